Context: an optimization exercise on an open-source flow, tuned for small area and a short achievable clock period. The choices shown serve that exercise and are no tape-out recipe.
RTL that was checked went through simulation tests only; none was proved equivalent to the original.
The runs stand in the order in which they began. Some may have run side by side, so a run need not build on the results above it, and the first need not be the original design.
Not every run is shown, and edits may drop behaviour that the tests do not exercise.
Only the layout flow was run in runs 9 and 10; the RTL was not checked for function there.

==> flow/design.v <==
module clock_divider #(parameter DIV = 2)(in_clk, sys_rst, rst, out_clk, rise);
	input in_clk;
    input sys_rst;
    input rst;
	output reg out_clk;
    output rise;
	reg [31:0] counter;
    assign rise = ~sys_rst & ~out_clk & (counter == (DIV/2) - 1);
	always @ (posedge in_clk) begin
        if (sys_rst) begin
            out_clk <= 0;
            counter <= 0;
        end
        else begin
        if(rst) begin
            out_clk <= 0;
            counter <= 0; 
        end
		if (counter == (DIV/2) - 1) begin
			out_clk <= ~out_clk;
			counter <= 0;
		end
		else begin
			counter <= counter + 1;
        end
        end
	end
endmodule
module note #(parameter H_MIDDLE = 320, WIDTH = 40, HEIGHT0 = 100, HEIGHT1 = 100)(clk, sys_rst, gameclk, in_reset, o_xlow, o_xhigh, o_ylow, o_yhigh);
   input clk, sys_rst;
   input gameclk, in_reset;
   output [9:0] o_xlow, o_xhigh, o_ylow;
   output reg [9:0] o_yhigh;
   wire [8:0] height;
   reg heightState;
   localparam SCREEN = 479;
   assign o_xlow = H_MIDDLE - WIDTH;
   assign o_xhigh = H_MIDDLE + WIDTH;
   assign o_ylow = o_yhigh - height;
   assign height = heightState ? HEIGHT0 : HEIGHT1;
   always @(posedge clk) begin
        if(sys_rst) begin
            o_yhigh <= 0;
            heightState <= 0;
        end
        else if(!gameclk) begin
        end
        else if(in_reset) begin
            o_yhigh <= 0;
            heightState <= 0;
        end
        else if(o_yhigh > SCREEN + height) begin
            o_yhigh <= 0;
            heightState <= ~heightState;
        end
        else begin
          o_yhigh <= o_yhigh + 1;
        end
    end
endmodule
module display (clk, sys_rst, switchClk, rst, score, segval, whichseg);
    input clk, sys_rst;
    input switchClk;
    input rst;
    input [13:0] score;
    output reg [6:0] segval;
    output reg [3:0] whichseg;
    reg [1:0] cntr;
    wire [6:0] digitval [3:0];
    assign digitval[0] = score % 10;
    assign digitval[1] = (score / 10) % 10;
    assign digitval[2] = (score / 100) % 10;
    assign digitval[3] = (score / 1000) % 10;
    always @ (*) begin
        case(cntr)
            0: begin whichseg = 4'b0111; end
            1: begin whichseg = 4'b1011; end
            2: begin whichseg = 4'b1101; end
            3: begin whichseg = 4'b1110; end
            default:  begin whichseg = 4'b0111; end
        endcase
    end
    always @ (*) begin
        case(digitval[cntr])
            0: segval = 7'b0000001;  
            1: segval = 7'b1001111;  
            2: segval = 7'b0010010;  
            3: segval = 7'b0000110;  
            4: segval = 7'b1001100;  
            5: segval = 7'b0100100;  
            6: segval = 7'b0100000;  
            7: segval = 7'b0001111;  
            8: segval = 7'b0000000;  
            9: segval = 7'b0000100;  
            default: segval = 7'b0000001;  
        endcase
    end
    always @(posedge clk) begin
        if (sys_rst) begin
            cntr <= 0;
        end
        else if (!switchClk) begin
        end
        else if (rst) begin
            cntr <= 0;
        end
        else begin
            cntr <= cntr + 1;
        end
    end
endmodule
module vga_controller(clk, sys_rst, VGAclk, reset, hsync, vsync, o_x, o_y);
    input clk, sys_rst;
    input VGAclk, reset;
    output hsync, vsync;
    output wire [9:0] o_x, o_y;
    reg [9:0] hcount, vcount;
    localparam HMAX = 799;
    localparam HACTIVE_START = 0;
    localparam HACTIVE_END = 639;
    localparam HSYNC_START = HACTIVE_END + 16;
    localparam HSYNC_END = HSYNC_START + 96;
    localparam VMAX = 524;
    localparam VACTIVE_START = 0;
    localparam VACTIVE_END = 479;
    localparam VSYNC_START = VACTIVE_END + 10;
    localparam VSYNC_END = VSYNC_START + 2;
    assign o_x = hcount <= HMAX ? hcount : HMAX;
    assign o_y = vcount <= VMAX ? vcount : VMAX;
    assign hsync = o_x < HSYNC_START || o_x > HSYNC_END;
    assign vsync = o_y < VSYNC_START || o_y > VSYNC_END;
    always @ (posedge clk) begin
        if (sys_rst) begin
            vcount <= 0;
            hcount <= 0;
        end
        else if (VGAclk) begin
        if(reset) begin
            vcount <= 0;
            hcount <= 0;
        end
        if (hcount == HMAX && vcount != VMAX) begin
            vcount <= vcount + 1;
            hcount <= 0;
        end
        else if (hcount == HMAX && vcount == VMAX) begin
            vcount <= 0;
            hcount <= 0;
        end
        else begin
            hcount <= hcount + 1;
        end
        end
    end
endmodule
module guitar_hero(clk, rst, btnRst, sw, hsync, vsync, buzzer, r, g, b, o_segval, o_whichseg);
    input clk, rst, btnRst;
    input [4:0] sw;
    output hsync, vsync;
    output reg [2:0] r, g;
    output reg [1:0] b;
    output [3:0] o_whichseg;
    output [6:0] o_segval;
    output reg buzzer;
    wire reset, VGAclk, gameclk, switchClk;
    wire a3, b3, c4, d4, e4;
    wire [9:0] x, y;
    wire [9:0] note1_xl, note1_xh, note1_yl, note1_yh;
    wire [9:0] note2_xl, note2_xh, note2_yl, note2_yh;
    wire [9:0] note3_xl, note3_xh, note3_yl, note3_yh;
    wire [9:0] note4_xl, note4_xh, note4_yl, note4_yh;
    wire [9:0] note5_xl, note5_xh, note5_yl, note5_yh;
    wire [13:0] total_score;
    reg [13:0] note1_score, note2_score, note3_score, note4_score, note5_score;
    reg [3:0] rstHist;
    assign reset = ~rstHist[3] & ~rstHist[2] & rstHist[1] & rstHist[0];
    assign total_score = note1_score + note2_score + note3_score + note4_score + note5_score;
    always @(posedge clk) begin
        if (rst)
            rstHist <= 4'b0000;
        else if (gameclk)
            rstHist <= {rstHist[2], rstHist[1], rstHist[0], btnRst};
    end
    localparam GAME_DIV = 200;
    clock_divider #(4) clock_vga(.in_clk(clk), .sys_rst(rst), .rst(reset), .out_clk(), .rise(VGAclk));
    clock_divider #(GAME_DIV) clock_game (.in_clk(clk), .sys_rst(rst), .rst(reset), .out_clk(), .rise(gameclk));
    clock_divider #(5000) clock_disp (.in_clk(clk), .sys_rst(rst), .rst(reset), .out_clk(), .rise(switchClk)); 
    vga_controller vga (.clk(clk), .sys_rst(rst), .VGAclk(VGAclk), .reset(reset), .hsync(hsync), .vsync(vsync), .o_x(x), .o_y(y));
    display disp(.clk(clk), .sys_rst(rst), .switchClk(switchClk), .rst(reset), .score(total_score), .segval(o_segval), .whichseg(o_whichseg));
    note #(114, 40, 73, 133) note1 (.clk(clk), .sys_rst(rst), .gameclk(gameclk), .in_reset(reset), .o_xlow(note1_xl), .o_xhigh(note1_xh), .o_ylow(note1_yl), .o_yhigh(note1_yh));
    note #(216, 40, 123, 67) note2 (.clk(clk), .sys_rst(rst), .gameclk(gameclk), .in_reset(reset), .o_xlow(note2_xl), .o_xhigh(note2_xh), .o_ylow(note2_yl), .o_yhigh(note2_yh));
    note #(318, 40, 53, 180) note3 (.clk(clk), .sys_rst(rst), .gameclk(gameclk), .in_reset(reset), .o_xlow(note3_xl), .o_xhigh(note3_xh), .o_ylow(note3_yl), .o_yhigh(note3_yh));
    note #(420, 40, 152, 43) note4 (.clk(clk), .sys_rst(rst), .gameclk(gameclk), .in_reset(reset), .o_xlow(note4_xl), .o_xhigh(note4_xh), .o_ylow(note4_yl), .o_yhigh(note4_yh));
    note #(522, 40, 85, 115) note5 (.clk(clk), .sys_rst(rst), .gameclk(gameclk), .in_reset(reset), .o_xlow(note5_xl), .o_xhigh(note5_xh), .o_ylow(note5_yl), .o_yhigh(note5_yh));
    clock_divider #(100000000 / 220) play_a3 (.in_clk(clk), .sys_rst(rst), .rst(reset), .out_clk(a3), .rise());
    clock_divider #(100000000 / 247) play_b3 (.in_clk(clk), .sys_rst(rst), .rst(reset), .out_clk(b3), .rise());
    clock_divider #(100000000 / 262) play_c4 (.in_clk(clk), .sys_rst(rst), .rst(reset), .out_clk(c4), .rise());
    clock_divider #(100000000 / 294) play_d4 (.in_clk(clk), .sys_rst(rst), .rst(reset), .out_clk(d4), .rise());
    clock_divider #(100000000 / 330) play_e4 (.in_clk(clk), .sys_rst(rst), .rst(reset), .out_clk(e4), .rise());
    localparam THICKNESS = 1;
    localparam VERTICAL_END = 431;
    localparam LINEV_1 = 63;
    localparam LINEV_2 = 165;
    localparam LINEV_3 = 267;
    localparam LINEV_4 = 369;
    localparam LINEV_5 = 471;
    localparam LINEV_6 = 573;
    localparam BOTTOM_LINE = 361;
    always @ (*) begin 
        if(x >= LINEV_1 - THICKNESS && x <= LINEV_1 + THICKNESS && y <= VERTICAL_END) begin
            r = 3'b011;
            g = 3'b011;
            b = 2'b01;
        end
        else if(x >= LINEV_2 - THICKNESS && x <= LINEV_2 + THICKNESS && y <= VERTICAL_END) begin
            r = 3'b011;
            g = 3'b011;
            b = 2'b01;
        end
        else if(x >= LINEV_3 - THICKNESS && x <= LINEV_3 + THICKNESS && y <= VERTICAL_END) begin
            r = 3'b011;
            g = 3'b011;
            b = 2'b01;
        end
        else if(x >= LINEV_4 - THICKNESS && x <= LINEV_4 + THICKNESS && y <= VERTICAL_END) begin
            r = 3'b011;
            g = 3'b011;
            b = 2'b01;
        end
        else if(x >= LINEV_5 - THICKNESS && x <= LINEV_5 + THICKNESS && y <= VERTICAL_END) begin
            r = 3'b011;
            g = 3'b011;
            b = 2'b01;
        end
        else if(x >= LINEV_6 - THICKNESS && x <= LINEV_6 + THICKNESS && y <= VERTICAL_END) begin
            r = 3'b011;
            g = 3'b011;
            b = 2'b01;
        end
        else if(x >= LINEV_1 && x <= LINEV_6 && y >= VERTICAL_END - THICKNESS && y <= VERTICAL_END + THICKNESS) begin
            r = 3'b011;
            g = 3'b011;
            b = 2'b01;
        end
        else if(y >= BOTTOM_LINE - THICKNESS && y <= BOTTOM_LINE + THICKNESS) begin
            r = 3'b111;
            g = 3'b111;
            b = 2'b11;
        end
        else if (y > VERTICAL_END + THICKNESS) begin
            r = 3'b000;
            g = 3'b000;
            b = 2'b00;
        end
        else if(x >= note1_xl && x <= note1_xh && y >= note1_yl && y <= note1_yh) begin
            r = 3'b111;
            g = 3'b000;
            b = 2'b00;
        end
        else if(x >= note2_xl && x <= note2_xh && y >= note2_yl && y <= note2_yh) begin
            r = 3'b000;
            g = 3'b000;
            b = 2'b11;
        end
        else if(x >= note3_xl && x <= note3_xh && y >= note3_yl && y <= note3_yh) begin
            r = 3'b000;
            g = 3'b111;
            b = 2'b00;
        end
        else if(x >= note4_xl && x <= note4_xh && y >= note4_yl && y <= note4_yh) begin
            r = 3'b111;
            g = 3'b111;
            b = 2'b00;
        end
        else if(x >= note5_xl && x <= note5_xh && y >= note5_yl && y <= note5_yh) begin
            r = 3'b111;
            g = 3'b000;
            b = 2'b11;
        end
        else begin
            r = 3'b000;
            g = 3'b000;
            b = 2'b00;
        end    
    end
   always @ (posedge clk) begin
    if(rst) begin
        note1_score <= 0;
        note2_score <= 0;
        note3_score <= 0;
        note4_score <= 0;
        note5_score <= 0;
    end
    else if(!gameclk) begin
    end
    else if(reset) begin
        note1_score <= 0;
        note2_score <= 0;
        note3_score <= 0;
        note4_score <= 0;
        note5_score <= 0;
    end
    else begin
        if (sw[4] && note1_yl <= BOTTOM_LINE - THICKNESS && note1_yh >= BOTTOM_LINE + THICKNESS) begin
            note1_score <= note1_score + 1;
        end
        else if (sw[4] && !(note1_yl <= BOTTOM_LINE - THICKNESS && note1_yh >= BOTTOM_LINE + THICKNESS) && note1_score > 0) begin
            note1_score <= note1_score - 1;
        end
        if (sw[3] && note2_yl <= BOTTOM_LINE - THICKNESS && note2_yh >= BOTTOM_LINE + THICKNESS) begin
            note2_score <= note2_score + 1;
        end
        else if (sw[3] && !(note2_yl <= BOTTOM_LINE - THICKNESS && note2_yh >= BOTTOM_LINE + THICKNESS) && note2_score > 0) begin
            note2_score <= note2_score - 1;
        end
        if (sw[2] && note3_yl <= BOTTOM_LINE - THICKNESS && note3_yh >= BOTTOM_LINE + THICKNESS) begin
            note3_score <= note3_score + 1;
        end
        else if (sw[2] && !(note3_yl <= BOTTOM_LINE - THICKNESS && note3_yh >= BOTTOM_LINE + THICKNESS) && note3_score > 0) begin
            note3_score <= note3_score - 1;
        end
        if (sw[1] && note4_yl <= BOTTOM_LINE - THICKNESS && note4_yh >= BOTTOM_LINE + THICKNESS) begin
            note4_score <= note4_score + 1;
        end
        else if (sw[1] && !(note4_yl <= BOTTOM_LINE - THICKNESS && note4_yh >= BOTTOM_LINE + THICKNESS) && note4_score > 0) begin
            note4_score <= note4_score - 1;
        end
        if (sw[0] && note5_yl <= BOTTOM_LINE - THICKNESS && note5_yh >= BOTTOM_LINE + THICKNESS) begin
            note5_score <= note5_score + 1;
        end
        else if (sw[0] && !(note5_yl <= BOTTOM_LINE - THICKNESS && note5_yh >= BOTTOM_LINE + THICKNESS) && note5_score > 0) begin
            note5_score <= note5_score - 1;
        end
    end
   end
   always @ (*) begin
        casex(sw) 
            5'b00000: buzzer = 1'b01;
            5'b1xxxx: buzzer = a3;
            5'b01xxx: buzzer = b3;
            5'b001xx: buzzer = c4;
            5'b0001x: buzzer = d4;
            5'b00001: buzzer = e4;
            default : buzzer = 1'b0;
        endcase
   end
endmodule
==> flow/run.sh <==
#!/bin/bash
# synth_recipe.tcl (not shown) runs the flow's synth.tcl, then flattens the netlist and writes it again
# the make line also repeats each setting of config.mk as NAME=value (left out here)
make -C /OpenROAD-flow-scripts/flow DESIGN_CONFIG=/design/flow/config.mk WORK_HOME=/design/flow/orfs CLKGATE_MAP_FILE= SYNTH_SCRIPT=/design/flow/synth_recipe.tcl finish
==> flow/config.mk <==
export PLATFORM = sky130hd
export DESIGN_NAME = guitar_hero
export DESIGN_NICKNAME = guitar_hero
export VERILOG_FILES = /design/flow/design.v
export SDC_FILE = /design/flow/constraint.sdc
export NUM_CORES = 4
export LEC_CHECK = 0
export ABC_CLOCK_PERIOD_IN_PS = 50000
export CAP_MARGIN = 20
export CORE_MARGIN = 2
export CORE_UTILIZATION = 40
export SLEW_MARGIN = 20
==> flow/constraint.sdc <==
create_clock -name core_clock -period 90.0 [get_ports {clk}]
set_input_delay 18.0000 -clock core_clock [delete_from_list [all_inputs] [get_ports {clk}]]
set_output_delay 18.0000 -clock core_clock [all_outputs]
set_load 0.01 [all_outputs]
==> flow_metrics.tcl, run 1 <==
set metrics [dict create \
    syn_area_per_cell_um2 7.34 \
    fin_nets 7230 \
    wl_met3_um 6530 \
    top_layer_used "met4" \
    rows 128 \
    die_h_um 355 \
    synthArstFlopShare 0 \
    grtUsageTotal 0.213 \
    dieWidth_um 355 \
    worst_ep_required_time_ns 72.00 \
    grt_max_degree 74 \
    n_fill_cell 12400 \
    synth_edf_count 0 \
    drt-met1-wl_um 66400 \
    r2r-end "note4_score[13]" \
    synth_flop_cell "dfxtp_1" \
    insertion_delay_ns 0.61 \
    slew_headroom 0.306 \
    path_buf_inv 16 \
    cp.arrival_ns 67.19 \
    design.portCount 30 \
    cts_buffers 51 \
    grt_pass1_wl_um 230000 \
    hold_slack_ns 0.446 \
    final_common_cell "nor2_1" \
    cpMaxStageDelayCell "clkdlybuf4s50_1" \
    ys_seq_elements 415 \
    final-hold-violation-count 0 \
    cp_slowest_stage_delay_ns 0.55 \
    detail-route-antenna-nets 0 \
    clk_path_buf_depth 3 \
    htreeDepth 2 \
    grt_overflow 0 \
    drcViolationCount 0 \
    r2r_start "note4.heightState" \
    crit_path_end "o_segval[1]" \
    cts_tree "built" \
    port_buffers 29 \
    clock_sinks 415 \
    dp_hpwl_um 108000 \
    area_delta_synth_final_pct 9.13 \
    wire_per_inst_um 16.9 \
    drive_gt1_frac 0.0649 \
    end_kind "output port" \
    fin_crit_sh 0.947 \
    routed_wl_um 141000 \
    setup_viol 0 \
    fin_crit_ns 85.19 \
    yosys_warnings 16 \
    first_pass_iters 6 \
    cts_hold_buf 0 \
    startpoint_type "flop" \
    synth_area_mm2 0.0494 \
    core-area_mm2 0.122 \
    mostFrequentLayoutCells "nor2_1, nand2_1, a21oi_1" \
    path_class "reg2out" \
    cp.depth 295 \
    worstHoldPathType "reg2reg" \
    cts-root-buf "clkbuf_16" \
    vias 48700 \
    status "no timing/DRC/antenna violations" \
    worst_pin_slew_ns 1.01 \
    fin_util 0.441 \
    min_from "play_a3.counter[0]" \
    cp_max_fo 21 \
    drv_cap 0 \
    final_cells 8378 \
    clock.fmax_mhz 11.7 \
    r2r_slack_ns 83.44 \
    initialDrtViolationCount 3845 \
    startpoint "disp.cntr[0]" \
    path_delay_family "simple AND/OR/NAND/NOR gates" \
    dr_wl_met2_um 64900 \
    skew_ns 0.0379 \
    reg2regPathDepth 28 \
    dieArea_mm2 0.126 \
    vias_per_cell 5.81 \
    cpMostUsedCell "ha_1" \
    synth-seq-area-share 0.168 \
    path_clk_slew_ns 0.06 \
    maxSlewViolCount 0 \
    antenna_found_initial 0 \
    gp_congestion 0.945 \
    diodes 0 \
    netlist-cell-type-count 136 \
    dp_cells 8250 \
    netlist_instances 6730 \
    start_util 0.404 \
    grt_pass1_vias 45200 \
]
-- sequential cells by signal (all words and copies together) (netlist names), 14 cells and up --
signal / flops
clock_disp.counter: 32
clock_game.counter: 32
clock_vga.counter: 32
note1_score: 14
note2_score: 14
note3_score: 14
note4_score: 14
note5_score: 14
play_a3.counter: 32
play_b3.counter: 32
play_c4.counter: 32
play_d4.counter: 32
play_e4.counter: 32
-- cell type report --
type | count | area [um^2] | area share
inverter | 329 | 1240 | 0.0230
clock buffer | 65 | 1380 | 0.0256
multi-input combinational | 5813 | 39600 | 0.735
clock inverter | 30 | 499 | 0.00926
tap | 1625 | 2030 | 0.0377
timing repair buffer | 101 | 845 | 0.0157
sequential | 415 | 8310 | 0.154
-- cells in the mapped netlist, drive strengths merged, types with 26 or more instances --
cell type / count / share of area
clkbuf: 153 / 0.012
mux2: 36 / 0.0082
and3: 122 / 0.015
nand3: 262 / 0.027
mux2i: 83 / 0.017
buf: 41 / 0.0054
nor3: 179 / 0.019
a21o: 131 / 0.020
o211ai: 40 / 0.0066
or3: 95 / 0.012
and2: 76 / 0.0096
or4: 31 / 0.0050
o21ai: 371 / 0.038
xnor2: 322 / 0.057
dfxtp: 415 / 0.17
or2: 49 / 0.0062
a31oi: 92 / 0.012
nor2b: 112 / 0.014
nand2b: 115 / 0.015
nor2: 898 / 0.068
fa: 45 / 0.018
nand4: 135 / 0.017
a211o: 29 / 0.0051
nor4: 93 / 0.013
o21bai: 59 / 0.0090
and4: 38 / 0.0068
a21oi: 484 / 0.050
a2111oi: 26 / 0.0071
nand2: 546 / 0.042
o21a: 77 / 0.012
o31ai: 42 / 0.0072
inv: 329 / 0.025
a211oi: 82 / 0.013
xor2: 264 / 0.047
ha: 466 / 0.12
-- routing by layer --
metal	vias up	GRT usage
met5	-	0
met4	0	0.0561
met1	22800	0.289
met2	1284	0.360
met3	225	0.0209
li1	24400	-
-- what timing repair did --
action | 4_1_cts | 5_1_grt
endpoints found under the hold margin | 0 | 0
gates resized for setup | 20 | 84
cloned | 0 | 3
pin swaps | 4 | 8
setup endpoints to repair | 7 | 7
buffers inserted | 8 | 22
-- kinds of logic after synthesis --
kind of cell    after synthesis  synth area share
simple gates               2850             0.289
fa+ha+maj                   513             0.137
buf+inv                     523            0.0421
compound gates             1723             0.234
xor+xnor                    586             0.105
other cells                   1         0.0000759
flops                       415             0.168
mux                         119            0.0254
-- stage by stage --
step | instance area [um^2] | setup WS [ns] | setup TNS (ns)
final | 53900 | 4.81 | 0
after detailed placement | 51300 | -2.97 | -19.37
after global placement | 51300 | -0.570 | -2.48
after floorplan | 49500 | 7.83 | 0
after CTS | 53300 | 0.137 | 0
after global routing | 53900 | -0.199 | -0.362
-- how the worst min path moves through the flow --
stage,end,slack [ns],depth (start not counted)
after floorplan,play_b3.counter[0],0.42,1
after global placement,play_a3.counter[0],0.43,1
after detailed placement,play_b3.counter[0],0.44,1
after CTS,play_a3.counter[0],0.45,1
after global routing,play_a3.counter[0],0.47,1
final,play_a3.counter[0],0.45,1
Power of run 1 is not shown: the default activity estimate is doubtful for this run.
==> run 2, diff against run 1 <==
==> flow/design.v (replaced) <==
module clock_divider #(parameter [17:0] TERM = 18'd0)(in_clk, sys_rst, rst, out_clk);
    input in_clk;
    input sys_rst;
    input rst;
    output reg out_clk;
    reg [17:0] lfsr;
    wire term = (lfsr == TERM);
    always @(posedge in_clk) begin
        if (sys_rst | term)
            lfsr <= 18'd0;
        else
            lfsr <= {lfsr[16:0], ~(lfsr[17] ^ lfsr[10])};
        if (sys_rst)
            out_clk <= 1'b0;
        else if (term)
            out_clk <= ~out_clk;
        else if (rst)
            out_clk <= 1'b0;
    end
endmodule
module note #(parameter HEIGHT0 = 100, HEIGHT1 = 100)(clk, sys_rst, gameclk, in_reset, o_yhigh, o_hs);
    input clk, sys_rst;
    input gameclk, in_reset;
    output reg [9:0] o_yhigh;
    output reg o_hs;
    localparam [9:0] END0 = 480 + HEIGHT1;
    localparam [9:0] END1 = 480 + HEIGHT0;
    wire last = o_hs ? ((o_yhigh & END1) == END1) : ((o_yhigh & END0) == END0);
    always @(posedge clk) begin
        if (sys_rst) begin
            o_yhigh <= 0;
            o_hs <= 0;
        end
        else if (gameclk) begin
            if (in_reset) begin
                o_yhigh <= 0;
                o_hs <= 0;
            end
            else if (last) begin
                o_yhigh <= 0;
                o_hs <= ~o_hs;
            end
            else
                o_yhigh <= o_yhigh + 1'b1;
        end
    end
endmodule
module lane_score(clk, clr, up, dn, zero);
    input clk, clr, up, dn;
    output zero;
    reg [13:0] s;
    assign zero = (s == 14'd0);
    wire fwd_fb = s[13] ^ s[4] ^ s[2] ^ s[0] ^ (s[12:0] == 13'd0);
    wire bwd_fb = s[0] ^ s[5] ^ s[3] ^ s[1] ^ (s[13:1] == 13'd0);
    always @(posedge clk) begin
        if (clr)
            s <= 14'd0;
        else if (up)
            s <= {s[12:0], fwd_fb};
        else if (dn)
            s <= {bwd_fb, s[13:1]};
    end
endmodule
module display (clk, sys_rst, switchClk, rst, clr, up, dn, segval, whichseg);
    input clk, sys_rst;
    input switchClk;
    input rst, clr;
    input [4:0] up, dn;
    output reg [6:0] segval;
    output reg [3:0] whichseg;
    reg [1:0] cntr;
    reg [3:0] d0, d1, d2, d3;
    reg top;
    wire [2:0] nup = up[0] + up[1] + up[2] + up[3] + up[4];
    wire [2:0] ndn = dn[0] + dn[1] + dn[2] + dn[3] + dn[4];
    wire [4:0] sum5 = d0 + nup + 5'd5 - ndn;
    reg [3:0] n0, n1, n2, n3;
    reg ntop;
    reg c0p, c0m, c1p, c1m, c2p, c2m, c3p, c3m;
    always @(*) begin
        c0p = (sum5 >= 15);
        c0m = (sum5 < 5);
        n0 = c0p ? sum5 - 5'd15 : c0m ? sum5 + 5'd5 : sum5 - 5'd5;
        c1p = c0p & (d1 == 9); c1m = c0m & (d1 == 0);
        n1 = c0p ? (c1p ? 4'd0 : d1 + 1'b1) : c0m ? (c1m ? 4'd9 : d1 - 1'b1) : d1;
        c2p = c1p & (d2 == 9); c2m = c1m & (d2 == 0);
        n2 = c1p ? (c2p ? 4'd0 : d2 + 1'b1) : c1m ? (c2m ? 4'd9 : d2 - 1'b1) : d2;
        c3p = c2p & (d3 == 9); c3m = c2m & (d3 == 0);
        n3 = c2p ? (c3p ? 4'd0 : d3 + 1'b1) : c2m ? (c3m ? 4'd9 : d3 - 1'b1) : d3;
        ntop = top ^ c3p ^ c3m;
        if (ntop && n3 == 6 && n2 == 3 && n1 == 8 && n0 >= 4) begin
            ntop = 0; n3 = 0; n2 = 0; n1 = 0; n0 = n0 - 4'd4;
        end
        else if (c3m && !top) begin
            ntop = 1; n3 = 6; n2 = 3;
            n1 = (n0 >= 6) ? 4'd8 : 4'd7;
            n0 = (n0 >= 6) ? n0 - 4'd6 : n0 + 4'd4;
        end
    end
    always @(posedge clk) begin
        if (clr) begin
            d0 <= 0; d1 <= 0; d2 <= 0; d3 <= 0; top <= 0;
        end
        else begin
            d0 <= n0; d1 <= n1; d2 <= n2; d3 <= n3; top <= ntop;
        end
    end
    always @(*) begin
        case (cntr)
            2'd0: whichseg = 4'b0111;
            2'd1: whichseg = 4'b1011;
            2'd2: whichseg = 4'b1101;
            default: whichseg = 4'b1110;
        endcase
    end
    reg [3:0] dig;
    always @(*) begin
        case (cntr)
            2'd0: dig = d0;
            2'd1: dig = d1;
            2'd2: dig = d2;
            default: dig = d3;
        endcase
    end
    always @(*) begin
        case (dig)
            4'd0: segval = 7'b0000001;
            4'd1: segval = 7'b1001111;
            4'd2: segval = 7'b0010010;
            4'd3: segval = 7'b0000110;
            4'd4: segval = 7'b1001100;
            4'd5: segval = 7'b0100100;
            4'd6: segval = 7'b0100000;
            4'd7: segval = 7'b0001111;
            4'd8: segval = 7'b0000000;
            4'd9: segval = 7'b0000100;
            default: segval = 7'bxxxxxxx;
        endcase
    end
    always @(posedge clk) begin
        if (sys_rst)
            cntr <= 0;
        else if (switchClk)
            cntr <= rst ? 2'd0 : cntr + 1'b1;
    end
endmodule
module vga_controller(clk, sys_rst, VGAclk, reset, hsync, vsync, o_x, o_y);
    input clk, sys_rst;
    input VGAclk, reset;
    output hsync, vsync;
    output reg [9:0] o_x, o_y;
    wire hlast = o_x[9] & o_x[8] & o_x[4] & o_x[3] & o_x[2] & o_x[1] & o_x[0];  
    wire vlast = o_y[9] & o_y[3] & o_y[2];                                     
    assign hsync = ~(o_x >= 10'd655 && o_x <= 10'd751);
    assign vsync = ~(o_y >= 10'd489 && o_y <= 10'd491);
    always @(posedge clk) begin
        if (sys_rst) begin
            o_x <= 0;
            o_y <= 0;
        end
        else if (VGAclk) begin
            o_x <= hlast ? 10'd0 : o_x + 1'b1;
            if (hlast)
                o_y <= vlast ? 10'd0 : o_y + 1'b1;
            else if (reset)
                o_y <= 0;
        end
    end
endmodule
module guitar_hero(clk, rst, btnRst, sw, hsync, vsync, buzzer, r, g, b, o_segval, o_whichseg);
    input clk, rst, btnRst;
    input [4:0] sw;
    output hsync, vsync;
    output reg [2:0] r, g;
    output reg [1:0] b;
    output [3:0] o_whichseg;
    output [6:0] o_segval;
    output reg buzzer;
    wire reset;
    wire a3, b3, c4, d4, e4;
    wire [9:0] x, y;
    reg [3:0] rstHist;
    assign reset = ~rstHist[3] & ~rstHist[2] & rstHist[1] & rstHist[0];
    reg [6:0] c100;
    reg [4:0] c25;
    reg vga_out, game_out, disp_out;
    wire vga_tc  = c100[0];
    wire game_tc = c100[6] & c100[5] & c100[1] & c100[0];    
    wire disp_tc = game_tc & c25[4] & c25[3];               
    wire VGAclk    = ~vga_out & vga_tc;
    wire gameclk   = ~game_out & game_tc;
    wire switchClk = ~disp_out & disp_tc;
    always @(posedge clk) begin
        if (rst) begin
            c100 <= 0;
            c25 <= 0;
        end
        else begin
            c100 <= game_tc ? 7'd0 : c100 + 1'b1;
            if (game_tc)
                c25 <= (c25[4] & c25[3]) ? 5'd0 : c25 + 1'b1;
        end
    end
    always @(posedge clk) begin
        if (rst) begin
            vga_out <= 0;
            game_out <= 0;
            disp_out <= 0;
        end
        else begin
            vga_out  <= vga_tc  ? ~vga_out  : vga_out  & ~reset;
            game_out <= game_tc ? ~game_out : game_out & ~reset;
            disp_out <= disp_tc ? ~disp_out : disp_out & ~reset;
        end
    end
    always @(posedge clk) begin
        if (rst)
            rstHist <= 4'b0000;
        else if (gameclk)
            rstHist <= {rstHist[2], rstHist[1], rstHist[0], btnRst};
    end
    vga_controller vga (.clk(clk), .sys_rst(rst), .VGAclk(VGAclk), .reset(reset), .hsync(hsync), .vsync(vsync), .o_x(x), .o_y(y));
    wire [9:0] yh1, yh2, yh3, yh4, yh5;
    wire hs1, hs2, hs3, hs4, hs5;
    note #(73, 133)  note1 (.clk(clk), .sys_rst(rst), .gameclk(gameclk), .in_reset(reset), .o_yhigh(yh1), .o_hs(hs1));
    note #(123, 67)  note2 (.clk(clk), .sys_rst(rst), .gameclk(gameclk), .in_reset(reset), .o_yhigh(yh2), .o_hs(hs2));
    note #(53, 180)  note3 (.clk(clk), .sys_rst(rst), .gameclk(gameclk), .in_reset(reset), .o_yhigh(yh3), .o_hs(hs3));
    note #(152, 43)  note4 (.clk(clk), .sys_rst(rst), .gameclk(gameclk), .in_reset(reset), .o_yhigh(yh4), .o_hs(hs4));
    note #(85, 115)  note5 (.clk(clk), .sys_rst(rst), .gameclk(gameclk), .in_reset(reset), .o_yhigh(yh5), .o_hs(hs5));
    clock_divider #(18'h1c37e) play_a3 (.in_clk(clk), .sys_rst(rst), .rst(reset), .out_clk(a3));
    clock_divider #(18'h36a3b) play_b3 (.in_clk(clk), .sys_rst(rst), .rst(reset), .out_clk(b3));
    clock_divider #(18'h07c8d) play_c4 (.in_clk(clk), .sys_rst(rst), .rst(reset), .out_clk(c4));
    clock_divider #(18'h1e197) play_d4 (.in_clk(clk), .sys_rst(rst), .rst(reset), .out_clk(d4));
    clock_divider #(18'h06577) play_e4 (.in_clk(clk), .sys_rst(rst), .rst(reset), .out_clk(e4));
    wire in1 = x >= 74  && x <= 154;
    wire in2 = x >= 176 && x <= 256;
    wire in3 = x >= 278 && x <= 358;
    wire in4 = x >= 380 && x <= 460;
    wire in5 = x >= 482 && x <= 562;
    reg [9:0] syh;
    reg [7:0] sh;
    always @(*) begin
        syh = 10'bx; sh = 8'bx;
        if (in1) begin syh = yh1; sh = hs1 ? 8'd73  : 8'd133; end
        if (in2) begin syh = yh2; sh = hs2 ? 8'd123 : 8'd67;  end
        if (in3) begin syh = yh3; sh = hs3 ? 8'd53  : 8'd180; end
        if (in4) begin syh = yh4; sh = hs4 ? 8'd152 : 8'd43;  end
        if (in5) begin syh = yh5; sh = hs5 ? 8'd85  : 8'd115; end
    end
    wire innote = (in1 | in2 | in3 | in4 | in5) && syh >= {2'b00, sh} && y <= syh && y + {2'b00, sh} >= syh;
    wire vline = (y <= 431) && (
        (x >= 62  && x <= 64)  || (x >= 164 && x <= 166) || (x >= 266 && x <= 268) ||
        (x >= 368 && x <= 370) || (x >= 470 && x <= 472) || (x >= 572 && x <= 574));
    wire hline = x >= 63 && x <= 573 && y >= 430 && y <= 432;
    wire bline = y >= 360 && y <= 362;
    always @ (*) begin
        if (vline || hline) begin
            r = 3'b011; g = 3'b011; b = 2'b01;
        end
        else if (bline) begin
            r = 3'b111; g = 3'b111; b = 2'b11;
        end
        else if (y > 432 || !innote) begin
            r = 3'b000; g = 3'b000; b = 2'b00;
        end
        else if (in1) begin
            r = 3'b111; g = 3'b000; b = 2'b00;
        end
        else if (in2) begin
            r = 3'b000; g = 3'b000; b = 2'b11;
        end
        else if (in3) begin
            r = 3'b000; g = 3'b111; b = 2'b00;
        end
        else if (in4) begin
            r = 3'b111; g = 3'b111; b = 2'b00;
        end
        else begin
            r = 3'b111; g = 3'b000; b = 2'b11;
        end
    end
    wire win1 = yh1 >= 362 && yh1 <= (hs1 ? 360 + 73  : 360 + 133);
    wire win2 = yh2 >= 362 && yh2 <= (hs2 ? 360 + 123 : 360 + 67);
    wire win3 = yh3 >= 362 && yh3 <= (hs3 ? 360 + 53  : 360 + 180);
    wire win4 = yh4 >= 362 && yh4 <= (hs4 ? 360 + 152 : 360 + 43);
    wire win5 = yh5 >= 362 && yh5 <= (hs5 ? 360 + 85  : 360 + 115);
    wire [4:0] win = {win1, win2, win3, win4, win5};
    wire tick = gameclk & ~reset;
    wire sclr = rst | (gameclk & reset);
    wire [4:0] nz;
    wire nz_n1, nz_n2, nz_n3, nz_n4, nz_n5;
    wire [4:0] up = {5{tick}} & sw & win;
    wire [4:0] dn = {5{tick}} & sw & ~win & nz;
    lane_score s1 (.clk(clk), .clr(sclr), .up(up[4]), .dn(dn[4]), .zero(nz_n1));
    lane_score s2 (.clk(clk), .clr(sclr), .up(up[3]), .dn(dn[3]), .zero(nz_n2));
    lane_score s3 (.clk(clk), .clr(sclr), .up(up[2]), .dn(dn[2]), .zero(nz_n3));
    lane_score s4 (.clk(clk), .clr(sclr), .up(up[1]), .dn(dn[1]), .zero(nz_n4));
    lane_score s5 (.clk(clk), .clr(sclr), .up(up[0]), .dn(dn[0]), .zero(nz_n5));
    assign nz = ~{nz_n1, nz_n2, nz_n3, nz_n4, nz_n5};
    display disp(.clk(clk), .sys_rst(rst), .switchClk(switchClk), .rst(reset), .clr(sclr), .up(up), .dn(dn), .segval(o_segval), .whichseg(o_whichseg));
    always @ (*) begin
        casez (sw)
            5'b1????: buzzer = a3;
            5'b01???: buzzer = b3;
            5'b001??: buzzer = c4;
            5'b0001?: buzzer = d4;
            5'b00001: buzzer = e4;
            default : buzzer = 1'b1;
        endcase
    end
endmodule
==> run 2 against run 1 <==
- still clean
- count of clock-buffer cells in the layout down 23
- clock skew down 0.010 ns
- hold slack worse by 0.0077 ns
- flip-flop and latch count fell by 137
- area after synthesis down 69%
- setup slack improved by 47 ns
- register-to-register slack got worse by 2.9 ns
- wire length decreased by 74%
- fmax rose by 130%
- die area is 68% lower
- global-route usage down 3.2 points
==> flow_metrics.tcl, run 2 <==
set metrics [dict create \
    fin_crit_sh 0.419 \
    end_kind "output port" \
    synth_edf_count 0 \
    maxSlewViolCount 0 \
    synth_area_mm2 0.0155 \
    path_clk_slew_ns 0.06 \
    final-hold-violation-count 0 \
    synth_top_cell_by_area "dfxtp_1" \
    gp_congestion 0.884 \
    diodes 0 \
    die_h_um 201 \
    dieWidth_um 201 \
    whs_endpoint "play_c4.lfsr[9]" \
    skew_ns 0.0274 \
    fin_crit_ns 37.75 \
    synth_commonest_cells "dfxtp_1, nor2_1, nand2_1, ha_1, a21oi_1" \
    synthArstFlopShare 0 \
    yosys_warnings 14 \
    hold_depth 1 \
    placed_area_mm2 0.0162 \
    grtUsageTotal 0.181 \
    startpoint_type "input port" \
    grt_max_degree 66 \
    grt_pass1_wl_um 62400 \
    tns_ns 0 \
    netlist-cell-type-count 77 \
    slew_headroom 0.350 \
    r2r_start "note1.o_hs" \
    rows 72 \
    synth_top_area_frac 0.360 \
    netlist_instances 1886 \
    path_class "in2out" \
    syn_area_per_cell_um2 8.20 \
    routed_wl_um 36700 \
    cp_max_fo 3 \
    area_delta_synth_final_pct 11.6 \
    ctsResizeCount 0 \
    grt_pass1_vias 12400 \
    rsz0062_at_grt "no" \
    drv_cap 0 \
    clock_sinks 278 \
    worstHoldPathType "reg2reg" \
    dp_hpwl_um 26000 \
    clock.fmax_mhz 26.5 \
    synth_flop_cell "dfxtp_1" \
    ys_seq_elements 278 \
    r2r-end "disp.d3[0]" \
    netlist_top_cells_area "dfxtp_1, ha_1, nor2_1" \
    initialDrtViolationCount 848 \
    synth-seq-area-share 0.360 \
    wire_per_inst_um 15.2 \
    cp.arrival_ns 19.75 \
    core-area_mm2 0.0384 \
    post-route-cell-area_mm2 0.0172 \
    antenna_found_initial 0 \
    cts_buffers 31 \
    worst_ep_required_time_ns 72.00 \
    vias_per_cell 5.47 \
    post_cts_buffers 0 \
    yosysMostFrequentCell "dfxtp_1" \
    first_pass_iters 5 \
    cts_tree "built" \
    dieArea_mm2 0.0402 \
    drcViolationCount 0 \
    drive_gt1_frac 0.0458 \
    grt_overflow 0 \
    detail-route-antenna-nets 0 \
    cts-root-buf "clkbuf_16" \
    final_common_cell "dfxtp_1" \
    design.portCount 30 \
    setup_viol 0 \
    start_util 0.403 \
    port_buffers 29 \
    fin_nets 2006 \
    reg2regPathDepth 32 \
    cts_hold_buf 0 \
    htreeDepth 1 \
    min_from "play_c4.lfsr[8]" \
    r2r_slack_ns 80.50 \
    worst_pin_slew_ns 0.962 \
    mostFrequentLayoutCells "dfxtp_1, nor2_1, nand2_1" \
    insertion_delay_ns 0.60 \
    status "no timing/DRC/antenna violations" \
    vias 13200 \
    clk_path_buf_depth 3 \
]
run 2: cell count changes after synthesis, sizes merged, moves of 95 or more:
cell    before  now
a21oi      484  103
nand3      262   52
inv        329   95
a21o       131   21
and3       122   20
nand4      135   35
ha         466  112
xnor2      322   43
dfxtp      415  278
o21ai      371   73
nand2      546  128
nand2b     115   20
nor2       898  247
xor2       264   52
run 2: layer usage:
metal / routed length (um) / track usage / vias up
met5: 0 / 0 / -
met4: 955 / 0.0585 / 0
met3: 1630 / 0.0219 / 71
met2: 16600 / 0.296 / 303
met1: 17500 / 0.249 / 6202
li1: - / - / 6660
run 2: layout make-up:
class	instances	area (um^2)
Clock inverter	15	228
Fill cell	3808	21100
Tap cell	518	648
Sequential cell	278	5570
Inverter	96	360
Multi-Input combinational cell	1428	9200
Clock buffer	42	867
Timing Repair Buffer	41	375
run 2: kinds of logic after synthesis:
logic type | share of synthesized area
muxes | 0.00785
AOI/OAI and AO/OA | 0.165
adders and majority gates | 0.104
and+or+nand+nor | 0.264
buffers and inverters | 0.0454
xor gates and xnor gates | 0.0538
DFF | 0.360
run 2: worst max path at each step:
stage	from	end	depth (start not counted)
floorplan	sw[1]	buzzer	4
global placement	sw[1]	buzzer	6
detailed placement	sw[1]	buzzer	6
CTS	sw[1]	buzzer	6
global route	sw[1]	buzzer	6
finish	sw[1]	buzzer	6
run 2: metrics by stage:
| step | std cells | hold slack (ns) | setup WS (ns) | utilization |
|---|---|---|---|---|
| 2_1_floorplan | 1886 | 0.420 | 53.32 | - |
| 3_3_place_gp | 2361 | 0.427 | 52.20 | 0.421 |
| 3_5_place_dp | 2361 | 0.432 | 52.25 | 0.421 |
| 4_1_cts | 2418 | 0.443 | 52.23 | 0.449 |
| 5_1_grt | 2418 | 0.463 | 52.11 | 0.449 |
| 6_report | 2418 | 0.438 | 52.25 | 0.449 |
run 2: critical path: stages:
cell             delay (ns)
clkdlybuf4s50_1        0.50
nor2_1                 0.05
a221oi_1               0.26
a211oi_1               0.07
o31ai_1                0.26
clkdlybuf4s50_1        0.60
Power of run 2 is not shown: the default activity estimate is doubtful for this run.
==> run 3, diff against run 2 <==
--- a/flow/design.v
+++ b/flow/design.v
@@ -5,9 +5,12 @@
     output reg out_clk;
-    reg [17:0] lfsr;
+    localparam [17:0] MASK = 18'h2aaaa;
+    reg [17:0] q;
+    wire [17:0] lfsr = q ^ MASK;
     wire term = (lfsr == TERM);
+    wire [17:0] nxt = {lfsr[16:0], ~(lfsr[17] ^ lfsr[10])};
     always @(posedge in_clk) begin
         if (sys_rst | term)
-            lfsr <= 18'd0;
+            q <= MASK;
         else
-            lfsr <= {lfsr[16:0], ~(lfsr[17] ^ lfsr[10])};
+            q <= nxt ^ MASK;
         if (sys_rst)
@@ -25,2 +28,38 @@
     output reg o_hs;
+    function [9:0] inc10;    
+        input [9:0] a;
+        input c;
+        integer i;
+        reg k;
+        begin
+            k = c;
+            for (i = 0; i < 10; i = i + 1) begin
+                inc10[i] = a[i] ^ k;
+                k = k & a[i];
+            end
+        end
+    endfunction
+    function le10;           
+        input [9:0] a, b;
+        integer i;
+        reg k;
+        begin
+            k = 1'b1;
+            for (i = 0; i < 10; i = i + 1)
+                k = (~a[i] & b[i]) | ((~a[i] | b[i]) & k);
+            le10 = k;
+        end
+    endfunction
+    function [9:0] add10;    
+        input [9:0] a, b;
+        integer i;
+        reg k;
+        begin
+            k = 1'b0;
+            for (i = 0; i < 10; i = i + 1) begin
+                add10[i] = a[i] ^ b[i] ^ k;
+                k = (a[i] & b[i]) | (k & (a[i] | b[i]));
+            end
+        end
+    endfunction
     localparam [9:0] END0 = 480 + HEIGHT1;
@@ -28,19 +67,6 @@
     wire last = o_hs ? ((o_yhigh & END1) == END1) : ((o_yhigh & END0) == END0);
+    wire clr = sys_rst | (gameclk & (in_reset | last));
     always @(posedge clk) begin
-        if (sys_rst) begin
-            o_yhigh <= 0;
-            o_hs <= 0;
-        end
-        else if (gameclk) begin
-            if (in_reset) begin
-                o_yhigh <= 0;
-                o_hs <= 0;
-            end
-            else if (last) begin
-                o_yhigh <= 0;
-                o_hs <= ~o_hs;
-            end
-            else
-                o_yhigh <= o_yhigh + 1'b1;
-        end
+        o_yhigh <= clr ? 10'd0 : inc10(o_yhigh, gameclk);
+        o_hs <= (sys_rst | (gameclk & in_reset)) ? 1'b0 : o_hs ^ (gameclk & last);
     end
@@ -51,13 +77,14 @@
     reg [13:0] s;
-    assign zero = (s == 14'd0);
-    wire fwd_fb = s[13] ^ s[4] ^ s[2] ^ s[0] ^ (s[12:0] == 13'd0);
-    wire bwd_fb = s[0] ^ s[5] ^ s[3] ^ s[1] ^ (s[13:1] == 13'd0);
-    always @(posedge clk) begin
-        if (clr)
-            s <= 14'd0;
-        else if (up)
-            s <= {s[12:0], fwd_fb};
-        else if (dn)
-            s <= {bwd_fb, s[13:1]};
+    wire z1 = (s[12:1] == 12'd0);
+    assign zero = z1 & ~s[13] & ~s[0];
+    wire fwd_fb = s[13] ^ s[4] ^ s[2] ^ s[0] ^ (z1 & ~s[0]);
+    wire bwd_fb = s[0] ^ s[5] ^ s[3] ^ s[1] ^ (z1 & ~s[13]);
+    wire hold = ~up & ~dn;
+    integer i;
+    reg [13:0] n;
+    always @(*) begin
+        for (i = 0; i < 14; i = i + 1)
+            n[i] = (up & (i == 0 ? fwd_fb : s[i-1])) | (dn & (i == 13 ? bwd_fb : s[i+1])) | (hold & s[i]);
     end
+    always @(posedge clk) s <= clr ? 14'd0 : n;
 endmodule
@@ -73,5 +100,40 @@
     reg top;
-    wire [2:0] nup = up[0] + up[1] + up[2] + up[3] + up[4];
-    wire [2:0] ndn = dn[0] + dn[1] + dn[2] + dn[3] + dn[4];
-    wire [4:0] sum5 = d0 + nup + 5'd5 - ndn;
+    function [1:0] fa;       
+        input a, b, c;
+        fa = {(a & b) | (c & (a | b)), a ^ b ^ c};
+    endfunction
+    function [2:0] pc5;      
+        input [4:0] v;
+        reg [1:0] x, y;
+        begin
+            x = fa(v[0], v[1], v[2]);
+            y = fa(x[0], v[3], v[4]);
+            pc5 = {x[1] & y[1], x[1] ^ y[1], y[0]};
+        end
+    endfunction
+    function [4:0] add4;     
+        input [3:0] a, b;
+        integer i;
+        reg k;
+        begin
+            k = 1'b0;
+            for (i = 0; i < 4; i = i + 1) begin
+                add4[i] = a[i] ^ b[i] ^ k;
+                k = (a[i] & b[i]) | (k & (a[i] | b[i]));
+            end
+            add4[4] = k;
+        end
+    endfunction
+    function [3:0] dinc;     
+        input [3:0] d;
+        dinc = (d[3] & d[0]) ? 4'd0 : {d[3] ^ (d[2] & d[1] & d[0]), d[2] ^ (d[1] & d[0]), d[1] ^ d[0], ~d[0]};
+    endfunction
+    function [3:0] ddec;     
+        input [3:0] d;
+        ddec = (d == 4'd0) ? 4'd9 : {d[3] & (d[2] | d[1] | d[0]), d[2] ^ ~(d[1] | d[0]), d[1] ^ ~d[0], ~d[0]};
+    endfunction
+    wire [2:0] nup = pc5(up);
+    wire [2:0] nndn = pc5(~dn);
+    wire [4:0] s6 = add4({1'b0, nup}, {1'b0, nndn});
+    wire [4:0] sum5 = add4(d0, s6[3:0]);
     reg [3:0] n0, n1, n2, n3;
@@ -79,20 +141,25 @@
     reg c0p, c0m, c1p, c1m, c2p, c2m, c3p, c3m;
+    reg [4:0] t;
     always @(*) begin
-        c0p = (sum5 >= 15);
-        c0m = (sum5 < 5);
-        n0 = c0p ? sum5 - 5'd15 : c0m ? sum5 + 5'd5 : sum5 - 5'd5;
-        c1p = c0p & (d1 == 9); c1m = c0m & (d1 == 0);
-        n1 = c0p ? (c1p ? 4'd0 : d1 + 1'b1) : c0m ? (c1m ? 4'd9 : d1 - 1'b1) : d1;
-        c2p = c1p & (d2 == 9); c2m = c1m & (d2 == 0);
-        n2 = c1p ? (c2p ? 4'd0 : d2 + 1'b1) : c1m ? (c2m ? 4'd9 : d2 - 1'b1) : d2;
-        c3p = c2p & (d3 == 9); c3m = c2m & (d3 == 0);
-        n3 = c2p ? (c3p ? 4'd0 : d3 + 1'b1) : c2m ? (c3m ? 4'd9 : d3 - 1'b1) : d3;
+        c0p = sum5[4] | (sum5[3] & sum5[2] & sum5[1] & sum5[0]);   
+        c0m = ~sum5[4] & ~sum5[3] & ~(sum5[2] & (sum5[1] | sum5[0]));                                     
+        t = add4(sum5[3:0], c0p ? 4'd1 : c0m ? 4'd5 : 4'd11);
+        n0 = t[3:0];
+        c1p = c0p & (d1 == 4'd9); c1m = c0m & (d1 == 4'd0);
+        n1 = c0p ? dinc(d1) : c0m ? ddec(d1) : d1;
+        c2p = c1p & (d2 == 4'd9); c2m = c1m & (d2 == 4'd0);
+        n2 = c1p ? dinc(d2) : c1m ? ddec(d2) : d2;
+        c3p = c2p & (d3 == 4'd9); c3m = c2m & (d3 == 4'd0);
+        n3 = c2p ? dinc(d3) : c2m ? ddec(d3) : d3;
         ntop = top ^ c3p ^ c3m;
-        if (ntop && n3 == 6 && n2 == 3 && n1 == 8 && n0 >= 4) begin
-            ntop = 0; n3 = 0; n2 = 0; n1 = 0; n0 = n0 - 4'd4;
+        if (ntop && n3 == 4'd6 && n2 == 4'd3 && n1 == 4'd8 && (n0[3] | n0[2])) begin
+            ntop = 0; n3 = 0; n2 = 0; n1 = 0;
+            t = add4(n0, 4'd12);
+            n0 = t[3:0];
         end
         else if (c3m && !top) begin
-            ntop = 1; n3 = 6; n2 = 3;
-            n1 = (n0 >= 6) ? 4'd8 : 4'd7;
-            n0 = (n0 >= 6) ? n0 - 4'd6 : n0 + 4'd4;
+            ntop = 1; n3 = 4'd6; n2 = 4'd3;
+            n1 = (n0 == 4'd5) ? 4'd7 : 4'd8;
+            t = add4(n0, (n0 == 4'd5) ? 4'd4 : 4'd10);
+            n0 = t[3:0];
         end
@@ -143,6 +210,6 @@
         else if (switchClk)
-            cntr <= rst ? 2'd0 : cntr + 1'b1;
+            cntr <= rst ? 2'd0 : {cntr[1] ^ cntr[0], ~cntr[0]};
     end
 endmodule
-module vga_controller(clk, sys_rst, VGAclk, reset, hsync, vsync, o_x, o_y);
+module vga_controller(clk, sys_rst, VGAclk, reset, hsync, vsync, o_q, o_rr, o_y);
     input clk, sys_rst;
@@ -150,10 +217,50 @@
     output hsync, vsync;
-    output reg [9:0] o_x, o_y;
-    wire hlast = o_x[9] & o_x[8] & o_x[4] & o_x[3] & o_x[2] & o_x[1] & o_x[0];  
-    wire vlast = o_y[9] & o_y[3] & o_y[2];                                     
-    assign hsync = ~(o_x >= 10'd655 && o_x <= 10'd751);
-    assign vsync = ~(o_y >= 10'd489 && o_y <= 10'd491);
+    output reg [2:0] o_q;
+    output reg [6:0] o_rr;
+    output reg [9:0] o_y;
+    function [9:0] inc10;    
+        input [9:0] a;
+        input c;
+        integer i;
+        reg k;
+        begin
+            k = c;
+            for (i = 0; i < 10; i = i + 1) begin
+                inc10[i] = a[i] ^ k;
+                k = k & a[i];
+            end
+        end
+    endfunction
+    function le10;           
+        input [9:0] a, b;
+        integer i;
+        reg k;
+        begin
+            k = 1'b1;
+            for (i = 0; i < 10; i = i + 1)
+                k = (~a[i] & b[i]) | ((~a[i] | b[i]) & k);
+            le10 = k;
+        end
+    endfunction
+    function [9:0] add10;    
+        input [9:0] a, b;
+        integer i;
+        reg k;
+        begin
+            k = 1'b0;
+            for (i = 0; i < 10; i = i + 1) begin
+                add10[i] = a[i] ^ b[i] ^ k;
+                k = (a[i] & b[i]) | (k & (a[i] | b[i]));
+            end
+        end
+    endfunction
+    wire rlast = o_rr[6] & o_rr[5] & o_rr[2] & o_rr[0];           
+    wire hlast = (o_q == 3'd7) && (o_rr == 7'd23);                  
+    wire vlast = o_y[9] & o_y[3] & o_y[2];                          
+    assign hsync = ~((o_q == 3'd5 && le10(10'd83, {3'b0, o_rr})) || (o_q == 3'd6 && le10({3'b0, o_rr}, 10'd77)));
+    assign vsync = ~(le10(10'd489, o_y) && le10(o_y, 10'd491));
     always @(posedge clk) begin
         if (sys_rst) begin
-            o_x <= 0;
+            o_q <= 3'd7;
+            o_rr <= 7'd40;
             o_y <= 0;
@@ -161,5 +268,12 @@
         else if (VGAclk) begin
-            o_x <= hlast ? 10'd0 : o_x + 1'b1;
             if (hlast)
-                o_y <= vlast ? 10'd0 : o_y + 1'b1;
+                o_rr <= 7'd40;
+            else if (rlast)
+                o_rr <= 7'd0;
+            else
+                o_rr <= inc10({3'b0, o_rr}, 1'b1);
+            if (rlast)
+                o_q <= inc10({7'b0, o_q}, 1'b1);
+            if (hlast)
+                o_y <= vlast ? 10'd0 : inc10(o_y, 1'b1);
             else if (reset)
@@ -178,5 +292,43 @@
     output reg buzzer;
+    function [9:0] inc10;    
+        input [9:0] a;
+        input c;
+        integer i;
+        reg k;
+        begin
+            k = c;
+            for (i = 0; i < 10; i = i + 1) begin
+                inc10[i] = a[i] ^ k;
+                k = k & a[i];
+            end
+        end
+    endfunction
+    function le10;           
+        input [9:0] a, b;
+        integer i;
+        reg k;
+        begin
+            k = 1'b1;
+            for (i = 0; i < 10; i = i + 1)
+                k = (~a[i] & b[i]) | ((~a[i] | b[i]) & k);
+            le10 = k;
+        end
+    endfunction
+    function [9:0] add10;    
+        input [9:0] a, b;
+        integer i;
+        reg k;
+        begin
+            k = 1'b0;
+            for (i = 0; i < 10; i = i + 1) begin
+                add10[i] = a[i] ^ b[i] ^ k;
+                k = (a[i] & b[i]) | (k & (a[i] | b[i]));
+            end
+        end
+    endfunction
     wire reset;
     wire a3, b3, c4, d4, e4;
-    wire [9:0] x, y;
+    wire [2:0] q;
+    wire [6:0] rr;
+    wire [9:0] y;
     reg [3:0] rstHist;
@@ -198,5 +350,5 @@
         else begin
-            c100 <= game_tc ? 7'd0 : c100 + 1'b1;
+            c100 <= game_tc ? 7'd0 : inc10({3'b0, c100}, 1'b1);
             if (game_tc)
-                c25 <= (c25[4] & c25[3]) ? 5'd0 : c25 + 1'b1;
+                c25 <= (c25[4] & c25[3]) ? 5'd0 : inc10({5'b0, c25}, 1'b1);
         end
@@ -221,3 +373,3 @@
     end
-    vga_controller vga (.clk(clk), .sys_rst(rst), .VGAclk(VGAclk), .reset(reset), .hsync(hsync), .vsync(vsync), .o_x(x), .o_y(y));
+    vga_controller vga (.clk(clk), .sys_rst(rst), .VGAclk(VGAclk), .reset(reset), .hsync(hsync), .vsync(vsync), .o_q(q), .o_rr(rr), .o_y(y));
     wire [9:0] yh1, yh2, yh3, yh4, yh5;
@@ -234,23 +386,21 @@
     clock_divider #(18'h06577) play_e4 (.in_clk(clk), .sys_rst(rst), .rst(reset), .out_clk(e4));
-    wire in1 = x >= 74  && x <= 154;
-    wire in2 = x >= 176 && x <= 256;
-    wire in3 = x >= 278 && x <= 358;
-    wire in4 = x >= 380 && x <= 460;
-    wire in5 = x >= 482 && x <= 562;
+    wire noterr = le10(10'd12, {3'b0, rr}) && le10({3'b0, rr}, 10'd92);
     reg [9:0] syh;
     reg [7:0] sh;
+    reg inn;
     always @(*) begin
-        syh = 10'bx; sh = 8'bx;
-        if (in1) begin syh = yh1; sh = hs1 ? 8'd73  : 8'd133; end
-        if (in2) begin syh = yh2; sh = hs2 ? 8'd123 : 8'd67;  end
-        if (in3) begin syh = yh3; sh = hs3 ? 8'd53  : 8'd180; end
-        if (in4) begin syh = yh4; sh = hs4 ? 8'd152 : 8'd43;  end
-        if (in5) begin syh = yh5; sh = hs5 ? 8'd85  : 8'd115; end
-    end
-    wire innote = (in1 | in2 | in3 | in4 | in5) && syh >= {2'b00, sh} && y <= syh && y + {2'b00, sh} >= syh;
-    wire vline = (y <= 431) && (
-        (x >= 62  && x <= 64)  || (x >= 164 && x <= 166) || (x >= 266 && x <= 268) ||
-        (x >= 368 && x <= 370) || (x >= 470 && x <= 472) || (x >= 572 && x <= 574));
-    wire hline = x >= 63 && x <= 573 && y >= 430 && y <= 432;
-    wire bline = y >= 360 && y <= 362;
+        inn = noterr;
+        case (q)
+            3'd0: begin syh = yh1; sh = hs1 ? 8'd73  : 8'd133; end
+            3'd1: begin syh = yh2; sh = hs2 ? 8'd123 : 8'd67;  end
+            3'd2: begin syh = yh3; sh = hs3 ? 8'd53  : 8'd180; end
+            3'd3: begin syh = yh4; sh = hs4 ? 8'd152 : 8'd43;  end
+            3'd4: begin syh = yh5; sh = hs5 ? 8'd85  : 8'd115; end
+            default: begin syh = 10'bx; sh = 8'bx; inn = 1'b0; end
+        endcase
+    end
+    wire innote = inn && le10({2'b00, sh}, syh) && le10(y, syh) && le10(syh, add10(y, {2'b00, sh}));
+    wire vline = le10(y, 10'd431) && le10({3'b0, rr}, 10'd2) && (q != 3'd6) && (q != 3'd7);
+    wire hline = le10(10'd430, y) && le10(y, 10'd432) && ((q == 3'd0 && rr != 7'd0) || (q != 3'd0 && q != 3'd5 && q != 3'd6 && q != 3'd7) || (q == 3'd5 && rr[6:1] == 6'd0));
+    wire bline = le10(10'd360, y) && le10(y, 10'd362);
     always @ (*) begin
@@ -262,26 +412,20 @@
         end
-        else if (y > 432 || !innote) begin
+        else if (!le10(y, 10'd432) || !innote) begin
             r = 3'b000; g = 3'b000; b = 2'b00;
         end
-        else if (in1) begin
-            r = 3'b111; g = 3'b000; b = 2'b00;
-        end
-        else if (in2) begin
-            r = 3'b000; g = 3'b000; b = 2'b11;
-        end
-        else if (in3) begin
-            r = 3'b000; g = 3'b111; b = 2'b00;
-        end
-        else if (in4) begin
-            r = 3'b111; g = 3'b111; b = 2'b00;
-        end
         else begin
-            r = 3'b111; g = 3'b000; b = 2'b11;
+            case (q)
+                3'd0: begin r = 3'b111; g = 3'b000; b = 2'b00; end
+                3'd1: begin r = 3'b000; g = 3'b000; b = 2'b11; end
+                3'd2: begin r = 3'b000; g = 3'b111; b = 2'b00; end
+                3'd3: begin r = 3'b111; g = 3'b111; b = 2'b00; end
+                default: begin r = 3'b111; g = 3'b000; b = 2'b11; end
+            endcase
         end
     end
-    wire win1 = yh1 >= 362 && yh1 <= (hs1 ? 360 + 73  : 360 + 133);
-    wire win2 = yh2 >= 362 && yh2 <= (hs2 ? 360 + 123 : 360 + 67);
-    wire win3 = yh3 >= 362 && yh3 <= (hs3 ? 360 + 53  : 360 + 180);
-    wire win4 = yh4 >= 362 && yh4 <= (hs4 ? 360 + 152 : 360 + 43);
-    wire win5 = yh5 >= 362 && yh5 <= (hs5 ? 360 + 85  : 360 + 115);
+    wire win1 = le10(10'd362, yh1) && (hs1 ? le10(yh1, 10'd433) : le10(yh1, 10'd493));
+    wire win2 = le10(10'd362, yh2) && (hs2 ? le10(yh2, 10'd483) : le10(yh2, 10'd427));
+    wire win3 = le10(10'd362, yh3) && (hs3 ? le10(yh3, 10'd413) : le10(yh3, 10'd540));
+    wire win4 = le10(10'd362, yh4) && (hs4 ? le10(yh4, 10'd512) : le10(yh4, 10'd403));
+    wire win5 = le10(10'd362, yh5) && (hs5 ? le10(yh5, 10'd445) : le10(yh5, 10'd475));
     wire [4:0] win = {win1, win2, win3, win4, win5};
==> run 3 against run 2 <==
- synthesized cell count down 13%
- sequential share of layout area increased by 2.2 points
- area after synthesis shrank 7.3%
- non-clock buffer count fell by 3
- final area decreased by 6.4%
- critical path depth up 1
- clock skew fell by 0.020 ns
- register-to-register slack worse by 0.03 ns
- setup slack improved by 0.14 ns
- flip-flop and latch count unchanged
- first-iteration DRC count fell by 4.6%
==> flow_metrics.tcl, run 3 <==
set metrics [dict create \
    first_pass_iters 6 \
    netlist_top_cells_area "dfxtp_1, ha_1, nand2_1" \
    setup_viol 0 \
    insertion_delay_ns 0.57 \
    fin_util 0.456 \
    post_cts_buffers 0 \
    end_kind "output port" \
    grt_pass1_vias 11100 \
    gp_congestion 0.854 \
    cp_cell_sequence "clkdlybuf4s50_1, a21oi_1, a21oi_1, o21ai_0, mux2i_1, o21ai_0, clkdlybuf4s50_1" \
    slew_headroom 0.303 \
    post-place-ws_ns 52.40 \
    fin_crit_ns 37.61 \
    antenna_found_initial 0 \
    fin_nets 1771 \
    path_buf_inv 2 \
    die_h_um 193 \
    start_util 0.405 \
    vias_per_cell 5.51 \
    synth-seq-area-share 0.388 \
    routed_wl_um 32600 \
    port_buffers 29 \
    path_delay_family "buffers and inverters" \
    synth_edf_count 0 \
    grt_pass1_wl_um 54700 \
    ctsResizeCount 0 \
    ys_seq_elements 278 \
    startpoint_type "input port" \
    cts_buffers 31 \
    rsz0062_at_grt "no" \
    cts_hold_buf 0 \
    worst_pin_slew_ns 1.04 \
    mostFrequentLayoutCells "dfxtp_1, nand2_1, nor2_1" \
    drcViolationCount 0 \
    area_delta_synth_final_pct 12.7 \
    worst_ep_required_time_ns 72.00 \
    vias 11700 \
    tns_ns 0 \
    dieWidth_um 193 \
    grt_overflow 0 \
    synthArstFlopShare 0 \
    synth_area_mm2 0.0143 \
    initialDrtViolationCount 809 \
    final_common_cell "dfxtp_1" \
    synth_top_area_frac 0.388 \
    yosys_warnings 14 \
    rows 69 \
    clock.fmax_mhz 26.6 \
    dieArea_mm2 0.0374 \
    path_class "in2out" \
    status "no timing/DRC/antenna violations" \
    synth_flop_cell "dfxtp_1" \
    cp_max_fo 3 \
    wire_per_inst_um 15.3 \
    synth_top_cell_by_area "dfxtp_1" \
    detail-route-antenna-nets 0 \
    skew_ns 0.00747 \
    fin_crit_sh 0.418 \
    syn_area_per_cell_um2 8.75 \
    maxSlewViolCount 0 \
    diodes 0 \
    cts-root-buf "clkbuf_16" \
    final-hold-violation-count 0 \
    yosysMostFrequentCell "dfxtp_1" \
    netlist-cell-type-count 87 \
    drv_cap 0 \
    clock_sinks 278 \
    path_clk_slew_ns 0.06 \
    worst_slack_ns 52.39 \
    worstHoldPathType "reg2reg" \
    drive_gt1_frac 0.0560 \
    core-area_mm2 0.0354 \
    netlist_instances 1638 \
    grtUsageTotal 0.169 \
    synth_commonest_cells "dfxtp_1, nand2_1, nor2_1, a21oi_1, ha_1" \
    clk_path_buf_depth 3 \
    cp_slowest_stage_delay_ns 0.56 \
    dp_hpwl_um 23200 \
    cp.arrival_ns 19.61 \
    design.portCount 30 \
    cpMaxStageDelayCell "clkdlybuf4s50_1" \
    cts_tree "built" \
    htreeDepth 1 \
    grt_max_degree 72 \
]
[run 3: changes by cell type in the layout (fill, tap and decap cells not counted), moves of 16 or more]
cell     previous run  this run
a21oi_1           102       132
nor2b_1            27         6
a22oi_1             8        74
xor2_1             52        13
nand4_1            35        14
o22ai_1            55         5
o21ai_0            70        54
nor2_1            246       144
nand2_1           127       177
and2_1             85        53
nor3_1             89        25
[run 3: area by class of cell]
class / instances / area (um^2)
Clock buffer: 41 / 883
Fill cell: 3467 / 19300
Timing Repair Buffer: 38 / 353
Multi-Input combinational cell: 1206 / 8150
Inverter: 84 / 315
Tap cell: 461 / 577
Clock inverter: 15 / 299
Sequential cell: 278 / 5570
[run 3: final timing paths]
| kind | startpoint | to | slack, ns | cells after the start |
|---|---|---|---|---|
| max reg2reg | c100[0] | disp.d0[3] | 80.47 | 33 |
| min reg2reg | play_e4.q[0] | play_e4.q[1] | 0.37 | 1 |
| max | sw[0] | buzzer | 52.39 | 7 |
| min | play_e4.q[0] | play_e4.q[1] | 0.37 | 1 |
[run 3: kinds of logic after synthesis]
| kind of cell | synth area share |
|---|---|
| simple gates | 0.204 |
| compound gates | 0.202 |
| flops | 0.388 |
| buf+inv | 0.0432 |
| fa+ha+maj | 0.121 |
| xor+xnor | 0.0287 |
| mux | 0.0115 |
[run 3: per-stage QoR]
step,hold slack [ns],cells,instance area (um^2)
finish,0.374,2123,16100
CTS,0.379,2123,16100
detailed placement,0.365,2067,15000
global route,0.389,2123,16100
floorplan,0.353,1638,14300
global placement,0.360,2067,15000
[run 3: per-layer routing]
metal | vias up | track usage | share of wire
li1 | 5873 | - | -
met1 | 5562 | 0.230 | 0.48
met2 | 223 | 0.283 | 0.46
met3 | 45 | 0.0228 | 0.039
met4 | 0 | 0.0447 | 0.021
met5 | - | 0 | 0
Power of run 3 is not shown: the default activity estimate is doubtful for this run.
==> run 4, diff against run 3 <==
==> flow/flow/run.sh (new file) <==
#!/bin/bash
# Own layout flow: the standard ORFS flow, with two changes.
#  - Synthesis maps the logic with an area-oriented ABC script
#    (flow/abc_area.script) and without the full/half-adder extraction.
#    Registers are mapped before ABC runs, so they are the standard
#    synthesis's (same names, count and cells).
#  - The ports get buf_4 buffers instead of the flow's default choice.
# Each tool's output goes to a log file of its own in this folder.
set -euo pipefail
HERE=$(pwd)
mkdir -p scripts_shadow
for f in "$FLOW_HOME"/scripts/*; do
    ln -sf "$f" scripts_shadow/
done
rm -f scripts_shadow/abc_speed.script
cp flow/abc_area.script scripts_shadow/abc_speed.script

bash standard.sh SCRIPTS_DIR="$HERE/scripts_shadow" ADDER_MAP_FILE= \
    BUFFER_PORTS_ARGS="-buffer_cell sky130_fd_sc_hd__buf_4" synth > synth.log 2>&1
bash standard.sh SCRIPTS_DIR="$HERE/scripts_shadow" ADDER_MAP_FILE= \
    BUFFER_PORTS_ARGS="-buffer_cell sky130_fd_sc_hd__buf_4" finish > layout.log 2>&1
==> flow/flow/abc_area.script (new file) <==
&get -n
&st
&syn2
&dch -f
&nf -a -R 1000
&st
&syn2
&dch -f
&nf -a -R 1000
&st
&dch -f
&nf -a -R 1000
&put
==> flow/standard.sh (new file) <==
#!/bin/bash
# synth_recipe.tcl (not shown) runs the flow's synth.tcl, then flattens the netlist and writes it again
# the make line also repeats each setting of config.mk as NAME=value (left out here)
make -C /OpenROAD-flow-scripts/flow DESIGN_CONFIG=/design/flow/config.mk WORK_HOME=/design/flow/orfs CLKGATE_MAP_FILE= SYNTH_SCRIPT=/design/flow/synth_recipe.tcl "${@:-finish}"
removed: flow/run.sh
==> run 4 against run 3 <==
- fmax is 2.0% higher
- flip-flop and latch count stayed put
- highest routed layer unchanged
- area after synthesis down 13%
- largest cell class unchanged
- still clean on timing, DRC and antenna
==> flow_metrics.tcl, run 4 <==
set metrics [dict create \
    status "no timing/DRC/antenna violations" \
    worst_ep_required_time_ns 72.00 \
    grt_pass1_vias 10400 \
    fin_crit_sh 0.410 \
    area_delta_synth_final_pct 15.5 \
    grt_overflow 0 \
    final_cells 2012 \
    skew_ns 0.0228 \
    port_buffers 29 \
    diodes 0 \
    fin_crit_ns 36.86 \
    path_clk_slew_ns 0.06 \
    cp_slowest_stage_delay_ns 0.15 \
    cp_cell_sequence "buf_4, a21oi_1, a21oi_1, nor2_1, a21oi_1, nor2_1, a21oi_1, o21ai_0, buf_4" \
    cpMaxStageDelayCell "o21ai_0" \
    n_fill_cell 3041 \
    post-route-cell-area_mm2 0.0145 \
    dp_hpwl_um 20900 \
    antenna_found_initial 0 \
    synth_commonest_cells "dfxtp_1, nor2_1, nand2_1, a21oi_1, xnor2_1" \
    placed_area_mm2 0.0133 \
    core-area_mm2 0.0307 \
    grt_max_degree 78 \
    htreeDepth 2 \
    netlist_instances 1518 \
    synth-seq-area-share 0.444 \
    yosysMostFrequentCell "dfxtp_1" \
    vias_per_cell 5.65 \
    synth_top_area_frac 0.444 \
    slew_headroom 0.331 \
    final_common_cell "dfxtp_1" \
    post-place-ws_ns 53.15 \
    cts_buffers 34 \
    synthArstFlopShare 0 \
    worst_slack_ns 53.14 \
    netlist-cell-type-count 58 \
    path_delay_family "compound AO/OA/AOI/OAI gates" \
    first_pass_iters 9 \
    cts_hold_buf 0 \
    detail-route-antenna-nets 0 \
    r2r_slack_ns 81.68 \
    fin_nets 1600 \
    path_buf_inv 2 \
    final-hold-violation-count 0 \
    cts-root-buf "clkbuf_16" \
    synth_edf_count 0 \
    drv_cap 0 \
    grtUsageTotal 0.184 \
    drcViolationCount 0 \
    insertion_delay_ns 0.53 \
    worst_pin_slew_ns 0.994 \
    clk_path_buf_depth 3 \
    synth_flop_cell "dfxtp_1" \
    clock.fmax_mhz 27.1 \
    cp_max_fo 3 \
    syn_area_per_cell_um2 8.25 \
    synth_top_cell_by_area "dfxtp_1" \
    post_cts_buffers 0 \
    dp_cells 1952 \
    clock_sinks 278 \
    wire_per_inst_um 15.0 \
    gp_congestion 0.824 \
    design.portCount 30 \
    yosys_warnings 14 \
    synth_area_mm2 0.0125 \
    multiInputGateArea_mm2 0.00685 \
    path_class "in2out" \
    grt_pass1_wl_um 51700 \
    ys_seq_elements 278 \
    worstHoldPathType "reg2reg" \
    drive_gt1_frac 0.0606 \
    startpoint_type "input port" \
    tns_ns 0 \
    cts_tree "built" \
    routed_wl_um 30300 \
    end_kind "output port" \
    cpMostUsedCell "a21oi_1" \
    dieArea_mm2 0.0328 \
    maxSlewViolCount 0 \
    initialDrtViolationCount 1081 \
    mostFrequentLayoutCells "dfxtp_1, nor2_1, nand2_1" \
    setup_viol 0 \
    vias 11400 \
    rows 64 \
    start_util 0.408 \
    ctsResizeCount 0 \
    netlist_top_cells_area "dfxtp_1, nor2_1, a21oi_1" \
    rsz0062_at_grt "no" \
    die_h_um 181 \
    cp.arrival_ns 18.86 \
    dieWidth_um 181 \
    seq_area_mm2 0.00557 \
]
[run 4: changes by cell type after synthesis, moves of 22 or more]
cell | previous run | this run
a21oi_1 | 132 | 156
a222oi_1 | 10 | 43
a22oi_1 | 74 | 45
and2_1 | 53 | 0
and3_1 | 13 | 35
clkbuf_1 | 53 | 0
clkinv_1 | 1 | 32
ha_1 | 105 | 0
inv_1 | 83 | 0
nor2_1 | 144 | 230
nor3_1 | 26 | 62
xnor2_1 | 34 | 65
[run 4: final timing paths]
| check | cells after the start | from | endpoint |
|---|---|---|---|
| worst max register to register | 30 | c100[0] | disp.d0[3] |
| worst min-delay path | 1 | play_a3.q[14] | play_a3.q[15] |
| worst min register to register | 1 | play_a3.q[14] | play_a3.q[15] |
| worst max-delay path | 9 | sw[0] | buzzer |
[run 4: area by class of cell]
| cell class | instances | area share |
|---|---|---|
| inverter | 32 | 0.00830 |
| clock inverter | 15 | 0.0128 |
| multi-input combinational | 1206 | 0.473 |
| timing repair buffer | 40 | 0.0207 |
| sequential | 278 | 0.385 |
| clock buffer | 45 | 0.0665 |
| tap | 396 | 0.0342 |
[run 4: stage by stage]
stage,utilization,hold WS (ns)
after floorplan,-,0.353
after CTS,0.471,0.379
after global routing,0.471,0.388
final,0.471,0.374
after global placement,0.433,0.363
after detailed placement,0.433,0.367
[run 4: cells by family after synthesis]
family / share of synthesized area
multiplexers: 0.00399
AND/OR/NAND/NOR: 0.264
AO/OA/AOI/OAI: 0.212
flip-flops: 0.444
adder cells (fa/ha/maj): 0.00799
buffers and inverters: 0.0108
XOR/XNOR: 0.0566
[run 4: routing by layer]
| metal | vias to the layer above | share of wire | GRT usage |
|---|---|---|---|
| li1 | 5748 | - | - |
| met1 | 5327 | 0.49 | 0.263 |
| met2 | 258 | 0.45 | 0.296 |
| met3 | 34 | 0.044 | 0.0266 |
| met4 | 0 | 0.015 | 0.0410 |
| met5 | - | 0 | 0 |
Power of run 4 is not shown: the default activity estimate is doubtful for this run.
==> run 5, diff against run 4 <==
--- a/flow/design.v
+++ b/flow/design.v
@@ -73,18 +73,58 @@
 endmodule
-module lane_score(clk, clr, up, dn, zero);
-    input clk, clr, up, dn;
-    output zero;
-    reg [13:0] s;
-    wire z1 = (s[12:1] == 12'd0);
-    assign zero = z1 & ~s[13] & ~s[0];
-    wire fwd_fb = s[13] ^ s[4] ^ s[2] ^ s[0] ^ (z1 & ~s[0]);
-    wire bwd_fb = s[0] ^ s[5] ^ s[3] ^ s[1] ^ (z1 & ~s[13]);
-    wire hold = ~up & ~dn;
-    integer i;
-    reg [13:0] n;
+module lane_ring(clk, sys_rst, clr, up, dn, nz);
+    input clk, sys_rst, clr;
+    input [4:0] up, dn;
+    output reg [4:0] nz;
+    reg [69:0] ring;
+    reg [3:0] b;             
+    reg [2:0] l;             
+    reg [9:0] op;            
+    reg [1:0] act;           
+    reg c;                   
+    reg nzacc;               
+    wire first = (b == 4'd0);
+    wire last = b[3] & b[2] & b[0];      
+    wire llast = l[2];                   
+    reg [1:0] opl;
     always @(*) begin
-        for (i = 0; i < 14; i = i + 1)
-            n[i] = (up & (i == 0 ? fwd_fb : s[i-1])) | (dn & (i == 13 ? bwd_fb : s[i+1])) | (hold & s[i]);
+        case (l)
+            3'd0: opl = op[1:0];
+            3'd1: opl = op[3:2];
+            3'd2: opl = op[5:4];
+            3'd3: opl = op[7:6];
+            default: opl = op[9:8];
+        endcase
+    end
+    wire [1:0] cur = first ? opl : act;
+    wire cin = first ? (opl[0] ^ opl[1]) : c;
+    wire h = ring[69];
+    wire out = ~(cur[1] & cur[0]) & (h ^ cin);
+    integer j;
+    always @(posedge clk) begin
+        ring <= {ring[68:0], out};
+        act <= cur;
+        c <= cin & (h ^ cur[1]);
+        nzacc <= out | (nzacc & ~first);
+        if (sys_rst) begin
+            b <= 4'd0;
+            l <= 3'd0;
+        end
+        else begin
+            b <= last ? 4'd0 : {b[3] ^ (b[2] & b[1] & b[0]), b[2] ^ (b[1] & b[0]), b[1] ^ b[0], ~b[0]};
+            if (last)
+                l <= llast ? 3'd0 : {l[1] & l[0], l[1] ^ l[0], ~l[0]};
+        end
+        for (j = 0; j < 5; j = j + 1) begin
+            if (clr)
+                op[2*j +: 2] <= 2'b11;
+            else if (up[j] | dn[j])
+                op[2*j +: 2] <= {dn[j], up[j]};
+            else if (first && l == j)
+                op[2*j +: 2] <= 2'b00;
+            if (clr)
+                nz[j] <= 1'b0;
+            else if (last && l == j)
+                nz[j] <= nzacc | out;
+        end
     end
-    always @(posedge clk) s <= clr ? 14'd0 : n;
 endmodule
@@ -431,14 +471,8 @@
     wire [4:0] win = {win1, win2, win3, win4, win5};
+    wire [4:0] nz;
     wire tick = gameclk & ~reset;
     wire sclr = rst | (gameclk & reset);
-    wire [4:0] nz;
-    wire nz_n1, nz_n2, nz_n3, nz_n4, nz_n5;
     wire [4:0] up = {5{tick}} & sw & win;
     wire [4:0] dn = {5{tick}} & sw & ~win & nz;
-    lane_score s1 (.clk(clk), .clr(sclr), .up(up[4]), .dn(dn[4]), .zero(nz_n1));
-    lane_score s2 (.clk(clk), .clr(sclr), .up(up[3]), .dn(dn[3]), .zero(nz_n2));
-    lane_score s3 (.clk(clk), .clr(sclr), .up(up[2]), .dn(dn[2]), .zero(nz_n3));
-    lane_score s4 (.clk(clk), .clr(sclr), .up(up[1]), .dn(dn[1]), .zero(nz_n4));
-    lane_score s5 (.clk(clk), .clr(sclr), .up(up[0]), .dn(dn[0]), .zero(nz_n5));
-    assign nz = ~{nz_n1, nz_n2, nz_n3, nz_n4, nz_n5};
+    lane_ring lanes (.clk(clk), .sys_rst(rst), .clr(sclr), .up(up), .dn(dn), .nz(nz));
     display disp(.clk(clk), .sys_rst(rst), .switchClk(switchClk), .rst(reset), .clr(sclr), .up(up), .dn(dn), .segval(o_segval), .whichseg(o_whichseg));
==> run 5 against run 4 <==
- global-route usage decreased by 1.0 points
- first-iteration DRC count decreased by 25%
- fmax decreased by 0.57%
- register-to-register slack got worse by 0.11 ns
- wire length decreased by 10%
==> flow_metrics.tcl, run 5 <==
set metrics [dict create \
    path_class "in2out" \
    drcViolationCount 0 \
    synth_flop_cell "dfxtp_1" \
    fin_crit_sh 0.412 \
    grt_pass1_vias 9215 \
    final_common_cell "dfxtp_1" \
    diodes 0 \
    dp_cells 1821 \
    maxSlewViolCount 0 \
    skew_ns 0.0269 \
    vias_per_cell 5.38 \
    tns_ns 0 \
    worst_pin_slew_ns 0.897 \
    insertion_delay_ns 0.59 \
    area_delta_synth_final_pct 15.2 \
    grtUsageTotal 0.174 \
    ys_seq_elements 304 \
    fin_crit_ns 37.07 \
    wire_per_inst_um 14.5 \
    design.portCount 30 \
    die_h_um 177 \
    synth-xor-area-share 0.0394 \
    synth_commonest_cells "dfxtp_1, nor2_1, nand2_1, a21oi_1, nor3_1" \
    clock.fmax_mhz 27.0 \
    netlist-cell-type-count 62 \
    initialDrtViolationCount 807 \
    gp_congestion 0.847 \
    synth-simple-area-share 0.269 \
    grt_pass1_wl_um 45700 \
    drv_cap 0 \
    final-hold-violation-count 0 \
    netlist_top_cells_area "dfxtp_1, nor2_1, nand2_1" \
    post-route-cell-area_mm2 0.0138 \
    htreeDepth 1 \
    rsz0062_at_grt "no" \
    yosys_warnings 14 \
    grt_max_degree 53 \
    detail-route-antenna-nets 0 \
    dieWidth_um 177 \
    clock_sinks 304 \
    port_buffers 29 \
    dieArea_mm2 0.0314 \
    largest_register_ffs 70 \
    synth_top_family_by_area "simple AND/OR/NAND/NOR gates" \
    cp_max_fo 4 \
    syn_area_per_cell_um2 8.58 \
    synth_top_cell_by_area "dfxtp_1" \
    synthMuxAreaShare 0.00334 \
    synth-adder-area-share 0.00751 \
    slew_headroom 0.400 \
    post_cts_buffers 0 \
    startpoint_type "input port" \
    cts-root-buf "clkbuf_16" \
    final_cells 1877 \
    rows 63 \
    ctsResizeCount 0 \
    path_clk_slew_ns 0.06 \
    regMostFlops "lanes.ring" \
    end_kind "output port" \
    synth_area_mm2 0.0120 \
    synth-compound-area-share 0.163 \
    yosysMostFrequentCell "dfxtp_1" \
    synthArstFlopShare 0 \
    cp.arrival_ns 19.07 \
    synth-seq-area-share 0.507 \
    cts_buffers 31 \
    drive_gt1_frac 0.0592 \
    mostFrequentLayoutCells "dfxtp_1, nor2_1, nand2_1" \
    dp_hpwl_um 18900 \
    cts_tree "built" \
    start_util 0.406 \
    core-area_mm2 0.0296 \
    fin_nets 1472 \
    synth_edf_count 0 \
    worstHoldPathType "reg2reg" \
    first_pass_iters 6 \
    cts_hold_buf 0 \
    worst_ep_required_time_ns 72.00 \
    synth_top_area_frac 0.507 \
    vias 10100 \
    worst_slack_ns 52.93 \
    grt_overflow 0 \
    clk_path_buf_depth 3 \
    netlist_instances 1398 \
    routed_wl_um 27100 \
    status "no timing/DRC/antenna violations" \
    antenna_found_initial 0 \
    post-place-ws_ns 52.93 \
    placed_area_mm2 0.0127 \
    setup_viol 0 \
]
-- run 5: cell count changes after synthesis, moves of 11 or more --
cell      change
a222oi_1     -39
nor4_1       -14
xnor2_1      -30
o211ai_1     +11
o21ai_0      -11
a22oi_1      -30
dfxtp_1      +26
a21oi_1      -45
-- run 5: through the flow --
step	util	hold slack [ns]
after floorplan	-	0.310
after global placement	0.431	0.313
after detailed placement	0.431	0.314
after CTS	0.468	0.324
after global routing	0.468	0.328
final	0.468	0.322
-- run 5: layer usage --
metal | track usage | part of all wire | vias to the layer above
met5 | 0 | 0 | -
met4 | 0.0465 | 0.021 | 0
met3 | 0.0271 | 0.055 | 36
met2 | 0.268 | 0.42 | 228
met1 | 0.253 | 0.50 | 4685
li1 | - | - | 5142
-- run 5: cell families (layout without fill, tap and decap cells) --
logic type / Yosys count / in the layout
AOI/OAI and AO/OA: 308 / 308
xor gates and xnor gates: 54 / 54
adders and majority gates: 9 / 9
buffers and inverters: 30 / 119
DFF: 304 / 304
muxes: 4 / 4
and+or+nand+nor: 689 / 689
-- run 5: critical path: stages --
cell and delay [ns]:
buf_4 0.13, a221oi_1 0.27, a21oi_1 0.14, nor2_1 0.12
a21oi_1 0.04, o21ai_0 0.20, buf_4 0.16
-- run 5: path summary, 6_finish.rpt --
path	slack, ns	depth (start not counted)	to	start
worst max-delay path	52.93	7	buzzer	sw[1]
worst min-delay path	0.32	0	lanes.ring[22]	lanes.ring[21]
worst max register to register	81.57	28	disp.d1[1]	c100[0]
worst min register to register	0.32	0	lanes.ring[22]	lanes.ring[21]
-- run 5: cell type report --
cell class                      instances  area (um^2)
Multi-Input combinational cell       1064         5790
Inverter                               28          105
Sequential cell                       304         6090
Timing Repair Buffer                   35          263
Fill cell                            2894        15700
Clock inverter                         11          151
Tap cell                              390          488
Clock buffer                           45          938
Power of run 5 is not shown: the default activity estimate is doubtful for this run.
==> run 6, diff against run 5 <==
--- a/flow/flow/run.sh
+++ b/flow/flow/run.sh
@@ -7,2 +7,5 @@
 #  - The ports get buf_4 buffers instead of the flow's default choice.
+#  - Timing repair aims at a setup slack of 60 ns: only the path from sw to
+#    buzzer (input and output delays 18 ns each) is below that, so only its
+#    cells are resized.
 # Each tool's output goes to a log file of its own in this folder.
@@ -17,5 +20,5 @@
 
-bash standard.sh SCRIPTS_DIR="$HERE/scripts_shadow" ADDER_MAP_FILE= \
+bash standard.sh SCRIPTS_DIR="$HERE/scripts_shadow" ADDER_MAP_FILE= SETUP_SLACK_MARGIN=60 \
     BUFFER_PORTS_ARGS="-buffer_cell sky130_fd_sc_hd__buf_4" synth > synth.log 2>&1
-bash standard.sh SCRIPTS_DIR="$HERE/scripts_shadow" ADDER_MAP_FILE= \
+bash standard.sh SCRIPTS_DIR="$HERE/scripts_shadow" ADDER_MAP_FILE= SETUP_SLACK_MARGIN=60 \
     BUFFER_PORTS_ARGS="-buffer_cell sky130_fd_sc_hd__buf_4" finish > layout.log 2>&1
==> run 6 against run 5 <==
- critical path depth grew 1
- largest cell class unchanged
- setup slack gained 0.15 ns
- clock skew shrank 0.013 ns
- sequential share of layout area shrank 0.11 points
- area after synthesis is the same
- critical path type unchanged
- synthesized cell count is the same
- first-iteration DRC count shrank 8.7%
==> flow_metrics.tcl, run 6 <==
set metrics [dict create \
    path_clk_slew_ns 0.06 \
    cp_cell_sequence "buf_8, nor2_4, a221oi_2, a21oi_1, nor2_1, a21oi_2, o21ai_2, buf_4" \
    synth-seq-area-share 0.507 \
    grt_max_degree 37 \
    wire_per_inst_um 14.9 \
    worst_ep_required_time_ns 72.00 \
    fin_nets 1472 \
    netlist_instances 1398 \
    maxSlewViolCount 0 \
    synth_area_mm2 0.0120 \
    first_pass_iters 5 \
    startpoint_type "input port" \
    fin_crit_ns 36.91 \
    core-area_mm2 0.0296 \
    setup_viol 0 \
    mostFrequentLayoutCells "dfxtp_1, nor2_1, nand2_1" \
    antenna_found_initial 0 \
    routed_wl_um 28000 \
    cts_buffers 31 \
    vias_per_cell 5.41 \
    vias 10200 \
    synth_top_area_frac 0.507 \
    port_buffers 29 \
    cpMaxStageDelayCell "a21oi_2" \
    worst_pin_slew_ns 0.956 \
    die_h_um 177 \
    htreeDepth 1 \
    synth_edf_count 0 \
    grtUsageTotal 0.179 \
    skew_ns 0.0138 \
    synth_flop_cell "dfxtp_1" \
    start_util 0.406 \
    min_from "lanes.ring[54]" \
    yosysMostFrequentCell "dfxtp_1" \
    design.portCount 30 \
    cp.arrival_ns 18.91 \
    drive_gt1_frac 0.0625 \
    grt_overflow 0 \
    insertion_delay_ns 0.57 \
    drcViolationCount 0 \
    dp_hpwl_um 19700 \
    synthArstFlopShare 0 \
    initialDrtViolationCount 737 \
    largest_register_ffs 70 \
    drv_cap 0 \
    netlist_top_cells_area "dfxtp_1, nor2_1, nand2_1" \
    gp_congestion 0.830 \
    r2r_start "c100[0]" \
    regMostFlops "lanes.ring" \
    worstHoldPathType "reg2reg" \
    diodes 0 \
    dieArea_mm2 0.0314 \
    synth_commonest_cells "dfxtp_1, nor2_1, nand2_1, a21oi_1, nor3_1" \
    synth_top_cell_by_area "dfxtp_1" \
    grt_pass1_wl_um 46600 \
    syn_area_per_cell_um2 8.58 \
    netlist-cell-type-count 62 \
    detail-route-antenna-nets 0 \
    tns_ns 0 \
    cts_tree "built" \
    clk_path_buf_depth 3 \
    rows 63 \
    cp_max_fo 3 \
    area_delta_synth_final_pct 15.5 \
    clock_sinks 304 \
    slew_headroom 0.360 \
    fin_crit_sh 0.410 \
    yosys_warnings 14 \
    cts-root-buf "clkbuf_16" \
    dieWidth_um 177 \
    ys_seq_elements 304 \
    final_common_cell "dfxtp_1" \
    end_kind "output port" \
    clock.fmax_mhz 27.1 \
    startpoint "sw[1]" \
    cts_hold_buf 0 \
    final-hold-violation-count 0 \
    status "no timing/DRC/antenna violations" \
    rsz0062_at_grt "yes" \
    path_class "in2out" \
    cp_slowest_stage_delay_ns 0.25 \
    grt_pass1_vias 9381 \
]
run 6: cell counts after synthesis:
Identical to the previous run, type by type.
run 6: per-stage QoR:
stage	std cells	instance area [um^2]	hold WS, ns	utilization	worst slack, ns
after floorplan	1398	12000	0.310	-	53.41
after global placement	1820	12700	0.312	0.431	52.81
after detailed placement	1820	12700	0.312	0.431	52.83
after CTS	1878	13900	0.328	0.469	53.08
after global routing	1878	13900	0.333	0.469	53.04
final	1878	13900	0.320	0.469	53.09
run 6: cell families after synthesis:
group	after synthesis	synth area share
AND/OR/NAND/NOR	689	0.269
adder cells (fa/ha/maj)	9	0.00751
buffers and inverters	30	0.0100
flip-flops	304	0.507
multiplexers	4	0.00334
AO/OA/AOI/OAI	308	0.163
XOR/XNOR	54	0.0394
run 6: final cells by class:
class                   count  area [um^2]
inverters                  28          105
fillers                  2884        15700
repair buffers             35          270
clock inverters            18          239
well taps                 390          488
clock buffers              39          856
flip-flops and latches    304         6090
multi-input cells        1064         5810
run 6: timing repair:
| item | in CTS | in global routing |
|---|---|---|
| pin swaps | 4 | 2 |
| setup buffers | 1 | 0 |
| gates resized for setup | 5 | 0 |
| endpoints found under the setup margin | 1 | 1 |
| gates cloned | 0 | 0 |
run 6: path summary, 6_finish.rpt:
kind,slack [ns],cells past startpoint,end
max,53.09,8,buzzer
min reg2reg,0.32,0,lanes.ring[55]
min,0.32,0,lanes.ring[55]
max reg2reg,81.62,28,disp.d1[2]
run 6: per-layer routing:
metal,wire length [um],up-vias,GRT usage
li1,-,5143,-
met1,14000,4787,0.254
met2,12200,203,0.287
met3,1300,36,0.0277
met4,571,0,0.0396
met5,0,-,0
run 6: critical path: cells and delay by family:
kind                   cells  cell delay (ns)
AND/OR/NAND/NOR            2             0.16
buffers and inverters      2             0.24
AO/OA/AOI/OAI              4             0.50
Power of run 6 is not shown: the default activity estimate is doubtful for this run.
==> run 7, diff against run 6 <==
--- a/flow/flow/run.sh
+++ b/flow/flow/run.sh
@@ -1,3 +1,3 @@
 #!/bin/bash
-# Own layout flow: the standard ORFS flow, with two changes.
+# Own layout flow: the standard ORFS flow, with three changes.
 #  - Synthesis maps the logic with an area-oriented ABC script
==> flow/flow/abc_area.script (replaced) <==
strash
dch -f
amap
strash
dch -f
amap
strash
dch -f
amap
topo
--- a/flow/config.mk
+++ b/flow/config.mk
@@ -11,2 +11,4 @@
 export CORE_UTILIZATION = 40
+export CTS_BUF_LIST = sky130_fd_sc_hd__clkbuf_4
+export CTS_CLUSTER_SIZE = 20
 export SLEW_MARGIN = 20
==> run 7 against run 6 <==
- still clean on timing, DRC and antenna
- first-iteration DRC count shrank 9.2%
- hold slack lost 0.0066 ns
- setup slack gained 0.11 ns
- core utilization shrank 0.38 points
- area after synthesis shrank 1.9%
- cell count grew 7.1%
- sequential share of layout area grew 1.4 points
- non-clock buffer count shrank 1
- wire length shrank 2.9%
- fmax grew 0.29%
- critical endpoint unchanged
- highest routed layer unchanged
==> flow_metrics.tcl, run 7 <==
set metrics [dict create \
    start_util 0.408 \
    ys_seq_elements 304 \
    synthMuxAreaShare 0 \
    min_from "lanes.ring[15]" \
    synth-adder-area-share 0 \
    antenna_found_initial 2 \
    first_pass_iters 5 \
    dieWidth_um 176 \
    synth_flop_cell "dfxtp_1" \
    cts_hold_buf 0 \
    core-area_mm2 0.0289 \
    fin_util 0.465 \
    routed_wl_um 27200 \
    clock_sinks 304 \
    startpoint_type "input port" \
    dp_hpwl_um 19600 \
    tns_ns 0 \
    rows 62 \
    wire_per_inst_um 13.5 \
    design.portCount 30 \
    fin_nets 1589 \
    post-route-cell-area_mm2 0.0134 \
    initialDrtViolationCount 669 \
    slew_headroom 0.302 \
    skew_ns 0.0459 \
    grtUsageTotal 0.182 \
    gp_congestion 0.853 \
    yosys_warnings 14 \
    port_buffers 29 \
    synth_top_family_by_area "simple AND/OR/NAND/NOR gates" \
    cts_buffers 78 \
    detail-route-antenna-nets 0 \
    worst_pin_slew_ns 1.03 \
    netlist-cell-type-count 47 \
    cp_slowest_stage_delay_ns 0.23 \
    synth-seq-area-share 0.517 \
    netlist_instances 1469 \
    synth-simple-area-share 0.238 \
    netlist_top_cells_area "dfxtp_1, nor2_1, clkinv_1" \
    final_common_cell "nor2_1" \
    path_class "in2out" \
    grt_max_degree 31 \
    insertion_delay_ns 0.70 \
    startpoint "sw[1]" \
    worst_ep_required_time_ns 72.00 \
    synth_commonest_cells "nor2_1, dfxtp_1, clkinv_1, nand2_1, o21ai_0" \
    cts_tree "built" \
    n_fill_cell 2933 \
    final-hold-violation-count 0 \
    maxSlewViolCount 0 \
    dp_cells 1885 \
    cts-root-buf "clkbuf_4" \
    synth-xor-area-share 0.000744 \
    fin_crit_sh 0.409 \
    largest_register_ffs 70 \
    path_buf_inv 2 \
    final_cells 2012 \
    cp_cell_sequence "buf_4, o32ai_2, o22ai_1, o22ai_1, o21ai_1, buf_4" \
    syn_area_per_cell_um2 8.01 \
    grt_pass1_wl_um 46300 \
    status "no timing/DRC/antenna violations" \
    mostFrequentLayoutCells "nor2_1, dfxtp_1, clkinv_1" \
    cp_max_fo 4 \
    regMostFlops "lanes.ring" \
    clk_path_buf_depth 3 \
    drive_gt1_frac 0.0947 \
    htreeDepth 3 \
    cpMaxStageDelayCell "o32ai_2" \
    synthArstFlopShare 0 \
    worstHoldPathType "reg2reg" \
    vias 10400 \
    synth_edf_count 0 \
    synth_top_area_frac 0.517 \
    dieArea_mm2 0.0308 \
    path_clk_slew_ns 0.06 \
    clock.fmax_mhz 27.2 \
    setup_viol 0 \
    synth-compound-area-share 0.186 \
    post_cts_buffers 0 \
    end_kind "output port" \
    synth_area_mm2 0.0118 \
    cp.arrival_ns 18.81 \
    placed_area_mm2 0.0125 \
    drv_cap 0 \
    path_delay_family "compound AO/OA/AOI/OAI gates" \
    grt_pass1_vias 9633 \
    synth_top_cell_by_area "dfxtp_1" \
    rsz0062_at_grt "yes" \
    fin_crit_ns 36.81 \
    yosysMostFrequentCell "nor2_1" \
    grt_overflow 0 \
    r2r_start "note3.o_yhigh[2]" \
    die_h_um 176 \
    vias_per_cell 5.15 \
    area_delta_synth_final_pct 14.0 \
    ctsResizeCount 1 \
    drcViolationCount 0 \
]
-- run 7: cell types whose count changed after synthesis, sizes merged, moves of 25 or more --
cell and delta:
nor2 +109, a211oi +34, clkinv +153, o21ai +31, xnor2 -35, nor3 -25
a21oi -42, nand2 -50, and3 -31
-- run 7: logic make-up after synthesis --
logic type,Yosys count
flip-flops,304
AO/OA/AOI/OAI,335
XOR/XNOR,1
buffers and inverters,183
AND/OR/NAND/NOR,646
-- run 7: final cells by class --
| class | instances | area, um^2 | share of cell area |
|---|---|---|---|
| Antenna cell | 2 | 5.00 | 0.000373 |
| Clock buffer | 111 | 833 | 0.0621 |
| Clock inverter | 14 | 83.8 | 0.00625 |
| Inverter | 181 | 679 | 0.0506 |
| Multi-Input combinational cell | 982 | 5000 | 0.372 |
| Sequential cell | 304 | 6090 | 0.453 |
| Tap cell | 384 | 480 | 0.0358 |
| Timing Repair Buffer | 34 | 255 | 0.0190 |
-- run 7: metal layers --
| layer | routed length, um | track usage |
|---|---|---|
| met1 | 12900 | 0.237 |
| met4 | 895 | 0.0847 |
| met2 | 12200 | 0.283 |
| met5 | 0 | 0 |
| met3 | 1250 | 0.0446 |
-- run 7: per-stage QoR --
step | hold slack, ns | setup WS [ns]
final | 0.314 | 53.19
after global routing | 0.312 | 53.14
after CTS | 0.299 | 53.18
after detailed placement | 0.312 | 53.16
after global placement | 0.313 | 53.14
after floorplan | 0.310 | 53.42
-- run 7: path summary, 6_finish.rpt --
path / endpoint / slack (ns) / cells after the start
worst max-delay path: buzzer / 53.19 / 6
worst min-delay path: lanes.ring[16] / 0.31 / 0
worst max register to register: disp.d1[3] / 82.01 / 37
worst min register to register: lanes.ring[16] / 0.31 / 0
-- run 7: worst register-to-register path: cells and delay by family (launching register included) --
family | cells | cell delay [ns]
simple gates | 25 | 5.01
compound gates | 7 | 1.61
buf+inv | 5 | 0.89
flops | 1 | 0.39
Power of run 7 is not shown: the default activity estimate is doubtful for this run.
==> run 8, diff against run 7 <==
--- a/flow/config.mk
+++ b/flow/config.mk
@@ -11,4 +11,3 @@
 export CORE_UTILIZATION = 40
-export CTS_BUF_LIST = sky130_fd_sc_hd__clkbuf_4
-export CTS_CLUSTER_SIZE = 20
+export CTS_BUF_LIST = sky130_fd_sc_hd__clkbuf_4 sky130_fd_sc_hd__clkbuf_8
 export SLEW_MARGIN = 20
==> run 8 against run 7 <==
- critical path type unchanged
- die area unchanged
- flip-flop and latch count unchanged
- fmax about the same
- setup slack better by 0.0020 ns
- first-iteration DRC count down 1.6%
- largest cell class unchanged
- still clean
- area after synthesis unchanged
- non-clock buffer count unchanged
- count of clock-buffer cells in the layout down 36
- highest routed layer unchanged
==> flow_metrics.tcl, run 8 <==
set metrics [dict create \
    htreeDepth 2 \
    worst_ep_required_time_ns 72.00 \
    skew_ns 0.0409 \
    cpMaxStageDelayCell "o32ai_2" \
    cp_slowest_stage_delay_ns 0.23 \
    drive_gt1_frac 0.0768 \
    synth_flop_cell "dfxtp_1" \
    area_delta_synth_final_pct 15.0 \
    slew_headroom 0.320 \
    first_pass_iters 8 \
    ys_seq_elements 304 \
    rows 62 \
    cp_cell_sequence "buf_4, o32ai_2, o22ai_1, o22ai_1, o21ai_1, buf_4" \
    synth_top_cell_by_area "dfxtp_1" \
    post_cts_buffers 0 \
    fin_crit_sh 0.409 \
    vias_per_cell 5.17 \
    fin_util 0.469 \
    ctsResizeCount 1 \
    grt_pass1_wl_um 45800 \
    clock.fmax_mhz 27.2 \
    worstHoldPathType "reg2reg" \
    yosys_warnings 14 \
    start_util 0.408 \
    insertion_delay_ns 0.59 \
    core-area_mm2 0.0289 \
    netlist-cell-type-count 47 \
    end_kind "output port" \
    status "no timing/DRC/antenna violations" \
    synth-seq-area-share 0.517 \
    startpoint_type "input port" \
    initialDrtViolationCount 658 \
    clk_path_buf_depth 3 \
    netlist_top_cells_area "dfxtp_1, nor2_1, clkinv_1" \
    cts_hold_buf 0 \
    cts_tree "built" \
    synth_edf_count 0 \
    regMostFlops "lanes.ring" \
    grt_overflow 0 \
    antenna_found_initial 1 \
    die_h_um 176 \
    cts-root-buf "clkbuf_8" \
    drcViolationCount 0 \
    routed_wl_um 27000 \
    dieWidth_um 176 \
    final-hold-violation-count 0 \
    synth_commonest_cells "nor2_1, dfxtp_1, clkinv_1, nand2_1, o21ai_0" \
    vias 10200 \
    fin_crit_ns 36.80 \
    synth_top_area_frac 0.517 \
    gp_congestion 0.853 \
    largest_register_ffs 70 \
    fin_nets 1560 \
    grtUsageTotal 0.178 \
    grt_max_degree 31 \
    cts_buffers 49 \
    mostFrequentLayoutCells "nor2_1, dfxtp_1, clkinv_1" \
    cp.arrival_ns 18.80 \
    port_buffers 29 \
    final_common_cell "nor2_1" \
    synthArstFlopShare 0 \
    placed_area_mm2 0.0125 \
    tns_ns 0 \
    detail-route-antenna-nets 0 \
    synth_area_mm2 0.0118 \
    clock_sinks 304 \
    rsz0062_at_grt "yes" \
    path_class "in2out" \
    syn_area_per_cell_um2 8.01 \
    hold_slack_ns 0.321 \
    netlist_instances 1469 \
    post-route-cell-area_mm2 0.0135 \
    dieArea_mm2 0.0308 \
    maxSlewViolCount 0 \
    wire_per_inst_um 13.7 \
    design.portCount 30 \
    drv_cap 0 \
    multiInputGateArea_mm2 0.00500 \
    yosysMostFrequentCell "nor2_1" \
    path_delay_family "compound AO/OA/AOI/OAI gates" \
    setup_viol 0 \
    path_buf_inv 2 \
    cp_max_fo 4 \
    path_clk_slew_ns 0.06 \
    grt_pass1_vias 9450 \
    dp_hpwl_um 19600 \
    n_fill_cell 2905 \
    seq_area_mm2 0.00609 \
    worst_pin_slew_ns 1.01 \
]
run 8: path summary, 6_finish.rpt:
kind | startpoint | to | slack (ns) | cells after the start
worst min register to register | lanes.ring[0] | lanes.ring[1] | 0.32 | 0
worst min-delay path | lanes.ring[0] | lanes.ring[1] | 0.32 | 0
worst max-delay path | sw[1] | buzzer | 53.20 | 6
worst max register to register | note3.o_yhigh[2] | disp.d1[3] | 82.07 | 37
run 8: layout make-up:
type,instances,area share
clock inverters,12,0.00592
clock buffers,75,0.0703
inverters,181,0.0502
diodes,1,0.000185
flip-flops and latches,304,0.450
repair buffers,34,0.0189
multi-input cells,982,0.369
well taps,384,0.0355
run 8: per-layer routing:
metal,part of all wire,global-route usage,wire length [um]
met1,0.47,0.236,12700
met2,0.45,0.286,12100
met3,0.048,0.0351,1300
met4,0.031,0.0706,841
met5,0,0,0
run 8: worst register-to-register path, delay by kind of cell (launching register included):
kind | cells | cell delay [ns]
simple gates | 25 | 4.93
compound gates | 7 | 1.60
buf+inv | 5 | 0.89
flops | 1 | 0.39
run 8: per-stage QoR:
stage	worst slack, ns	instances
3_5_place_dp	53.16	1885
2_1_floorplan	53.42	1469
4_1_cts	53.18	1972
3_3_place_gp	53.14	1885
6_report	53.20	1973
5_1_grt	53.14	1972
run 8: cell families (layout without fill, tap and decap cells):
logic type / count (synthesis) / in the layout / synth area share
compound gates: 335 / 335 / 0.186
xor+xnor: 1 / 1 / 0.000744
buf+inv: 183 / 302 / 0.0590
flops: 304 / 304 / 0.517
other cells: 0 / 1 / 0
simple gates: 646 / 646 / 0.238
Power of run 8 is not shown: the default activity estimate is doubtful for this run.
==> run 9, diff against run 8 <==
--- a/flow/design.v
+++ b/flow/design.v
@@ -5,12 +5,9 @@
     output reg out_clk;
-    localparam [17:0] MASK = 18'h2aaaa;
     reg [17:0] q;
-    wire [17:0] lfsr = q ^ MASK;
-    wire term = (lfsr == TERM);
-    wire [17:0] nxt = {lfsr[16:0], ~(lfsr[17] ^ lfsr[10])};
+    wire term = (q == TERM);
     always @(posedge in_clk) begin
         if (sys_rst | term)
-            q <= MASK;
+            q <= 18'd0;
         else
-            q <= nxt ^ MASK;
+            q <= {~q[16:0], q[17] ^ q[10]};
         if (sys_rst)
@@ -421,7 +418,7 @@
     note #(85, 115)  note5 (.clk(clk), .sys_rst(rst), .gameclk(gameclk), .in_reset(reset), .o_yhigh(yh5), .o_hs(hs5));
-    clock_divider #(18'h1c37e) play_a3 (.in_clk(clk), .sys_rst(rst), .rst(reset), .out_clk(a3));
-    clock_divider #(18'h36a3b) play_b3 (.in_clk(clk), .sys_rst(rst), .rst(reset), .out_clk(b3));
-    clock_divider #(18'h07c8d) play_c4 (.in_clk(clk), .sys_rst(rst), .rst(reset), .out_clk(c4));
-    clock_divider #(18'h1e197) play_d4 (.in_clk(clk), .sys_rst(rst), .rst(reset), .out_clk(d4));
-    clock_divider #(18'h06577) play_e4 (.in_clk(clk), .sys_rst(rst), .rst(reset), .out_clk(e4));
+    clock_divider #(18'h17dab) play_a3 (.in_clk(clk), .sys_rst(rst), .rst(reset), .out_clk(a3));
+    clock_divider #(18'h24c2d) play_b3 (.in_clk(clk), .sys_rst(rst), .rst(reset), .out_clk(b3));
+    clock_divider #(18'h3a8f6) play_c4 (.in_clk(clk), .sys_rst(rst), .rst(reset), .out_clk(c4));
+    clock_divider #(18'h1411a) play_d4 (.in_clk(clk), .sys_rst(rst), .rst(reset), .out_clk(d4));
+    clock_divider #(18'h0465a) play_e4 (.in_clk(clk), .sys_rst(rst), .rst(reset), .out_clk(e4));
     wire noterr = le10(10'd12, {3'b0, rr}) && le10({3'b0, rr}, 10'd92);
--- a/flow/config.mk
+++ b/flow/config.mk
@@ -11,3 +11,5 @@
 export CORE_UTILIZATION = 40
-export CTS_BUF_LIST = sky130_fd_sc_hd__clkbuf_4 sky130_fd_sc_hd__clkbuf_8
+export CTS_BUF_LIST = sky130_fd_sc_hd__clkbuf_8
+export CTS_CLUSTER_DIAMETER = 50
+export CTS_CLUSTER_SIZE = 18
 export SLEW_MARGIN = 20
==> run 9 against run 8 <==
- register-to-register slack worse by 0.57 ns
- global-route usage down 0.67 points
- final area down 2.4%
- largest cell class unchanged
- clock skew down 0.015 ns
- via count down 0.32%
- hold slack worse by 0.0099 ns
- sequential share of layout area up 1.1 points
- flip-flop and latch count unchanged
- critical path type unchanged
- fmax down 0.19%
==> flow_metrics.tcl, run 9 <==
set metrics [dict create \
    status "no timing/DRC/antenna violations" \
    regMostFlops "lanes.ring" \
    grt_pass1_vias 9155 \
    synth_top_family_by_area "simple AND/OR/NAND/NOR gates" \
    netlist-cell-type-count 48 \
    ys_seq_elements 304 \
    synth_flop_cell "dfxtp_1" \
    cpMaxStageDelayCell "a211oi_2" \
    end_kind "output port" \
    synthArstFlopShare 0 \
    path_delay_family "compound AO/OA/AOI/OAI gates" \
    port_buffers 29 \
    cp_cell_sequence "buf_8, clkinv_4, o21ai_2, a21oi_2, a21oi_2, nor2_1, a211oi_2, a21oi_2, buf_4" \
    maxSlewViolCount 0 \
    synth_edf_count 0 \
    first_pass_iters 7 \
    post-route-cell-area_mm2 0.0132 \
    grtUsageTotal 0.171 \
    synth_top_area_frac 0.518 \
    synth_commonest_cells "nor2_1, dfxtp_1, clkinv_1, nand2_1, o21ai_0" \
    gp_congestion 0.887 \
    yosysMostFrequentCell "nor2_1" \
    path_clk_slew_ns 0.10 \
    detail-route-antenna-nets 0 \
    dp_hpwl_um 19800 \
    cts_tree "built" \
    fin_nets 1540 \
    area_delta_synth_final_pct 12.6 \
    final_common_cell "nor2_1" \
    dieWidth_um 175 \
    rsz0062_at_grt "yes" \
    grt_overflow 0 \
    synth-adder-area-share 0 \
    fin_crit_ns 36.87 \
    design.portCount 30 \
    drv_cap 0 \
    worst_ep_required_time_ns 72.00 \
    initialDrtViolationCount 617 \
    cts_hold_buf 0 \
    netlist_top_cells_area "dfxtp_1, nor2_1, clkinv_1" \
    synth-xor-area-share 0.000746 \
    synth-compound-area-share 0.183 \
    cts-root-buf "clkbuf_8" \
    yosys_warnings 14 \
    fin_crit_sh 0.410 \
    rows 62 \
    antenna_found_initial 0 \
    placed_area_mm2 0.0125 \
    cts_buffers 30 \
    wl_met3_um 1380 \
    clock.fmax_mhz 27.1 \
    clk_path_buf_depth 3 \
    dieArea_mm2 0.0307 \
    worst_pin_slew_ns 1.11 \
    cp_max_fo 2 \
    die_h_um 175 \
    clock_sinks 304 \
    htreeDepth 1 \
    insertion_delay_ns 0.59 \
    drive_gt1_frac 0.0599 \
    diodes 0 \
    netlist_instances 1469 \
    vias 10200 \
    synth-seq-area-share 0.518 \
    startpoint_type "input port" \
    cp.arrival_ns 18.87 \
    cpMostUsedCell "a21oi_2" \
    top_layer_used "met4" \
    fin_util 0.459 \
    drcViolationCount 0 \
    slew_headroom 0.238 \
    synth_top_cell_by_area "dfxtp_1" \
    routed_wl_um 26700 \
    path_class "in2out" \
    syn_area_per_cell_um2 7.99 \
    start_util 0.408 \
    tns_ns 0 \
    mostFrequentLayoutCells "nor2_1, dfxtp_1, clkinv_1" \
    setup_viol 0 \
    synthMuxAreaShare 0 \
    grt_pass1_wl_um 44200 \
    skew_ns 0.0255 \
    synth_area_mm2 0.0117 \
    hold_slack_ns 0.311 \
    vias_per_cell 5.25 \
    worstHoldPathType "reg2reg" \
    grt_max_degree 28 \
    path_buf_inv 3 \
    synth-simple-area-share 0.242 \
    post_cts_buffers 0 \
    n_fill_cell 2864 \
    largest_register_ffs 70 \
    core-area_mm2 0.0288 \
    dr_wl_met2_um 12100 \
    final-hold-violation-count 0 \
    cp_slowest_stage_delay_ns 0.18 \
    drt-met1-wl_um 12600 \
    wire_per_inst_um 13.8 \
]
[run 9: cell type report]
| class | instances | area [um^2] | share of cell area |
|---|---|---|---|
| Clock buffer | 32 | 440 | 0.0333 |
| Clock inverter | 21 | 275 | 0.0208 |
| Inverter | 169 | 644 | 0.0488 |
| Multi-Input combinational cell | 994 | 5030 | 0.380 |
| Sequential cell | 304 | 6090 | 0.461 |
| Tap cell | 384 | 480 | 0.0364 |
| Timing Repair Buffer | 33 | 259 | 0.0196 |
[run 9: metrics by stage]
step / instances / worst slack, ns
floorplan: 1469 / 53.38
global placement: 1884 / 52.92
detailed placement: 1884 / 52.95
CTS: 1937 / 53.02
global route: 1937 / 53.05
finish: 1937 / 53.13
[run 9: per-layer routing]
metal  track usage  vias to the layer above
li1              -                     5251
met1         0.231                     4636
met2         0.282                      234
met3        0.0290                       55
met4        0.0514                        0
met5             0                        -
[run 9: logic make-up after synthesis]
logic type,Yosys count
and+or+nand+nor,654
AOI/OAI and AO/OA,339
DFF,304
buffers and inverters,171
xor gates and xnor gates,1
[run 9: worst paths after layout]
check,start,end,slack [ns],cells past startpoint
worst max-delay path,sw[0],buzzer,53.13,9
worst min-delay path,lanes.ring[0],lanes.ring[1],0.31,0
worst max register to register,note5.o_yhigh[5],disp.d0[3],81.50,38
worst min register to register,lanes.ring[0],lanes.ring[1],0.31,0
[run 9: repair_timing]
item,CTS,global route
resized for setup,10,2
setup endpoints to repair,1,1
pin swaps,4,4
[run 9: worst register-to-register path, delay by kind of cell (launching register included)]
kind                   cells  cell delay [ns]
flip-flops                 1             0.39
AND/OR/NAND/NOR           22             3.99
AO/OA/AOI/OAI             13             3.46
buffers and inverters      3             0.54
Power of run 9 is not shown: the default activity estimate is doubtful for this run.
==> run 10, diff against run 9 <==
--- a/flow/config.mk
+++ b/flow/config.mk
@@ -11,5 +11,5 @@
 export CORE_UTILIZATION = 40
-export CTS_BUF_LIST = sky130_fd_sc_hd__clkbuf_8
-export CTS_CLUSTER_DIAMETER = 50
-export CTS_CLUSTER_SIZE = 18
+export CTS_BUF_LIST = sky130_fd_sc_hd__clkbuf_16
+export CTS_CLUSTER_DIAMETER = 80
+export CTS_CLUSTER_SIZE = 30
 export SLEW_MARGIN = 20
==> run 10 against run 9 <==
- via count fell by 0.70%
- global-route usage barely moved
- largest cell class unchanged
- non-clock buffer count did not move
- count of clock-buffer cells in the layout fell by 13
- wire length rose by 0.27%
- fmax barely moved
==> flow_metrics.tcl, run 10 <==
set metrics [dict create \
    design.portCount 30 \
    core-area_mm2 0.0288 \
    first_pass_iters 5 \
    synth-seq-area-share 0.518 \
    cts_hold_buf 0 \
    final-hold-violation-count 0 \
    clock_sinks 304 \
    synthArstFlopShare 0 \
    port_buffers 29 \
    worstHoldPathType "reg2reg" \
    gp_congestion 0.887 \
    rsz0062_at_grt "yes" \
    path_clk_slew_ns 0.11 \
    end_kind "output port" \
    syn_area_per_cell_um2 7.99 \
    clock.fmax_mhz 27.1 \
    insertion_delay_ns 0.52 \
    maxSlewViolCount 0 \
    status "no timing/DRC/antenna violations" \
    area_delta_synth_final_pct 12.0 \
    cts-root-buf "clkbuf_16" \
    grt_max_degree 31 \
    tns_ns 0 \
    dieArea_mm2 0.0307 \
    setup_viol 0 \
    fin_crit_sh 0.410 \
    slew_headroom 0.206 \
    startpoint_type "input port" \
    netlist_instances 1469 \
    htreeDepth 1 \
    synth_top_area_frac 0.518 \
    vias_per_cell 5.28 \
    synth_area_mm2 0.0117 \
    cts_tree "built" \
    synth_flop_cell "dfxtp_1" \
    worst_ep_required_time_ns 72.00 \
    netlist-cell-type-count 48 \
    grt_pass1_vias 9131 \
    multiInputGateArea_mm2 0.00503 \
    vias 10100 \
    cts_buffers 18 \
    synth_commonest_cells "nor2_1, dfxtp_1, clkinv_1, nand2_1, o21ai_0" \
    clk_path_buf_depth 3 \
    final_common_cell "nor2_1" \
    detail-route-antenna-nets 0 \
    grtUsageTotal 0.172 \
    synth_edf_count 0 \
    worst_pin_slew_ns 1.16 \
    skew_ns 0.0173 \
    routed_wl_um 26800 \
    drv_cap 0 \
    path_class "in2out" \
    diodes 0 \
    dieWidth_um 175 \
    start_util 0.408 \
    dp_hpwl_um 19800 \
    post_cts_buffers 0 \
    final_cells 1914 \
    antenna_found_initial 0 \
    seq_area_mm2 0.00609 \
    grt_overflow 0 \
    n_fill_cell 2856 \
    initialDrtViolationCount 684 \
    drive_gt1_frac 0.0464 \
    fin_nets 1528 \
    ys_seq_elements 304 \
    wire_per_inst_um 14.0 \
    cp.arrival_ns 18.87 \
    netlist_top_cells_area "dfxtp_1, nor2_1, clkinv_1" \
    fin_crit_ns 36.87 \
    regMostFlops "lanes.ring" \
    fin_util 0.457 \
    dp_cells 1884 \
    die_h_um 175 \
    yosys_warnings 14 \
    grt_pass1_wl_um 44200 \
    mostFrequentLayoutCells "nor2_1, dfxtp_1, clkinv_1" \
    rows 62 \
    drcViolationCount 0 \
    yosysMostFrequentCell "nor2_1" \
    synth_top_cell_by_area "dfxtp_1" \
    largest_register_ffs 70 \
    cp_max_fo 2 \
]
==> run 10: cell count changes in the layout (fill, tap and decap cells not counted), sizes merged <==
cell	before	now
bufinv	2	0
inv	12	7
clkinv	174	173
clkbuf	32	19
clkinvlp	2	0
==> run 10: stage by stage <==
step	worst slack (ns)	area [um^2]	hold WS (ns)
global placement	52.92	12500	0.312
detailed placement	52.95	12500	0.312
floorplan	53.38	11700	0.310
global route	53.05	13200	0.330
finish	53.13	13200	0.315
CTS	53.04	13100	0.317
==> run 10: path summary, 6_finish.rpt <==
check | to | slack, ns | depth (start not counted) | startpoint
worst max-delay path | buzzer | 53.13 | 9 | sw[0]
worst min register to register | lanes.ring[4] | 0.31 | 0 | lanes.ring[3]
worst min-delay path | lanes.ring[4] | 0.31 | 0 | lanes.ring[3]
worst max register to register | disp.d0[3] | 81.51 | 38 | note5.o_yhigh[5]
==> run 10: timing repair <==
item / CTS / global route
endpoints found under the setup margin: 1 / 1
gates cloned: 0 / 0
pin swaps: 4 / 4
gates resized for setup: 9 / 3
==> run 10: logic make-up (layout without fill, tap and decap cells) <==
family / after synthesis / count (layout) / share of synthesized area
XOR/XNOR: 1 / 1 / 0.000746
buffers and inverters: 171 / 232 / 0.0553
flip-flops: 304 / 304 / 0.518
AO/OA/AOI/OAI: 339 / 339 / 0.183
AND/OR/NAND/NOR: 654 / 654 / 0.242
==> run 10: cell type report <==
class / instances / area share
sequential: 304 / 0.463
multi-input combinational: 994 / 0.382
inverter: 169 / 0.0490
tap: 384 / 0.0365
clock buffer: 19 / 0.0362
timing repair buffer: 33 / 0.0197
clock inverter: 11 / 0.0134
==> run 10: routing by layer <==
metal | share of wire | GRT usage | vias to the layer above
met3 | 0.053 | 0.0299 | 48
met2 | 0.45 | 0.286 | 211
met1 | 0.48 | 0.230 | 4621
met5 | 0 | 0 | -
li1 | - | - | 5225
met4 | 0.021 | 0.0458 | 0
==> run 10: worst max-delay path: stages <==
cell and delay [ns]:
buf_8 0.08, clkinv_4 0.04, o21ai_2 0.11, a21oi_2 0.07, a21oi_2 0.10, nor2_1 0.06
a211oi_2 0.17, a21oi_2 0.08, buf_4 0.15
Power of run 10 is not shown: the default activity estimate is doubtful for this run.
==> run 11, diff against run 10 <==
--- a/flow/design.v
+++ b/flow/design.v
@@ -70,45 +70,38 @@
 endmodule
-module lane_ring(clk, sys_rst, clr, up, dn, nz);
-    input clk, sys_rst, clr;
+module lane_ring(clk, clr, ph, hi, up, dn, nz);
+    input clk, clr;
+    input [2:0] ph;
+    input hi;
     input [4:0] up, dn;
     output reg [4:0] nz;
-    reg [69:0] ring;
-    reg [3:0] b;             
-    reg [2:0] l;             
-    reg [9:0] op;            
-    reg [1:0] act;           
-    reg c;                   
-    reg nzacc;               
-    wire first = (b == 4'd0);
-    wire last = b[3] & b[2] & b[0];      
-    wire llast = l[2];                   
-    reg [1:0] opl;
+    reg [6:0] w0, w1, w2, w3, w4, w5, w6, w7, w8, w9;   
+    reg [9:0] op;                    
+    reg c;                           
+    reg nzlo;                        
+    reg [1:0] oph;
     always @(*) begin
-        case (l)
-            3'd0: opl = op[1:0];
-            3'd1: opl = op[3:2];
-            3'd2: opl = op[5:4];
-            3'd3: opl = op[7:6];
-            default: opl = op[9:8];
+        case (ph)
+            3'd0: oph = op[1:0];
+            3'd1: oph = op[3:2];
+            3'd2: oph = op[5:4];
+            3'd3: oph = op[7:6];
+            default: oph = op[9:8];
         endcase
     end
-    wire [1:0] cur = first ? opl : act;
-    wire cin = first ? (opl[0] ^ opl[1]) : c;
-    wire h = ring[69];
-    wire out = ~(cur[1] & cur[0]) & (h ^ cin);
-    integer j;
-    always @(posedge clk) begin
-        ring <= {ring[68:0], out};
-        act <= cur;
-        c <= cin & (h ^ cur[1]);
-        nzacc <= out | (nzacc & ~first);
-        if (sys_rst) begin
-            b <= 4'd0;
-            l <= 3'd0;
-        end
-        else begin
-            b <= last ? 4'd0 : {b[3] ^ (b[2] & b[1] & b[0]), b[2] ^ (b[1] & b[0]), b[1] ^ b[0], ~b[0]};
-            if (last)
-                l <= llast ? 3'd0 : {l[1] & l[0], l[1] ^ l[0], ~l[0]};
+    reg [6:0] nw;
+    reg k;
+    integer i, j;
+    always @(*) begin
+        k = hi ? c : (oph[0] ^ oph[1]);
+        for (i = 0; i < 7; i = i + 1) begin
+            nw[i] = ~(oph[1] & oph[0]) & (w9[i] ^ k);
+            k = k & (w9[i] ^ oph[1]);
         end
+    end
+    always @(posedge clk) begin
+        w0 <= nw;
+        w1 <= w0; w2 <= w1; w3 <= w2; w4 <= w3;
+        w5 <= w4; w6 <= w5; w7 <= w6; w8 <= w7; w9 <= w8;
+        c <= k;
+        nzlo <= |nw;
         for (j = 0; j < 5; j = j + 1) begin
@@ -118,3 +111,3 @@
                 op[2*j +: 2] <= {dn[j], up[j]};
-            else if (first && l == j)
+            else if (hi && ph == j)
                 op[2*j +: 2] <= 2'b00;
@@ -122,4 +115,4 @@
                 nz[j] <= 1'b0;
-            else if (last && l == j)
-                nz[j] <= nzacc | out;
+            else if (hi && ph == j)
+                nz[j] <= nzlo | (|nw);
         end
@@ -372,7 +365,11 @@
     assign reset = ~rstHist[3] & ~rstHist[2] & rstHist[1] & rstHist[0];
-    reg [6:0] c100;
+    reg c2;
+    reg [2:0] c5;
+    reg [3:0] c10;
     reg [4:0] c25;
     reg vga_out, game_out, disp_out;
-    wire vga_tc  = c100[0];
-    wire game_tc = c100[6] & c100[5] & c100[1] & c100[0];    
+    wire c5_last  = c5[2];                                   
+    wire c10_last = c10[3] & c10[0];                         
+    wire vga_tc  = c2;
+    wire game_tc = c2 & c5_last & c10_last;
     wire disp_tc = game_tc & c25[4] & c25[3];               
@@ -383,3 +380,5 @@
         if (rst) begin
-            c100 <= 0;
+            c2 <= 0;
+            c5 <= 0;
+            c10 <= 0;
             c25 <= 0;
@@ -387,3 +386,7 @@
         else begin
-            c100 <= game_tc ? 7'd0 : inc10({3'b0, c100}, 1'b1);
+            c2 <= ~c2;
+            if (c2)
+                c5 <= c5_last ? 3'd0 : {c5[1] & c5[0], c5[1] ^ c5[0], ~c5[0]};
+            if (c2 & c5_last)
+                c10 <= c10_last ? 4'd0 : inc10({6'b0, c10}, 1'b1);
             if (game_tc)
@@ -473,3 +476,3 @@
     wire [4:0] dn = {5{tick}} & sw & ~win & nz;
-    lane_ring lanes (.clk(clk), .sys_rst(rst), .clr(sclr), .up(up), .dn(dn), .nz(nz));
+    lane_ring lanes (.clk(clk), .clr(sclr), .ph(c5), .hi(c2), .up(up), .dn(dn), .nz(nz));
     display disp(.clk(clk), .sys_rst(rst), .switchClk(switchClk), .rst(reset), .clr(sclr), .up(up), .dn(dn), .segval(o_segval), .whichseg(o_whichseg));
==> run 11 against run 10 <==
- critical path type unchanged
- flip-flop and latch count fell by 8
- core utilization fell by 0.65 points
- die area fell by 1.1%
- first-iteration DRC count rose by 6.1%
- hold slack improved by 0.017 ns
- still clean on timing, DRC and antenna
- via count fell by 0.33%
- area after synthesis fell by 1.2%
- wire length fell by 0.66%
- cell count fell by 1.6%
- clock skew rose by 0.016 ns
- synthesized cell count fell by 1.9%
- setup slack improved by 0.055 ns
- largest cell class unchanged
==> flow_metrics.tcl, run 11 <==
set metrics [dict create \
    status "no timing/DRC/antenna violations" \
    first_pass_iters 6 \
    drv_cap 0 \
    worst_ep_required_time_ns 72.00 \
    grt_pass1_vias 9127 \
    synth_commonest_cells "nor2_1, dfxtp_1, clkinv_1, nand2_1, a21oi_1" \
    detail-route-antenna-nets 0 \
    routed_wl_um 26600 \
    cp_max_fo 3 \
    port_buffers 29 \
    netlist_top_cells_area "dfxtp_1, nor2_1, clkinv_1" \
    clk_path_buf_depth 3 \
    dp_hpwl_um 20100 \
    synth_flop_cell "dfxtp_1" \
    netlist_instances 1441 \
    synth_area_mm2 0.0116 \
    post-place-ws_ns 53.16 \
    dieArea_mm2 0.0304 \
    cts_buffers 16 \
    dieWidth_um 174 \
    vias_per_cell 5.35 \
    cts-root-buf "clkbuf_16" \
    grt_overflow 0 \
    wire_per_inst_um 14.1 \
    final_cells 1883 \
    antenna_found_initial 1 \
    cp_slowest_stage_delay_ns 0.23 \
    path_clk_slew_ns 0.10 \
    final_common_cell "nor2_1" \
    core-area_mm2 0.0286 \
    ys_seq_elements 296 \
    syn_area_per_cell_um2 8.05 \
    cp_cell_sequence "buf_8, nor2_4, a22oi_2, o221a_1, a21oi_2, o21ai_2, buf_4" \
    clock.fmax_mhz 27.2 \
    worst_pin_slew_ns 1.04 \
    insertion_delay_ns 0.52 \
    synth-adder-area-share 0 \
    cts_tree "built" \
    drcViolationCount 0 \
    cpMaxStageDelayCell "o221a_1" \
    cp.arrival_ns 18.82 \
    synth-simple-area-share 0.229 \
    fin_crit_sh 0.409 \
    start_util 0.405 \
    grt_pass1_wl_um 44200 \
    synth_top_cell_by_area "dfxtp_1" \
    yosysMostFrequentCell "nor2_1" \
    skew_ns 0.0332 \
    grtUsageTotal 0.174 \
    htreeDepth 1 \
    design.portCount 30 \
    r2r_slack_ns 81.52 \
    drive_gt1_frac 0.0420 \
    synth-xor-area-share 0.000755 \
    synth_top_area_frac 0.511 \
    final-hold-violation-count 0 \
    clock_sinks 296 \
    synth-compound-area-share 0.196 \
    netlist-cell-type-count 47 \
    gp_congestion 0.887 \
    end_kind "output port" \
    mostFrequentLayoutCells "nor2_1, dfxtp_1, clkinv_1" \
    cts_hold_buf 0 \
    slew_headroom 0.300 \
    fin_nets 1501 \
    fin_crit_ns 36.82 \
    hold_slack_ns 0.332 \
    die_h_um 174 \
    path_class "in2out" \
    n_fill_cell 2804 \
    grt_max_degree 31 \
    synthMuxAreaShare 0 \
    maxSlewViolCount 0 \
    worstHoldPathType "reg2reg" \
    synth_top_family_by_area "simple AND/OR/NAND/NOR gates" \
    tns_ns 0 \
    synth-seq-area-share 0.511 \
    startpoint_type "input port" \
    setup_viol 0 \
    worst_slack_ns 53.18 \
    initialDrtViolationCount 726 \
    yosys_warnings 14 \
    dp_cells 1858 \
    synth_edf_count 0 \
    diodes 0 \
    vias 10100 \
    rsz0062_at_grt "yes" \
    rows 62 \
    area_delta_synth_final_pct 11.1 \
    synthArstFlopShare 0 \
]
run 11: changes by cell type after synthesis, moves of 8 or more:
cell | before | now
nand2_1 | 98 | 85
clkinv_1 | 169 | 194
a221oi_1 | 11 | 25
dfxtp_1 | 304 | 296
nor2_1 | 375 | 351
a31oi_1 | 21 | 12
o21ai_0 | 79 | 63
run 11: final timing paths:
check,startpoint,endpoint,cells after the start
min,lanes.w5[6],lanes.w6[6],0
max,sw[1],buzzer,7
min reg2reg,lanes.w5[6],lanes.w6[6],0
max reg2reg,note3.o_yhigh[2],disp.d1[3],37
run 11: logic make-up (layout without fill, tap and decap cells):
group | count (synthesis) | after routing
xor+xnor | 1 | 1
compound gates | 341 | 341
flops | 296 | 296
buf+inv | 196 | 254
simple gates | 607 | 607
run 11: metrics by stage:
stage | utilization | cell area (um^2)
final | 0.450 | 12900
after global routing | 0.450 | 12900
after CTS | 0.449 | 12900
after detailed placement | 0.431 | 12300
after global placement | 0.431 | 12300
after floorplan | - | 11600
run 11: repair_timing:
item,CTS,global route
setup buffers,0,1
pin swaps,0,4
endpoints found under the setup margin,1,1
gates resized for setup,1,5
run 11: worst max-delay path, delay by kind of cell:
kind / cells / cell delay [ns]
compound gates: 4 / 0.48
buf+inv: 2 / 0.24
simple gates: 1 / 0.09
run 11: final cells by class:
class                      instances  area (um^2)  share of cell area
clock buffer                      17          425              0.0330
sequential                       296         5930               0.460
multi-input combinational        949         4950               0.384
tap                              384          480              0.0373
inverter                         194          728              0.0565
clock inverter                     7          104             0.00806
timing repair buffer              36          278              0.0215
run 11: routing by layer:
metal / global-route usage / share of wire
met1: 0.255 / 0.50
met2: 0.270 / 0.42
met3: 0.0243 / 0.057
met5: 0 / 0
met4: 0.0424 / 0.019
Power of run 11 is not shown: the default activity estimate is doubtful for this run.
==> run 12, diff against run 11 <==
--- a/flow/design.v
+++ b/flow/design.v
@@ -156,9 +156,15 @@
     endfunction
-    function [3:0] dinc;     
+    function [5:0] dstep;
         input [3:0] d;
-        dinc = (d[3] & d[0]) ? 4'd0 : {d[3] ^ (d[2] & d[1] & d[0]), d[2] ^ (d[1] & d[0]), d[1] ^ d[0], ~d[0]};
-    endfunction
-    function [3:0] ddec;     
-        input [3:0] d;
-        ddec = (d == 4'd0) ? 4'd9 : {d[3] & (d[2] | d[1] | d[0]), d[2] ^ ~(d[1] | d[0]), d[1] ^ ~d[0], ~d[0]};
+        input p, m;
+        reg z;
+        begin
+            z = ~d[3] & ~d[2] & ~d[1] & ~d[0];
+            dstep[0] = d[0] ^ (p | m);
+            dstep[1] = d[1] ^ ((p & d[0] & ~d[3]) | (m & ~d[0] & ~z));
+            dstep[2] = d[2] ^ ((p & d[1] & d[0]) | (m & ~d[1] & ~d[0] & (d[3] | d[2])));
+            dstep[3] = d[3] ^ ((p & d[0] & (d[3] | (d[2] & d[1]))) | (m & ((d[3] & ~d[0]) | z)));
+            dstep[4] = m & z;
+            dstep[5] = p & d[3] & d[0];
+        end
     endfunction
@@ -170,4 +176,5 @@
     reg ntop;
-    reg c0p, c0m, c1p, c1m, c2p, c2m, c3p, c3m;
+    reg c0p, c0m, c3p, c3m;
     reg [4:0] t;
+    reg [5:0] st1, st2, st3;
     always @(*) begin
@@ -177,8 +184,7 @@
         n0 = t[3:0];
-        c1p = c0p & (d1 == 4'd9); c1m = c0m & (d1 == 4'd0);
-        n1 = c0p ? dinc(d1) : c0m ? ddec(d1) : d1;
-        c2p = c1p & (d2 == 4'd9); c2m = c1m & (d2 == 4'd0);
-        n2 = c1p ? dinc(d2) : c1m ? ddec(d2) : d2;
-        c3p = c2p & (d3 == 4'd9); c3m = c2m & (d3 == 4'd0);
-        n3 = c2p ? dinc(d3) : c2m ? ddec(d3) : d3;
+        st1 = dstep(d1, c0p, c0m);
+        st2 = dstep(d2, st1[5], st1[4]);
+        st3 = dstep(d3, st2[5], st2[4]);
+        n1 = st1[3:0]; n2 = st2[3:0]; n3 = st3[3:0];
+        c3p = st3[5]; c3m = st3[4];
         ntop = top ^ c3p ^ c3m;
@@ -426,2 +432,15 @@
     clock_divider #(18'h0465a) play_e4 (.in_clk(clk), .sys_rst(rst), .rst(reset), .out_clk(e4));
+    function [10:0] sub10;    
+        input [9:0] a, b;
+        integer i;
+        reg k;
+        begin
+            k = 1'b0;
+            for (i = 0; i < 10; i = i + 1) begin
+                sub10[i] = a[i] ^ b[i] ^ k;
+                k = (~a[i] & b[i]) | (k & ~(a[i] ^ b[i]));
+            end
+            sub10[10] = k;
+        end
+    endfunction
     wire noterr = le10(10'd12, {3'b0, rr}) && le10({3'b0, rr}, 10'd92);
@@ -441,3 +460,4 @@
     end
-    wire innote = inn && le10({2'b00, sh}, syh) && le10(y, syh) && le10(syh, add10(y, {2'b00, sh}));
+    wire [10:0] dd = sub10(syh, y);
+    wire innote = inn && le10({2'b00, sh}, syh) && !dd[10] && le10(dd[9:0], {2'b00, sh});
     wire vline = le10(y, 10'd431) && le10({3'b0, rr}, 10'd2) && (q != 3'd6) && (q != 3'd7);
==> run 12 against run 11 <==
- still clean
- critical path depth did not move
- via count shrank 4.5%
- register-to-register slack worse by 0.40 ns
- non-clock buffer count is 2 higher
- synthesized cell count shrank 3.8%
- global-route usage decreased by 0.37 points
- first-iteration DRC count is 19% higher
- sequential share of layout area increased by 0.99 points
- core utilization grew 0.39 points
- flip-flop and latch count unchanged
- cell count is 3.1% lower
- count of clock-buffer cells in the layout unchanged
- critical path type unchanged
- critical endpoint unchanged
- highest routed layer unchanged
==> flow_metrics.tcl, run 12 <==
set metrics [dict create \
    gp_congestion 0.919 \
    fin_crit_sh 0.411 \
    start_util 0.407 \
    wire_per_inst_um 13.6 \
    r2r-end "disp.d1[3]" \
    maxSlewViolCount 0 \
    clock.fmax_mhz 27.0 \
    diodes 0 \
    grt_max_degree 31 \
    cp_max_fo 3 \
    end_kind "output port" \
    cts_tree "built" \
    grtUsageTotal 0.170 \
    worst_pin_slew_ns 0.998 \
    whs_endpoint "lanes.w4[1]" \
    port_buffers 29 \
    dp_cells 1800 \
    status "no timing/DRC/antenna violations" \
    grt_pass1_vias 8558 \
    dieWidth_um 172 \
    final_cells 1825 \
    cts_buffers 16 \
    setup_viol 0 \
    antenna_found_initial 0 \
    ys_seq_elements 296 \
    drcViolationCount 0 \
    path_class "in2out" \
    area_delta_synth_final_pct 11.6 \
    yosys_warnings 14 \
    vias_per_cell 5.27 \
    dieArea_mm2 0.0296 \
    core-area_mm2 0.0278 \
    min_from "lanes.w3[1]" \
    initialDrtViolationCount 863 \
    synth_top_cell_by_area "dfxtp_1" \
    r2r_start "note4.o_hs" \
    post-route-cell-area_mm2 0.0126 \
    grt_pass1_wl_um 41500 \
    final_common_cell "nor2_1" \
    drv_cap 0 \
    slew_headroom 0.327 \
    cts_hold_buf 0 \
    dp_hpwl_um 18400 \
    synth_area_mm2 0.0113 \
    detail-route-antenna-nets 0 \
    design.portCount 30 \
    rsz0062_at_grt "yes" \
    worstHoldPathType "reg2reg" \
    n_fill_cell 2797 \
    grt_overflow 0 \
    synth_top_area_frac 0.524 \
    clock_sinks 296 \
    r2r_slack_ns 81.12 \
    netlist_top_cells_area "dfxtp_1, nor2_1, clkinv_1" \
    synth_edf_count 0 \
    fin_nets 1448 \
    synth_commonest_cells "nor2_1, dfxtp_1, clkinv_1, nand2_1, o21ai_0" \
    netlist_instances 1386 \
    tns_ns 0 \
    fin_crit_ns 36.99 \
    yosysMostFrequentCell "nor2_1" \
    syn_area_per_cell_um2 8.16 \
    hold_depth 0 \
    reg2regPathDepth 36 \
    rows 61 \
    cts-root-buf "clkbuf_16" \
    synthArstFlopShare 0 \
    synth_flop_cell "dfxtp_1" \
    placed_area_mm2 0.0121 \
    skew_ns 0.0240 \
    path_clk_slew_ns 0.11 \
    cp.arrival_ns 18.99 \
    mostFrequentLayoutCells "nor2_1, dfxtp_1, clkinv_1" \
    routed_wl_um 24900 \
    final-hold-violation-count 0 \
    clk_path_buf_depth 3 \
    synth-seq-area-share 0.524 \
    drive_gt1_frac 0.0463 \
    worst_ep_required_time_ns 72.00 \
    vias 9617 \
    startpoint_type "input port" \
    htreeDepth 1 \
    first_pass_iters 8 \
    netlist-cell-type-count 50 \
    die_h_um 172 \
    insertion_delay_ns 0.51 \
]
## run 12: final cells by class
| cell class | count | area, um^2 | share of cell area |
|---|---|---|---|
| clock buffers | 17 | 425 | 0.0337 |
| clock inverters | 8 | 120 | 0.00952 |
| inverters | 161 | 606 | 0.0480 |
| multi-input cells | 927 | 4790 | 0.379 |
| flip-flops and latches | 296 | 5930 | 0.470 |
| well taps | 378 | 473 | 0.0375 |
| repair buffers | 38 | 285 | 0.0226 |
## run 12: through the flow
stage                     hold WS, ns   util  setup WS [ns]
final                           0.329  0.454          53.01
after global routing            0.342  0.454          52.92
after CTS                       0.336  0.454          52.97
after detailed placement        0.312  0.434          52.92
after global placement          0.310  0.434          52.90
after floorplan                 0.310      -          53.24
## run 12: what timing repair did
item                       in CTS  in global routing
buffers inserted                0                  0
resized for setup               2                  1
setup endpoints to repair       1                  1
## run 12: critical path, stage by stage
cell and delay [ns]:
buf_4 0.13, o32ai_2 0.23, nor2_1 0.07, a211oi_2 0.14
a21oi_1 0.06, o22a_1 0.21, buf_4 0.14
## run 12: how the worst max path moves through the flow
stage | start | endpoint | slack, ns | cells past startpoint
6_report | sw[1] | buzzer | 53.01 | 7
5_1_grt | sw[0] | buzzer | 52.92 | 8
4_1_cts | sw[1] | buzzer | 52.97 | 7
3_5_place_dp | sw[0] | buzzer | 52.92 | 8
3_3_place_gp | sw[0] | buzzer | 52.90 | 8
2_1_floorplan | sw[0] | buzzer | 53.24 | 6
## run 12: logic make-up (layout without fill, tap and decap cells)
group / count (synthesis) / in the layout / share of synthesized area
flip-flops: 296 / 296 / 0.524
AO/OA/AOI/OAI: 322 / 322 / 0.188
AND/OR/NAND/NOR: 605 / 605 / 0.233
buffers and inverters: 163 / 224 / 0.0547
## run 12: per-layer routing
layer / vias to the layer above / wire length (um) / GRT usage / share of wire
li1: 4986 / - / - / -
met4: 0 / 494 / 0.0420 / 0.020
met3: 34 / 1400 / 0.0227 / 0.056
met5: - / 0 / 0 / 0
met2: 219 / 10200 / 0.262 / 0.41
met1: 4378 / 12700 / 0.252 / 0.51
Power of run 12 is not shown: the default activity estimate is doubtful for this run.
==> run 13, diff against run 12 <==
--- a/flow/flow/run.sh
+++ b/flow/flow/run.sh
@@ -6,3 +6,3 @@
 #    synthesis's (same names, count and cells).
-#  - The ports get buf_4 buffers instead of the flow's default choice.
+#  - The ports get buf_1 buffers instead of the flow's default choice.
 #  - Timing repair aims at a setup slack of 60 ns: only the path from sw to
@@ -21,4 +21,4 @@
 bash standard.sh SCRIPTS_DIR="$HERE/scripts_shadow" ADDER_MAP_FILE= SETUP_SLACK_MARGIN=60 \
-    BUFFER_PORTS_ARGS="-buffer_cell sky130_fd_sc_hd__buf_4" synth > synth.log 2>&1
+    BUFFER_PORTS_ARGS="-buffer_cell sky130_fd_sc_hd__buf_1" synth > synth.log 2>&1
 bash standard.sh SCRIPTS_DIR="$HERE/scripts_shadow" ADDER_MAP_FILE= SETUP_SLACK_MARGIN=60 \
-    BUFFER_PORTS_ARGS="-buffer_cell sky130_fd_sc_hd__buf_4" finish > layout.log 2>&1
+    BUFFER_PORTS_ARGS="-buffer_cell sky130_fd_sc_hd__buf_1" finish > layout.log 2>&1
--- a/flow/config.mk
+++ b/flow/config.mk
@@ -8,3 +8,3 @@
 export ABC_CLOCK_PERIOD_IN_PS = 50000
-export CAP_MARGIN = 20
+export CAP_MARGIN = 0
 export CORE_MARGIN = 2
@@ -14,2 +14,2 @@
 export CTS_CLUSTER_SIZE = 30
-export SLEW_MARGIN = 20
+export SLEW_MARGIN = 0
==> run 13 against run 12 <==
- final area shrank 1.2%
- cell count shrank 0.16%
- clock skew grew 0.012 ns
- wire length grew 0.47%
- count of clock-buffer cells in the layout shrank 2
- via count shrank 0.12%
- still clean
- area after synthesis is the same
- sequential share of layout area grew 0.59 points
- setup slack lost 0.0012 ns
==> flow_metrics.tcl, run 13 <==
set metrics [dict create \
    status "no timing/DRC/antenna violations" \
    first_pass_iters 6 \
    insertion_delay_ns 0.52 \
    multiInputGateArea_mm2 0.00478 \
    reg2regPathDepth 39 \
    netlist-cell-type-count 50 \
    vias_per_cell 5.27 \
    synth_area_mm2 0.0113 \
    cts_buffers 15 \
    netlist_instances 1386 \
    cp_cell_sequence "buf_8, o32ai_2, nor2_1, a211oi_1, a21oi_1, o22a_1, buf_2" \
    fin_crit_sh 0.411 \
    wire_per_inst_um 13.7 \
    n_fill_cell 2781 \
    hold_slack_ns 0.334 \
    die_h_um 172 \
    seq_area_mm2 0.00593 \
    routed_wl_um 25000 \
    drcViolationCount 0 \
    post-place-ws_ns 52.91 \
    grt_pass1_wl_um 41800 \
    initialDrtViolationCount 910 \
    cp_slowest_stage_delay_ns 0.23 \
    grt_max_degree 31 \
    path_buf_inv 2 \
    synthArstFlopShare 0 \
    clk_path_buf_depth 3 \
    port_buffers 29 \
    fin_nets 1448 \
    post_cts_buffers 0 \
    synth-seq-area-share 0.524 \
    grtUsageTotal 0.171 \
    worst_ep_required_time_ns 72.00 \
    detail-route-antenna-nets 0 \
    path_class "in2out" \
    slew_headroom 0.237 \
    gp_congestion 0.904 \
    cp.depth 7 \
    end_kind "output port" \
    path_clk_slew_ns 0.10 \
    drv_cap 0 \
    cts_tree "built" \
    final-hold-violation-count 0 \
    hold_depth 0 \
    netlist_top_cells_area "dfxtp_1, nor2_1, clkinv_1" \
    core-area_mm2 0.0278 \
    synth_top_area_frac 0.524 \
    synth_flop_cell "dfxtp_1" \
    worstHoldPathType "reg2reg" \
    syn_area_per_cell_um2 8.16 \
    cts_hold_buf 0 \
    startpoint_type "input port" \
    cp.arrival_ns 18.99 \
    rsz0062_at_grt "yes" \
    final_common_cell "nor2_1" \
    tns_ns 0 \
    fin_crit_ns 36.99 \
    maxSlewViolCount 0 \
    dp_hpwl_um 18400 \
    cts-root-buf "clkbuf_16" \
    dieWidth_um 172 \
    clock_sinks 296 \
    yosysMostFrequentCell "nor2_1" \
    grt_overflow 0 \
    synth_edf_count 0 \
    grt_pass1_vias 8533 \
    drive_gt1_frac 0.0249 \
    htreeDepth 1 \
    antenna_found_initial 0 \
    area_delta_synth_final_pct 10.2 \
    yosys_warnings 14 \
    rows 61 \
    mostFrequentLayoutCells "nor2_1, dfxtp_1, clkinv_1" \
    start_util 0.407 \
    clock.fmax_mhz 27.0 \
    worst_pin_slew_ns 1.13 \
    cpMaxStageDelayCell "o32ai_2" \
    worst_slack_ns 53.01 \
    diodes 0 \
    synth_commonest_cells "nor2_1, dfxtp_1, clkinv_1, nand2_1, o21ai_0" \
    dieArea_mm2 0.0296 \
    design.portCount 30 \
    cp_max_fo 3 \
    ys_seq_elements 296 \
    vias 9605 \
    skew_ns 0.0359 \
    path_delay_family "compound AO/OA/AOI/OAI gates" \
    synth_top_cell_by_area "dfxtp_1" \
    setup_viol 0 \
]
run 13: cell counts after synthesis:
No cell type changed its count.
run 13: final cells by class:
cell class                 count  share of cell area
sequential                   296               0.475
multi-input combinational    927               0.384
inverter                     161              0.0489
tap                          378              0.0379
clock buffer                  15              0.0301
timing repair buffer          39              0.0167
clock inverter                 6             0.00733
run 13: cell families (layout without fill, tap and decap cells):
kind of cell	Yosys count	in the layout	synth area share
compound gates	322	322	0.188
buf+inv	163	221	0.0547
flops	296	296	0.524
simple gates	605	605	0.233
run 13: path summary, 6_finish.rpt:
check / to / from / slack [ns]
max: buzzer / sw[1] / 53.01
min: lanes.w7[2] / lanes.w6[2] / 0.33
max reg2reg: disp.d1[3] / c5[2] / 81.09
min reg2reg: lanes.w7[2] / lanes.w6[2] / 0.33
run 13: metal layers:
metal	part of all wire	routed length [um]	global-route usage	vias to the layer above
met5	0	0	0	-
met4	0.021	514	0.0424	0
met3	0.053	1340	0.0229	35
met2	0.41	10100	0.259	235
met1	0.52	13000	0.258	4334
li1	-	-	-	5001
run 13: worst register-to-register path, delay by kind of cell, from the launching register on:
kind | cells | cell delay (ns)
AO/OA/AOI/OAI | 10 | 2.21
flip-flops | 1 | 0.48
buffers and inverters | 4 | 0.80
AND/OR/NAND/NOR | 25 | 5.28
run 13: per-stage QoR:
stage               std cells   util  area [um^2]
floorplan                1386      -        11300
global placement         1801  0.431        12000
detailed placement       1801  0.431        12000
CTS                      1822  0.448        12500
global route             1822  0.449        12500
finish                   1822  0.449        12500
run 13: repair_timing:
item,CTS,global route
pin swaps,4,4
gates resized for setup,9,3
setup endpoints to repair,1,1
cloned,0,0
Power of run 13 is not shown: the default activity estimate is doubtful for this run.
==> run 14, diff against run 13 <==
--- a/flow/config.mk
+++ b/flow/config.mk
@@ -8,3 +8,3 @@
 export ABC_CLOCK_PERIOD_IN_PS = 50000
-export CAP_MARGIN = 0
+export CAP_MARGIN = 20
 export CORE_MARGIN = 2
@@ -14,2 +14,2 @@
 export CTS_CLUSTER_SIZE = 30
-export SLEW_MARGIN = 0
+export SLEW_MARGIN = 20
==> run 14 against run 13 <==
- cell count unchanged
- non-clock buffer count did not move
- area after synthesis unchanged
- hold slack is the same
- first-iteration DRC count is the same
- final area unchanged
- via count is the same
- fmax did not move
- critical path type unchanged
- critical endpoint unchanged
- highest routed layer unchanged
==> flow_metrics.tcl, run 14 <==
set metrics [dict create \
    status "no timing/DRC/antenna violations" \
    port_buffers 29 \
    slew_headroom 0.237 \
    synth-simple-area-share 0.233 \
    insertion_delay_ns 0.52 \
    clk_path_buf_depth 3 \
    worst_ep_required_time_ns 72.00 \
    drv_cap 0 \
    synth_edf_count 0 \
    wire_per_inst_um 13.7 \
    synthMuxAreaShare 0 \
    cp.arrival_ns 18.99 \
    cts_tree "built" \
    synth-adder-area-share 0 \
    fin_nets 1448 \
    grtUsageTotal 0.171 \
    synth_top_cell_by_area "dfxtp_1" \
    yosysMostFrequentCell "nor2_1" \
    yosys_warnings 14 \
    clock.fmax_mhz 27.0 \
    synth-xor-area-share 0 \
    fin_crit_sh 0.411 \
    startpoint_type "input port" \
    htreeDepth 1 \
    grt_pass1_wl_um 41800 \
    synth_commonest_cells "nor2_1, dfxtp_1, clkinv_1, nand2_1, o21ai_0" \
    synth-compound-area-share 0.188 \
    tns_ns 0 \
    synth_flop_cell "dfxtp_1" \
    setup_viol 0 \
    drive_gt1_frac 0.0249 \
    routed_wl_um 25000 \
    final_common_cell "nor2_1" \
    rows 61 \
    grt_pass1_vias 8533 \
    fin_crit_ns 36.99 \
    dieArea_mm2 0.0296 \
    dieWidth_um 172 \
    skew_ns 0.0359 \
    synth_area_mm2 0.0113 \
    synth_top_area_frac 0.524 \
    area_delta_synth_final_pct 10.2 \
    antenna_found_initial 0 \
    vias_per_cell 5.27 \
    post_cts_buffers 0 \
    syn_area_per_cell_um2 8.16 \
    worst_pin_slew_ns 1.13 \
    start_util 0.407 \
    end_kind "output port" \
    synth_top_family_by_area "simple AND/OR/NAND/NOR gates" \
    die_h_um 172 \
    synthArstFlopShare 0 \
    path_class "in2out" \
    cts-root-buf "clkbuf_16" \
    design.portCount 30 \
    clock_sinks 296 \
    ys_seq_elements 296 \
    diodes 0 \
    netlist_top_cells_area "dfxtp_1, nor2_1, clkinv_1" \
    worstHoldPathType "reg2reg" \
    dp_hpwl_um 18400 \
    rsz0062_at_grt "yes" \
    cts_buffers 15 \
    grt_overflow 0 \
    mostFrequentLayoutCells "nor2_1, dfxtp_1, clkinv_1" \
    cp_max_fo 3 \
    netlist-cell-type-count 50 \
    final-hold-violation-count 0 \
    gp_congestion 0.904 \
    n_fill_cell 2781 \
    grt_max_degree 31 \
    detail-route-antenna-nets 0 \
    synth-seq-area-share 0.524 \
    first_pass_iters 6 \
    core-area_mm2 0.0278 \
    vias 9605 \
    path_clk_slew_ns 0.10 \
    netlist_instances 1386 \
    maxSlewViolCount 0 \
    drcViolationCount 0 \
    initialDrtViolationCount 910 \
]
run 14: cell counts after synthesis:
No cell type changed its count.
run 14: final timing paths:
path	from	end	slack, ns	cells after the start
max	sw[1]	buzzer	53.01	7
min	lanes.w6[2]	lanes.w7[2]	0.33	0
max reg2reg	c5[2]	disp.d1[3]	81.09	39
min reg2reg	lanes.w6[2]	lanes.w7[2]	0.33	0
run 14: layer usage:
| layer | GRT usage | vias to the layer above | wire [um] | share of wire |
|---|---|---|---|---|
| li1 | - | 5001 | - | - |
| met1 | 0.258 | 4334 | 13000 | 0.52 |
| met2 | 0.259 | 235 | 10100 | 0.41 |
| met3 | 0.0229 | 35 | 1340 | 0.053 |
| met4 | 0.0424 | 0 | 514 | 0.021 |
| met5 | 0 | - | 0 | 0 |
run 14: cell type report:
cell class / instances / area, um^2 / share of cell area
Tap cell: 378 / 473 / 0.0379
Clock inverter: 6 / 91.3 / 0.00733
Inverter: 161 / 609 / 0.0489
Timing Repair Buffer: 39 / 208 / 0.0167
Sequential cell: 296 / 5930 / 0.475
Clock buffer: 15 / 375 / 0.0301
Multi-Input combinational cell: 927 / 4780 / 0.384
run 14: kinds of logic (layout without fill, tap and decap cells):
logic type / count (synthesis) / count (layout)
simple gates: 605 / 605
compound gates: 322 / 322
flops: 296 / 296
buf+inv: 163 / 221
run 14: metrics by stage:
stage | util | instances | instance area [um^2] | setup WS (ns) | hold slack [ns]
2_1_floorplan | - | 1386 | 11300 | 53.24 | 0.310
3_3_place_gp | 0.431 | 1801 | 12000 | 52.86 | 0.310
3_5_place_dp | 0.431 | 1801 | 12000 | 52.91 | 0.312
4_1_cts | 0.448 | 1822 | 12500 | 52.95 | 0.334
5_1_grt | 0.449 | 1822 | 12500 | 52.98 | 0.342
6_report | 0.449 | 1822 | 12500 | 53.01 | 0.334
run 14: timing repair:
action / CTS / global route
endpoints found under the setup margin: 1 / 1
resized for setup: 9 / 3
gates cloned: 0 / 0
pin swaps: 4 / 4
hold buffers: 0 / 0
run 14: worst max-delay path, stage by stage:
cell and delay, ns:
buf_8 0.10, o32ai_2 0.23, nor2_1 0.06, a211oi_1 0.17, a21oi_1 0.07, o22a_1 0.22
buf_2 0.14
Power of run 14 is not shown: the default activity estimate is doubtful for this run.
==> run 15, diff against run 14 <==
--- a/flow/config.mk
+++ b/flow/config.mk
@@ -11,3 +11,3 @@
 export CORE_UTILIZATION = 40
-export CTS_BUF_LIST = sky130_fd_sc_hd__clkbuf_16
+export CTS_BUF_LIST = sky130_fd_sc_hd__clkbuf_8 sky130_fd_sc_hd__clkbuf_16
 export CTS_CLUSTER_DIAMETER = 80
==> run 15 against run 14 <==
- count of clock-buffer cells in the layout grew 1
- fmax unchanged
- via count fell by 0.23%
- non-clock buffer count is the same
- hold slack is essentially flat
- critical path type unchanged
- highest routed layer unchanged
==> flow_metrics.tcl, run 15 <==
set metrics [dict create \
    status "no timing/DRC/antenna violations" \
    vias 9583 \
    r2r_slack_ns 81.11 \
    path_clk_slew_ns 0.10 \
    port_buffers 29 \
    grt_pass1_wl_um 41700 \
    n_fill_cell 2780 \
    tns_ns 0 \
    synth_flop_cell "dfxtp_1" \
    wire_per_inst_um 13.7 \
    hold_slack_ns 0.334 \
    grt_overflow 0 \
    post-route-cell-area_mm2 0.0125 \
    final_common_cell "nor2_1" \
    fin_crit_ns 36.99 \
    syn_area_per_cell_um2 8.16 \
    final-hold-violation-count 0 \
    initialDrtViolationCount 785 \
    start_util 0.407 \
    rsz0062_at_grt "yes" \
    cts_buffers 15 \
    cts-root-buf "clkbuf_16" \
    dp_hpwl_um 18400 \
    post_cts_buffers 0 \
    gp_congestion 0.904 \
    path_class "in2out" \
    setup_viol 0 \
    synth_edf_count 0 \
    routed_wl_um 24900 \
    placed_area_mm2 0.0120 \
    cp_max_fo 3 \
    synth_commonest_cells "nor2_1, dfxtp_1, clkinv_1, nand2_1, o21ai_0" \
    vias_per_cell 5.26 \
    fin_util 0.449 \
    slew_headroom 0.271 \
    grt_max_degree 31 \
    first_pass_iters 6 \
    drive_gt1_frac 0.0256 \
    synth_area_mm2 0.0113 \
    cts_tree "built" \
    synth_top_area_frac 0.524 \
    skew_ns 0.0328 \
    core-area_mm2 0.0278 \
    netlist_top_cells_area "dfxtp_1, nor2_1, clkinv_1" \
    htreeDepth 1 \
    insertion_delay_ns 0.52 \
    dieArea_mm2 0.0296 \
    netlist_instances 1386 \
    ys_seq_elements 296 \
    design.portCount 30 \
    antenna_found_initial 0 \
    clk_path_buf_depth 3 \
    cp.arrival_ns 18.99 \
    drcViolationCount 0 \
    fin_crit_sh 0.411 \
    synth-seq-area-share 0.524 \
    yosys_warnings 14 \
    diodes 0 \
    fin_nets 1448 \
    area_delta_synth_final_pct 10.3 \
    die_h_um 172 \
    synthArstFlopShare 0 \
    maxSlewViolCount 0 \
    cp_slowest_stage_delay_ns 0.23 \
    grtUsageTotal 0.171 \
    worstHoldPathType "reg2reg" \
    startpoint_type "input port" \
    grt_pass1_vias 8534 \
    mostFrequentLayoutCells "nor2_1, dfxtp_1, clkinv_1" \
    netlist-cell-type-count 50 \
    cpMaxStageDelayCell "o32ai_2" \
    synth_top_cell_by_area "dfxtp_1" \
    end_kind "output port" \
    dieWidth_um 172 \
    rows 61 \
    worst_pin_slew_ns 1.08 \
    yosysMostFrequentCell "nor2_1" \
    detail-route-antenna-nets 0 \
    worst_ep_required_time_ns 72.00 \
    clock.fmax_mhz 27.0 \
    cp_cell_sequence "buf_8, o32ai_2, nor2_1, a211oi_1, a21oi_1, o22a_1, buf_2" \
    drv_cap 0 \
    clock_sinks 296 \
]
-- run 15: cell counts after synthesis --
Identical to the previous run, type by type.
-- run 15: worst paths after layout --
kind / endpoint / cells after the start / startpoint
min: lanes.w7[2] / 0 / lanes.w6[2]
max: buzzer / 7 / sw[1]
min reg2reg: lanes.w7[2] / 0 / lanes.w6[2]
max reg2reg: disp.d1[3] / 36 / c5[2]
-- run 15: cell families (layout without fill, tap and decap cells) --
kind of cell           count (synthesis)  after routing  share of synthesized area
and+or+nand+nor                      605            605                      0.233
AOI/OAI and AO/OA                    322            322                      0.188
DFF                                  296            296                      0.524
buffers and inverters                163            221                     0.0547
-- run 15: area by class of cell --
cell class	instances	area, um^2	share of cell area
flip-flops and latches	296	5930	0.475
multi-input cells	927	4780	0.383
inverters	161	609	0.0489
well taps	378	473	0.0379
clock buffers	16	389	0.0312
repair buffers	39	208	0.0167
clock inverters	5	87.6	0.00702
-- run 15: critical path: cells and delay by family --
family                 cells  cell delay, ns
AND/OR/NAND/NOR            1            0.06
AO/OA/AOI/OAI              4            0.69
buffers and inverters      2            0.24
-- run 15: per-layer routing --
metal	wire length, um	global-route usage	vias up
met2	10100	0.259	216
li1	-	-	5004
met5	0	0	-
met3	1230	0.0229	31
met4	496	0.0424	0
met1	13000	0.258	4332
-- run 15: through the flow --
| step | cells | setup WS (ns) |
|---|---|---|
| 3_3_place_gp | 1801 | 52.86 |
| 6_report | 1822 | 53.01 |
| 4_1_cts | 1822 | 52.95 |
| 3_5_place_dp | 1801 | 52.91 |
| 2_1_floorplan | 1386 | 53.24 |
| 5_1_grt | 1822 | 52.98 |
-- run 15: timing repair --
action                     4_1_cts  5_1_grt
setup endpoints to repair        1        1
hold buffers                     0        0
pin swaps                        4        4
gates resized for setup          9        3
Power of run 15 is not shown: the default activity estimate is doubtful for this run.
==> run 16, diff against run 15 <==
--- a/flow/config.mk
+++ b/flow/config.mk
@@ -10,4 +10,4 @@
 export CORE_MARGIN = 2
-export CORE_UTILIZATION = 40
-export CTS_BUF_LIST = sky130_fd_sc_hd__clkbuf_8 sky130_fd_sc_hd__clkbuf_16
+export CORE_UTILIZATION = 60
+export CTS_BUF_LIST = sky130_fd_sc_hd__clkbuf_16
 export CTS_CLUSTER_DIAMETER = 80
==> run 16 against run 15 <==
- global-route usage increased by 7.2 points
- via count increased by 0.51%
- die area down 33%
- setup slack improved by 0.036 ns
- hold slack worse by 0.0081 ns
- count of clock-buffer cells in the layout decreased by 1
- fmax barely moved
- flip-flop and latch count unchanged
- critical path type unchanged
==> flow_metrics.tcl, run 16 <==
set metrics [dict create \
    status "no timing/DRC/antenna violations" \
    crit_path_end "buzzer" \
    cts_tree "built" \
    hold_depth 0 \
    rows 50 \
    fin_crit_ns 36.95 \
    cts_hold_buf 0 \
    dieArea_mm2 0.0200 \
    fin_nets 1449 \
    htreeDepth 1 \
    cts-root-buf "clkbuf_16" \
    r2r-end "disp.d1[3]" \
    area_delta_synth_final_pct 8.66 \
    netlist_instances 1386 \
    fin_crit_sh 0.411 \
    final-hold-violation-count 0 \
    maxSlewViolCount 0 \
    drive_gt1_frac 0.0270 \
    end_kind "output port" \
    yosysMostFrequentCell "nor2_1" \
    netlist-cell-type-count 50 \
    synth_top_cell_by_area "dfxtp_1" \
    netlist_top_cells_area "dfxtp_1, nor2_1, clkinv_1" \
    r2r_slack_ns 81.26 \
    dieWidth_um 141 \
    cpMaxStageDelayCell "o32ai_4" \
    gp_congestion 0.913 \
    cp_cell_sequence "buf_8, o32ai_4, nor2_1, a211oi_2, a21oi_1, o22a_1, buf_2" \
    antenna_found_initial 0 \
    dp_hpwl_um 17700 \
    cp_slowest_stage_delay_ns 0.24 \
    rsz0062_at_grt "yes" \
    synth_flop_cell "dfxtp_1" \
    drv_cap 0 \
    clk_path_buf_depth 3 \
    detail-route-antenna-nets 0 \
    worst_pin_slew_ns 1.03 \
    clock_sinks 296 \
    skew_ns 0.0141 \
    reg2regPathDepth 38 \
    vias 9632 \
    die_h_um 141 \
    placed_area_mm2 0.0118 \
    grt_max_degree 31 \
    core-area_mm2 0.0186 \
    grtUsageTotal 0.244 \
    startpoint_type "input port" \
    final_common_cell "nor2_1" \
    grt_pass1_wl_um 40600 \
    grt_pass1_vias 8549 \
    port_buffers 29 \
    cts_buffers 15 \
    worst_ep_required_time_ns 72.00 \
    drcViolationCount 0 \
    path_class "in2out" \
    cp.arrival_ns 18.95 \
    r2r_start "c5[2]" \
    path_clk_slew_ns 0.10 \
    design.portCount 30 \
    insertion_delay_ns 0.49 \
    clock.fmax_mhz 27.1 \
    startpoint "sw[1]" \
    initialDrtViolationCount 688 \
    yosys_warnings 14 \
    synth_commonest_cells "nor2_1, dfxtp_1, clkinv_1, nand2_1, o21ai_0" \
    wire_per_inst_um 14.5 \
    tns_ns 0 \
    grt_overflow 0 \
    diodes 0 \
    routed_wl_um 24400 \
    syn_area_per_cell_um2 8.16 \
    start_util 0.609 \
    hold_slack_ns 0.326 \
    ys_seq_elements 296 \
    vias_per_cell 5.74 \
    worstHoldPathType "reg2reg" \
    mostFrequentLayoutCells "nor2_1, dfxtp_1, clkinv_1" \
    post-route-cell-area_mm2 0.0123 \
    cp_max_fo 3 \
    synthArstFlopShare 0 \
    synth_edf_count 0 \
    synth_area_mm2 0.0113 \
    first_pass_iters 5 \
    setup_viol 0 \
    slew_headroom 0.305 \
    synth-seq-area-share 0.524 \
    synth_top_area_frac 0.524 \
]
[run 16: cell counts after synthesis]
No cell type changed its count.
[run 16: layout make-up]
| type | instances | area, um^2 |
|---|---|---|
| fill | 1556 | 6290 |
| sequential | 296 | 5930 |
| multi-input combinational | 927 | 4800 |
| inverter | 161 | 611 |
| clock buffer | 15 | 375 |
| tap | 234 | 293 |
| timing repair buffer | 40 | 215 |
| clock inverter | 6 | 77.6 |
[run 16: worst max-delay path: cells and delay by family]
family                 cells  cell delay [ns]
AOI/OAI and AO/OA          4             0.64
and+or+nand+nor            1             0.07
buffers and inverters      2             0.23
[run 16: per-stage QoR]
stage                     setup WS [ns]  instances   util
final                             53.05       1679  0.662
after global routing              52.96       1679  0.662
after CTS                         52.96       1679  0.660
after detailed placement          52.90       1657  0.634
after global placement            52.88       1657  0.634
after floorplan                   53.24       1386      -
[run 16: how the worst min path moves through the flow]
stage	startpoint	endpoint	slack (ns)
4_1_cts	lanes.w1[4]	lanes.w2[4]	0.34
5_1_grt	lanes.w1[4]	lanes.w2[4]	0.34
3_3_place_gp	lanes.w0[3]	lanes.w1[3]	0.31
3_5_place_dp	lanes.w8[1]	lanes.w9[1]	0.31
6_report	lanes.w6[6]	lanes.w7[6]	0.33
2_1_floorplan	lanes.w0[0]	lanes.w1[0]	0.31
[run 16: cell families (layout without fill, tap and decap cells)]
group	Yosys count	in the layout	share of synthesized area
buffers and inverters	163	222	0.0547
DFF	296	296	0.524
AOI/OAI and AO/OA	322	322	0.188
and+or+nand+nor	605	605	0.233
[run 16: routing by layer]
metal	wire [um]	vias to the layer above	global-route usage
li1	-	5003	-
met2	10500	260	0.388
met3	1300	37	0.0310
met4	500	0	0.0684
met5	0	-	0
met1	12100	4332	0.352
[run 16: timing repair]
| item | in CTS | in global routing |
|---|---|---|
| setup buffers | 1 | 0 |
| endpoints found under the setup margin | 1 | 1 |
| gates resized for setup | 9 | 7 |
| pin swaps | 4 | 4 |
Power of run 16 is not shown: the default activity estimate is doubtful for this run.
==> run 17, diff against run 16 <==
--- a/flow/flow/run.sh
+++ b/flow/flow/run.sh
@@ -1,3 +1,3 @@
 #!/bin/bash
-# Own layout flow: the standard ORFS flow, with three changes.
+# Own layout flow: the standard ORFS flow, with these changes.
 #  - Synthesis maps the logic with an area-oriented ABC script
@@ -7,2 +7,4 @@
 #  - The ports get buf_1 buffers instead of the flow's default choice.
+#  - Clock tree synthesis uses no dummy loads (CTS_ARGS repeats the
+#    flow's own arguments from config.mk's CTS settings otherwise).
 #  - Timing repair aims at a setup slack of 60 ns: only the path from sw to
@@ -13,2 +15,4 @@
 HERE=$(pwd)
+CTS="-sink_clustering_enable -repair_clock_nets -sink_clustering_size 30 -sink_clustering_max_diameter 80"
+CTS="$CTS -buf_list sky130_fd_sc_hd__clkbuf_16 -dont_use_dummy_load"
 mkdir -p scripts_shadow
@@ -20,5 +24,5 @@
 
-bash standard.sh SCRIPTS_DIR="$HERE/scripts_shadow" ADDER_MAP_FILE= SETUP_SLACK_MARGIN=60 \
+bash standard.sh SCRIPTS_DIR="$HERE/scripts_shadow" ADDER_MAP_FILE= SETUP_SLACK_MARGIN=60 CTS_ARGS="$CTS" \
     BUFFER_PORTS_ARGS="-buffer_cell sky130_fd_sc_hd__buf_1" synth > synth.log 2>&1
-bash standard.sh SCRIPTS_DIR="$HERE/scripts_shadow" ADDER_MAP_FILE= SETUP_SLACK_MARGIN=60 \
+bash standard.sh SCRIPTS_DIR="$HERE/scripts_shadow" ADDER_MAP_FILE= SETUP_SLACK_MARGIN=60 CTS_ARGS="$CTS" \
     BUFFER_PORTS_ARGS="-buffer_cell sky130_fd_sc_hd__buf_1" finish > layout.log 2>&1
--- a/flow/config.mk
+++ b/flow/config.mk
@@ -10,3 +10,3 @@
 export CORE_MARGIN = 2
-export CORE_UTILIZATION = 60
+export CORE_UTILIZATION = 40
 export CTS_BUF_LIST = sky130_fd_sc_hd__clkbuf_16
==> run 17 against run 16 <==
- sequential share of layout area decreased by 0.31 points
- cell count increased by 8.2%
- still clean on timing, DRC and antenna
- critical endpoint unchanged
- largest cell class unchanged
- clock skew increased by 0.061 ns
- setup slack got worse by 0.038 ns
- critical path depth unchanged
- register-to-register slack got worse by 0.22 ns
- non-clock buffer count decreased by 1
- synthesized cell count unchanged
- area after synthesis unchanged
- via count decreased by 0.60%
- count of clock-buffer cells in the layout unchanged
- first-iteration DRC count increased by 33%
==> flow_metrics.tcl, run 17 <==
set metrics [dict create \
    insertion_delay_ns 0.52 \
    cts_buffers 15 \
    fin_util 0.445 \
    skew_ns 0.0747 \
    dieArea_mm2 0.0296 \
    slew_headroom 0.300 \
    synth_edf_count 0 \
    r2r-end "disp.d1[2]" \
    grt_overflow 0 \
    tns_ns 0 \
    synth_top_area_frac 0.524 \
    gp_congestion 0.904 \
    synth_flop_cell "dfxtp_1" \
    synth-seq-area-share 0.524 \
    die_h_um 172 \
    first_pass_iters 6 \
    post-route-cell-area_mm2 0.0124 \
    ys_seq_elements 296 \
    vias_per_cell 5.27 \
    seq_area_mm2 0.00593 \
    grtUsageTotal 0.171 \
    setup_viol 0 \
    initialDrtViolationCount 918 \
    synth_top_family_by_area "simple AND/OR/NAND/NOR gates" \
    core-area_mm2 0.0278 \
    final_common_cell "nor2_1" \
    r2r_start "c5[2]" \
    cts-root-buf "clkbuf_16" \
    final-hold-violation-count 0 \
    drv_cap 0 \
    end_kind "output port" \
    routed_wl_um 25000 \
    startpoint_type "input port" \
    n_fill_cell 2785 \
    crit_path_end "buzzer" \
    grt_pass1_wl_um 41600 \
    synth_top_cell_by_area "dfxtp_1" \
    grt_pass1_vias 8523 \
    synth_area_mm2 0.0113 \
    design.portCount 30 \
    netlist-cell-type-count 50 \
    worst_ep_required_time_ns 72.00 \
    post_cts_buffers 0 \
    synth-compound-area-share 0.188 \
    cp_max_fo 3 \
    drive_gt1_frac 0.0216 \
    clock_sinks 296 \
    wire_per_inst_um 13.7 \
    placed_area_mm2 0.0120 \
    yosys_warnings 14 \
    rows 61 \
    fin_crit_sh 0.411 \
    yosysMostFrequentCell "nor2_1" \
    cp.arrival_ns 18.99 \
    synth-adder-area-share 0 \
    dieWidth_um 172 \
    r2r_slack_ns 81.04 \
    mostFrequentLayoutCells "nor2_1, dfxtp_1, clkinv_1" \
    clk_path_buf_depth 3 \
    dp_hpwl_um 18400 \
    maxSlewViolCount 0 \
    netlist_instances 1386 \
    reg2regPathDepth 36 \
    path_clk_slew_ns 0.10 \
    port_buffers 29 \
    synthMuxAreaShare 0 \
    vias 9574 \
    multiInputGateArea_mm2 0.00478 \
    grt_max_degree 31 \
    syn_area_per_cell_um2 8.16 \
    synth-xor-area-share 0 \
    hold_slack_ns 0.304 \
    path_class "in2out" \
    htreeDepth 1 \
    worstHoldPathType "reg2reg" \
    worst_pin_slew_ns 1.03 \
    synth-simple-area-share 0.233 \
    cts_tree "built" \
    antenna_found_initial 0 \
    netlist_top_cells_area "dfxtp_1, nor2_1, clkinv_1" \
    fin_nets 1448 \
    clock.fmax_mhz 27.0 \
    rsz0062_at_grt "yes" \
    area_delta_synth_final_pct 9.36 \
    fin_crit_ns 36.99 \
    status "no timing/DRC/antenna violations" \
    start_util 0.407 \
    detail-route-antenna-nets 0 \
    drcViolationCount 0 \
    synth_commonest_cells "nor2_1, dfxtp_1, clkinv_1, nand2_1, o21ai_0" \
    synthArstFlopShare 0 \
    startpoint "sw[1]" \
    diodes 0 \
]
## run 17: cell counts after synthesis
Identical to the previous run, type by type.
## run 17: layer usage
metal  share of wire  GRT usage  up-vias
li1                -          -     4986
met1            0.52      0.256     4341
met2            0.41      0.258      211
met3           0.048     0.0233       36
met4           0.022     0.0417        0
met5               0          0        -
## run 17: stage by stage
step                std cells  setup slack, ns
finish                   1816            53.01
global placement         1801            52.86
detailed placement       1801            52.91
CTS                      1816            52.95
global route             1816            52.98
floorplan                1386            53.24
## run 17: area by class of cell
| type | count | area share |
|---|---|---|
| sequential | 296 | 0.479 |
| inverter | 161 | 0.0493 |
| tap | 378 | 0.0382 |
| clock buffer | 15 | 0.0303 |
| timing repair buffer | 39 | 0.0168 |
| multi-input combinational | 927 | 0.386 |
## run 17: timing repair
item,CTS,global route
endpoints found under the setup margin,1,1
resized for setup,9,3
endpoints found under the hold margin,0,0
hold buffers,0,0
pin swaps,4,4
## run 17: kinds of logic (layout without fill, tap and decap cells)
kind of cell	count (synthesis)	count (layout)
buffers and inverters	163	215
AND/OR/NAND/NOR	605	605
flip-flops	296	296
AO/OA/AOI/OAI	322	322
## run 17: worst min path at each step
stage / from / end / cells after the start
4_1_cts: lanes.w6[2] / lanes.w7[2] / 0
2_1_floorplan: lanes.w0[0] / lanes.w1[0] / 0
5_1_grt: lanes.w6[2] / lanes.w7[2] / 0
3_3_place_gp: lanes.w3[3] / lanes.w4[3] / 0
3_5_place_dp: lanes.w0[5] / lanes.w1[5] / 0
6_report: lanes.w6[2] / lanes.w7[2] / 0
## run 17: worst max-delay path: stages
cell	delay, ns
buf_8	0.10
o32ai_2	0.23
nor2_1	0.06
a211oi_1	0.18
a21oi_1	0.07
o22a_1	0.22
buf_2	0.14
Power of run 17 is not shown: the default activity estimate is doubtful for this run.
==> run 18, diff against run 17 <==
--- a/flow/config.mk
+++ b/flow/config.mk
@@ -10,3 +10,3 @@
 export CORE_MARGIN = 2
-export CORE_UTILIZATION = 40
+export CORE_UTILIZATION = 60
 export CTS_BUF_LIST = sky130_fd_sc_hd__clkbuf_16
@@ -14,2 +14,3 @@
 export CTS_CLUSTER_SIZE = 30
+export GPL_TIMING_DRIVEN = 0
 export SLEW_MARGIN = 20
==> run 18 against run 17 <==
- via count fell by 0.36%
- count of clock-buffer cells in the layout decreased by 1
- fmax hardly changed
- global-route usage rose by 6.8 points
- wire length down 4.5%
- first-iteration DRC count decreased by 41%
- register-to-register slack got worse by 0.37 ns
- critical path type unchanged
- critical endpoint unchanged
==> flow_metrics.tcl, run 18 <==
set metrics [dict create \
    n_fill_cell 1632 \
    synth_top_cell_by_area "dfxtp_1" \
    start_util 0.609 \
    netlist_top_cells_area "dfxtp_1, nor2_1, clkinv_1" \
    port_buffers 29 \
    wire_per_inst_um 14.3 \
    placed_area_mm2 0.0118 \
    design.portCount 30 \
    synth_top_area_frac 0.524 \
    tns_ns 0 \
    cpMaxStageDelayCell "o32ai_2" \
    synthArstFlopShare 0 \
    maxSlewViolCount 0 \
    grt_pass1_vias 8620 \
    rows 50 \
    final_cells 1665 \
    synth_area_mm2 0.0113 \
    yosysMostFrequentCell "nor2_1" \
    rsz0062_at_grt "yes" \
    synth_commonest_cells "nor2_1, dfxtp_1, clkinv_1, nand2_1, o21ai_0" \
    synth-seq-area-share 0.524 \
    drive_gt1_frac 0.0189 \
    dp_hpwl_um 17400 \
    worst_ep_required_time_ns 72.00 \
    worst_pin_slew_ns 1.08 \
    grt_overflow 0 \
    vias_per_cell 5.73 \
    cp_cell_sequence "buf_8, inv_4, o32ai_2, nor2_1, a211oi_1, a21oi_1, o22a_1, buf_6" \
    netlist-cell-type-count 50 \
    post-route-cell-area_mm2 0.0121 \
    vias 9540 \
    worstHoldPathType "reg2reg" \
    clock_sinks 296 \
    area_delta_synth_final_pct 7.25 \
    first_pass_iters 5 \
    antenna_found_initial 0 \
    core-area_mm2 0.0186 \
    cts_buffers 14 \
    path_class "in2out" \
    fin_crit_sh 0.411 \
    syn_area_per_cell_um2 8.16 \
    grtUsageTotal 0.239 \
    diodes 0 \
    synth_flop_cell "dfxtp_1" \
    cp_slowest_stage_delay_ns 0.22 \
    grt_pass1_wl_um 39900 \
    netlist_instances 1386 \
    routed_wl_um 23800 \
    clock.fmax_mhz 27.0 \
    clk_path_buf_depth 3 \
    skew_ns 0.0403 \
    gp_congestion 0.884 \
    seq_area_mm2 0.00593 \
    final-hold-violation-count 0 \
    startpoint_type "input port" \
    fin_nets 1441 \
    mostFrequentLayoutCells "nor2_1, dfxtp_1, clkinv_1" \
    setup_viol 0 \
    dieWidth_um 141 \
    htreeDepth 1 \
    cp_max_fo 2 \
    status "no timing/DRC/antenna violations" \
    synth_edf_count 0 \
    fin_crit_ns 37.02 \
    path_clk_slew_ns 0.10 \
    drcViolationCount 0 \
    final_common_cell "nor2_1" \
    slew_headroom 0.267 \
    cts-root-buf "clkbuf_16" \
    cts_tree "built" \
    insertion_delay_ns 0.49 \
    initialDrtViolationCount 544 \
    end_kind "output port" \
    multiInputGateArea_mm2 0.00479 \
    cp.arrival_ns 19.02 \
    ys_seq_elements 296 \
    dp_cells 1651 \
    drv_cap 0 \
    detail-route-antenna-nets 0 \
    grt_max_degree 31 \
    die_h_um 141 \
    dieArea_mm2 0.0200 \
    post_cts_buffers 0 \
    yosys_warnings 14 \
]
==> run 18: cell counts after synthesis <==
No cell type changed its count.
==> run 18: cell type report <==
class                      count  share of cell area
sequential                   296               0.488
multi-input combinational    927               0.395
inverter                     161              0.0500
clock buffer                  14              0.0289
tap                          234              0.0241
timing repair buffer          31              0.0126
buffer                         2             0.00124
==> run 18: kinds of logic after synthesis <==
group / share of synthesized area
compound gates: 0.188
buf+inv: 0.0547
simple gates: 0.233
flops: 0.524
==> run 18: per-layer routing <==
| metal | GRT usage | wire, um | share of wire | vias to the layer above |
|---|---|---|---|---|
| met3 | 0.0378 | 1410 | 0.059 | 36 |
| met4 | 0.0632 | 488 | 0.020 | 0 |
| met1 | 0.334 | 11600 | 0.49 | 4318 |
| met2 | 0.389 | 10300 | 0.43 | 229 |
| li1 | - | - | - | 4957 |
| met5 | 0 | 0 | 0 | - |
==> run 18: through the flow <==
step           hold slack (ns)  setup slack [ns]   util
2_1_floorplan            0.310             53.24      -
3_3_place_gp             0.310             52.82  0.631
3_5_place_dp             0.312             52.82  0.633
4_1_cts                  0.319             52.96  0.652
5_1_grt                  0.327             52.90  0.653
6_report                 0.311             52.98  0.653
==> run 18: path summary, 6_finish.rpt <==
path	startpoint	end	slack [ns]	cells after the start
setup reg to reg	c5[2]	disp.d1[3]	80.67	37
setup / recovery	sw[0]	buzzer	52.98	8
hold reg to reg	lanes.w8[0]	lanes.w9[0]	0.31	0
hold / removal	lanes.w8[0]	lanes.w9[0]	0.31	0
==> run 18: worst max-delay path, delay by kind of cell <==
family	cells	cell delay, ns
AO/OA/AOI/OAI	4	0.71
buffers and inverters	3	0.23
AND/OR/NAND/NOR	1	0.07
==> run 18: timing repair <==
item,CTS,global route
endpoints found under the setup margin,1,1
hold buffers,0,0
pin swaps,0,4
gates resized for setup,5,6
Power of run 18 is not shown: the default activity estimate is doubtful for this run.
==> run 19, diff against run 18 <==
--- a/flow/config.mk
+++ b/flow/config.mk
@@ -10,3 +10,3 @@
 export CORE_MARGIN = 2
-export CORE_UTILIZATION = 60
+export CORE_UTILIZATION = 40
 export CTS_BUF_LIST = sky130_fd_sc_hd__clkbuf_16
==> run 19 against run 18 <==
- wire length grew 2.8%
- flip-flop and latch count is the same
- register-to-register slack lost 0.08 ns
- cell count grew 8.9%
- synthesized cell count is the same
- fmax shrank 0.11%
- setup slack lost 0.042 ns
==> flow_metrics.tcl, run 19 <==
set metrics [dict create \
    status "no timing/DRC/antenna violations" \
    cts-root-buf "clkbuf_16" \
    grt_max_degree 31 \
    fin_crit_ns 37.06 \
    synth-compound-area-share 0.188 \
    detail-route-antenna-nets 0 \
    final_common_cell "nor2_1" \
    cp.arrival_ns 19.06 \
    area_delta_synth_final_pct 9.28 \
    path_clk_slew_ns 0.11 \
    setup_viol 0 \
    design.portCount 30 \
    port_buffers 29 \
    synth_top_family_by_area "simple AND/OR/NAND/NOR gates" \
    maxSlewViolCount 0 \
    synth_flop_cell "dfxtp_1" \
    dieArea_mm2 0.0296 \
    drcViolationCount 0 \
    gp_congestion 0.913 \
    synth_top_area_frac 0.524 \
    rows 61 \
    skew_ns 0.0579 \
    synth-xor-area-share 0 \
    dieWidth_um 172 \
    path_class "in2out" \
    drv_cap 0 \
    grt_overflow 0 \
    worstHoldPathType "reg2reg" \
    crit_path_end "buzzer" \
    netlist_top_cells_area "dfxtp_1, nor2_1, clkinv_1" \
    routed_wl_um 24500 \
    grtUsageTotal 0.166 \
    n_fill_cell 2811 \
    synth_area_mm2 0.0113 \
    synth_commonest_cells "nor2_1, dfxtp_1, clkinv_1, nand2_1, o21ai_0" \
    reg2regPathDepth 36 \
    vias 9562 \
    slew_headroom 0.259 \
    synth-adder-area-share 0 \
    r2r_start "c5[2]" \
    ys_seq_elements 296 \
    seq_area_mm2 0.00593 \
    die_h_um 172 \
    worst_pin_slew_ns 1.11 \
    r2r-end "disp.d1[3]" \
    cts_tree "built" \
    rsz0062_at_grt "yes" \
    clock.fmax_mhz 27.0 \
    synthArstFlopShare 0 \
    htreeDepth 1 \
    synthMuxAreaShare 0 \
    initialDrtViolationCount 658 \
    tns_ns 0 \
    grt_pass1_wl_um 40500 \
    yosysMostFrequentCell "nor2_1" \
    fin_crit_sh 0.412 \
    insertion_delay_ns 0.51 \
    startpoint_type "input port" \
    drive_gt1_frac 0.0216 \
    vias_per_cell 5.27 \
    start_util 0.407 \
    r2r_slack_ns 80.59 \
    cp_max_fo 3 \
    syn_area_per_cell_um2 8.16 \
    clock_sinks 296 \
    fin_nets 1444 \
    worst_ep_required_time_ns 72.00 \
    startpoint "sw[1]" \
    end_kind "output port" \
    mostFrequentLayoutCells "nor2_1, dfxtp_1, clkinv_1" \
    antenna_found_initial 2 \
    post_cts_buffers 0 \
    synth-seq-area-share 0.524 \
    synth-simple-area-share 0.233 \
    wire_per_inst_um 13.5 \
    netlist_instances 1386 \
    multiInputGateArea_mm2 0.00479 \
    clk_path_buf_depth 3 \
    final-hold-violation-count 0 \
    synth_edf_count 0 \
    core-area_mm2 0.0278 \
    grt_pass1_vias 8499 \
    first_pass_iters 6 \
    cts_buffers 16 \
    yosys_warnings 14 \
    synth_top_cell_by_area "dfxtp_1" \
    dp_hpwl_um 18100 \
    netlist-cell-type-count 50 \
]
run 19: worst min-delay path by stage:
stage                start     endpoint  slack (ns)  cells after the start
2_1_floorplan  lanes.w0[0]  lanes.w1[0]        0.31                      0
3_3_place_gp   lanes.w0[1]  lanes.w1[1]        0.31                      0
3_5_place_dp   lanes.w5[4]  lanes.w6[4]        0.31                      0
4_1_cts        lanes.w2[1]  lanes.w3[1]        0.33                      0
5_1_grt        lanes.w2[1]  lanes.w3[1]        0.34                      0
6_report       lanes.w2[1]  lanes.w3[1]        0.33                      0
run 19: logic make-up (layout without fill, tap and decap cells):
kind of cell | Yosys count | count (layout)
compound gates | 322 | 322
buf+inv | 163 | 211
flops | 296 | 296
other cells | 0 | 1
simple gates | 605 | 605
run 19: cell type report:
type,instances,share of cell area
antenna,1,0.000202
sequential,296,0.479
inverter,161,0.0494
timing repair buffer,32,0.0118
multi-input combinational,927,0.387
tap,378,0.0383
buffer,2,0.00121
clock buffer,16,0.0324
run 19: per-layer routing:
layer / track usage / part of all wire / wire [um] / up-vias
met5: 0 / 0.00053 / 13 / -
met4: 0.0501 / 0.026 / 643 / 2
met3: 0.0334 / 0.062 / 1530 / 41
met2: 0.263 / 0.42 / 10300 / 234
met1: 0.230 / 0.49 / 12000 / 4305
li1: - / - / - / 4980
run 19: what timing repair did:
item                       in CTS  in global routing
resized for setup               9                  0
hold buffers                    0                  0
setup endpoints to repair       1                  1
pin swaps                       2                  1
run 19: critical path, cell delays in order:
cell and delay (ns):
buf_2 0.13, o32ai_2 0.25, nor2_1 0.06, a211oi_1 0.18, a21oi_1 0.06, o22a_1 0.23
buf_2 0.15
run 19: per-stage QoR:
step                cells  setup slack [ns]  instance area, um^2   util  hold WS, ns
global placement     1793             52.72                11900  0.428        0.311
finish               1813             52.94                12400  0.445        0.330
CTS                  1812             52.90                12400  0.445        0.329
global route         1812             52.89                12400  0.445        0.341
floorplan            1386             53.24                11300      -        0.310
detailed placement   1796             52.72                11900  0.430        0.312
Power of run 19 is not shown: the default activity estimate is doubtful for this run.

-- port drivers added, routing unchanged --
How much do the figures lean on ideal ports? The routed layouts below were timed once more, with nothing changed but the port constraints. Step 1: set_driving_cell puts a clkbuf_16 on clk and a buf_2 on each other input, an assumption about the parent block. Step 2 adds t to the input delays and takes it off the output delays; t is the mean of the earliest and latest rising clock arrival at the registers after step 1. Input paths then give back, and output paths get back, about the clock's delay inside the block. Slacks: ideal / step 1 / step 2; pairs: ideal / step 1.
run | t, ns | setup slack, ns | cell pins on the clock port's net
run 1 | 0.662 | 4.810 / 4.740 / 5.402 | 1
run 2 | 0.642 | 52.253 / 52.231 / 52.231 | 1
run 3 | 0.612 | 52.393 / 52.372 / 52.372 | 1
run 4 | 0.567 | 53.143 / 53.121 / 53.121 | 1
run 5 | 0.621 | 52.933 / 52.878 / 52.878 | 1
run 6 | 0.616 | 53.087 / 53.045 / 53.045 | 1
run 7 | 0.720 | 53.194 / 53.172 / 53.172 | 1
run 8 | 0.617 | 53.196 / 53.174 / 53.174 | 1
run 9 | 0.622 | 53.126 / 53.041 / 53.041 | 1
run 10 | 0.562 | 53.129 / 53.042 / 53.042 | 1
run 11 | 0.555 | 53.184 / 53.145 / 53.145 | 1
run 12 | 0.542 | 53.014 / 52.916 / 52.916 | 1
run 13 | 0.549 | 53.013 / 52.892 / 52.892 | 1
run 14 | 0.549 | 53.013 / 52.892 / 52.892 | 1
run 15 | 0.548 | 53.013 / 52.896 / 52.896 | 1
run 16 | 0.530 | 53.048 / 52.967 / 52.967 | 1
run 17 | 0.528 | 53.010 / 52.890 / 52.890 | 1
run 18 | 0.518 | 52.981 / 52.919 / 52.919 | 1
run 19 | 0.536 | 52.939 / 52.891 / 52.891 | 1
After both steps every run listed still meets setup and hold.
